Source: an optimization exercise on an open RTL-to-GDS flow (aim: small area, a short achievable clock period and few clock cycles). Production flows keep margins and buffers that such runs may drop. At most, simulation tests tie the RTL to the original design; equivalence was not proved. Order is by start time. A run may have started before the one above it ended, and the first run may already hold edits. Some runs may be left out. An edit can pass the tests and still lose a function that they never use. The RTL of runs 1 to 3 was laid out without a check of its function. Power figures rest on the tool's default switching activity, not on a simulated workload.

==> design.v <==
`timescale 1ns/1ps
`default_nettype none
module Decode
(
    input   wire    [31:0]  instr_i,
    output  wire    [4:0]   rd_o,
    output  wire    [4:0]   rs1_o,
    output  wire    [4:0]   rs2_o,
    output  wire    [2:0]   f3_o,
    output  wire            lui_o,
    output  wire            auipc_o,
    output  wire            jal_o,
    output  wire            jalr_o,
    output  wire            branch_o,
    output  wire            load_o,
    output  wire            store_o,
    output  wire            op_o,        
    output  wire            md_o,        
    output  wire            system_o,    
    output  wire            rd_we_o,     
    output  wire            use_rs1_o,
    output  wire            use_rs2_o,
    output  wire            sub_o,       
    output  wire            sra_o,
    output  wire    [31:0]  imm_o,       
    output  wire    [31:0]  bimm_o       
);
    wire [4:0] opc = instr_i[6:2];
    wire [2:0] f3  = instr_i[14:12];
    assign rd_o  = instr_i[11:7];
    assign rs1_o = instr_i[19:15];
    assign rs2_o = instr_i[24:20];
    assign f3_o  = f3;
    assign lui_o    = (opc == 5'b01101);
    assign auipc_o  = (opc == 5'b00101);
    assign jal_o    = (opc == 5'b11011);
    assign jalr_o   = (opc == 5'b11001);
    assign branch_o = (opc == 5'b11000);
    assign load_o   = (opc == 5'b00000);
    assign store_o  = (opc == 5'b01000);
    wire   opimm    = (opc == 5'b00100);
    wire   op       = (opc == 5'b01100);
    assign op_o     = op & ~instr_i[25];
    assign md_o     = op &  instr_i[25];
    assign system_o = (opc == 5'b11100);
    assign rd_we_o  = (rd_o != 5'd0) &
                      (lui_o | auipc_o | jal_o | jalr_o | load_o | opimm | op | system_o);
    assign use_rs1_o = ~(lui_o | auipc_o | jal_o);
    assign use_rs2_o = op | store_o | branch_o;
    assign sub_o = branch_o | ((op | opimm) & (f3 == 3'b010 | f3 == 3'b011)) |
                   (op & instr_i[30] & (f3 == 3'b000));
    assign sra_o = instr_i[30];
    wire [31:0] imm_i = {{20{instr_i[31]}}, instr_i[31:20]};
    wire [31:0] imm_s = {{20{instr_i[31]}}, instr_i[31:25], instr_i[11:7]};
    wire [31:0] imm_u = {instr_i[31:12], 12'd0};
    wire [31:0] imm_j = {{12{instr_i[31]}}, instr_i[19:12], instr_i[20], instr_i[30:21], 1'b0};
    assign imm_o = store_o ? imm_s :
                   (lui_o | auipc_o) ? imm_u :
                   jal_o ? imm_j : imm_i;
    assign bimm_o = {{20{instr_i[31]}}, instr_i[7], instr_i[30:25], instr_i[11:8], 1'b0};
endmodule
`default_nettype none
module RegisterFile
(
    input   wire            Clk_i,
    input   wire            Rst_i,
    input   wire    [4:0]   Ra_Sel_i,
    output  reg     [31:0]  Ra_o,
    input   wire    [4:0]   Rb_Sel_i,
    output  reg     [31:0]  Rb_o,
    input   wire            Data_We_i,
    input   wire    [4:0]   Rd_Sel_i,
    input   wire    [31:0]  Data_i
);
    reg [31:1] valid;
    wire [31:0] regs [1:31];
    genvar g;
    generate
        for (g = 1; g < 32; g = g + 1) begin : r
            reg [31:0] q;
            always @(posedge Clk_i)
                if (Data_We_i && Rd_Sel_i == g)
                    q <= Data_i;
            assign regs[g] = q;
        end
    endgenerate
    always @(posedge Clk_i) begin
        if (Rst_i)
            valid <= 31'd0;
        else if (Data_We_i && Rd_Sel_i != 5'd0)
            valid[Rd_Sel_i] <= 1'b1;
    end
    integer i;
    always @(*) begin
        Ra_o = 32'd0;
        Rb_o = 32'd0;
        for (i = 1; i < 32; i = i + 1) begin
            Ra_o = Ra_o | ({32{Ra_Sel_i == i[4:0] && valid[i]}} & regs[i]);
            Rb_o = Rb_o | ({32{Rb_Sel_i == i[4:0] && valid[i]}} & regs[i]);
        end
    end
endmodule
`default_nettype none
module Alu
(
    input   wire    [31:0]  a_i,
    input   wire    [31:0]  b_i,
    input   wire            sub_i,       
    input   wire    [2:0]   f3_i,        
    input   wire            sra_i,       
    input   wire            sh_ovr_i,    
    input   wire    [31:0]  sh_x_i,
    input   wire    [4:0]   sh_s_i,
    output  reg     [31:0]  result_o,
    output  wire    [31:0]  sum_o,
    output  wire    [31:0]  shift_o,
    output  wire            eq_o,
    output  wire            lt_o,
    output  wire            ltu_o
);
    wire [32:0] sum33 = {1'b0, a_i} + {1'b0, b_i ^ {32{sub_i}}} + {32'd0, sub_i};
    assign sum_o = sum33[31:0];
    wire [31:0] x_ab = a_i ^ b_i;
    assign eq_o  = ~|x_ab;
    assign ltu_o = ~sum33[32];
    assign lt_o  = (a_i[31] ^ b_i[31]) ? a_i[31] : sum33[31];
    function [31:0] reverse;
        input [31:0] x;
        integer k;
        begin
            for (k = 0; k < 32; k = k + 1)
                reverse[31-k] = x[k];
        end
    endfunction
    wire        left   = sh_ovr_i | (f3_i == 3'b001);
    wire [31:0] sh_src = sh_ovr_i ? sh_x_i : a_i;
    wire [4:0]  sh_amt = sh_ovr_i ? sh_s_i : b_i[4:0];
    wire [31:0] sh_in  = left ? reverse(sh_src) : sh_src;
    wire        sh_fill = sra_i & ~left & sh_src[31];
    /*verilator lint_off UNUSEDSIGNAL*/
    wire [32:0] sh_out = $signed({sh_fill, sh_in}) >>> sh_amt;
    /*verilator lint_on UNUSEDSIGNAL*/
    assign shift_o = left ? reverse(sh_out[31:0]) : sh_out[31:0];
    always @(*) begin
        case (f3_i)
            3'b000:  result_o = sum_o;
            3'b001:  result_o = shift_o;
            3'b010:  result_o = {31'd0, lt_o};
            3'b011:  result_o = {31'd0, ltu_o};
            3'b100:  result_o = x_ab;
            3'b101:  result_o = shift_o;
            3'b110:  result_o = a_i | b_i;
            default: result_o = a_i & b_i;
        endcase
    end
endmodule
module MulDiv
(
    input   wire            clk_i,
    input   wire            rst_i,
    input   wire    [31:0]  a_i,         
    input   wire    [31:0]  b_i,         
    input   wire    [2:0]   f3_i,        
    input   wire            go_i,        
    output  wire            done_o,      
    output  wire    [31:0]  res_o,
    output  wire    [31:0]  sh_x_o,      
    output  wire    [4:0]   sh_s_o,
    input   wire    [31:0]  sh_y_i
);
    reg         act;         
    reg [31:0]  P;           
    reg [31:0]  Q;           
    reg [31:0]  Bs;          
    reg [5:0]   cnt;         
    wire first  = ~act;
    wire is_div = f3_i[2];
    wire is_mul = (f3_i[1:0] == 2'b00);
    wire [1:0] k0 = (|b_i[31:24]) ? 2'd3 :
                    (|b_i[23:16]) ? 2'd2 :
                    (|b_i[15:8])  ? 2'd1 : 2'd0;
    wire [1:0] didx = first ? (is_mul ? k0 : 2'd0) : cnt[1:0];
    reg  [7:0] d8;
    always @(*) begin
        case (didx)
            2'd0: d8 = b_i[7:0];
            2'd1: d8 = b_i[15:8];
            2'd2: d8 = b_i[23:16];
            default: d8 = b_i[31:24];
        endcase
    end
    wire dsg = (f3_i[1:0] == 2'b01) & (didx == 2'd3) & d8[7];
    wire a_signed = (f3_i[1:0] == 2'b01) | (f3_i[1:0] == 2'b10);
    wire asg = a_signed & a_i[31];
    wire signed [32:0] A33 = {asg, a_i};
    wire signed [8:0]  D9  = {dsg, d8};
    wire signed [39:0] X   = first  ? 40'd0 :
                             is_mul ? {8'd0, P[23:0], 8'd0} :
                                      {{8{a_signed & P[31]}}, P};
    wire signed [41:0] S   = X + A33 * D9;
    wire        mul_done = is_mul ? (didx == 2'd0) : (didx == 2'd3);
    wire [31:0] mul_res  = is_mul ? S[31:0] : S[39:8];
    wire [1:0]  mul_cnt  = is_mul ? didx - 2'd1 : didx + 2'd1;
    wire sgn = ~f3_i[0];
    wire rem = f3_i[1];
    wire sa  = sgn & a_i[31];
    wire sb  = sgn & b_i[31];
    wire [32:0] t1 = {1'b0, P} - {1'b0, Bs};
    wire        q1 = ~t1[32];
    wire [31:0] R1 = q1 ? t1[31:0] : P;
    wire [32:0] t2 = {1'b0, R1} - {2'b0, Bs[31:1]};
    wire        q2 = ~t2[32];
    wire [31:0] R2 = q2 ? t2[31:0] : R1;
    wire        two = |cnt[5:1];
    wire [31:0] Rn = two ? R2 : R1;
    wire [31:0] Qn = two ? {Q[29:0], q1, q2} : {Q[30:0], q1};
    wire [31:0] raw = rem ? Rn : Qn;
    wire [31:0] nin  = first ? a_i : raw;
    wire [31:0] nout = 32'd0 - nin;
    wire [31:0] amag = sa ? nout : a_i;
    wire [31:0] bmag = sb ? (32'd0 - b_i) : b_i;
    function [5:0] bitlen;
        input [31:0] x;
        integer k;
        begin
            bitlen = 6'd0;
            for (k = 0; k < 32; k = k + 1)
                if (x[k]) bitlen = k[5:0] + 6'd1;
        end
    endfunction
    wire [5:0] la = bitlen(amag);
    wire [5:0] lb = bitlen(bmag);
    wire       bz = ~|b_i;
    wire       a_lt_b = (la < lb);
    wire [5:0] s6 = la - lb;
    assign sh_x_o = bmag;
    assign sh_s_o = s6[4:0];
    wire neg = rem ? sa : (sa ^ sb);
    wire div_done = first ? (bz | a_lt_b) : ~two | (cnt == 6'd2);
    wire [31:0] div_res = first ? ((rem | ~bz) ? (rem ? a_i : 32'd0) : 32'hffffffff)
                                : (neg ? nout : raw);
    assign done_o = is_div ? div_done : mul_done;
    assign res_o  = is_div ? div_res : mul_res;
    always @(posedge clk_i) begin
        if (rst_i)
            act <= 1'b0;
        else if (go_i)
            act <= ~done_o;
    end
    always @(posedge clk_i) begin
        if (go_i) begin
            if (is_div) begin
                if (first) begin
                    P   <= amag;
                    Q   <= 32'd0;
                    Bs  <= sh_y_i;
                    cnt <= s6 + 6'd1;
                end else begin
                    P   <= Rn;
                    Q   <= Qn;
                    Bs  <= {2'b00, Bs[31:2]};
                    cnt <= cnt - 6'd2;
                end
            end else begin
                P   <= mul_res;
                cnt <= {4'd0, mul_cnt};
            end
        end
    end
endmodule
`default_nettype none
module CSR_Unit
(
    input   wire            clk_i,
    input   wire            rst_i,
    input   wire [11:0]     addr_i,
    output  wire [31:0]     data_o
);
    reg [63:0]  csr_cycle;
    always @(posedge clk_i) begin
        if (rst_i)
            csr_cycle <= 64'd0;
        else
            csr_cycle <= csr_cycle + 64'd1;
    end
    assign data_o = (addr_i == 12'hc00) ? csr_cycle[31:0] :
                    (addr_i == 12'hc80) ? csr_cycle[63:32] : 32'd0;
endmodule
`default_nettype none
module AtomRV
(
    input   wire            clk_i,
    input   wire            rst_i,
    output  wire    [31:0]  imem_addr_o,
    input   wire    [31:0]  imem_data_i,
    output  wire            imem_valid_o,
    input   wire            imem_ack_i,
    output  wire    [31:0]  dmem_addr_o,
    input   wire    [31:0]  dmem_data_i,
    output  wire    [31:0]  dmem_data_o,
    output  wire     [3:0]  dmem_sel_o,
    output  wire            dmem_we_o,
    output  wire            dmem_valid_o,
    input   wire            dmem_ack_i
);
    reg  [31:2] pc_f;
    reg         fetch_en;
    reg         v_e;
    reg  [31:0] ir;
    reg  [31:2] pc_e;
    reg         m_v;         
    reg         m_we;        
    reg         m_wen;       
    reg         m_load;
    reg  [31:0] m_addr;
    reg  [31:0] m_data;      
    reg  [3:0]  m_sel;
    reg  [4:0]  m_rd;
    reg  [2:0]  m_f3;
    wire [4:0]  rd, rs1, rs2;
    wire [2:0]  f3;
    wire        is_lui, is_auipc, is_jal, is_jalr, is_br, is_ld, is_st, is_op, is_md, is_sys;
    wire        rd_we, use1, use2, sub, sra;
    wire [31:0] imm, bimm;
    Decode decode
    (
        .instr_i    (ir),
        .rd_o       (rd),
        .rs1_o      (rs1),
        .rs2_o      (rs2),
        .f3_o       (f3),
        .lui_o      (is_lui),
        .auipc_o    (is_auipc),
        .jal_o      (is_jal),
        .jalr_o     (is_jalr),
        .branch_o   (is_br),
        .load_o     (is_ld),
        .store_o    (is_st),
        .op_o       (is_op),
        .md_o       (is_md),
        .system_o   (is_sys),
        .rd_we_o    (rd_we),
        .use_rs1_o  (use1),
        .use_rs2_o  (use2),
        .sub_o      (sub),
        .sra_o      (sra),
        .imm_o      (imm),
        .bimm_o     (bimm)
    );
    wire [31:0] rf1, rf2;
    reg  [31:0] ld_val;
    wire        rf_we = m_wen & (~m_load | dmem_ack_i);
    wire [31:0] rf_wd = m_load ? ld_val : m_data;
    RegisterFile rf
    (
        .Clk_i      (clk_i),
        .Rst_i      (rst_i),
        .Ra_Sel_i   (rs1),
        .Ra_o       (rf1),
        .Rb_Sel_i   (rs2),
        .Rb_o       (rf2),
        .Data_We_i  (rf_we),
        .Rd_Sel_i   (m_rd),
        .Data_i     (rf_wd)
    );
    wire m_fwd = m_wen & ~m_load;
    wire [31:0] rs1v = (m_fwd && m_rd == rs1) ? m_data : rf1;
    wire [31:0] rs2v = (m_fwd && m_rd == rs2) ? m_data : rf2;
    wire mem_busy = m_v & ~dmem_ack_i;
    wire load_use = m_wen & m_load & ((use1 && m_rd == rs1) || (use2 && m_rd == rs2));
    wire csr_wait = is_sys & m_v;
    wire md_done;
    wire md_go    = v_e & is_md & ~mem_busy & ~load_use;
    wire ex_stall = mem_busy | load_use | csr_wait | (is_md & ~md_done);
    wire ex_go    = v_e & ~ex_stall;
    wire ex_free  = ~v_e | ex_go;
    wire [31:0] pc_e32 = {pc_e, 2'b00};
    wire [31:0] op_a = is_lui ? 32'd0 : ((is_auipc | is_jal) ? pc_e32 : rs1v);
    wire [31:0] op_b = (is_op | is_md | is_br) ? rs2v : imm;
    wire [31:0] alu_res, sum, shift_out;
    wire        eq, lt, ltu;
    wire [31:0] md_sh_x;
    wire [4:0]  md_sh_s;
    wire [31:0] md_res;
    Alu alu
    (
        .a_i        (op_a),
        .b_i        (op_b),
        .sub_i      (sub),
        .f3_i       ((is_op | ~is_md & (ir[4] & ~ir[2])) ? f3 : 3'b000),
        .sra_i      (sra),
        .sh_ovr_i   (is_md),
        .sh_x_i     (md_sh_x),
        .sh_s_i     (md_sh_s),
        .result_o   (alu_res),
        .sum_o      (sum),
        .shift_o    (shift_out),
        .eq_o       (eq),
        .lt_o       (lt),
        .ltu_o      (ltu)
    );
    MulDiv muldiv
    (
        .clk_i      (clk_i),
        .rst_i      (rst_i),
        .a_i        (rs1v),
        .b_i        (rs2v),
        .f3_i       (f3),
        .go_i       (md_go),
        .done_o     (md_done),
        .res_o      (md_res),
        .sh_x_o     (md_sh_x),
        .sh_s_o     (md_sh_s),
        .sh_y_i     (shift_out)
    );
    wire [31:2] tsum = pc_e + (is_br ? bimm[31:2] : 30'd1);
    wire br_cond = (f3[2] ? (f3[1] ? ltu : lt) : eq) ^ f3[0];
    wire taken   = is_jal | is_jalr | (is_br & br_cond);
    wire [31:2] target = is_br ? tsum : sum[31:2];
    wire [31:0] csr_val;
    CSR_Unit csr_unit
    (
        .clk_i      (clk_i),
        .rst_i      (rst_i),
        .addr_i     (ir[31:20]),
        .data_o     (csr_val)
    );
    reg [31:0] ex_res;
    always @(*) begin
        if (is_st)
            ex_res = f3[1] ? rs2v : (f3[0] ? {2{rs2v[15:0]}} : {4{rs2v[7:0]}});
        else if (is_jal | is_jalr)
            ex_res = {tsum, 2'b00};
        else if (is_sys)
            ex_res = csr_val;
        else if (is_md)
            ex_res = md_res;
        else
            ex_res = alu_res;
    end
    reg [3:0] st_sel;
    always @(*) begin
        case (f3[1:0])
            2'b00:   st_sel = 4'b0001 << sum[1:0];
            2'b01:   st_sel = sum[1] ? 4'b1100 : 4'b0011;
            default: st_sel = 4'b1111;
        endcase
    end
    wire redirect = ex_go & taken;
    wire fetched  = fetch_en & imem_ack_i;
    assign imem_addr_o  = {pc_f, 2'b00};
    assign imem_valid_o = fetch_en;
    always @(posedge clk_i) begin
        if (rst_i) begin
            fetch_en <= 1'b0;
            pc_f     <= 30'd0;
            v_e      <= 1'b0;
        end else begin
            fetch_en <= 1'b1;
            if (redirect) begin
                pc_f <= target;
                v_e  <= 1'b0;
            end else if (ex_free) begin
                v_e  <= fetched;
                if (fetched)
                    pc_f <= pc_f + 30'd1;
            end
        end
    end
    always @(posedge clk_i) begin
        if (ex_free) begin
            ir   <= imem_data_i;
            pc_e <= pc_f;
        end
    end
    always @(posedge clk_i) begin
        if (rst_i) begin
            m_v   <= 1'b0;
            m_wen <= 1'b0;
        end else if (~mem_busy) begin
            m_v   <= ex_go & (is_ld | is_st);
            m_wen <= ex_go & rd_we;
        end
    end
    always @(posedge clk_i) begin
        if (~mem_busy) begin
            m_we   <= is_st;
            m_load <= is_ld;
            m_addr <= sum;
            m_data <= ex_res;
            m_sel  <= st_sel;
            m_rd   <= rd;
            m_f3   <= f3;
        end
    end
    assign dmem_valid_o = m_v;
    assign dmem_we_o    = m_we;
    assign dmem_addr_o  = {m_addr[31:2], 2'b00};
    assign dmem_sel_o   = m_sel;
    assign dmem_data_o  = m_data;
    wire [7:0]  ld_b = m_addr[1] ? (m_addr[0] ? dmem_data_i[31:24] : dmem_data_i[23:16])
                                 : (m_addr[0] ? dmem_data_i[15:8]  : dmem_data_i[7:0]);
    wire [15:0] ld_h = m_addr[1] ? dmem_data_i[31:16] : dmem_data_i[15:0];
    always @(*) begin
        case (m_f3[1:0])
            2'b00:   ld_val = {{24{~m_f3[2] & ld_b[7]}}, ld_b};
            2'b01:   ld_val = {{16{~m_f3[2] & ld_h[15]}}, ld_h};
            default: ld_val = dmem_data_i;
        endcase
    end
endmodule
`default_nettype none
 module AtomBones
(
    input   wire    clk_i,
    input   wire    rst_i,
    output  wire    [31:0]  imem_addr_o,     
    input   wire    [31:0]  imem_data_i,     
    output  wire            imem_valid_o,    
    input   wire            imem_ack_i,      
    output  wire    [31:0]  dmem_addr_o,     
    input   wire    [31:0]  dmem_data_i,     
    output  wire    [31:0]  dmem_data_o,     
    output  wire    [3:0]   dmem_sel_o,      
    output  wire            dmem_we_o,       
    output  wire            dmem_valid_o,    
    input   wire            dmem_ack_i       
);
    AtomRV atom_core
    (
        .clk_i          (clk_i),   
        .rst_i          (rst_i),   
        .imem_addr_o    (imem_addr_o),   
        .imem_data_i    (imem_data_i),   
        .imem_valid_o   (imem_valid_o),   
        .imem_ack_i     (imem_ack_i),   
        .dmem_addr_o    (dmem_addr_o),   
        .dmem_data_i    (dmem_data_i),   
        .dmem_data_o    (dmem_data_o),   
        .dmem_sel_o     (dmem_sel_o),   
        .dmem_we_o      (dmem_we_o),   
        .dmem_valid_o   (dmem_valid_o),   
        .dmem_ack_i     (dmem_ack_i)
    );
endmodule
==> run.sh <==
#!/bin/bash
# synth_recipe.tcl (not shown) runs the flow's synth.tcl, then flattens the netlist and writes it again
# the make line also repeats each setting of config.mk as NAME=value (left out here)
make -C /OpenROAD-flow-scripts/flow DESIGN_CONFIG=/design/flow/config.mk WORK_HOME=/design/flow/orfs CLKGATE_MAP_FILE= SYNTH_SCRIPT=/design/flow/synth_recipe.tcl finish
==> config.mk <==
export PLATFORM = sky130hd
export DESIGN_NAME = AtomBones
export DESIGN_NICKNAME = AtomBones
export VERILOG_FILES = /design/flow/design.v
export SDC_FILE = /design/flow/constraint.sdc
export NUM_CORES = 8
export LEC_CHECK = 0
export CAP_MARGIN = 30
export CORE_MARGIN = 2
export CORE_UTILIZATION = 40
export SLEW_MARGIN = 20
==> constraint.sdc <==
create_clock -name core_clock -period 135.0 [get_ports {clk_i}]
set_input_delay 27.0000 -clock core_clock [delete_from_list [all_inputs] [get_ports {clk_i}]]
set_output_delay 27.0000 -clock core_clock [all_outputs]
set_load 0.01 [all_outputs]
==> flow_metrics.env, run 1 <==
export IMPL_setup_violations=0
export IMPL_layout_area_overhead_vs_synth_pct=12.64
export IMPL_globalplace_congestion=1.034
export IMPL_routed_via_count=84990
export IMPL_fin_nets=9629
export IMPL_run_status="timing/DRC/antenna clean"
export IMPL_reg2reg_setup_slack_ns=118.86
export IMPL_post_route_cell_area_um2=101500
export IMPL_synth_seq_area_share=0.4389
export IMPL_min_to="atom_core.pc_e[20]"
export IMPL_final_min_period_over_clock_period=0.2195
export IMPL_critPathMaxFanout=18
export IMPL_cts_repair_resize_count=0
export IMPL_buffer_ports_inserted=164
export IMPL_placeableCoreArea_um2=224500
export IMPL_worst_slew_margin_rel=0.1261
export IMPL_htreeDepth=4
export IMPL_reg2reg_to="atom_core.m_data[30]"
export IMPL_rsz0062_at_grt="no"
export IMPL_highest_clock_rate_mhz=33.75
export IMPL_number_of_slew_limit_violations_in_the_final_report=0
export IMPL_finish_utilization=0.4524
export IMPL_avgViaCountPerCell=7.012
export IMPL_dpl_instance_area_um2=96270
export IMPL_maximum_number_of_pins_on_one_net_before_global_route_repair=99
export IMPL_startpoint_type="primary input"
export IMPL_finalWirelength_mm=470.0
export IMPL_fillCellCount=20980
export IMPL_tritoncts="done"
export IMPL_clk_root_buffer_cell="sky130_fd_sc_hd__clkbuf_16"
export IMPL_layout_commonest_cell="sky130_fd_sc_hd__edfxtp_1"
export IMPL_synthesis_area_um2=90150
export IMPL_final_min_clock_period_ns=29.63
export IMPL_power_leakage_nw=37.97
export IMPL_cts_hold_buffers=0
export IMPL_grt_antenna_before_repair=56
export IMPL_chipWidth_um=478.7
export IMPL_postSynthCellCount=8942
export IMPL_grt_remaining_overflow=0
export IMPL_cts_buffer_count=150
export IMPL_reg2regPathDepth=48
export IMPL_postSynth_topFlopCell="sky130_fd_sc_hd__edfxtp_1"
export IMPL_grt_util_all_layers=0.3964
export IMPL_synthDistinctLibCells=109
export IMPL_async_flop_share=0
export IMPL_detailedRoute_firstIterationViolations=16270
export IMPL_grt_util_met3=0.1586
export IMPL_grt_pass1_wl_mm=637.7
export IMPL_insertion_delay_ns=0.89
export IMPL_die_h_um=478.7
export IMPL_cp_required_ns=135.41
export IMPL_synthesis_area_per_instance_um2=10.08
export IMPL_detailedPlacementHpwl_mm=311.0
export IMPL_vdd_ir_drop_max_mv=0.01159
export IMPL_clockBufferDepth=3
export IMPL_fin_worst_skew_ns=0.1192
export IMPL_post_cts_setup_buffers=0
export IMPL_detail_route_drc_violations=0
export IMPL_timing_worst_slew_pin_value_ns=1.308
export IMPL_synth_enable_flop_cells=1231
export IMPL_hold_class="register to register"
export IMPL_gr_peak_layer="met2"
export IMPL_synth_register_bits=1361
export IMPL_grt_met1_usage=0.5014
export IMPL_globalRouteMet2Util=0.5546
export IMPL_fin_setup_tns_ns=0
export IMPL_finalPower_w=0.001003
export IMPL_floorplan_die_area_um2=229200
export IMPL_ant_nets=0
export IMPL_final_layout_size_suffix_gt1_frac=0.1047
export IMPL_io_pins=171
export IMPL_most_frequent_cells_in_the_layout="sky130_fd_sc_hd__edfxtp_1, sky130_fd_sc_hd__nand2_1, sky130_fd_sc_hd__a22oi_1"
export IMPL_power_per_cell_area_nw_per_um2=9.880
export IMPL_std_cell_rows=174
export IMPL_r2r_start="atom_core.ir[24]"
export IMPL_clkSlewWorstSetupHoldPaths_ns=0.06
export IMPL_worstHoldStart="atom_core.pc_f[20]"
export IMPL_drt_first_pass_iters=13
export IMPL_first_global_vias=79380
export IMPL_finalHoldViolations=0
export IMPL_hold_ws_ns=0.4770
export IMPL_yosys_warnings=5
export IMPL_initial_utilization=0.4016
export IMPL_hold_path_depth=0
export IMPL_worst_setup_path_end_kind="register"
export IMPL_clock_sink_count=1361
export IMPL_worstPathArrival_ns=30.04
export IMPL_cap_viol_max_count=0
export IMPL_timing_worst_setup_path_type="primary input to register"
export IMPL_route_detailed_wl_per_inst_um=38.78
[worst max-delay path, stage by stage]
cell and delay (ns):
sky130_fd_sc_hd__clkdlybuf4s50_1 0.55, sky130_fd_sc_hd__o21ai_0 0.27, sky130_fd_sc_hd__nor2_1 0.35, sky130_fd_sc_hd__nand2_1 0.29, sky130_fd_sc_hd__nor2_4 0.85, sky130_fd_sc_hd__buf_4 0.67
[synth_stat cells (132+ instances only)]
cell,n,area (um^2)
sky130_fd_sc_hd__mux2i_1,199,1992
sky130_fd_sc_hd__xnor2_1,174,1524
sky130_fd_sc_hd__nor3_1,132,660.6
sky130_fd_sc_hd__fa_1,271,5425
sky130_fd_sc_hd__nand3_1,260,1301
sky130_fd_sc_hd__nand4_1,133,832.1
sky130_fd_sc_hd__nor2_1,729,2736
sky130_fd_sc_hd__a21oi_1,480,2402
sky130_fd_sc_hd__inv_1,452,1697
sky130_fd_sc_hd__a22oi_1,725,5443
sky130_fd_sc_hd__o21ai_0,318,1592
sky130_fd_sc_hd__nand2_1,796,2988
sky130_fd_sc_hd__clkbuf_1,417,1565
sky130_fd_sc_hd__edfxtp_1,1231,36970
sky130_fd_sc_hd__ha_1,310,3879
sky130_fd_sc_hd__xor2_1,158,1384
sky130_fd_sc_hd__and3_1,172,1076
sky130_fd_sc_hd__and2_1,201,1257
[power breakdown]
group	total, W	leakage, nW	internal (W)	switching [W]
clock network	0.000422	2.39	0.000230	0.000192
registers	0.000483	12.4	0.000474	0.00000938
logic	0.0000976	23.2	0.0000288	0.0000688
total	0.00100	38.0	0.000733	0.000270
[logic make-up after synthesis]
logic type | synth area share
AND/OR/NAND/NOR | 0.1495
AO/OA/AOI/OAI | 0.1955
flip-flops | 0.4389
buffers and inverters | 0.04879
adder cells (fa/ha/maj) | 0.1032
XOR/XNOR | 0.03226
multiplexers | 0.03187
other | 0.00004160
[sequential cells by signal (all words and copies together) (netlist names), 3 cells and up]
| name | cells |
|---|---|
| atom_core.muldiv.Bs | 32 |
| atom_core.csr_unit.csr_cycle | 64 |
| atom_core.muldiv.Q | 31 |
| atom_core.rf.r.q | 992 |
| atom_core.m_addr | 32 |
| atom_core.pc_e | 30 |
| atom_core.muldiv.P | 32 |
| atom_core.ir | 30 |
| atom_core.m_f3 | 3 |
| atom_core.muldiv.cnt | 6 |
| atom_core.m_sel | 4 |
| atom_core.pc_f | 30 |
| atom_core.m_data | 32 |
| atom_core.rf.valid | 31 |
| atom_core.m_rd | 5 |
[cell type report]
type	count	area, um^2	share of cell area
multi-input combinational	6499	46970	0.4626
sequential	1361	39570	0.3897
timing repair buffer	512	4473	0.04405
clock buffer	181	3914	0.03854
tap	2992	3744	0.03687
inverter	456	1718	0.01692
clock inverter	91	1076	0.01060
antenna	30	75.07	0.0007393
[metal layers]
layer / vias up / wire, um
met4: 32 / 41270
met5: - / 284
met3: 2099 / 73230
met1: 41430 / 167900
li1: 33690 / -
met2: 7744 / 187400
[how the worst max path moves through the flow]
stage | from | end | slack (ns) | cells past startpoint
after global placement | dmem_ack_i | atom_core.v_e | 104.34 | 8
after floorplan | dmem_ack_i | atom_core.muldiv.Bs[0] | 102.80 | 4
after CTS | dmem_ack_i | atom_core.pc_f[25] | 105.21 | 8
final | dmem_ack_i | atom_core.rf.r[23].q[21] | 105.37 | 6
after detailed placement | dmem_ack_i | atom_core.pc_f[8] | 104.33 | 8
after global routing | dmem_ack_i | atom_core.pc_f[15] | 105.11 | 10
[metrics by stage]
step	worst slack, ns	instances
2_1_floorplan	102.80	8945
3_3_place_gp	104.34	11770
3_5_place_dp	104.33	11810
4_1_cts	105.21	12080
5_1_grt	105.11	12100
6_report	105.37	12120
==> run 2, diff against run 1 <==
--- a/design.v
+++ b/design.v
@@ -62,2 +62,34 @@
 `default_nettype none
+module RfAoi222 (input wire a1, a2, b1, b2, c1, c2, output wire y);
+    assign y = ~((a1 & a2) | (b1 & b2) | (c1 & c2));
+endmodule
+module RfAoi22 (input wire a1, a2, b1, b2, output wire y);
+    assign y = ~((a1 & a2) | (b1 & b2));
+endmodule
+module RfNand4 (input wire a, b, c, d, output wire y);
+    assign y = ~(a & b & c & d);
+endmodule
+module RfNand3 (input wire a, b, c, output wire y);
+    assign y = ~(a & b & c);
+endmodule
+module RfOr3 (input wire a, b, c, output wire y);
+    assign y = a | b | c;
+endmodule
+module RfRdBit (input wire [30:0] s, input wire [30:0] d, output wire y);
+    wire [10:0] t;
+    genvar k;
+    generate
+        for (k = 0; k < 9; k = k + 1) begin : a3
+            RfAoi222 u (.a1(s[3*k]), .a2(d[3*k]), .b1(s[3*k+1]), .b2(d[3*k+1]),
+                        .c1(s[3*k+2]), .c2(d[3*k+2]), .y(t[k]));
+        end
+    endgenerate
+    RfAoi22 u9  (.a1(s[27]), .a2(d[27]), .b1(s[28]), .b2(d[28]), .y(t[9]));
+    RfAoi22 u10 (.a1(s[29]), .a2(d[29]), .b1(s[30]), .b2(d[30]), .y(t[10]));
+    wire n0, n1, n2;
+    RfNand4 v0 (.a(t[0]), .b(t[1]), .c(t[2]),  .d(t[3]), .y(n0));
+    RfNand4 v1 (.a(t[4]), .b(t[5]), .c(t[6]),  .d(t[7]), .y(n1));
+    RfNand3 v2 (.a(t[8]), .b(t[9]), .c(t[10]), .y(n2));
+    RfOr3   w  (.a(n0), .b(n1), .c(n2), .y(y));
+endmodule
 module RegisterFile
@@ -67,5 +99,5 @@
     input   wire    [4:0]   Ra_Sel_i,
-    output  reg     [31:0]  Ra_o,
+    output  wire    [31:0]  Ra_o,
     input   wire    [4:0]   Rb_Sel_i,
-    output  reg     [31:0]  Rb_o,
+    output  wire    [31:0]  Rb_o,
     input   wire            Data_We_i,
@@ -76,3 +108,3 @@
     wire [31:0] regs [1:31];
-    genvar g;
+    genvar g, b;
     generate
@@ -92,13 +124,38 @@
     end
-    integer i;
-    always @(*) begin
-        Ra_o = 32'd0;
-        Rb_o = 32'd0;
-        for (i = 1; i < 32; i = i + 1) begin
-            Ra_o = Ra_o | ({32{Ra_Sel_i == i[4:0] && valid[i]}} & regs[i]);
-            Rb_o = Rb_o | ({32{Rb_Sel_i == i[4:0] && valid[i]}} & regs[i]);
+    wire [30:0] sa, sb;
+    generate
+        for (g = 1; g < 32; g = g + 1) begin : sel
+            assign sa[g-1] = (Ra_Sel_i == g) & valid[g];
+            assign sb[g-1] = (Rb_Sel_i == g) & valid[g];
         end
-    end
+        for (b = 0; b < 32; b = b + 1) begin : rd
+            wire [30:0] col;
+            for (g = 1; g < 32; g = g + 1) begin : c
+                assign col[g-1] = regs[g][b];
+            end
+            RfRdBit pa (.s(sa), .d(col), .y(Ra_o[b]));
+            RfRdBit pb (.s(sb), .d(col), .y(Rb_o[b]));
+        end
+    endgenerate
 endmodule
 `default_nettype none
+module RcAdd #(parameter W = 32)
+(
+    input   wire    [W-1:0] a_i,
+    input   wire    [W-1:0] b_i,
+    input   wire            c_i,
+    output  wire    [W-1:0] s_o,
+    output  wire            c_o
+);
+    wire [W:0] c;
+    assign c[0] = c_i;
+    genvar i;
+    generate
+        for (i = 0; i < W; i = i + 1) begin : fa
+            assign s_o[i]  = a_i[i] ^ b_i[i] ^ c[i];
+            assign c[i+1]  = (a_i[i] & b_i[i]) | (c[i] & (a_i[i] ^ b_i[i]));
+        end
+    endgenerate
+    assign c_o = c[W];
+endmodule
 module Alu
@@ -120,8 +177,15 @@
 );
-    wire [32:0] sum33 = {1'b0, a_i} + {1'b0, b_i ^ {32{sub_i}}} + {32'd0, sub_i};
-    assign sum_o = sum33[31:0];
+    wire carry;
+    RcAdd #(.W(32)) add
+    (
+        .a_i    (a_i),
+        .b_i    (b_i ^ {32{sub_i}}),
+        .c_i    (sub_i),
+        .s_o    (sum_o),
+        .c_o    (carry)
+    );
     wire [31:0] x_ab = a_i ^ b_i;
     assign eq_o  = ~|x_ab;
-    assign ltu_o = ~sum33[32];
-    assign lt_o  = (a_i[31] ^ b_i[31]) ? a_i[31] : sum33[31];
+    assign ltu_o = ~carry;
+    assign lt_o  = (a_i[31] ^ b_i[31]) ? a_i[31] : sum_o[31];
     function [31:0] reverse;
@@ -177,28 +241,63 @@
     wire is_div = f3_i[2];
-    wire is_mul = (f3_i[1:0] == 2'b00);
-    wire [1:0] k0 = (|b_i[31:24]) ? 2'd3 :
-                    (|b_i[23:16]) ? 2'd2 :
-                    (|b_i[15:8])  ? 2'd1 : 2'd0;
-    wire [1:0] didx = first ? (is_mul ? k0 : 2'd0) : cnt[1:0];
-    reg  [7:0] d8;
+    wire is_mul   = (f3_i[1:0] == 2'b00);
+    wire a_signed = (f3_i[1:0] == 2'b01) | (f3_i[1:0] == 2'b10);
+    wire corr     = ~is_mul & ~(f3_i[1:0] == 2'b01) & b_i[31];    
+    wire [35:0] bx = {3'b000, b_i, 1'b0};
+    wire [8:0]  g0 = bx[8:0];
+    wire [8:0]  g1 = bx[16:8];
+    wire [8:0]  g2 = bx[24:16];
+    wire [8:0]  g3 = bx[32:24];
+    wire nz1 = ~((g1 == 9'h000) | (g1 == 9'h1ff));
+    wire nz2 = ~((g2 == 9'h000) | (g2 == 9'h1ff));
+    wire nz3 = ~((g3 == 9'h000) | (g3 == 9'h1ff));
+    wire [2:0] k0 = nz3 ? 3'd3 : nz2 ? 3'd2 : nz1 ? 3'd1 : 3'd0;
+    wire [2:0] didx = first ? (is_mul ? k0 : 3'd0) : cnt[2:0];
+    reg  [8:0] g;
     always @(*) begin
         case (didx)
-            2'd0: d8 = b_i[7:0];
-            2'd1: d8 = b_i[15:8];
-            2'd2: d8 = b_i[23:16];
-            default: d8 = b_i[31:24];
+            3'd0:    g = g0;
+            3'd1:    g = g1;
+            3'd2:    g = g2;
+            3'd3:    g = g3;
+            default: g = 9'b000000010;       
         endcase
     end
-    wire dsg = (f3_i[1:0] == 2'b01) & (didx == 2'd3) & d8[7];
-    wire a_signed = (f3_i[1:0] == 2'b01) | (f3_i[1:0] == 2'b10);
-    wire asg = a_signed & a_i[31];
-    wire signed [32:0] A33 = {asg, a_i};
-    wire signed [8:0]  D9  = {dsg, d8};
-    wire signed [39:0] X   = first  ? 40'd0 :
-                             is_mul ? {8'd0, P[23:0], 8'd0} :
-                                      {{8{a_signed & P[31]}}, P};
-    wire signed [41:0] S   = X + A33 * D9;
-    wire        mul_done = is_mul ? (didx == 2'd0) : (didx == 2'd3);
-    wire [31:0] mul_res  = is_mul ? S[31:0] : S[39:8];
-    wire [1:0]  mul_cnt  = is_mul ? didx - 2'd1 : didx + 2'd1;
+    wire [32:0] A33 = {a_signed & a_i[31], a_i};
+    wire [39:0] pp [0:3];
+    wire [3:0]  pneg;
+    genvar gj;
+    generate
+        for (gj = 0; gj < 4; gj = gj + 1) begin : booth
+            wire b2 = g[2*gj+2];
+            wire b1 = g[2*gj+1];
+            wire b0 = g[2*gj];
+            wire one = b1 ^ b0;
+            wire two = (b2 & ~b1 & ~b0) | (~b2 & b1 & b0);
+            wire ng  = b2 & ~(b1 & b0);
+            wire [33:0] m  = one ? {A33[32], A33} : (two ? {A33, 1'b0} : 34'd0);
+            wire [33:0] mx = m ^ {34{ng}};
+            wire [39:0] e  = {{6{mx[33]}}, mx};
+            assign pp[gj]   = e << (2 * gj);
+            assign pneg[gj] = ng;
+        end
+    endgenerate
+    wire [39:0] X = first  ? 40'd0 :
+                    is_mul ? {8'd0, P[23:0], 8'd0} :
+                             {{8{P[31]}}, P};
+    wire [39:0] nb = {33'd0, pneg[3], 1'b0, pneg[2], 1'b0, pneg[1], 1'b0, pneg[0]};
+    wire [39:0] s1, c1, s2, c2, s3, c3, s4, c4;
+    assign s1 = X ^ pp[0] ^ pp[1];
+    assign c1 = {((X & pp[0]) | (pp[1] & (X ^ pp[0]))), 1'b0} ;
+    assign s2 = pp[2] ^ pp[3] ^ nb;
+    assign c2 = {((pp[2] & pp[3]) | (nb & (pp[2] ^ pp[3]))), 1'b0};
+    assign s3 = s1 ^ c1 ^ s2;
+    assign c3 = {((s1 & c1) | (s2 & (s1 ^ c1))), 1'b0};
+    assign s4 = s3 ^ c3 ^ c2;
+    assign c4 = {((s3 & c3) | (c2 & (s3 ^ c3))), 1'b0};
+    wire [39:0] S;
+    RcAdd #(.W(40)) mfin (.a_i(s4), .b_i(c4), .c_i(1'b0), .s_o(S), .c_o());
+    wire        noshift  = is_mul | (didx == 3'd4);
+    wire        mul_done = is_mul ? (didx == 3'd0) : ((didx == 3'd3) & ~corr) | (didx == 3'd4);
+    wire [31:0] mul_res  = noshift ? S[31:0] : S[39:8];
+    wire [2:0]  mul_cnt  = is_mul ? didx - 3'd1 : didx + 3'd1;
     wire sgn = ~f3_i[0];
@@ -207,2 +306,4 @@
     wire sb  = sgn & b_i[31];
+    wire neg = rem ? sa : (sa ^ sb);
+    wire fix = ~first & (cnt == 6'd0);       
     wire [32:0] t1 = {1'b0, P} - {1'b0, Bs};
@@ -210,5 +311,14 @@
     wire [31:0] R1 = q1 ? t1[31:0] : P;
-    wire [32:0] t2 = {1'b0, R1} - {2'b0, Bs[31:1]};
-    wire        q2 = ~t2[32];
-    wire [31:0] R2 = q2 ? t2[31:0] : R1;
+    wire [31:0] t2;
+    wire        c2o;
+    RcAdd #(.W(32)) sub2
+    (
+        .a_i    (R1),
+        .b_i    (~{1'b0, Bs[31:1]}),
+        .c_i    (1'b1),
+        .s_o    (t2),
+        .c_o    (c2o)
+    );
+    wire        q2 = c2o;
+    wire [31:0] R2 = q2 ? t2 : R1;
     wire        two = |cnt[5:1];
@@ -217,6 +327,18 @@
     wire [31:0] raw = rem ? Rn : Qn;
-    wire [31:0] nin  = first ? a_i : raw;
-    wire [31:0] nout = 32'd0 - nin;
+    wire [31:0] nin  = first ? a_i : (rem ? P : Q);
+    wire [31:0] nout, bneg;
+    wire [32:0] na, nb2;
+    assign na[0]  = 1'b1;
+    assign nb2[0] = 1'b1;
+    genvar gn;
+    generate
+        for (gn = 0; gn < 32; gn = gn + 1) begin : negs
+            assign nout[gn]  = ~nin[gn] ^ na[gn];
+            assign na[gn+1]  = ~nin[gn] & na[gn];
+            assign bneg[gn]  = ~b_i[gn] ^ nb2[gn];
+            assign nb2[gn+1] = ~b_i[gn] & nb2[gn];
+        end
+    endgenerate
     wire [31:0] amag = sa ? nout : a_i;
-    wire [31:0] bmag = sb ? (32'd0 - b_i) : b_i;
+    wire [31:0] bmag = sb ? bneg : b_i;
     function [5:0] bitlen;
@@ -237,6 +359,6 @@
     assign sh_s_o = s6[4:0];
-    wire neg = rem ? sa : (sa ^ sb);
-    wire div_done = first ? (bz | a_lt_b) : ~two | (cnt == 6'd2);
+    wire [5:0] cnt_dec = cnt - (two ? 6'd2 : 6'd1);
+    wire div_done = first ? (bz | a_lt_b) : (fix | (~two | (cnt == 6'd2)) & ~neg);
     wire [31:0] div_res = first ? ((rem | ~bz) ? (rem ? a_i : 32'd0) : 32'hffffffff)
-                                : (neg ? nout : raw);
+                                : (fix ? nout : raw);
     assign done_o = is_div ? div_done : mul_done;
@@ -261,3 +383,3 @@
                     Bs  <= {2'b00, Bs[31:2]};
-                    cnt <= cnt - 6'd2;
+                    cnt <= cnt_dec;
                 end
@@ -265,3 +387,3 @@
                 P   <= mul_res;
-                cnt <= {4'd0, mul_cnt};
+                cnt <= {3'd0, mul_cnt};
             end
@@ -279,2 +401,10 @@
     reg [63:0]  csr_cycle;
+    wire [64:0] cy;
+    assign cy[0] = 1'b1;
+    genvar i;
+    generate
+        for (i = 0; i < 64; i = i + 1) begin : inc
+            assign cy[i+1] = cy[i] & csr_cycle[i];
+        end
+    endgenerate
     always @(posedge clk_i) begin
@@ -283,3 +413,3 @@
         else
-            csr_cycle <= csr_cycle + 64'd1;
+            csr_cycle <= csr_cycle ^ cy[63:0];
     end
@@ -310,2 +440,3 @@
     reg  [31:2] pc_e;
+    reg         p_e;         
     reg         m_v;         
@@ -351,3 +482,3 @@
     reg  [31:0] ld_val;
-    wire        rf_we = m_wen & (~m_load | dmem_ack_i);
+    wire        rf_we = m_wen;
     wire [31:0] rf_wd = m_load ? ld_val : m_data;
@@ -368,3 +499,2 @@
     wire [31:0] rs2v = (m_fwd && m_rd == rs2) ? m_data : rf2;
-    wire mem_busy = m_v & ~dmem_ack_i;
     wire load_use = m_wen & m_load & ((use1 && m_rd == rs1) || (use2 && m_rd == rs2));
@@ -372,5 +502,6 @@
     wire md_done;
-    wire md_go    = v_e & is_md & ~mem_busy & ~load_use;
-    wire ex_stall = mem_busy | load_use | csr_wait | (is_md & ~md_done);
-    wire ex_go    = v_e & ~ex_stall;
+    wire md_go    = v_e & is_md & ~m_v & ~load_use;
+    wire ex_want  = v_e & ~load_use & ~csr_wait & ~(is_md & (m_v | ~md_done));
+    wire mem_free = ~m_v | dmem_ack_i;
+    wire ex_go    = ex_want & mem_free;
     wire ex_free  = ~v_e | ex_go;
@@ -415,5 +546,6 @@
     );
-    wire [31:2] tsum = pc_e + (is_br ? bimm[31:2] : 30'd1);
+    wire [31:2] tsum;
+    RcAdd #(.W(30)) tadd (.a_i(pc_e), .b_i(p_e ? 30'd1 : bimm[31:2]), .c_i(1'b0), .s_o(tsum), .c_o());
     wire br_cond = (f3[2] ? (f3[1] ? ltu : lt) : eq) ^ f3[0];
-    wire taken   = is_jal | is_jalr | (is_br & br_cond);
+    wire taken   = is_jal | is_jalr | (is_br & (br_cond ^ p_e));
     wire [31:2] target = is_br ? tsum : sum[31:2];
@@ -432,3 +564,3 @@
         else if (is_jal | is_jalr)
-            ex_res = {tsum, 2'b00};
+            ex_res = {pc_f, 2'b00};      
         else if (is_sys)
@@ -449,3 +581,28 @@
     wire redirect = ex_go & taken;
+    wire [31:2] pc_inc;
+    wire [30:0] pcc;
+    assign pcc[0] = 1'b1;
+    genvar gi;
+    generate
+        for (gi = 0; gi < 30; gi = gi + 1) begin : pcinc
+            assign pc_inc[gi+2] = pc_f[gi+2] ^ pcc[gi];
+            assign pcc[gi+1]    = pc_f[gi+2] & pcc[gi];
+        end
+    endgenerate
     wire fetched  = fetch_en & imem_ack_i;
+    wire [31:0] fi = imem_data_i;
+    wire        f_bwd = (fi[6:2] == 5'b11000) & fi[31];
+    wire [10:0] f_off = {fi[31], fi[7], fi[30:25], fi[11:9]};
+    wire [11:0] f_lo  = {1'b0, pc_f[12:2]} + {1'b0, f_off};
+    wire [31:13] pc_hi_dec;
+    wire [19:0] phb;
+    assign phb[0] = 1'b1;
+    genvar gh;
+    generate
+        for (gh = 0; gh < 19; gh = gh + 1) begin : hidec
+            assign pc_hi_dec[gh+13] = pc_f[gh+13] ^ phb[gh];
+            assign phb[gh+1]        = ~pc_f[gh+13] & phb[gh];
+        end
+    endgenerate
+    wire [31:2] f_target = {f_lo[11] ? pc_f[31:13] : pc_hi_dec, f_lo[10:0]};
     assign imem_addr_o  = {pc_f, 2'b00};
@@ -465,3 +622,3 @@
                 if (fetched)
-                    pc_f <= pc_f + 30'd1;
+                    pc_f <= f_bwd ? f_target : pc_inc;
             end
@@ -473,2 +630,3 @@
             pc_e <= pc_f;
+            p_e  <= f_bwd;
         end
@@ -479,5 +637,5 @@
             m_wen <= 1'b0;
-        end else if (~mem_busy) begin
-            m_v   <= ex_go & (is_ld | is_st);
-            m_wen <= ex_go & rd_we;
+        end else if (mem_free) begin
+            m_v   <= ex_want & (is_ld | is_st);
+            m_wen <= ex_want & rd_we;
         end
@@ -485,3 +643,3 @@
     always @(posedge clk_i) begin
-        if (~mem_busy) begin
+        if (mem_free) begin
             m_we   <= is_st;
--- a/config.mk
+++ b/config.mk
@@ -9,3 +9,5 @@
 export CORE_MARGIN = 2
-export CORE_UTILIZATION = 40
+export CORE_UTILIZATION = 75
 export SLEW_MARGIN = 20
+export SYNTH_HIERARCHICAL = 1
+export SYNTH_MINIMUM_KEEP_SIZE = 0
==> flow_metrics.env, run 2 <==
export IMPL_postSynthCellCount=7774
export IMPL_haltStage="5_1_grt"
export IMPL_run_status="did not finish"
export IMPL_cts_buffer_count=134
export IMPL_clockBufferDepth=3
export IMPL_globalplace_congestion=1.097
export IMPL_detailedPlacementHpwl_mm=252.3
export IMPL_maximum_number_of_pins_on_one_net_before_global_route_repair=80
export IMPL_yosys_warnings=11
export IMPL_buffer_ports_inserted=164
export IMPL_synthesis_area_um2=86980
export IMPL_chipWidth_um=344.5
export IMPL_post_place_cells=9212
export IMPL_grt_remaining_overflow=317
export IMPL_synthesis_area_per_instance_um2=11.19
export IMPL_cts_repair_resize_count=0
export IMPL_io_pins=171
export IMPL_grt_util_all_layers=0.7713
export IMPL_grt_pass1_wl_mm=659.2
export IMPL_std_cell_rows=124
export IMPL_initial_utilization=0.7586
export IMPL_clk_root_buffer_cell="sky130_fd_sc_hd__clkbuf_16"
export IMPL_cts_hold_buffers=0
export IMPL_post_cts_setup_buffers=0
export IMPL_die_h_um=344.5
export IMPL_htreeDepth=4
export IMPL_first_global_vias=92360
export IMPL_error_message="[ERROR GRT-0116] Global routing finished with congestion. Check the congestion regions in the DRC Viewer."
-- run 2: worst min path at each step --
| stage | slack [ns] | cells after the start | endpoint | start |
|---|---|---|---|---|
| global placement | 0.43 | 1 | atom_core.csr_unit.csr_cycle[0] | atom_core.csr_unit.csr_cycle[0] |
| CTS | 0.49 | 2 | atom_core.rf.valid[31] | atom_core.rf.valid[31] |
| detailed placement | 0.44 | 1 | atom_core.csr_unit.csr_cycle[0] | atom_core.csr_unit.csr_cycle[0] |
| floorplan | 0.42 | 1 | atom_core.csr_unit.csr_cycle[0] | atom_core.csr_unit.csr_cycle[0] |
-- run 2: power groups by stage --
stage / Combinational [W] / Sequential (W) / Clock (W)
floorplan: 0.0000584 / 0.000492 / 0
global placement: 0.0000969 / 0.000497 / 0
detailed placement: 0.000104 / 0.000497 / 0
CTS: 0.000108 / 0.000488 / 0.000396
-- run 2: stage by stage --
step	cell area, um^2	setup WS [ns]	util
CTS	95220	105.25	0.8304
detailed placement	90710	104.81	0.7911
global placement	90360	104.65	0.7881
floorplan	87000	105.80	-
-- run 2: metal layers --
metal  track usage  GRT overflow
met5        0.4243            12
met4        0.6663           140
met3        0.6668            40
met2        0.9019            97
met1        0.8012            28
==> run 3, diff against run 2 <==
==> flow/run.sh (new file) <==
#!/bin/bash
# Layout flow: the standard flow (standard.sh) with repair_timing asked to
# work down to a 28.5 ns period (setup margin 106.5 ns at the 135 ns clock)
# and faster port buffers. Tool output goes to standard.log here.
bash standard.sh SETUP_SLACK_MARGIN=106.5 "BUFFER_PORTS_ARGS=-buffer_cell sky130_fd_sc_hd__buf_2" finish > standard.log 2>&1
==> standard.sh (new file) <==
#!/bin/bash
# synth_recipe.tcl (not shown) runs the flow's synth.tcl, then flattens the netlist and writes it again
# the make line also repeats each setting of config.mk as NAME=value (left out here)
make -C /OpenROAD-flow-scripts/flow DESIGN_CONFIG=/design/flow/config.mk WORK_HOME=/design/flow/orfs CLKGATE_MAP_FILE= SYNTH_SCRIPT=/design/flow/synth_recipe.tcl "${@:-finish}"
--- a/config.mk
+++ b/config.mk
@@ -9,3 +9,3 @@
 export CORE_MARGIN = 2
-export CORE_UTILIZATION = 75
+export CORE_UTILIZATION = 60
 export SLEW_MARGIN = 20
removed: run.sh
==> flow_metrics.env, run 3 <==
export IMPL_run_status="timing/DRC/antenna clean"
export IMPL_sw_frac_of_total=0.2696
export IMPL_vdd_ir_drop_max_mv=0.01259
export IMPL_highest_clock_rate_mhz=34.84
export IMPL_final_min_period_over_clock_period=0.2126
export IMPL_top_register="atom_core.rf.r.q"
export IMPL_globalRouteMet2Util=0.6515
export IMPL_yosys_warnings=11
export IMPL_floorplan_die_area_um2=148000
export IMPL_finalWirelength_mm=360.2
export IMPL_hold_path_depth=1
export IMPL_fin_worst_skew_ns=0.1235
export IMPL_route_detailed_wl_per_inst_um=36.15
export IMPL_initial_utilization=0.6047
export IMPL_grt_remaining_overflow=0
export IMPL_routed_via_count=75490
export IMPL_rsz0062_at_grt="yes"
export IMPL_drt_first_pass_iters=12
export IMPL_cp_required_ns=135.47
export IMPL_grt_antenna_before_repair=36
export IMPL_post_place_cells=9594
export IMPL_layout_area_overhead_vs_synth_pct=11.34
export IMPL_power_per_cell_area_nw_per_um2=10.50
export IMPL_cap_viol_max_count=0
export IMPL_comb_power_share=0.119
export IMPL_synthesis_area_per_instance_um2=11.19
export IMPL_largest_reg_flops=992
export IMPL_total_switching_power_w=0.0002742
export IMPL_gr_peak_layer="met2"
export IMPL_htreeDepth=4
export IMPL_number_of_slew_limit_violations_in_the_final_report=0
export IMPL_std_cell_rows=139
export IMPL_cp_launch_point="dmem_data_i[23]"
export IMPL_final_layout_size_suffix_gt1_frac=0.1666
export IMPL_path_depth=7
export IMPL_detailedPlacementHpwl_mm=247.4
export IMPL_clk_root_buffer_cell="sky130_fd_sc_hd__clkbuf_16"
export IMPL_worst_slew_margin_rel=0.1367
export IMPL_dpl_instance_area_um2=90550
export IMPL_worst_path_largest_cell_delay_ns=0.68
export IMPL_largestRegisters="atom_core.rf.r.q: 992 flops, atom_core.csr_unit.csr_cycle: 64 flops"
export IMPL_tritoncts="done"
export IMPL_power_leakage_nw=36.23
export IMPL_timing_worst_slew_pin_value_ns=1.295
export IMPL_globalplace_congestion=1.062
export IMPL_post_route_cell_area_um2=96840
export IMPL_power_report_internal_total_w=0.0007428
export IMPL_clockBufferDepth=3
export IMPL_chipWidth_um=384.7
export IMPL_synthesis_area_um2=86980
export IMPL_layout_commonest_cell="sky130_fd_sc_hd__edfxtp_1"
export IMPL_grt_util_met3=0.1937
export IMPL_io_pins=171
export IMPL_startpoint_type="primary input"
export IMPL_fin_nets=8560
export IMPL_share_of_total_power_in_the_clock_network=0.405
export IMPL_first_global_vias=71360
export IMPL_path_buf_inv=2
export IMPL_worstHoldStart="atom_core.csr_unit.csr_cycle[0]"
export IMPL_ant_nets=0
export IMPL_grt_met1_usage=0.6304
export IMPL_insertion_delay_ns=0.85
export IMPL_detailedRoute_firstIterationViolations=15560
export IMPL_clock_sink_count=1363
export IMPL_maximum_number_of_pins_on_one_net_before_global_route_repair=97
export IMPL_fillCellCount=10850
export IMPL_die_h_um=384.7
export IMPL_postSynthCellCount=7774
export IMPL_r2r_start="atom_core.ir[20]"
export IMPL_power_frac_seq=0.476
export IMPL_most_frequent_cells_in_the_layout="sky130_fd_sc_hd__edfxtp_1, sky130_fd_sc_hd__a222oi_1, sky130_fd_sc_hd__nor2_1"
export IMPL_avgViaCountPerCell=7.576
export IMPL_fin_cells=9964
export IMPL_clkSlewWorstSetupHoldPaths_ns=0.07
export IMPL_reg2regPathDepth=83
export IMPL_grt_pass1_wl_mm=500.6
export IMPL_buffer_ports_inserted=164
export IMPL_cp_cell_sequence="buf_2, mux4_2, nand2_1, nor2_4, buf_4, a211oi_4, a21oi_4"
export IMPL_worst_path_dominant_cell_family="compound AO/OA/AOI/OAI gates"
export IMPL_grt_util_all_layers=0.4713
export IMPL_hold_ws_ns=0.4529
export IMPL_detail_route_drc_violations=0
export IMPL_worst_setup_path_end_kind="register"
export IMPL_worstPathArrival_ns=29.17
export IMPL_cts_hold_buffers=0
export IMPL_placeableCoreArea_um2=143800
export IMPL_setup_violations=0
export IMPL_critPathMaxFanout=15
export IMPL_slowest_stage="sky130_fd_sc_hd__a211oi_4"
export IMPL_cts_buffer_count=145
export IMPL_hold_class="register to register"
export IMPL_fin_setup_tns_ns=0
export IMPL_final_min_clock_period_ns=28.70
export IMPL_timing_worst_setup_path_type="primary input to register"
export IMPL_finalHoldViolations=0
run 3: worst paths after layout:
kind	end	slack, ns
max	atom_core.rf.r[30].q[15]	106.30
min reg2reg	atom_core.csr_unit.csr_cycle[0]	0.45
min	atom_core.csr_unit.csr_cycle[0]	0.45
max reg2reg	atom_core.m_data[31]	106.80
run 3: metal layers:
metal / part of all wire / up-vias
li1: - / 30770
met1: 0.35 / 36580
met2: 0.41 / 6880
met3: 0.18 / 1222
met4: 0.064 / 32
met5: 0.0017 / -
run 3: area by class of cell:
cell class / count / area [um^2] / share of cell area
multi-input cells: 5463 / 44480 / 0.4594
clock buffers: 176 / 3836 / 0.03961
repair buffers: 493 / 3527 / 0.03642
well taps: 1903 / 2381 / 0.02459
diodes: 10 / 25.02 / 0.0002584
clock inverters: 87 / 1111 / 0.01147
inverters: 468 / 1763 / 0.01821
repair inverters: 1 / 5.005 / 0.00005168
flip-flops and latches: 1363 / 39710 / 0.4100
run 3: power groups by stage:
stage	Combinational [W]	Clock, W	Sequential, W
global placement	0.0000976	0	0.000497
finish	0.000121	0.000412	0.000484
global route	0.000124	0.000426	0.000484
floorplan	0.0000611	0	0.000491
CTS	0.000110	0.000410	0.000484
detailed placement	0.000100	0	0.000497
run 3: worst reg2reg max path: cells and delay by family (launching register included):
| kind | cells | cell delay (ns) |
|---|---|---|
| buf+inv | 10 | 1.88 |
| xor+xnor | 1 | 0.18 |
| flops | 1 | 0.69 |
| compound gates | 12 | 2.56 |
| mux | 2 | 1.34 |
| simple gates | 14 | 4.03 |
| fa+ha+maj | 44 | 17.36 |
run 3: metrics by stage:
stage          setup slack (ns)    util  power [W]
4_1_cts                  106.40  0.6693   0.001004
5_1_grt                  106.30  0.6731   0.001034
3_5_place_dp             105.27  0.6296  0.0005969
6_report                 106.30  0.6733   0.001017
2_1_floorplan            105.82       -  0.0005523
3_3_place_gp             105.14  0.6288  0.0005943
run 3: timing repair:
item	4_1_cts	5_1_grt
pin swaps	14	29
resized for setup	73	32
setup buffers	48	27
endpoints found under the hold margin	0	0
endpoints found under the setup margin	862	267
gates cloned	6	9
==> run 4, diff against run 3 <==
--- a/design.v
+++ b/design.v
@@ -297,3 +297,8 @@
     wire [39:0] S;
-    RcAdd #(.W(40)) mfin (.a_i(s4), .b_i(c4), .c_i(1'b0), .s_o(S), .c_o());
+    wire        clo;
+    wire [19:0] shi0, shi1;
+    RcAdd #(.W(20)) mfl  (.a_i(s4[19:0]),  .b_i(c4[19:0]),  .c_i(1'b0), .s_o(S[19:0]), .c_o(clo));
+    RcAdd #(.W(20)) mfh0 (.a_i(s4[39:20]), .b_i(c4[39:20]), .c_i(1'b0), .s_o(shi0), .c_o());
+    RcAdd #(.W(20)) mfh1 (.a_i(s4[39:20]), .b_i(c4[39:20]), .c_i(1'b1), .s_o(shi1), .c_o());
+    assign S[39:20] = clo ? shi1 : shi0;
     wire        noshift  = is_mul | (didx == 3'd4);
@@ -449,3 +454,5 @@
     reg  [4:0]  m_rd;
-    reg  [2:0]  m_f3;
+    reg  [3:0]  m_lb0;
+    reg         m_l1w, m_l1h, m_lhi;
+    reg  [3:0]  m_ssel;
     wire [4:0]  rd, rs1, rs2;
@@ -481,3 +488,3 @@
     wire [31:0] rf1, rf2;
-    reg  [31:0] ld_val;
+    wire [31:0] ld_val;
     wire        rf_we = m_wen;
@@ -572,2 +579,15 @@
     end
+    reg [3:0] ld_lb0, ld_ssel;
+    always @(*) begin
+        case (f3[1:0])
+            2'b00:   ld_lb0 = 4'b0001 << sum[1:0];
+            2'b01:   ld_lb0 = sum[1] ? 4'b0100 : 4'b0001;
+            default: ld_lb0 = 4'b0001;
+        endcase
+        case ({f3[2], f3[1:0]})
+            3'b000:  ld_ssel = 4'b0001 << sum[1:0];
+            3'b001:  ld_ssel = sum[1] ? 4'b1000 : 4'b0010;
+            default: ld_ssel = 4'b0000;
+        endcase
+    end
     reg [3:0] st_sel;
@@ -650,3 +670,7 @@
             m_rd   <= rd;
-            m_f3   <= f3;
+            m_lb0  <= ld_lb0;
+            m_l1w  <= f3[1] | (f3[0] & ~sum[1]);
+            m_l1h  <= ~f3[1] & f3[0] & sum[1];
+            m_lhi  <= f3[1];
+            m_ssel <= ld_ssel;
         end
@@ -658,12 +682,9 @@
     assign dmem_data_o  = m_data;
-    wire [7:0]  ld_b = m_addr[1] ? (m_addr[0] ? dmem_data_i[31:24] : dmem_data_i[23:16])
-                                 : (m_addr[0] ? dmem_data_i[15:8]  : dmem_data_i[7:0]);
-    wire [15:0] ld_h = m_addr[1] ? dmem_data_i[31:16] : dmem_data_i[15:0];
-    always @(*) begin
-        case (m_f3[1:0])
-            2'b00:   ld_val = {{24{~m_f3[2] & ld_b[7]}}, ld_b};
-            2'b01:   ld_val = {{16{~m_f3[2] & ld_h[15]}}, ld_h};
-            default: ld_val = dmem_data_i;
-        endcase
-    end
+    wire [31:0] d = dmem_data_i;
+    wire        ld_sign = |(m_ssel & {d[31], d[23], d[15], d[7]});
+    wire [7:0]  ld_b0 = ({8{m_lb0[0]}} & d[7:0])   | ({8{m_lb0[1]}} & d[15:8]) |
+                        ({8{m_lb0[2]}} & d[23:16]) | ({8{m_lb0[3]}} & d[31:24]);
+    wire [7:0]  ld_b1 = m_l1w ? d[15:8] : (m_l1h ? d[31:24] : {8{ld_sign}});
+    wire [15:0] ld_hi = m_lhi ? d[31:16] : {16{ld_sign}};
+    assign ld_val = {ld_hi, ld_b1, ld_b0};
 endmodule
==> flow/run.sh (replaced) <==
#!/bin/bash
# Layout flow: the standard flow (standard.sh) with repair_timing asked to
# work down to a 28 ns period (setup margin 107 ns at the 135 ns clock)
# and faster port buffers. Tool output goes to standard.log here.
bash standard.sh SETUP_SLACK_MARGIN=107 "BUFFER_PORTS_ARGS=-buffer_cell sky130_fd_sc_hd__buf_2" finish > standard.log 2>&1
==> flow_metrics.env, run 4 <==
export IMPL_run_status="failed layout checks"
export IMPL_layout_failed_checks="capacitance limit, slew limit"
export IMPL_worst_path_dominant_cell_family="flip-flops"
export IMPL_slowest_stage="sky130_fd_sc_hd__edfxtp_1"
export IMPL_setup_violations=0
export IMPL_route_detailed_wl_per_inst_um=37.06
export IMPL_highest_clock_rate_mhz=34.95
export IMPL_timing_worst_slew_pin_value_ns=1.648
export IMPL_power_leakage_nw=37.40
export IMPL_worstHoldStart="atom_core.csr_unit.csr_cycle[0]"
export IMPL_clk_root_buffer_cell="sky130_fd_sc_hd__clkbuf_16"
export IMPL_grt_util_all_layers=0.4800
export IMPL_rsz0062_at_grt="yes"
export IMPL_startpoint_type="register"
export IMPL_path_buf_inv=1
export IMPL_cp_cell_sequence="buf_2"
export IMPL_worst_slew_margin_rel=-0.09847
export IMPL_vdd_ir_drop_max_mv=0.01207
export IMPL_reg2reg_setup_slack_ns=113.87
export IMPL_worst_setup_path_end_kind="output port"
export IMPL_critPathMaxFanout=2
export IMPL_layout_commonest_cell="sky130_fd_sc_hd__edfxtp_1"
export IMPL_maximum_number_of_pins_on_one_net_before_global_route_repair=98
export IMPL_synthesis_area_um2=87740
export IMPL_die_h_um=386.4
export IMPL_chipWidth_um=386.4
export IMPL_buffer_ports_inserted=164
export IMPL_min_to="atom_core.csr_unit.csr_cycle[0]"
export IMPL_grt_antenna_before_repair=32
export IMPL_drt_first_pass_iters=15
export IMPL_final_min_clock_period_ns=28.61
export IMPL_grt_pass1_wl_mm=517.7
export IMPL_cp_required_ns=108.00
export IMPL_largest_reg_flops=992
export IMPL_globalplace_congestion=1.049
export IMPL_fin_setup_tns_ns=0
export IMPL_cap_viol_max_count=1
export IMPL_tritoncts="done"
export IMPL_detailedRoute_firstIterationViolations=17270
export IMPL_final_layout_size_suffix_gt1_frac=0.1879
export IMPL_htreeDepth=4
export IMPL_clock_sink_count=1368
export IMPL_globalRouteMet2Util=0.6534
export IMPL_floorplan_die_area_um2=149300
export IMPL_largestRegisters="atom_core.rf.r.q: 992 flops, atom_core.csr_unit.csr_cycle: 64 flops"
export IMPL_postSynthCellCount=7810
export IMPL_reg2reg_to="atom_core.m_data[30]"
export IMPL_layout_area_overhead_vs_synth_pct=14.15
export IMPL_reg2regPathDepth=61
export IMPL_io_pins=171
export IMPL_clkSlewWorstSetupHoldPaths_ns=0.06
export IMPL_cp_launch_point="atom_core.m_data[23]"
export IMPL_placeableCoreArea_um2=145400
export IMPL_insertion_delay_ns=0.88
export IMPL_cts_hold_buffers=0
export IMPL_synthesis_area_per_instance_um2=11.23
export IMPL_gr_peak_layer="met2"
export IMPL_std_cell_rows=140
export IMPL_top_register="atom_core.rf.r.q"
export IMPL_timing_worst_setup_path_type="register to output port"
export IMPL_finalHoldViolations=0
export IMPL_power_per_cell_area_nw_per_um2=10.20
export IMPL_clockBufferDepth=3
export IMPL_hold_class="register to register"
export IMPL_routed_via_count=78030
export IMPL_fin_nets=8789
export IMPL_grt_met1_usage=0.6332
export IMPL_detailedPlacementHpwl_mm=253.1
export IMPL_initial_utilization=0.6035
export IMPL_finish_utilization=0.6889
export IMPL_worstPathArrival_ns=1.61
export IMPL_number_of_slew_limit_violations_in_the_final_report=61
export IMPL_ant_nets=0
export IMPL_yosys_warnings=11
export IMPL_most_frequent_cells_in_the_layout="sky130_fd_sc_hd__edfxtp_1, sky130_fd_sc_hd__a222oi_1, sky130_fd_sc_hd__inv_1"
export IMPL_detail_route_drc_violations=0
export IMPL_hold_path_depth=1
export IMPL_first_global_vias=73030
export IMPL_worst_path_largest_cell_delay_ns=0.63
export IMPL_fin_worst_skew_ns=0.1220
export IMPL_grt_remaining_overflow=0
export IMPL_finalWirelength_mm=377.9
export IMPL_avgViaCountPerCell=7.654
export IMPL_r2r_start="atom_core.ir[23]"
export IMPL_cts_buffer_count=143
export IMPL_grt_util_met3=0.2075
export IMPL_final_min_period_over_clock_period=0.2120
==> run 4: worst reg2reg max path: cells and delay by family (launching register included) <==
family / cells / cell delay (ns)
DFF: 1 / 0.65
AOI/OAI and AO/OA: 9 / 3.24
muxes: 3 / 1.93
buffers and inverters: 9 / 1.81
adders and majority gates: 25 / 9.88
xor gates and xnor gates: 1 / 0.11
and+or+nand+nor: 14 / 3.08
==> run 4: per-layer routing <==
metal / vias to the layer above / share of wire
li1: 31320 / -
met1: 37670 / 0.34
met2: 7355 / 0.40
met3: 1657 / 0.18
met4: 30 / 0.075
met5: - / 0.0016
==> run 4: layout make-up <==
type / count / area [um^2]
diodes: 20 / 50.05
clock buffers: 185 / 3777
clock inverters: 74 / 974.7
fillers: 10550 / 45240
inverters: 498 / 1879
multi-input cells: 5530 / 46300
flip-flops and latches: 1368 / 39900
well taps: 1917 / 2399
repair buffers: 603 / 4875
==> run 4: metrics by stage <==
| stage | hold slack [ns] | area, um^2 | instances | setup slack, ns | power (W) |
|---|---|---|---|---|---|
| global placement | 0.4276 | 91830 | 9685 | 105.50 | 0.0005953 |
| floorplan | 0.4167 | 88560 | 7819 | 106.05 | 0.0005534 |
| finish | 0.4633 | 100200 | 10200 | 106.39 | 0.001022 |
| CTS | 0.4533 | 98540 | 10070 | 106.43 | 0.001000 |
| global route | 0.5049 | 100100 | 10180 | 106.40 | 0.001037 |
| detailed placement | 0.4399 | 91860 | 9688 | 105.41 | 0.0005976 |
==> run 4: what timing repair did <==
action	CTS	global route
endpoints found under the setup margin	934	640
buffers inserted	108	58
resized for setup	219	126
cloned	19	33
pin swaps	44	39
==> run 4: how the worst max path moves through the flow <==
stage / endpoint / slack (ns) / cells after the start
after floorplan: atom_core.ir[10] / 106.05 / 6
after global placement: atom_core.pc_f[20] / 105.50 / 9
after detailed placement: atom_core.pc_f[20] / 105.41 / 9
after CTS: dmem_data_o[6] / 106.43 / 1
after global routing: dmem_data_o[12] / 106.40 / 1
final: dmem_data_o[23] / 106.39 / 1
==> run 4: power breakdown <==
part,total [W],switching (W),internal (W),leakage (nW)
combinational,0.000131,0.0000902,0.0000410,22.5
clock,0.000404,0.000184,0.000220,2.26
sequential,0.000487,0.00000704,0.000480,12.6
Testbench counts for the RTL of run 4, summed over its fixed seeds: cycles 515,098.
==> run 5, diff against run 4 <==
--- a/design.v
+++ b/design.v
@@ -230,2 +230,5 @@
     output  wire    [31:0]  res_o,
+    input   wire    [31:0]  p_i,
+    input   wire    [31:0]  q_i,
+    output  wire    [31:0]  q_o,         
     output  wire    [31:0]  sh_x_o,      
@@ -235,4 +238,4 @@
     reg         act;         
-    reg [31:0]  P;           
-    reg [31:0]  Q;           
+    wire [31:0] P = p_i;     
+    wire [31:0] Q = q_i;     
     reg [31:0]  Bs;          
@@ -369,3 +372,4 @@
     assign done_o = is_div ? div_done : mul_done;
-    assign res_o  = is_div ? div_res : mul_res;
+    assign res_o  = is_div ? (div_done ? div_res : (first ? amag : Rn)) : mul_res;
+    assign q_o    = first ? 32'd0 : Qn;
     always @(posedge clk_i) begin
@@ -380,4 +384,2 @@
                 if (first) begin
-                    P   <= amag;
-                    Q   <= 32'd0;
                     Bs  <= sh_y_i;
@@ -385,4 +387,2 @@
                 end else begin
-                    P   <= Rn;
-                    Q   <= Qn;
                     Bs  <= {2'b00, Bs[31:2]};
@@ -391,3 +391,2 @@
             end else begin
-                P   <= mul_res;
                 cnt <= {3'd0, mul_cnt};
@@ -522,2 +521,3 @@
     wire [31:0] md_res;
+    wire [31:0] md_q;
     Alu alu
@@ -549,2 +549,5 @@
         .res_o      (md_res),
+        .p_i        (m_data),
+        .q_i        (m_addr),
+        .q_o        (md_q),
         .sh_x_o     (md_sh_x),
@@ -666,3 +669,3 @@
             m_load <= is_ld;
-            m_addr <= sum;
+            m_addr <= is_md ? md_q : sum;
             m_data <= ex_res;
==> flow/run.sh (replaced) <==
#!/bin/bash
# Layout flow: the standard flow (standard.sh) with repair_timing asked to
# work the paths to and from the ports down to a 28.6 ns period (setup
# margin 106.4 ns at the 135 ns clock), no gate cloning, and faster port
# buffers. Tool output goes to standard.log here.
bash standard.sh SETUP_SLACK_MARGIN=106.4 SKIP_GATE_CLONING=1 "BUFFER_PORTS_ARGS=-buffer_cell sky130_fd_sc_hd__buf_2" finish > standard.log 2>&1
==> flow_metrics.env, run 5 <==
export IMPL_worst_setup_path_end_kind="output port"
export IMPL_maximum_number_of_pins_on_one_net_before_global_route_repair=74
export IMPL_multi_input_comb_area_um2=45690
export IMPL_routed_via_count=80000
export IMPL_fin_setup_tns_ns=0
export IMPL_avgViaCountPerCell=7.972
export IMPL_share_of_total_power_in_the_clock_network=0.368
export IMPL_detail_route_drc_violations=0
export IMPL_route_detailed_wl_per_inst_um=41.28
export IMPL_insertion_delay_ns=0.84
export IMPL_finalHoldViolations=0
export IMPL_hold_path_depth=2
export IMPL_final_layout_size_suffix_gt1_frac=0.1764
export IMPL_cp_required_ns=108.00
export IMPL_seqCellArea_um2=37950
export IMPL_reg2regPathDepth=60
export IMPL_final_min_period_over_clock_period=0.2124
export IMPL_clock_sink_count=1306
export IMPL_placeableCoreArea_um2=143800
export IMPL_worst_slew_margin_rel=0.1697
export IMPL_synthesis_area_per_instance_um2=11.21
export IMPL_yosys_warnings=11
export IMPL_clk_root_buffer_cell="sky130_fd_sc_hd__clkbuf_16"
export IMPL_timing_worst_slew_pin_value_ns=1.245
export IMPL_grt_remaining_overflow=0
export IMPL_clkSlewWorstSetupHoldPaths_ns=0.06
export IMPL_tritoncts="done"
export IMPL_cts_hold_buffers=0
export IMPL_power_per_cell_area_nw_per_um2=10.88
export IMPL_hold_class="register to register"
export IMPL_worst_path_dominant_cell_family="flip-flops"
export IMPL_std_cell_rows=139
export IMPL_number_of_slew_limit_violations_in_the_final_report=0
export IMPL_fin_worst_skew_ns=0.08106
export IMPL_startpoint_type="register"
export IMPL_first_global_vias=73420
export IMPL_synthesis_area_um2=87110
export IMPL_timing_worst_setup_path_type="register to output port"
export IMPL_power_frac_seq=0.446
export IMPL_clockBufferDepth=3
export IMPL_worstPathArrival_ns=1.67
export IMPL_ant_nets=0
export IMPL_io_pins=171
export IMPL_top_register="atom_core.rf.r.q"
export IMPL_fin_nets=8592
export IMPL_floorplan_die_area_um2=148300
export IMPL_initial_utilization=0.6057
export IMPL_dpl_instance_area_um2=91110
export IMPL_sw_frac_of_total=0.3077
export IMPL_cap_viol_max_count=0
export IMPL_grt_pass1_wl_mm=565.0
export IMPL_setup_violations=0
export IMPL_comb_power_share=0.186
export IMPL_rsz0062_at_grt="yes"
export IMPL_vdd_ir_drop_max_mv=0.01525
export IMPL_chipWidth_um=385.0
export IMPL_detailedPlacementHpwl_mm=284.1
export IMPL_layout_commonest_cell="sky130_fd_sc_hd__edfxtp_1"
export IMPL_run_status="timing/DRC/antenna clean"
export IMPL_most_frequent_cells_in_the_layout="sky130_fd_sc_hd__edfxtp_1, sky130_fd_sc_hd__a222oi_1, sky130_fd_sc_hd__inv_1"
export IMPL_drt_first_pass_iters=22
export IMPL_die_h_um=385.0
export IMPL_layout_area_overhead_vs_synth_pct=10.61
export IMPL_buffer_ports_inserted=164
export IMPL_post_route_cell_area_um2=96350
export IMPL_total_switching_power_w=0.0003226
export IMPL_htreeDepth=4
export IMPL_cp_cell_sequence="buf_2"
export IMPL_final_min_clock_period_ns=28.67
export IMPL_fillCellCount=10790
export IMPL_grt_antenna_before_repair=84
export IMPL_highest_clock_rate_mhz=34.87
export IMPL_reg2reg_setup_slack_ns=112.71
export IMPL_cts_buffer_count=138
export IMPL_postSynthCellCount=7773
export IMPL_largestRegisters="atom_core.rf.r.q: 992 flops, atom_core.csr_unit.csr_cycle: 64 flops"
export IMPL_detailedRoute_firstIterationViolations=17650
export IMPL_globalplace_congestion=1.107
export IMPL_reg2reg_to="atom_core.m_data[18]"
export IMPL_critPathMaxFanout=2
export IMPL_finalWirelength_mm=414.3
export IMPL_slowest_stage="sky130_fd_sc_hd__edfxtp_1"
export IMPL_r2r_start="atom_core.ir[20]"
export IMPL_power_report_internal_total_w=0.0007260
export IMPL_worstHoldStart="atom_core.rf.valid[28]"
export IMPL_worst_path_largest_cell_delay_ns=0.64
export IMPL_min_to="atom_core.rf.valid[28]"
export IMPL_power_leakage_nw=35.98
export IMPL_path_buf_inv=1
export IMPL_largest_reg_flops=992
export IMPL_grt_util_all_layers=0.5484
-- run 5: cell types whose count changed in the layout (fill, tap and decap cells not counted), moves of 32 or more --
cell / change
sky130_fd_sc_hd__buf_6: -83
sky130_fd_sc_hd__diode_2: +71
sky130_fd_sc_hd__a21oi_1: -67
sky130_fd_sc_hd__buf_2: +65
sky130_fd_sc_hd__edfxtp_1: -62
sky130_fd_sc_hd__mux2_2: +50
sky130_fd_sc_hd__mux2_1: +44
sky130_fd_sc_hd__buf_4: -43
sky130_fd_sc_hd__mux2i_1: -41
sky130_fd_sc_hd__o21ai_0: +38
sky130_fd_sc_hd__a211oi_1: +34
sky130_fd_sc_hd__o21ai_4: -33
sky130_fd_sc_hd__nor2_1: -32
-- run 5: timing repair --
item / in CTS / in global routing
pin swaps: 1 / 0
cloned: 0 / 0
setup endpoints to repair: 119 / 256
gates resized for setup: 40 / 23
setup buffers: 17 / 6
-- run 5: final cells by class --
type | instances | area share
clock inverters | 76 | 0.009726
multi-input cells | 5479 | 0.4742
flip-flops and latches | 1306 | 0.3939
clock buffers | 163 | 0.03692
well taps | 1903 | 0.02471
inverters | 485 | 0.01893
repair buffers | 533 | 0.03932
diodes | 91 | 0.002363
-- run 5: worst max-delay path by stage --
| stage | slack (ns) | to | cells after the start | from |
|---|---|---|---|---|
| 6_report | 106.33 | dmem_data_o[5] | 1 | atom_core.m_data[5] |
| 4_1_cts | 106.40 | dmem_data_o[27] | 2 | atom_core.m_data[27] |
| 2_1_floorplan | 105.98 | atom_core.rf.r[10].q[27] | 7 | dmem_data_i[23] |
| 3_5_place_dp | 105.37 | atom_core.pc_f[23] | 7 | imem_data_i[3] |
| 3_3_place_gp | 105.39 | atom_core.pc_f[22] | 7 | imem_data_i[3] |
| 5_1_grt | 106.36 | atom_core.rf.r[10].q[31] | 7 | dmem_data_i[23] |
-- run 5: per-stage QoR --
stage / total power (W) / setup slack (ns) / cells / hold WS [ns] / utilization
final: 0.001049 / 106.33 / 10040 / 0.4972 / 0.6699
after CTS: 0.001023 / 106.40 / 9928 / 0.4914 / 0.6666
after detailed placement: 0.0006472 / 105.37 / 9672 / 0.4665 / 0.6335
after global placement: 0.0006436 / 105.39 / 9662 / 0.4364 / 0.6325
after floorplan: 0.0005641 / 105.98 / 7782 / 0.4167 / -
after global routing: 0.001058 / 106.36 / 9957 / 0.5073 / 0.6686
-- run 5: power groups by stage --
stage | logic [W] | clock network (W) | registers, W
floorplan | 0.0000899 | 0 | 0.000474
global placement | 0.000167 | 0 | 0.000477
detailed placement | 0.000171 | 0 | 0.000477
CTS | 0.000176 | 0.000381 | 0.000466
global route | 0.000195 | 0.000396 | 0.000467
finish | 0.000195 | 0.000386 | 0.000467
-- run 5: metal layers --
metal  share of wire  up-vias  track usage  wire [um]
met5          0.0036        -      0.04224       1500
met4           0.087       80       0.3471      35950
met3            0.20     2102       0.3342      81340
met2            0.39     8468       0.7279     160200
met1            0.33    38440       0.6608     135200
li1                -    30910            -          -
Testbench counts for the RTL of run 5, summed over its fixed seeds: cycles 515,098.
==> run 6, diff against run 5 <==
==> flow/run.sh (replaced) <==
#!/bin/bash
# Layout flow: the standard flow (standard.sh) with repair_timing asked to
# work the paths to and from the ports down to a 28.6 ns period (setup
# margin 106.4 ns at the 135 ns clock), no gate cloning, faster port
# buffers, and a clock tree of smaller buffers without dummy loads.
# Tool output goes to standard.log here.
bash standard.sh SETUP_SLACK_MARGIN=106.4 SKIP_GATE_CLONING=1 \
  "BUFFER_PORTS_ARGS=-buffer_cell sky130_fd_sc_hd__buf_2" \
  "CTS_ARGS=-sink_clustering_enable -repair_clock_nets -dont_use_dummy_load -buf_list {sky130_fd_sc_hd__clkbuf_8}" \
  finish > standard.log 2>&1
--- a/config.mk
+++ b/config.mk
@@ -9,3 +9,3 @@
 export CORE_MARGIN = 2
-export CORE_UTILIZATION = 60
+export CORE_UTILIZATION = 45
 export SLEW_MARGIN = 20
==> flow_metrics.env, run 6 <==
export IMPL_synthesis_area_per_instance_um2=11.21
export IMPL_std_cell_rows=161
export IMPL_final_layout_size_suffix_gt1_frac=0.1857
export IMPL_clock_sink_count=1306
export IMPL_grt_remaining_overflow=0
export IMPL_hold_class="register to register"
export IMPL_cp_required_ns=108.00
export IMPL_globalplace_congestion=1.080
export IMPL_power_leakage_nw=35.71
export IMPL_final_min_clock_period_ns=28.78
export IMPL_clkSlewWorstSetupHoldPaths_ns=0.05
export IMPL_worst_slew_margin_rel=0.2388
export IMPL_drt_first_pass_iters=12
export IMPL_placeableCoreArea_um2=192400
export IMPL_min_to="atom_core.csr_unit.csr_cycle[0]"
export IMPL_chipWidth_um=444.0
export IMPL_startpoint_type="register"
export IMPL_most_frequent_cells_in_the_layout="sky130_fd_sc_hd__edfxtp_1, sky130_fd_sc_hd__a222oi_1, sky130_fd_sc_hd__inv_1"
export IMPL_clk_root_buffer_cell="sky130_fd_sc_hd__clkbuf_8"
export IMPL_ant_nets=0
export IMPL_fin_cells=10620
export IMPL_postSynthCellCount=7773
export IMPL_largestRegisters="atom_core.rf.r.q: 992 flops, atom_core.csr_unit.csr_cycle: 64 flops"
export IMPL_detailedPlacementHpwl_mm=280.9
export IMPL_top_register="atom_core.rf.r.q"
export IMPL_reg2reg_to="atom_core.m_data[31]"
export IMPL_grt_pass1_wl_mm=559.6
export IMPL_run_status="timing/DRC/antenna clean"
export IMPL_critPathMaxFanout=2
export IMPL_post_place_cells=10290
export IMPL_final_min_period_over_clock_period=0.2132
export IMPL_buffer_ports_inserted=164
export IMPL_highest_clock_rate_mhz=34.75
export IMPL_route_detailed_wl_per_inst_um=38.87
export IMPL_floorplan_die_area_um2=197100
export IMPL_maximum_number_of_pins_on_one_net_before_global_route_repair=129
export IMPL_initial_utilization=0.4528
export IMPL_yosys_warnings=11
export IMPL_rsz0062_at_grt="yes"
export IMPL_reg2regPathDepth=63
export IMPL_fin_setup_tns_ns=0
export IMPL_first_global_vias=71450
export IMPL_finalWirelength_mm=412.8
export IMPL_io_pins=171
export IMPL_setup_violations=0
export IMPL_fin_nets=8718
export IMPL_reg2reg_setup_slack_ns=113.33
export IMPL_synthesis_area_um2=87110
export IMPL_detailedRoute_firstIterationViolations=15200
export IMPL_routed_via_count=76970
export IMPL_cts_hold_buffers=0
export IMPL_worstHoldStart="atom_core.csr_unit.csr_cycle[0]"
export IMPL_grt_util_all_layers=0.4041
export IMPL_insertion_delay_ns=1.07
export IMPL_detail_route_drc_violations=0
export IMPL_layout_area_overhead_vs_synth_pct=10.36
export IMPL_r2r_start="atom_core.ir[24]"
export IMPL_fin_worst_skew_ns=0.2661
export IMPL_fillCellCount=17190
export IMPL_clockBufferDepth=3
export IMPL_post_route_cell_area_um2=96140
export IMPL_layout_commonest_cell="sky130_fd_sc_hd__edfxtp_1"
export IMPL_finalHoldViolations=0
export IMPL_finalPower_w=0.0009522
export IMPL_number_of_slew_limit_violations_in_the_final_report=0
export IMPL_htreeDepth=4
export IMPL_timing_worst_slew_pin_value_ns=1.142
export IMPL_die_h_um=444.0
export IMPL_tritoncts="done"
export IMPL_worst_setup_path_end_kind="output port"
export IMPL_cap_viol_max_count=0
export IMPL_largest_reg_flops=992
export IMPL_grt_antenna_before_repair=60
export IMPL_worstPathArrival_ns=1.78
export IMPL_cts_buffer_count=217
export IMPL_vdd_ir_drop_max_mv=0.008216
export IMPL_power_per_cell_area_nw_per_um2=9.904
export IMPL_dpl_instance_area_um2=91830
export IMPL_timing_worst_setup_path_type="register to output port"
export IMPL_avgViaCountPerCell=7.247
export IMPL_hold_path_depth=1
-- run 6: where the power goes --
part	switching, W	total [W]	leakage (nW)	internal, W
Sequential	0.00000670	0.000466	12.1	0.000459
Clock	0.000149	0.000289	1.56	0.000140
Combinational	0.000138	0.000197	22.1	0.0000591
Total	0.000294	0.000952	35.7	0.000658
-- run 6: worst max-delay path by stage --
stage / from / to / depth (start not counted)
finish: atom_core.m_data[1] / dmem_data_o[1] / 2
global route: atom_core.m_data[1] / dmem_data_o[1] / 2
CTS: atom_core.m_data[1] / dmem_data_o[1] / 2
detailed placement: imem_data_i[3] / atom_core.pc_f[24] / 7
global placement: imem_data_i[3] / atom_core.pc_f[16] / 7
floorplan: dmem_data_i[23] / atom_core.rf.r[10].q[27] / 7
-- run 6: routing by layer --
layer / GRT usage / routed length [um] / vias to the layer above
met5: 0 / 565 / -
met4: 0.2251 / 28410 / 44
met3: 0.1679 / 67270 / 1387
met2: 0.5631 / 166700 / 6406
met1: 0.5275 / 149900 / 38150
li1: - / - / 30980
-- run 6: worst max-delay path, cell delays in order (launching register included) --
cell and delay, ns:
sky130_fd_sc_hd__edfxtp_1 0.50, sky130_fd_sc_hd__buf_12 0.20, sky130_fd_sc_hd__buf_6 0.11
-- run 6: stage by stage --
step           setup WS (ns)  hold slack [ns]    util
2_1_floorplan         105.98           0.4167       -
3_3_place_gp          105.36           0.4258  0.4770
3_5_place_dp          105.31           0.4388  0.4773
4_1_cts               106.19           0.4521  0.4989
5_1_grt               106.22           0.4761  0.4994
6_report              106.22           0.4497  0.4998
-- run 6: layout make-up --
class,count,area (um^2),area share
timing repair buffer,580,4473,0.04653
inverter,485,1824,0.01897
antenna,28,70.07,0.0007288
tap,2526,3161,0.03287
clock buffer,217,2987,0.03106
sequential,1306,38010,0.3953
multi-input combinational,5479,45620,0.4745
-- run 6: timing repair --
action / in CTS / in global routing
setup endpoints to repair: 98 / 35
setup buffers: 78 / 4
pin swaps: 0 / 1
resized for setup: 126 / 2
==> run 7, diff against run 6 <==
--- a/flow/run.sh
+++ b/flow/run.sh
@@ -8,3 +8,3 @@
   "BUFFER_PORTS_ARGS=-buffer_cell sky130_fd_sc_hd__buf_2" \
-  "CTS_ARGS=-sink_clustering_enable -repair_clock_nets -dont_use_dummy_load -buf_list {sky130_fd_sc_hd__clkbuf_8}" \
+  "CTS_ARGS=-sink_clustering_enable -repair_clock_nets -dont_use_dummy_load -buf_list {sky130_fd_sc_hd__clkbuf_4 sky130_fd_sc_hd__clkbuf_8}" \
   finish > standard.log 2>&1
==> flow_metrics.env, run 7 <==
export IMPL_run_status="timing/DRC/antenna clean"
export IMPL_comb_power_share=0.207
export IMPL_fin_worst_skew_ns=0.2661
export IMPL_first_global_vias=71450
export IMPL_routed_via_count=76970
export IMPL_ant_nets=0
export IMPL_final_layout_size_suffix_gt1_frac=0.1857
export IMPL_post_route_cell_area_um2=96140
export IMPL_total_switching_power_w=0.0002941
export IMPL_detailedPlacementHpwl_mm=280.9
export IMPL_die_h_um=444.0
export IMPL_critPathMaxFanout=2
export IMPL_maximum_number_of_pins_on_one_net_before_global_route_repair=129
export IMPL_power_per_cell_area_nw_per_um2=9.904
export IMPL_avgViaCountPerCell=7.247
export IMPL_setup_violations=0
export IMPL_cap_viol_max_count=0
export IMPL_clk_root_buffer_cell="sky130_fd_sc_hd__clkbuf_8"
export IMPL_synthesis_area_um2=87110
export IMPL_multi_input_comb_area_um2=45620
export IMPL_worst_setup_path_end_kind="output port"
export IMPL_share_of_total_power_in_the_clock_network=0.304
export IMPL_hold_class="register to register"
export IMPL_number_of_slew_limit_violations_in_the_final_report=0
export IMPL_startpoint_type="register"
export IMPL_grt_antenna_before_repair=60
export IMPL_tritoncts="done"
export IMPL_power_report_internal_total_w=0.0006581
export IMPL_final_min_period_over_clock_period=0.2132
export IMPL_r2r_start="atom_core.ir[24]"
export IMPL_rsz0062_at_grt="yes"
export IMPL_grt_util_all_layers=0.4041
export IMPL_postSynthCellCount=7773
export IMPL_hold_path_depth=1
export IMPL_detail_route_drc_violations=0
export IMPL_chipWidth_um=444.0
export IMPL_sw_frac_of_total=0.3089
export IMPL_grt_pass1_wl_mm=559.6
export IMPL_reg2regPathDepth=63
export IMPL_finalWirelength_mm=412.8
export IMPL_buffer_ports_inserted=164
export IMPL_synthesis_area_per_instance_um2=11.21
export IMPL_grt_remaining_overflow=0
export IMPL_largestRegisters="atom_core.rf.r.q: 992 flops, atom_core.csr_unit.csr_cycle: 64 flops"
export IMPL_min_to="atom_core.csr_unit.csr_cycle[0]"
export IMPL_worstPathArrival_ns=1.78
export IMPL_initial_utilization=0.4528
export IMPL_power_leakage_nw=35.71
export IMPL_finalHoldViolations=0
export IMPL_dpl_instance_area_um2=91830
export IMPL_reg2reg_to="atom_core.m_data[31]"
export IMPL_fillCellCount=17190
export IMPL_worstHoldStart="atom_core.csr_unit.csr_cycle[0]"
export IMPL_timing_worst_slew_pin_value_ns=1.142
export IMPL_vdd_ir_drop_max_mv=0.008216
export IMPL_fin_nets=8718
export IMPL_cts_hold_buffers=0
export IMPL_layout_area_overhead_vs_synth_pct=10.36
export IMPL_insertion_delay_ns=1.07
export IMPL_clockBufferDepth=3
export IMPL_fin_setup_tns_ns=0
export IMPL_clock_sink_count=1306
export IMPL_drt_first_pass_iters=12
export IMPL_placeableCoreArea_um2=192400
export IMPL_final_critical_path_setup_slack_ns=106.22
export IMPL_cts_buffer_count=217
export IMPL_cp_required_ns=108.00
export IMPL_worst_slew_margin_rel=0.2388
export IMPL_route_detailed_wl_per_inst_um=38.87
export IMPL_htreeDepth=4
export IMPL_timing_worst_setup_path_type="register to output port"
export IMPL_reg2reg_setup_slack_ns=113.33
export IMPL_clkSlewWorstSetupHoldPaths_ns=0.05
export IMPL_globalplace_congestion=1.080
export IMPL_detailedRoute_firstIterationViolations=15200
export IMPL_seqCellArea_um2=38010
export IMPL_top_register="atom_core.rf.r.q"
export IMPL_io_pins=171
export IMPL_most_frequent_cells_in_the_layout="sky130_fd_sc_hd__edfxtp_1, sky130_fd_sc_hd__a222oi_1, sky130_fd_sc_hd__inv_1"
export IMPL_largest_reg_flops=992
export IMPL_layout_commonest_cell="sky130_fd_sc_hd__edfxtp_1"
export IMPL_floorplan_die_area_um2=197100
export IMPL_final_min_clock_period_ns=28.78
export IMPL_highest_clock_rate_mhz=34.75
export IMPL_pre_cts_slack_ns=105.31
export IMPL_std_cell_rows=161
export IMPL_yosys_warnings=11
export IMPL_power_frac_seq=0.489
run 7: cell type report:
type	count	area share
tap	2526	0.03287
clock buffer	217	0.03106
timing repair buffer	580	0.04653
multi-input combinational	5479	0.4745
inverter	485	0.01897
antenna	28	0.0007288
sequential	1306	0.3953
run 7: worst max path at each step:
| stage | from | to | slack (ns) | depth (start not counted) |
|---|---|---|---|---|
| 6_report | atom_core.m_data[1] | dmem_data_o[1] | 106.22 | 2 |
| 5_1_grt | atom_core.m_data[1] | dmem_data_o[1] | 106.22 | 2 |
| 4_1_cts | atom_core.m_data[1] | dmem_data_o[1] | 106.19 | 2 |
| 3_5_place_dp | imem_data_i[3] | atom_core.pc_f[24] | 105.31 | 7 |
| 3_3_place_gp | imem_data_i[3] | atom_core.pc_f[16] | 105.36 | 7 |
| 2_1_floorplan | dmem_data_i[23] | atom_core.rf.r[10].q[27] | 105.98 | 7 |
run 7: power by group through the flow:
stage | registers, W | clock network, W | logic, W
final | 0.000466 | 0.000289 | 0.000197
after CTS | 0.000465 | 0.000288 | 0.000185
after global placement | 0.000479 | 0 | 0.000164
after global routing | 0.000466 | 0.000304 | 0.000200
after detailed placement | 0.000479 | 0 | 0.000166
after floorplan | 0.000474 | 0 | 0.0000899
run 7: layer usage:
| metal | share of wire | track usage |
|---|---|---|
| met5 | 0.0014 | 0 |
| met4 | 0.069 | 0.2251 |
| met3 | 0.16 | 0.1679 |
| met2 | 0.40 | 0.5631 |
| met1 | 0.36 | 0.5275 |
run 7: worst max-delay path, stage by stage, from the launching register on:
cell and delay [ns]:
sky130_fd_sc_hd__edfxtp_1 0.50, sky130_fd_sc_hd__buf_12 0.20, sky130_fd_sc_hd__buf_6 0.11
run 7: metrics by stage:
| step | hold slack [ns] | total power (W) | cells | util |
|---|---|---|---|---|
| after global routing | 0.4761 | 0.0009696 | 10600 | 0.4994 |
| after global placement | 0.4258 | 0.0006423 | 10280 | 0.4770 |
| after floorplan | 0.4167 | 0.0005641 | 7782 | - |
| final | 0.4497 | 0.0009522 | 10620 | 0.4998 |
| after CTS | 0.4521 | 0.0009385 | 10580 | 0.4989 |
| after detailed placement | 0.4388 | 0.0006450 | 10290 | 0.4773 |
run 7: repair_timing:
item | 4_1_cts | 5_1_grt
pin swaps | 0 | 1
buffers inserted | 78 | 4
resized for setup | 126 | 2
setup endpoints to repair | 98 | 35
==> run 8, diff against run 7 <==
--- a/flow/run.sh
+++ b/flow/run.sh
@@ -8,3 +8,3 @@
   "BUFFER_PORTS_ARGS=-buffer_cell sky130_fd_sc_hd__buf_2" \
-  "CTS_ARGS=-sink_clustering_enable -repair_clock_nets -dont_use_dummy_load -buf_list {sky130_fd_sc_hd__clkbuf_4 sky130_fd_sc_hd__clkbuf_8}" \
+  "CTS_ARGS=-sink_clustering_enable -repair_clock_nets -dont_use_dummy_load -buf_list {sky130_fd_sc_hd__clkbuf_4}" \
   finish > standard.log 2>&1
--- a/config.mk
+++ b/config.mk
@@ -9,3 +9,3 @@
 export CORE_MARGIN = 2
-export CORE_UTILIZATION = 45
+export CORE_UTILIZATION = 50
 export SLEW_MARGIN = 20
==> flow_metrics.env, run 8 <==
export IMPL_reg2reg_to="atom_core.pc_f[27]"
export IMPL_slowest_stage="sky130_fd_sc_hd__edfxtp_1"
export IMPL_worst_setup_path_end_kind="output port"
export IMPL_power_per_cell_area_nw_per_um2=9.731
export IMPL_seqCellArea_um2=38010
export IMPL_yosys_warnings=11
export IMPL_final_min_period_over_clock_period=0.2163
export IMPL_clkSlewWorstSetupHoldPaths_ns=0.06
export IMPL_clockBufferDepth=4
export IMPL_die_h_um=421.4
export IMPL_globalplace_congestion=1.059
export IMPL_insertion_delay_ns=1.45
export IMPL_fillCellCount=15230
export IMPL_critPathCapture="dmem_addr_o[24]"
export IMPL_fin_setup_tns_ns=0
export IMPL_hold_class="register to register"
export IMPL_detailedPlacementHpwl_mm=297.8
export IMPL_layout_area_overhead_vs_synth_pct=10.57
export IMPL_setup_violations=0
export IMPL_cp_cell_sequence="buf_2"
export IMPL_path_depth=1
export IMPL_detail_route_drc_violations=0
export IMPL_finalHoldViolations=0
export IMPL_final_min_clock_period_ns=29.19
export IMPL_route_detailed_wl_per_inst_um=40.38
export IMPL_grt_util_all_layers=0.4678
export IMPL_buffer_ports_inserted=164
export IMPL_grt_remaining_overflow=0
export IMPL_startpoint_type="register"
export IMPL_floorplan_die_area_um2=177600
export IMPL_hold_ws_ns=0.4607
export IMPL_placeableCoreArea_um2=173400
export IMPL_synthesis_area_um2=87110
export IMPL_initial_utilization=0.5023
export IMPL_avgViaCountPerCell=7.337
export IMPL_maximum_number_of_pins_on_one_net_before_global_route_repair=96
export IMPL_cts_buffer_count=352
export IMPL_drt_first_pass_iters=11
export IMPL_most_frequent_cells_in_the_layout="sky130_fd_sc_hd__edfxtp_1, sky130_fd_sc_hd__a222oi_1, sky130_fd_sc_hd__inv_1"
export IMPL_timing_worst_setup_path_type="register to output port"
export IMPL_top_register="atom_core.rf.r.q"
export IMPL_grt_pass1_wl_mm=581.4
export IMPL_ant_nets=0
export IMPL_detailedRoute_firstIterationViolations=15300
export IMPL_grt_antenna_before_repair=63
export IMPL_finalWirelength_mm=428.3
export IMPL_cts_hold_buffers=0
export IMPL_synthesis_area_per_instance_um2=11.21
export IMPL_worst_slew_margin_rel=0.07196
export IMPL_postSynthCellCount=7773
export IMPL_layout_commonest_cell="sky130_fd_sc_hd__edfxtp_1"
export IMPL_chipWidth_um=421.4
export IMPL_power_leakage_nw=36.13
export IMPL_highest_clock_rate_mhz=34.25
export IMPL_r2r_start="atom_core.ir[23]"
export IMPL_reg2regPathDepth=54
export IMPL_timing_worst_slew_pin_value_ns=1.392
export IMPL_final_layout_size_suffix_gt1_frac=0.2044
export IMPL_clock_sink_count=1306
export IMPL_largestRegisters="atom_core.rf.r.q: 992 flops, atom_core.csr_unit.csr_cycle: 64 flops"
export IMPL_cap_viol_max_count=0
export IMPL_worst_path_largest_cell_delay_ns=0.54
export IMPL_worst_path_dominant_cell_family="flip-flops"
export IMPL_path_buf_inv=1
export IMPL_fin_worst_skew_ns=0.2269
export IMPL_fin_nets=8906
export IMPL_critPathMaxFanout=4
export IMPL_reg2reg_setup_slack_ns=113.37
export IMPL_std_cell_rows=153
export IMPL_worstPathArrival_ns=2.19
export IMPL_clk_root_buffer_cell="sky130_fd_sc_hd__clkbuf_4"
export IMPL_run_status="timing/DRC/antenna clean"
export IMPL_vdd_ir_drop_max_mv=0.009722
export IMPL_routed_via_count=77840
export IMPL_first_global_vias=72720
export IMPL_cp_launch_point="atom_core.m_addr[24]"
export IMPL_htreeDepth=5
export IMPL_cp_required_ns=108.00
export IMPL_tritoncts="done"
export IMPL_largest_reg_flops=992
export IMPL_io_pins=171
export IMPL_number_of_slew_limit_violations_in_the_final_report=0
export IMPL_rsz0062_at_grt="yes"
export IMPL_multi_input_comb_area_um2=45610
run 8: worst min-delay path by stage:
| stage | cells after the start | endpoint | start |
|---|---|---|---|
| floorplan | 1 | atom_core.csr_unit.csr_cycle[0] | atom_core.csr_unit.csr_cycle[0] |
| global placement | 1 | atom_core.csr_unit.csr_cycle[0] | atom_core.csr_unit.csr_cycle[0] |
| detailed placement | 1 | atom_core.csr_unit.csr_cycle[0] | atom_core.csr_unit.csr_cycle[0] |
| CTS | 1 | atom_core.csr_unit.csr_cycle[0] | atom_core.csr_unit.csr_cycle[0] |
| global route | 1 | atom_core.csr_unit.csr_cycle[0] | atom_core.csr_unit.csr_cycle[0] |
| finish | 1 | atom_core.csr_unit.csr_cycle[0] | atom_core.csr_unit.csr_cycle[0] |
run 8: layout make-up:
type	count	share of cell area
inverters	485	0.01894
repair buffers	633	0.05464
flip-flops and latches	1306	0.3946
well taps	2325	0.03020
diodes	29	0.0007534
clock buffers	352	0.02743
multi-input cells	5479	0.4735
run 8: power breakdown:
part	leakage, nW	switching (W)	internal [W]	total (W)
registers	12.1	0.00000663	0.000459	0.000465
clock network	1.62	0.000151	0.000118	0.000269
logic	22.4	0.000141	0.0000615	0.000203
total	36.1	0.000299	0.000638	0.000937
run 8: routing by layer:
layer	share of wire	wire, um	up-vias	track usage
met1	0.36	152700	38430	0.5942
li1	-	-	31470	-
met3	0.14	60140	1441	0.1560
met4	0.087	37140	40	0.3255
met5	0.00070	301	-	0
met2	0.42	178100	6456	0.6721
run 8: stage by stage:
step           instance area [um^2]  cells    util  setup WS [ns]  power (W)
2_1_floorplan                 87390   7782       -         105.98  0.0005641
4_1_cts                       96070  10560  0.5539         105.74  0.0009241
3_3_place_gp                  91690  10110  0.5287         105.29  0.0006445
5_1_grt                       96260  10590  0.5550         105.81  0.0009584
3_5_place_dp                  91850  10120  0.5296         105.25  0.0006467
6_report                      96320  10610  0.5554         105.81  0.0009373
run 8: timing repair:
action	4_1_cts	5_1_grt
setup endpoints to repair	99	112
gates resized for setup	219	9
pin swaps	0	0
setup buffers	88	15
==> run 9, diff against run 8 <==
--- a/flow/run.sh
+++ b/flow/run.sh
@@ -8,3 +8,3 @@
   "BUFFER_PORTS_ARGS=-buffer_cell sky130_fd_sc_hd__buf_2" \
-  "CTS_ARGS=-sink_clustering_enable -repair_clock_nets -dont_use_dummy_load -buf_list {sky130_fd_sc_hd__clkbuf_4}" \
+  "CTS_ARGS=-sink_clustering_enable -repair_clock_nets -dont_use_dummy_load -sink_clustering_size 20 -buf_list {sky130_fd_sc_hd__clkbuf_4 sky130_fd_sc_hd__clkbuf_8}" \
   finish > standard.log 2>&1
==> flow_metrics.env, run 9 <==
export IMPL_cp_cell_sequence="buf_2"
export IMPL_chipWidth_um=421.4
export IMPL_detailedPlacementHpwl_mm=297.8
export IMPL_top_register="atom_core.rf.r.q"
export IMPL_finalPower_w=0.0009518
export IMPL_routed_via_count=76980
export IMPL_fin_nets=8748
export IMPL_cp_required_ns=108.00
export IMPL_final_min_clock_period_ns=28.82
export IMPL_finalHoldViolations=0
export IMPL_insertion_delay_ns=1.07
export IMPL_detail_route_drc_violations=0
export IMPL_postSynthCellCount=7773
export IMPL_die_h_um=421.4
export IMPL_std_cell_rows=153
export IMPL_hold_class="register to register"
export IMPL_multi_input_comb_area_um2=45630
export IMPL_layout_area_overhead_vs_synth_pct=10.44
export IMPL_layout_commonest_cell="sky130_fd_sc_hd__edfxtp_1"
export IMPL_grt_util_all_layers=0.4656
export IMPL_synthesis_area_um2=87110
export IMPL_worst_slew_margin_rel=0.1785
export IMPL_synthesis_area_per_instance_um2=11.21
export IMPL_fin_setup_tns_ns=0
export IMPL_cts_buffer_count=212
export IMPL_worst_path_dominant_cell_family="flip-flops"
export IMPL_clkSlewWorstSetupHoldPaths_ns=0.06
export IMPL_final_layout_size_suffix_gt1_frac=0.1871
export IMPL_grt_pass1_wl_mm=578.0
export IMPL_path_buf_inv=1
export IMPL_post_route_cell_area_um2=96210
export IMPL_globalplace_congestion=1.059
export IMPL_io_pins=171
export IMPL_seqCellArea_um2=37960
export IMPL_route_detailed_wl_per_inst_um=40.79
export IMPL_run_status="timing/DRC/antenna clean"
export IMPL_largestRegisters="atom_core.rf.r.q: 992 flops, atom_core.csr_unit.csr_cycle: 64 flops"
export IMPL_number_of_slew_limit_violations_in_the_final_report=0
export IMPL_fin_worst_skew_ns=0.2085
export IMPL_clk_root_buffer_cell="sky130_fd_sc_hd__clkbuf_8"
export IMPL_timing_worst_setup_path_type="register to output port"
export IMPL_largest_reg_flops=992
export IMPL_floorplan_die_area_um2=177600
export IMPL_power_per_cell_area_nw_per_um2=9.893
export IMPL_maximum_number_of_pins_on_one_net_before_global_route_repair=96
export IMPL_clockBufferDepth=3
export IMPL_tritoncts="done"
export IMPL_fillCellCount=15150
export IMPL_rsz0062_at_grt="yes"
export IMPL_dpl_instance_area_um2=91850
export IMPL_initial_utilization=0.5023
export IMPL_htreeDepth=4
export IMPL_worst_path_largest_cell_delay_ns=0.55
export IMPL_grt_remaining_overflow=0
export IMPL_detailedRoute_firstIterationViolations=14780
export IMPL_power_leakage_nw=35.89
export IMPL_drt_first_pass_iters=13
export IMPL_worstPathArrival_ns=1.82
export IMPL_setup_violations=0
export IMPL_critPathMaxFanout=4
export IMPL_cap_viol_max_count=0
export IMPL_buffer_ports_inserted=164
export IMPL_vdd_ir_drop_max_mv=0.01478
export IMPL_most_frequent_cells_in_the_layout="sky130_fd_sc_hd__edfxtp_1, sky130_fd_sc_hd__a222oi_1, sky130_fd_sc_hd__inv_1"
export IMPL_startpoint_type="register"
export IMPL_yosys_warnings=11
export IMPL_finalWirelength_mm=426.6
export IMPL_grt_antenna_before_repair=67
export IMPL_worst_setup_path_end_kind="output port"
export IMPL_slowest_stage="sky130_fd_sc_hd__edfxtp_1"
export IMPL_clock_sink_count=1306
export IMPL_first_global_vias=71670
export IMPL_placeableCoreArea_um2=173400
export IMPL_avgViaCountPerCell=7.361
export IMPL_highest_clock_rate_mhz=34.70
export IMPL_reg2regPathDepth=54
export IMPL_timing_worst_slew_pin_value_ns=1.232
export IMPL_ant_nets=0
export IMPL_final_min_period_over_clock_period=0.2135
export IMPL_path_depth=1
export IMPL_hold_path_depth=1
[run 9: path summary, 6_finish.rpt]
kind | from | end | slack (ns)
worst max-delay path | atom_core.m_addr[24] | dmem_addr_o[24] | 106.18
worst min register to register | atom_core.csr_unit.csr_cycle[0] | atom_core.csr_unit.csr_cycle[0] | 0.46
worst min-delay path | atom_core.csr_unit.csr_cycle[0] | atom_core.csr_unit.csr_cycle[0] | 0.46
worst max register to register | atom_core.ir[23] | atom_core.pc_f[27] | 113.50
[run 9: where the power goes]
group	switching [W]	internal (W)
registers	0.00000686	0.000459
logic	0.000141	0.0000605
clock network	0.000148	0.000137
[run 9: metrics by stage]
stage               setup slack [ns]  std cells  hold slack, ns    util
global route                  106.18      10430          0.4627  0.5543
finish                        106.18      10460          0.4602  0.5547
CTS                           106.18      10400          0.4572  0.5530
floorplan                     105.98       7782          0.4167       -
global placement              105.29      10110          0.4294  0.5287
detailed placement            105.25      10120          0.4442  0.5296
[run 9: what timing repair did]
item,in CTS,in global routing
pin swaps,0,1
resized for setup,151,8
hold buffers,0,0
setup endpoints to repair,147,169
gates cloned,0,0
buffers inserted,69,13
[run 9: cell type report]
type                    count  share of cell area
diodes                     35           0.0009104
well taps                2325             0.03024
inverters                 485             0.01896
multi-input cells        5479              0.4743
repair buffers            615             0.05067
flip-flops and latches   1306              0.3946
clock buffers             212             0.03033
[run 9: layer usage]
| layer | up-vias | GRT usage | routed length (um) | share of wire |
|---|---|---|---|---|
| met5 | - | 0.002688 | 284 | 0.00067 |
| met4 | 36 | 0.3297 | 37350 | 0.088 |
| met3 | 1406 | 0.1546 | 60660 | 0.14 |
| met2 | 6357 | 0.6677 | 177800 | 0.42 |
| met1 | 38120 | 0.5905 | 150500 | 0.35 |
| li1 | 31060 | - | - | - |
==> run 10, diff against run 9 <==
--- a/design.v
+++ b/design.v
@@ -220,2 +220,5 @@
 endmodule
+module MdBoothCell (input wire one, two, ng, a, am1, output wire y);
+    assign y = ((one & a) | (two & am1)) ^ ng;
+endmodule
 module MulDiv
@@ -276,10 +279,14 @@
             wire b0 = g[2*gj];
-            wire one = b1 ^ b0;
-            wire two = (b2 & ~b1 & ~b0) | (~b2 & b1 & b0);
-            wire ng  = b2 & ~(b1 & b0);
-            wire [33:0] m  = one ? {A33[32], A33} : (two ? {A33, 1'b0} : 34'd0);
-            wire [33:0] mx = m ^ {34{ng}};
+            wire bone = b1 ^ b0;
+            wire btwo = (b2 & ~b1 & ~b0) | (~b2 & b1 & b0);
+            wire bng = b2 & ~(b1 & b0);
+            wire [33:0] mx;
+            wire [34:0] ae = {A33[32], A33, 1'b0};
+            genvar gb;
+            for (gb = 0; gb < 34; gb = gb + 1) begin : sel
+                MdBoothCell u (.one(bone), .two(btwo), .ng(bng), .a(ae[gb+1]), .am1(ae[gb]), .y(mx[gb]));
+            end
             wire [39:0] e  = {{6{mx[33]}}, mx};
             assign pp[gj]   = e << (2 * gj);
-            assign pneg[gj] = ng;
+            assign pneg[gj] = bng;
         end
--- a/flow/run.sh
+++ b/flow/run.sh
@@ -8,3 +8,3 @@
   "BUFFER_PORTS_ARGS=-buffer_cell sky130_fd_sc_hd__buf_2" \
-  "CTS_ARGS=-sink_clustering_enable -repair_clock_nets -dont_use_dummy_load -sink_clustering_size 20 -buf_list {sky130_fd_sc_hd__clkbuf_4 sky130_fd_sc_hd__clkbuf_8}" \
+  "CTS_ARGS=-sink_clustering_enable -repair_clock_nets -dont_use_dummy_load -buf_list {sky130_fd_sc_hd__clkbuf_4 sky130_fd_sc_hd__clkbuf_8}" \
   finish > standard.log 2>&1
--- a/config.mk
+++ b/config.mk
@@ -9,3 +9,3 @@
 export CORE_MARGIN = 2
-export CORE_UTILIZATION = 50
+export CORE_UTILIZATION = 45
 export SLEW_MARGIN = 20
==> flow_metrics.env, run 10 <==
export IMPL_layout_area_overhead_vs_synth_pct=10.77
export IMPL_worst_path_largest_cell_delay_ns=0.38
export IMPL_hold_ws_ns=0.4675
export IMPL_clkSlewWorstSetupHoldPaths_ns=0.06
export IMPL_chipWidth_um=442.9
export IMPL_worst_path_dominant_cell_family="buffers and inverters"
export IMPL_dpl_instance_area_um2=91700
export IMPL_final_layout_size_suffix_gt1_frac=0.1927
export IMPL_finish_utilization=0.5002
export IMPL_run_status="timing/DRC/antenna clean"
export IMPL_fin_nets=8592
export IMPL_fin_setup_tns_ns=0
export IMPL_cp_common_cell="sky130_fd_sc_hd__buf_6"
export IMPL_grt_remaining_overflow=0
export IMPL_floorplan_die_area_um2=196200
export IMPL_worstPathArrival_ns=1.70
export IMPL_routed_via_count=75530
export IMPL_largestRegisters="atom_core.rf.r.q: 992 flops, atom_core.csr_unit.csr_cycle: 64 flops"
export IMPL_ant_nets=0
export IMPL_reg2reg_to="atom_core.m_data[31]"
export IMPL_htreeDepth=4
export IMPL_grt_util_all_layers=0.3946
export IMPL_number_of_slew_limit_violations_in_the_final_report=0
export IMPL_timing_worst_setup_path_type="register to output port"
export IMPL_startpoint_type="register"
export IMPL_most_frequent_cells_in_the_layout="sky130_fd_sc_hd__edfxtp_1, sky130_fd_sc_hd__a222oi_1, sky130_fd_sc_hd__inv_1"
export IMPL_cts_buffer_count=220
export IMPL_critPathMaxFanout=2
export IMPL_finalWirelength_mm=399.7
export IMPL_clk_root_buffer_cell="sky130_fd_sc_hd__clkbuf_8"
export IMPL_layout_commonest_cell="sky130_fd_sc_hd__edfxtp_1"
export IMPL_tritoncts="done"
export IMPL_setup_violations=0
export IMPL_cts_hold_buffers=0
export IMPL_largest_reg_flops=992
export IMPL_post_route_cell_area_um2=96030
export IMPL_timing_worst_slew_pin_value_ns=1.163
export IMPL_hold_class="register to register"
export IMPL_slowest_stage="sky130_fd_sc_hd__edfxtp_1"
export IMPL_clock_sink_count=1306
export IMPL_final_min_clock_period_ns=28.70
export IMPL_avgViaCountPerCell=7.197
export IMPL_detail_route_drc_violations=0
export IMPL_die_h_um=442.9
export IMPL_cp_required_ns=108.00
export IMPL_drt_first_pass_iters=14
export IMPL_synthesis_area_um2=86690
export IMPL_power_per_cell_area_nw_per_um2=9.862
export IMPL_synthesis_area_per_instance_um2=11.42
export IMPL_first_global_vias=70820
export IMPL_std_cell_rows=161
export IMPL_route_detailed_wl_per_inst_um=38.09
export IMPL_cap_viol_max_count=0
export IMPL_vdd_ir_drop_max_mv=0.009090
export IMPL_yosys_warnings=11
export IMPL_worst_slew_margin_rel=0.2236
export IMPL_rsz0062_at_grt="yes"
export IMPL_top_register="atom_core.rf.r.q"
export IMPL_maximum_number_of_pins_on_one_net_before_global_route_repair=129
export IMPL_finalHoldViolations=0
export IMPL_insertion_delay_ns=1.01
export IMPL_reg2reg_setup_slack_ns=113.27
export IMPL_r2r_start="atom_core.ir[22]"
export IMPL_grt_antenna_before_repair=60
export IMPL_path_buf_inv=3
export IMPL_postSynthCellCount=7590
export IMPL_final_min_period_over_clock_period=0.2126
export IMPL_initial_utilization=0.4516
export IMPL_globalplace_congestion=1.082
export IMPL_clockBufferDepth=3
export IMPL_power_leakage_nw=34.97
export IMPL_buffer_ports_inserted=164
export IMPL_grt_pass1_wl_mm=547.4
export IMPL_detailedRoute_firstIterationViolations=14490
export IMPL_worstHoldStart="atom_core.csr_unit.csr_cycle[0]"
export IMPL_highest_clock_rate_mhz=34.84
export IMPL_min_to="atom_core.csr_unit.csr_cycle[0]"
export IMPL_io_pins=171
export IMPL_detailedPlacementHpwl_mm=270.0
export IMPL_reg2regPathDepth=66
export IMPL_fin_worst_skew_ns=0.1412
export IMPL_hold_path_depth=1
export IMPL_worst_setup_path_end_kind="output port"
export IMPL_cp_cell_sequence="buf_6, buf_12, buf_6"
export IMPL_placeableCoreArea_um2=192000
run 10: cell types whose count changed in the layout (fill, tap and decap cells not counted), sizes merged, moves of 14 or more:
cell	delta
nor3	-22
nor3b	-26
nor2	-43
o21ai	-14
mux2	-80
nand2	-68
mux2i	-38
xor2	-32
buf	-57
a22oi	+133
xnor2	+36
run 10: power by group:
part	internal [W]	switching [W]	total, W	leakage, nW
clock network	0.000142	0.000150	0.000291	1.58
logic	0.0000574	0.000132	0.000190	21.3
registers	0.000459	0.00000664	0.000466	12.1
run 10: layout make-up:
cell class / instances / area, um^2
antenna: 29 / 72.57
clock buffer: 220 / 3028
fill: 17200 / 95950
inverter: 485 / 1823
multi-input combinational: 5369 / 45590
sequential: 1306 / 38020
tap: 2526 / 3161
timing repair buffer: 559 / 4337
run 10: worst max path at each step:
stage	start	to	slack, ns	cells past startpoint
after CTS	atom_core.m_data[7]	dmem_data_o[7]	106.26	3
after floorplan	dmem_data_i[23]	atom_core.rf.r[10].q[27]	105.98	7
after detailed placement	imem_data_i[3]	atom_core.pc_f[15]	105.08	7
after global placement	imem_data_i[3]	atom_core.pc_f[16]	105.10	7
final	atom_core.m_data[7]	dmem_data_o[7]	106.30	3
after global routing	atom_core.m_data[7]	dmem_data_o[7]	106.24	3
run 10: repair_timing:
| item | in CTS | in global routing |
|---|---|---|
| setup buffers | 69 | 1 |
| cloned | 0 | 0 |
| pin swaps | 1 | 0 |
| setup endpoints to repair | 113 | 105 |
| gates resized for setup | 152 | 7 |
run 10: per-stage QoR:
stage	std cells	power, W	setup slack, ns
2_1_floorplan	7603	0.0005630	105.98
3_3_place_gp	10160	0.0006353	105.10
3_5_place_dp	10170	0.0006382	105.08
4_1_cts	10460	0.0009350	106.26
5_1_grt	10470	0.0009669	106.24
6_report	10490	0.0009470	106.30
run 10: routing by layer:
metal	vias to the layer above	wire (um)	global-route usage
li1	30710	-	-
met1	37150	142800	0.5032
met2	6370	160700	0.5486
met3	1268	64310	0.1604
met4	34	31620	0.2584
met5	-	211	0
run 10: worst register-to-register path: cells and delay by family (launching register included):
| kind | cells | cell delay [ns] |
|---|---|---|
| fa+ha+maj | 26 | 10.16 |
| xor+xnor | 1 | 0.18 |
| buf+inv | 11 | 1.79 |
| flops | 1 | 0.78 |
| compound gates | 11 | 3.74 |
| mux | 3 | 1.12 |
| simple gates | 14 | 3.69 |
Testbench counts for the RTL of run 10, summed over its fixed seeds: cycles 515,098.
==> run 11, diff against run 10 <==
--- a/config.mk
+++ b/config.mk
@@ -10,2 +10,3 @@
 export CORE_UTILIZATION = 45
+export GPL_TIMING_DRIVEN = 0
 export SLEW_MARGIN = 20
==> flow_metrics.env, run 11 <==
export IMPL_post_place_cells=10540
export IMPL_final_min_clock_period_ns=28.80
export IMPL_detailedRoute_firstIterationViolations=15950
export IMPL_grt_pass1_wl_mm=615.8
export IMPL_avgViaCountPerCell=7.261
export IMPL_routed_via_count=79270
export IMPL_final_critical_path_setup_slack_ns=106.20
export IMPL_timing_worst_setup_path_type="register to output port"
export IMPL_r2r_start="atom_core.ir[20]"
export IMPL_insertion_delay_ns=1.04
export IMPL_io_pins=171
export IMPL_reg2reg_setup_slack_ns=112.02
export IMPL_maximum_number_of_pins_on_one_net_before_global_route_repair=63
export IMPL_power_per_cell_area_nw_per_um2=9.585
export IMPL_std_cell_rows=161
export IMPL_finalHoldViolations=0
export IMPL_layout_commonest_cell="sky130_fd_sc_hd__edfxtp_1"
export IMPL_placeableCoreArea_um2=192000
export IMPL_highest_clock_rate_mhz=34.72
export IMPL_worstHoldStart="atom_core.csr_unit.csr_cycle[0]"
export IMPL_setup_violations=0
export IMPL_cap_viol_max_count=0
export IMPL_rsz0062_at_grt="yes"
export IMPL_most_frequent_cells_in_the_layout="sky130_fd_sc_hd__edfxtp_1, sky130_fd_sc_hd__a222oi_1, sky130_fd_sc_hd__inv_1"
export IMPL_synthesis_area_um2=86690
export IMPL_grt_util_all_layers=0.4545
export IMPL_worst_setup_path_end_kind="output port"
export IMPL_route_detailed_wl_per_inst_um=42.18
export IMPL_fin_nets=9012
export IMPL_largestRegisters="atom_core.rf.r.q: 992 flops, atom_core.csr_unit.csr_cycle: 64 flops"
export IMPL_power_leakage_nw=36.81
export IMPL_die_h_um=442.9
export IMPL_initial_utilization=0.4516
export IMPL_floorplan_die_area_um2=196200
export IMPL_number_of_slew_limit_violations_in_the_final_report=0
export IMPL_htreeDepth=4
export IMPL_top_register="atom_core.rf.r.q"
export IMPL_detailedPlacementHpwl_mm=350.0
export IMPL_worst_slew_margin_rel=0.1869
export IMPL_vdd_ir_drop_max_mv=0.01238
export IMPL_finalWirelength_mm=460.5
export IMPL_startpoint_type="register"
export IMPL_cts_buffer_count=212
export IMPL_buffer_ports_inserted=164
export IMPL_ant_nets=0
export IMPL_tritoncts="done"
export IMPL_critPathMaxFanout=2
export IMPL_globalplace_congestion=1.054
export IMPL_fin_cells=10920
export IMPL_pre_cts_slack_ns=105.62
export IMPL_first_global_vias=73760
export IMPL_final_layout_size_suffix_gt1_frac=0.2088
export IMPL_drt_first_pass_iters=11
export IMPL_finalPower_w=0.0009697
export IMPL_cp_launch_point="atom_core.m_data[7]"
export IMPL_timing_worst_slew_pin_value_ns=1.201
export IMPL_hold_class="register to register"
export IMPL_fin_setup_tns_ns=0
export IMPL_worstPathArrival_ns=1.80
export IMPL_run_status="timing/DRC/antenna clean"
export IMPL_grt_remaining_overflow=0
export IMPL_cp_required_ns=108.00
export IMPL_detail_route_drc_violations=0
export IMPL_clock_sink_count=1306
export IMPL_yosys_warnings=11
export IMPL_clk_root_buffer_cell="sky130_fd_sc_hd__clkbuf_8"
export IMPL_synthesis_area_per_instance_um2=11.42
export IMPL_fin_worst_skew_ns=0.2210
export IMPL_final_min_period_over_clock_period=0.2134
export IMPL_largest_reg_flops=992
export IMPL_layout_area_overhead_vs_synth_pct=16.70
export IMPL_grt_antenna_before_repair=73
export IMPL_clkSlewWorstSetupHoldPaths_ns=0.05
export IMPL_clockBufferDepth=3
export IMPL_postSynthCellCount=7590
export IMPL_chipWidth_um=442.9
==> run 11: metrics by stage <==
stage / cell area [um^2] / hold WS (ns) / util
after floorplan: 86990 / 0.4167 / -
after global placement: 90970 / 0.4297 / 0.4739
after detailed placement: 96480 / 0.4378 / 0.5025
after CTS: 100800 / 0.4553 / 0.5251
after global routing: 101100 / 0.4964 / 0.5266
final: 101200 / 0.4496 / 0.5270
==> run 11: report_power, final <==
group	internal [W]	leakage [nW]	switching, W
clock network	0.000137	1.52	0.000146
logic	0.0000709	23.2	0.000149
registers	0.000459	12.1	0.00000802
total	0.000667	36.8	0.000303
==> run 11: path summary, 6_finish.rpt <==
kind                                endpoint  cells after the start
max                           dmem_data_o[7]                      2
max reg2reg             atom_core.m_data[31]                     67
min reg2reg  atom_core.csr_unit.csr_cycle[0]                      1
min          atom_core.csr_unit.csr_cycle[0]                      1
==> run 11: cell type report <==
cell class	count	area (um^2)
fillers	16890	90810
multi-input cells	5369	45830
flip-flops and latches	1306	37990
repair buffers	544	6974
well taps	2526	3161
clock buffers	212	2918
plain buffers	443	2405
inverters	485	1821
diodes	32	80.08
==> run 11: metal layers <==
metal,wire length (um),global-route usage,up-vias
met5,249,0,-
li1,-,-,31600
met4,32210,0.2601,32
met1,171000,0.5947,39520
met3,69490,0.1771,1341
met2,187500,0.6374,6776
==> run 11: what timing repair did <==
action	CTS	global route
hold buffers	0	0
buffers inserted	111	12
resized for setup	130	30
cloned	0	0
endpoints found under the setup margin	89	56
pin swaps	0	0
==> run 11: worst max-delay path, cell delays in order, from the launching register on <==
cell and delay, ns:
sky130_fd_sc_hd__edfxtp_1 0.55, sky130_fd_sc_hd__buf_12 0.23, sky130_fd_sc_hd__buf_6 0.12
==> run 12, diff against run 11 <==
--- a/config.mk
+++ b/config.mk
@@ -10,3 +10,3 @@
 export CORE_UTILIZATION = 45
-export GPL_TIMING_DRIVEN = 0
+export PLACE_DENSITY = 0.75
 export SLEW_MARGIN = 20
==> flow_metrics.env, run 12 <==
export IMPL_run_status="timing/DRC/antenna clean"
export IMPL_total_switching_power_w=0.0002920
export IMPL_finalWirelength_mm=411.8
export IMPL_hold_class="register to register"
export IMPL_first_global_vias=72580
export IMPL_top_register="atom_core.rf.r.q"
export IMPL_clock_sink_count=1306
export IMPL_dpl_instance_area_um2=91850
export IMPL_critPathMaxFanout=2
export IMPL_share_of_total_power_in_the_clock_network=0.300
export IMPL_seqCellArea_um2=38020
export IMPL_detailedPlacementHpwl_mm=281.7
export IMPL_htreeDepth=4
export IMPL_postSynthCellCount=7590
export IMPL_highest_clock_rate_mhz=34.64
export IMPL_worst_path_largest_cell_delay_ns=0.57
export IMPL_largestRegisters="atom_core.rf.r.q: 992 flops, atom_core.csr_unit.csr_cycle: 64 flops"
export IMPL_startpoint_type="register"
export IMPL_rsz0062_at_grt="yes"
export IMPL_fillCellCount=16740
export IMPL_pre_cts_slack_ns=105.30
export IMPL_most_frequent_cells_in_the_layout="sky130_fd_sc_hd__edfxtp_1, sky130_fd_sc_hd__a222oi_1, sky130_fd_sc_hd__inv_1"
export IMPL_layout_commonest_cell="sky130_fd_sc_hd__edfxtp_1"
export IMPL_std_cell_rows=161
export IMPL_clk_root_buffer_cell="sky130_fd_sc_hd__clkbuf_8"
export IMPL_setup_violations=0
export IMPL_worst_path_dominant_cell_family="flip-flops"
export IMPL_comb_power_share=0.206
export IMPL_placeableCoreArea_um2=192000
export IMPL_cts_buffer_count=209
export IMPL_cp_common_cell="sky130_fd_sc_hd__buf_6"
export IMPL_worst_setup_path_end_kind="output port"
export IMPL_yosys_warnings=11
export IMPL_hold_path_depth=1
export IMPL_avgViaCountPerCell=7.314
export IMPL_grt_met1_usage=0.4922
export IMPL_cap_viol_max_count=0
export IMPL_grt_pass1_wl_mm=561.1
export IMPL_slowest_stage="sky130_fd_sc_hd__edfxtp_1"
export IMPL_multi_input_comb_area_um2=45550
export IMPL_post_route_cell_area_um2=96120
export IMPL_grt_remaining_overflow=0
export IMPL_chipWidth_um=442.9
export IMPL_worst_slew_margin_rel=0.1876
export IMPL_largest_reg_flops=992
export IMPL_detailedRoute_firstIterationViolations=15690
export IMPL_tritoncts="done"
export IMPL_buffer_ports_inserted=164
export IMPL_gr_peak_layer="met2"
export IMPL_timing_worst_slew_pin_value_ns=1.203
export IMPL_globalplace_congestion=1.069
export IMPL_cp_cell_sequence="buf_6, buf_6"
export IMPL_timing_worst_setup_path_type="register to output port"
export IMPL_final_layout_size_suffix_gt1_frac=0.1938
export IMPL_grt_antenna_before_repair=84
export IMPL_r2r_start="atom_core.ir[20]"
export IMPL_floorplan_die_area_um2=196200
export IMPL_power_leakage_nw=35.08
export IMPL_drt_first_pass_iters=13
export IMPL_reg2regPathDepth=66
export IMPL_cp_required_ns=108.00
export IMPL_detail_route_drc_violations=0
export IMPL_initial_utilization=0.4516
export IMPL_vdd_ir_drop_max_mv=0.008066
export IMPL_grt_util_met3=0.1822
export IMPL_grt_util_all_layers=0.4055
export IMPL_clkSlewWorstSetupHoldPaths_ns=0.06
export IMPL_synthesis_area_um2=86690
export IMPL_fin_setup_tns_ns=0
export IMPL_reg2reg_setup_slack_ns=113.78
export IMPL_io_pins=171
export IMPL_fin_nets=8615
export IMPL_min_to="atom_core.csr_unit.csr_cycle[0]"
export IMPL_power_report_internal_total_w=0.0006510
export IMPL_final_min_period_over_clock_period=0.2138
export IMPL_final_min_clock_period_ns=28.86
export IMPL_fin_worst_skew_ns=0.1453
export IMPL_maximum_number_of_pins_on_one_net_before_global_route_repair=71
export IMPL_worstPathArrival_ns=1.86
export IMPL_ant_nets=0
export IMPL_routed_via_count=77010
export IMPL_final_critical_path_setup_slack_ns=106.14
export IMPL_clockBufferDepth=3
export IMPL_globalRouteMet2Util=0.5698
export IMPL_finalHoldViolations=0
export IMPL_reg2reg_to="atom_core.m_data[31]"
export IMPL_worstHoldStart="atom_core.csr_unit.csr_cycle[0]"
export IMPL_layout_area_overhead_vs_synth_pct=10.87
export IMPL_route_detailed_wl_per_inst_um=39.11
export IMPL_die_h_um=442.9
export IMPL_sw_frac_of_total=0.3097
export IMPL_insertion_delay_ns=1.00
export IMPL_path_buf_inv=2
export IMPL_power_frac_seq=0.495
export IMPL_number_of_slew_limit_violations_in_the_final_report=0
export IMPL_synthesis_area_per_instance_um2=11.42
export IMPL_power_per_cell_area_nw_per_um2=9.811
==> run 12: how the worst max path moves through the flow <==
stage,slack (ns),end,cells after the start,start
5_1_grt,106.19,dmem_data_o[21],2,atom_core.m_data[21]
4_1_cts,106.15,dmem_data_o[21],2,atom_core.m_data[21]
3_3_place_gp,105.32,atom_core.rf.r[4].q[10],7,dmem_data_i[23]
6_report,106.14,dmem_data_o[21],2,atom_core.m_data[21]
3_5_place_dp,105.30,atom_core.pc_f[16],7,imem_data_i[3]
2_1_floorplan,105.98,atom_core.rf.r[10].q[27],7,dmem_data_i[23]
==> run 12: area by class of cell <==
| class | instances | area share |
|---|---|---|
| multi-input combinational | 5369 | 0.4739 |
| sequential | 1306 | 0.3956 |
| timing repair buffer | 593 | 0.04770 |
| tap | 2526 | 0.03288 |
| clock buffer | 209 | 0.02993 |
| inverter | 485 | 0.01897 |
| antenna | 41 | 0.001067 |
==> run 12: through the flow <==
step                      instances  hold slack, ns  total power, W  utilization
after global routing          10490          0.4911       0.0009584       0.5002
final                         10530          0.4489       0.0009430       0.5007
after CTS                     10470          0.4546       0.0009275       0.4991
after detailed placement      10190          0.4428       0.0006445       0.4785
after floorplan                7603          0.4167       0.0005630            -
after global placement        10170          0.4275       0.0006408       0.4772
==> run 12: power groups by stage <==
stage                     clock [W]  sequential (W)  combinational [W]
final                      0.000283        0.000466           0.000194
after detailed placement          0        0.000477           0.000168
after floorplan                   0        0.000474          0.0000889
after CTS                  0.000280        0.000466           0.000181
after global placement            0        0.000477           0.000164
after global routing       0.000295        0.000466           0.000197
==> run 12: what timing repair did <==
item	CTS	global route
setup buffers	74	7
gates resized for setup	138	7
hold buffers	0	0
endpoints found under the setup margin	110	133
pin swaps	0	2
==> run 12: per-layer routing <==
layer / up-vias / share of wire
li1: 30790 / -
met3: 1719 / 0.17
met1: 37230 / 0.34
met2: 7210 / 0.40
met5: - / 0.0011
met4: 62 / 0.091
==> run 13, diff against run 12 <==
==> flow/run.sh (replaced) <==
#!/bin/bash
# Layout flow: the standard flow (standard.sh) with repair_timing asked to
# work the paths to and from the ports down to a 28.4 ns period (setup
# margin 106.6 ns at the 135 ns clock), no gate cloning, faster port
# buffers, and a clock tree of smaller buffers without dummy loads.
# Tool output goes to standard.log here.
bash standard.sh SETUP_SLACK_MARGIN=106.6 SKIP_GATE_CLONING=1 \
  "BUFFER_PORTS_ARGS=-buffer_cell sky130_fd_sc_hd__buf_2" \
  "CTS_ARGS=-sink_clustering_enable -repair_clock_nets -dont_use_dummy_load -buf_list {sky130_fd_sc_hd__clkbuf_4 sky130_fd_sc_hd__clkbuf_8}" \
  finish > standard.log 2>&1
--- a/config.mk
+++ b/config.mk
@@ -10,3 +10,2 @@
 export CORE_UTILIZATION = 45
-export PLACE_DENSITY = 0.75
 export SLEW_MARGIN = 20
==> flow_metrics.env, run 13 <==
export IMPL_cts_hold_buffers=0
export IMPL_maximum_number_of_pins_on_one_net_before_global_route_repair=111
export IMPL_tritoncts="done"
export IMPL_vdd_ir_drop_max_mv=0.007819
export IMPL_floorplan_die_area_um2=196200
export IMPL_detail_route_drc_violations=0
export IMPL_layout_area_overhead_vs_synth_pct=11.40
export IMPL_detailedRoute_firstIterationViolations=14620
export IMPL_route_detailed_wl_per_inst_um=39.52
export IMPL_synthesis_area_um2=86690
export IMPL_finalPower_w=0.0009493
export IMPL_insertion_delay_ns=1.04
export IMPL_globalplace_congestion=1.067
export IMPL_cp_required_ns=108.00
export IMPL_postSynthCellCount=7590
export IMPL_finalHoldViolations=0
export IMPL_reg2regPathDepth=66
export IMPL_clockBufferDepth=3
export IMPL_worst_path_largest_cell_delay_ns=0.62
export IMPL_worstPathArrival_ns=1.72
export IMPL_power_leakage_nw=35.28
export IMPL_io_pins=171
export IMPL_cp_cell_sequence="buf_2"
export IMPL_timing_worst_slew_pin_value_ns=1.211
export IMPL_number_of_slew_limit_violations_in_the_final_report=0
export IMPL_final_min_clock_period_ns=28.72
export IMPL_power_per_cell_area_nw_per_um2=9.830
export IMPL_grt_antenna_before_repair=58
export IMPL_die_h_um=442.9
export IMPL_cts_buffer_count=217
export IMPL_layout_commonest_cell="sky130_fd_sc_hd__edfxtp_1"
export IMPL_largestRegisters="atom_core.rf.r.q: 992 flops, atom_core.csr_unit.csr_cycle: 64 flops"
export IMPL_detailedPlacementHpwl_mm=287.1
export IMPL_cp_launch_point="atom_core.m_sel[2]"
export IMPL_critPathCapture="dmem_sel_o[2]"
export IMPL_top_register="atom_core.rf.r.q"
export IMPL_highest_clock_rate_mhz=34.82
export IMPL_run_status="timing/DRC/antenna clean"
export IMPL_drt_first_pass_iters=13
export IMPL_htreeDepth=4
export IMPL_final_layout_size_suffix_gt1_frac=0.1974
export IMPL_rsz0062_at_grt="yes"
export IMPL_ant_nets=0
export IMPL_clkSlewWorstSetupHoldPaths_ns=0.06
export IMPL_startpoint_type="register"
export IMPL_path_buf_inv=1
export IMPL_hold_class="register to register"
export IMPL_worst_path_dominant_cell_family="flip-flops"
export IMPL_reg2reg_setup_slack_ns=113.41
export IMPL_buffer_ports_inserted=164
export IMPL_synthesis_area_per_instance_um2=11.42
export IMPL_worst_setup_path_end_kind="output port"
export IMPL_reg2reg_to="atom_core.m_data[31]"
export IMPL_initial_utilization=0.4516
export IMPL_timing_worst_setup_path_type="register to output port"
export IMPL_clk_root_buffer_cell="sky130_fd_sc_hd__clkbuf_8"
export IMPL_setup_violations=0
export IMPL_placeableCoreArea_um2=192000
export IMPL_avgViaCountPerCell=7.208
export IMPL_grt_util_all_layers=0.4116
export IMPL_std_cell_rows=161
export IMPL_chipWidth_um=442.9
export IMPL_routed_via_count=76060
export IMPL_slowest_stage="sky130_fd_sc_hd__edfxtp_1"
export IMPL_fin_worst_skew_ns=0.2038
export IMPL_yosys_warnings=11
export IMPL_grt_pass1_wl_mm=566.9
export IMPL_fin_nets=8645
export IMPL_grt_remaining_overflow=0
export IMPL_fin_setup_tns_ns=0
export IMPL_largest_reg_flops=992
export IMPL_final_min_period_over_clock_period=0.2127
export IMPL_r2r_start="atom_core.ir[23]"
export IMPL_most_frequent_cells_in_the_layout="sky130_fd_sc_hd__edfxtp_1, sky130_fd_sc_hd__a222oi_1, sky130_fd_sc_hd__inv_1"
export IMPL_first_global_vias=71520
export IMPL_path_depth=1
export IMPL_finalWirelength_mm=417.0
export IMPL_cap_viol_max_count=0
export IMPL_critPathMaxFanout=1
export IMPL_worst_slew_margin_rel=0.1823
export IMPL_clock_sink_count=1306
[run 13: where the power goes]
part | internal (W) | switching, W | total [W] | leakage (nW)
clock | 0.000140 | 0.000149 | 0.000289 | 1.56
sequential | 0.000459 | 0.00000643 | 0.000465 | 12.1
combinational | 0.0000583 | 0.000137 | 0.000195 | 21.7
total | 0.000657 | 0.000292 | 0.000949 | 35.3
[run 13: layout make-up]
class,instances,area (um^2)
Fill cell,17190,95400
Inverter,485,1823
Tap cell,2526,3161
Sequential cell,1306,38040
Timing Repair Buffer,615,4926
Multi-Input combinational cell,5369,45550
Antenna cell,34,85.08
Clock buffer,217,2987
[run 13: worst min path at each step]
stage / startpoint / endpoint / slack, ns / cells past startpoint
2_1_floorplan: atom_core.csr_unit.csr_cycle[0] / atom_core.csr_unit.csr_cycle[0] / 0.42 / 1
6_report: atom_core.csr_unit.csr_cycle[0] / atom_core.csr_unit.csr_cycle[0] / 0.46 / 1
3_5_place_dp: atom_core.csr_unit.csr_cycle[0] / atom_core.csr_unit.csr_cycle[0] / 0.45 / 1
3_3_place_gp: atom_core.csr_unit.csr_cycle[0] / atom_core.csr_unit.csr_cycle[0] / 0.43 / 1
5_1_grt: atom_core.csr_unit.csr_cycle[0] / atom_core.csr_unit.csr_cycle[0] / 0.48 / 1
4_1_cts: atom_core.csr_unit.csr_cycle[0] / atom_core.csr_unit.csr_cycle[0] / 0.47 / 1
[run 13: timing repair]
action | 4_1_cts | 5_1_grt
gates resized for setup | 203 | 12
pin swaps | 1 | 5
setup endpoints to repair | 118 | 114
setup buffers | 99 | 14
[run 13: routing by layer]
metal	share of wire	GRT usage	up-vias	wire length, um
li1	-	-	30780	-
met1	0.37	0.5291	37860	152600
met2	0.40	0.5730	6188	168600
met3	0.16	0.1746	1192	66000
met4	0.070	0.2454	42	29360
met5	0.0011	0	-	447
[run 13: metrics by stage]
stage,utilization,cell area (um^2),hold slack [ns],cells,setup slack [ns]
2_1_floorplan,-,87100,0.4167,7603,106.08
3_5_place_dp,0.4779,91740,0.4537,10180,105.17
3_3_place_gp,0.4774,91640,0.4323,10170,105.19
5_1_grt,0.5027,96510,0.4837,10520,106.27
6_report,0.5031,96580,0.4620,10550,106.28
4_1_cts,0.5015,96270,0.4669,10500,106.27
==> run 14, diff against run 13 <==
--- a/design.v
+++ b/design.v
@@ -2,62 +2,2 @@
 `default_nettype none
-module Decode
-(
-    input   wire    [31:0]  instr_i,
-    output  wire    [4:0]   rd_o,
-    output  wire    [4:0]   rs1_o,
-    output  wire    [4:0]   rs2_o,
-    output  wire    [2:0]   f3_o,
-    output  wire            lui_o,
-    output  wire            auipc_o,
-    output  wire            jal_o,
-    output  wire            jalr_o,
-    output  wire            branch_o,
-    output  wire            load_o,
-    output  wire            store_o,
-    output  wire            op_o,        
-    output  wire            md_o,        
-    output  wire            system_o,    
-    output  wire            rd_we_o,     
-    output  wire            use_rs1_o,
-    output  wire            use_rs2_o,
-    output  wire            sub_o,       
-    output  wire            sra_o,
-    output  wire    [31:0]  imm_o,       
-    output  wire    [31:0]  bimm_o       
-);
-    wire [4:0] opc = instr_i[6:2];
-    wire [2:0] f3  = instr_i[14:12];
-    assign rd_o  = instr_i[11:7];
-    assign rs1_o = instr_i[19:15];
-    assign rs2_o = instr_i[24:20];
-    assign f3_o  = f3;
-    assign lui_o    = (opc == 5'b01101);
-    assign auipc_o  = (opc == 5'b00101);
-    assign jal_o    = (opc == 5'b11011);
-    assign jalr_o   = (opc == 5'b11001);
-    assign branch_o = (opc == 5'b11000);
-    assign load_o   = (opc == 5'b00000);
-    assign store_o  = (opc == 5'b01000);
-    wire   opimm    = (opc == 5'b00100);
-    wire   op       = (opc == 5'b01100);
-    assign op_o     = op & ~instr_i[25];
-    assign md_o     = op &  instr_i[25];
-    assign system_o = (opc == 5'b11100);
-    assign rd_we_o  = (rd_o != 5'd0) &
-                      (lui_o | auipc_o | jal_o | jalr_o | load_o | opimm | op | system_o);
-    assign use_rs1_o = ~(lui_o | auipc_o | jal_o);
-    assign use_rs2_o = op | store_o | branch_o;
-    assign sub_o = branch_o | ((op | opimm) & (f3 == 3'b010 | f3 == 3'b011)) |
-                   (op & instr_i[30] & (f3 == 3'b000));
-    assign sra_o = instr_i[30];
-    wire [31:0] imm_i = {{20{instr_i[31]}}, instr_i[31:20]};
-    wire [31:0] imm_s = {{20{instr_i[31]}}, instr_i[31:25], instr_i[11:7]};
-    wire [31:0] imm_u = {instr_i[31:12], 12'd0};
-    wire [31:0] imm_j = {{12{instr_i[31]}}, instr_i[19:12], instr_i[20], instr_i[30:21], 1'b0};
-    assign imm_o = store_o ? imm_s :
-                   (lui_o | auipc_o) ? imm_u :
-                   jal_o ? imm_j : imm_i;
-    assign bimm_o = {{20{instr_i[31]}}, instr_i[7], instr_i[30:25], instr_i[11:8], 1'b0};
-endmodule
-`default_nettype none
 module RfAoi222 (input wire a1, a2, b1, b2, c1, c2, output wire y);
@@ -141,81 +81,2 @@
 `default_nettype none
-module RcAdd #(parameter W = 32)
-(
-    input   wire    [W-1:0] a_i,
-    input   wire    [W-1:0] b_i,
-    input   wire            c_i,
-    output  wire    [W-1:0] s_o,
-    output  wire            c_o
-);
-    wire [W:0] c;
-    assign c[0] = c_i;
-    genvar i;
-    generate
-        for (i = 0; i < W; i = i + 1) begin : fa
-            assign s_o[i]  = a_i[i] ^ b_i[i] ^ c[i];
-            assign c[i+1]  = (a_i[i] & b_i[i]) | (c[i] & (a_i[i] ^ b_i[i]));
-        end
-    endgenerate
-    assign c_o = c[W];
-endmodule
-module Alu
-(
-    input   wire    [31:0]  a_i,
-    input   wire    [31:0]  b_i,
-    input   wire            sub_i,       
-    input   wire    [2:0]   f3_i,        
-    input   wire            sra_i,       
-    input   wire            sh_ovr_i,    
-    input   wire    [31:0]  sh_x_i,
-    input   wire    [4:0]   sh_s_i,
-    output  reg     [31:0]  result_o,
-    output  wire    [31:0]  sum_o,
-    output  wire    [31:0]  shift_o,
-    output  wire            eq_o,
-    output  wire            lt_o,
-    output  wire            ltu_o
-);
-    wire carry;
-    RcAdd #(.W(32)) add
-    (
-        .a_i    (a_i),
-        .b_i    (b_i ^ {32{sub_i}}),
-        .c_i    (sub_i),
-        .s_o    (sum_o),
-        .c_o    (carry)
-    );
-    wire [31:0] x_ab = a_i ^ b_i;
-    assign eq_o  = ~|x_ab;
-    assign ltu_o = ~carry;
-    assign lt_o  = (a_i[31] ^ b_i[31]) ? a_i[31] : sum_o[31];
-    function [31:0] reverse;
-        input [31:0] x;
-        integer k;
-        begin
-            for (k = 0; k < 32; k = k + 1)
-                reverse[31-k] = x[k];
-        end
-    endfunction
-    wire        left   = sh_ovr_i | (f3_i == 3'b001);
-    wire [31:0] sh_src = sh_ovr_i ? sh_x_i : a_i;
-    wire [4:0]  sh_amt = sh_ovr_i ? sh_s_i : b_i[4:0];
-    wire [31:0] sh_in  = left ? reverse(sh_src) : sh_src;
-    wire        sh_fill = sra_i & ~left & sh_src[31];
-    /*verilator lint_off UNUSEDSIGNAL*/
-    wire [32:0] sh_out = $signed({sh_fill, sh_in}) >>> sh_amt;
-    /*verilator lint_on UNUSEDSIGNAL*/
-    assign shift_o = left ? reverse(sh_out[31:0]) : sh_out[31:0];
-    always @(*) begin
-        case (f3_i)
-            3'b000:  result_o = sum_o;
-            3'b001:  result_o = shift_o;
-            3'b010:  result_o = {31'd0, lt_o};
-            3'b011:  result_o = {31'd0, ltu_o};
-            3'b100:  result_o = x_ab;
-            3'b101:  result_o = shift_o;
-            3'b110:  result_o = a_i | b_i;
-            default: result_o = a_i & b_i;
-        endcase
-    end
-endmodule
 module MdBoothCell (input wire one, two, ng, a, am1, output wire y);
@@ -240,2 +101,15 @@
 );
+    function [32:0] rc_add;
+        input [32:0] a, b;
+        input        c;
+        integer k;
+        reg cy;
+        begin
+            cy = c;
+            for (k = 0; k < 33; k = k + 1) begin
+                rc_add[k] = a[k] ^ b[k] ^ cy;
+                cy = (a[k] & b[k]) | (cy & (a[k] ^ b[k]));
+            end
+        end
+    endfunction
     reg         act;         
@@ -309,5 +183,9 @@
     wire [19:0] shi0, shi1;
-    RcAdd #(.W(20)) mfl  (.a_i(s4[19:0]),  .b_i(c4[19:0]),  .c_i(1'b0), .s_o(S[19:0]), .c_o(clo));
-    RcAdd #(.W(20)) mfh0 (.a_i(s4[39:20]), .b_i(c4[39:20]), .c_i(1'b0), .s_o(shi0), .c_o());
-    RcAdd #(.W(20)) mfh1 (.a_i(s4[39:20]), .b_i(c4[39:20]), .c_i(1'b1), .s_o(shi1), .c_o());
+    wire [32:0] slo  = rc_add({13'd0, s4[19:0]},  {13'd0, c4[19:0]},  1'b0);
+    wire [32:0] sh0x = rc_add({13'd0, s4[39:20]}, {13'd0, c4[39:20]}, 1'b0);
+    wire [32:0] sh1x = rc_add({13'd0, s4[39:20]}, {13'd0, c4[39:20]}, 1'b1);
+    assign S[19:0] = slo[19:0];
+    assign clo  = slo[20];
+    assign shi0 = sh0x[19:0];
+    assign shi1 = sh1x[19:0];
     assign S[39:20] = clo ? shi1 : shi0;
@@ -326,13 +204,5 @@
     wire [31:0] R1 = q1 ? t1[31:0] : P;
-    wire [31:0] t2;
-    wire        c2o;
-    RcAdd #(.W(32)) sub2
-    (
-        .a_i    (R1),
-        .b_i    (~{1'b0, Bs[31:1]}),
-        .c_i    (1'b1),
-        .s_o    (t2),
-        .c_o    (c2o)
-    );
-    wire        q2 = c2o;
+    wire [32:0] t2x = rc_add({1'b0, R1}, {1'b0, ~{1'b0, Bs[31:1]}}, 1'b1);
+    wire [31:0] t2  = t2x[31:0];
+    wire        q2  = t2x[32];
     wire [31:0] R2 = q2 ? t2 : R1;
@@ -446,2 +316,23 @@
 );
+    function [32:0] rc_add;
+        input [32:0] a, b;
+        input        c;
+        integer k;
+        reg cy;
+        begin
+            cy = c;
+            for (k = 0; k < 33; k = k + 1) begin
+                rc_add[k] = a[k] ^ b[k] ^ cy;
+                cy = (a[k] & b[k]) | (cy & (a[k] ^ b[k]));
+            end
+        end
+    endfunction
+    function [31:0] reverse32;
+        input [31:0] x;
+        integer k;
+        begin
+            for (k = 0; k < 32; k = k + 1)
+                reverse32[31-k] = x[k];
+        end
+    endfunction
     reg  [31:2] pc_f;
@@ -468,27 +359,32 @@
     wire [31:0] imm, bimm;
-    Decode decode
-    (
-        .instr_i    (ir),
-        .rd_o       (rd),
-        .rs1_o      (rs1),
-        .rs2_o      (rs2),
-        .f3_o       (f3),
-        .lui_o      (is_lui),
-        .auipc_o    (is_auipc),
-        .jal_o      (is_jal),
-        .jalr_o     (is_jalr),
-        .branch_o   (is_br),
-        .load_o     (is_ld),
-        .store_o    (is_st),
-        .op_o       (is_op),
-        .md_o       (is_md),
-        .system_o   (is_sys),
-        .rd_we_o    (rd_we),
-        .use_rs1_o  (use1),
-        .use_rs2_o  (use2),
-        .sub_o      (sub),
-        .sra_o      (sra),
-        .imm_o      (imm),
-        .bimm_o     (bimm)
-    );
+    wire [4:0] opc   = ir[6:2];
+    assign rd  = ir[11:7];
+    assign rs1 = ir[19:15];
+    assign rs2 = ir[24:20];
+    assign f3  = ir[14:12];
+    assign is_lui   = (opc == 5'b01101);
+    assign is_auipc = (opc == 5'b00101);
+    assign is_jal   = (opc == 5'b11011);
+    assign is_jalr  = (opc == 5'b11001);
+    assign is_br    = (opc == 5'b11000);
+    assign is_ld    = (opc == 5'b00000);
+    assign is_st    = (opc == 5'b01000);
+    wire   is_opimm = (opc == 5'b00100);
+    wire   is_opall = (opc == 5'b01100);
+    assign is_op    = is_opall & ~ir[25];
+    assign is_md    = is_opall &  ir[25];
+    assign is_sys   = (opc == 5'b11100);
+    assign rd_we = (rd != 5'd0) &
+                   (is_lui | is_auipc | is_jal | is_jalr | is_ld | is_opimm | is_opall | is_sys);
+    assign use1  = ~(is_lui | is_auipc | is_jal);
+    assign use2  = is_opall | is_st | is_br;
+    assign sub   = is_br | ((is_opall | is_opimm) & (f3 == 3'b010 | f3 == 3'b011)) |
+                   (is_opall & ir[30] & (f3 == 3'b000));
+    assign sra   = ir[30];
+    wire [31:0] imm_i = {{20{ir[31]}}, ir[31:20]};
+    wire [31:0] imm_s = {{20{ir[31]}}, ir[31:25], ir[11:7]};
+    wire [31:0] imm_u = {ir[31:12], 12'd0};
+    wire [31:0] imm_j = {{12{ir[31]}}, ir[19:12], ir[20], ir[30:21], 1'b0};
+    assign imm  = is_st ? imm_s : (is_lui | is_auipc) ? imm_u : is_jal ? imm_j : imm_i;
+    assign bimm = {{20{ir[31]}}, ir[7], ir[30:25], ir[11:8], 1'b0};
     wire [31:0] rf1, rf2;
@@ -529,19 +425,33 @@
     wire [31:0] md_q;
-    Alu alu
-    (
-        .a_i        (op_a),
-        .b_i        (op_b),
-        .sub_i      (sub),
-        .f3_i       ((is_op | ~is_md & (ir[4] & ~ir[2])) ? f3 : 3'b000),
-        .sra_i      (sra),
-        .sh_ovr_i   (is_md),
-        .sh_x_i     (md_sh_x),
-        .sh_s_i     (md_sh_s),
-        .result_o   (alu_res),
-        .sum_o      (sum),
-        .shift_o    (shift_out),
-        .eq_o       (eq),
-        .lt_o       (lt),
-        .ltu_o      (ltu)
-    );
+    wire [32:0] sum33 = rc_add({1'b0, op_a}, {1'b0, op_b ^ {32{sub}}}, sub);
+    assign sum = sum33[31:0];
+    wire carry = sum33[32];
+    wire [31:0] x_ab = op_a ^ op_b;
+    assign eq  = ~|x_ab;
+    assign ltu = ~carry;
+    assign lt  = (op_a[31] ^ op_b[31]) ? op_a[31] : sum[31];
+    wire [2:0]  alu_f3 = (is_op | ~is_md & (ir[4] & ~ir[2])) ? f3 : 3'b000;
+    wire        sh_left = is_md | (alu_f3 == 3'b001);
+    wire [31:0] sh_src  = is_md ? md_sh_x : op_a;
+    wire [4:0]  sh_amt  = is_md ? md_sh_s : op_b[4:0];
+    wire [31:0] sh_in   = sh_left ? reverse32(sh_src) : sh_src;
+    wire        sh_fill = sra & ~sh_left & sh_src[31];
+    /*verilator lint_off UNUSEDSIGNAL*/
+    wire [32:0] sh_out  = $signed({sh_fill, sh_in}) >>> sh_amt;
+    /*verilator lint_on UNUSEDSIGNAL*/
+    assign shift_out = sh_left ? reverse32(sh_out[31:0]) : sh_out[31:0];
+    reg [31:0] alu_r;
+    always @(*) begin
+        case (alu_f3)
+            3'b000:  alu_r = sum;
+            3'b001:  alu_r = shift_out;
+            3'b010:  alu_r = {31'd0, lt};
+            3'b011:  alu_r = {31'd0, ltu};
+            3'b100:  alu_r = x_ab;
+            3'b101:  alu_r = shift_out;
+            3'b110:  alu_r = op_a | op_b;
+            default: alu_r = op_a & op_b;
+        endcase
+    end
+    assign alu_res = alu_r;
     MulDiv muldiv
@@ -563,4 +473,4 @@
     );
-    wire [31:2] tsum;
-    RcAdd #(.W(30)) tadd (.a_i(pc_e), .b_i(p_e ? 30'd1 : bimm[31:2]), .c_i(1'b0), .s_o(tsum), .c_o());
+    wire [32:0] tsum33 = rc_add({3'd0, pc_e}, {3'd0, p_e ? 30'd1 : bimm[31:2]}, 1'b0);
+    wire [31:2] tsum   = tsum33[29:0];
     wire br_cond = (f3[2] ? (f3[1] ? ltu : lt) : eq) ^ f3[0];
==> flow/run.sh (replaced) <==
#!/bin/bash
# Layout flow: the standard flow (standard.sh) with repair_timing asked to
# work the paths to and from the ports down to a 28.6 ns period (setup
# margin 106.4 ns at the 135 ns clock), no gate cloning, faster port
# buffers, and a clock tree of smaller buffers without dummy loads.
# Tool output goes to standard.log here.
bash standard.sh SETUP_SLACK_MARGIN=106.4 SKIP_GATE_CLONING=1 \
  "BUFFER_PORTS_ARGS=-buffer_cell sky130_fd_sc_hd__buf_2" \
  "CTS_ARGS=-sink_clustering_enable -repair_clock_nets -dont_use_dummy_load -buf_list {sky130_fd_sc_hd__clkbuf_4 sky130_fd_sc_hd__clkbuf_8}" \
  finish > standard.log 2>&1
==> flow_metrics.env, run 14 <==
export IMPL_final_min_clock_period_ns=29.06
export IMPL_hold_class="register to register"
export IMPL_r2r_start="atom_core.ir[22]"
export IMPL_detailedPlacementHpwl_mm=291.0
export IMPL_insertion_delay_ns=1.09
export IMPL_post_place_cells=9987
export IMPL_synthTopCellsByCount="sky130_fd_sc_hd__edfxtp_1, sky130_fd_sc_hd__a222oi_1, sky130_fd_sc_hd__nor2_1, sky130_fd_sc_hd__inv_1, sky130_fd_sc_hd__nand2_1"
export IMPL_detailedRoute_firstIterationViolations=13100
export IMPL_synthDominantAreaCellType="sky130_fd_sc_hd__edfxtp_1"
export IMPL_synthDistinctLibCells=114
export IMPL_avgViaCountPerCell=7.225
export IMPL_postSynth_topFlopCell="sky130_fd_sc_hd__edfxtp_1"
export IMPL_top_register="atom_core.rf.r.q"
export IMPL_chipWidth_um=433.9
export IMPL_clk_root_buffer_cell="sky130_fd_sc_hd__clkbuf_8"
export IMPL_floorplan_die_area_um2=188300
export IMPL_dr_wl_met3_mm=51.09
export IMPL_number_of_slew_limit_violations_in_the_final_report=0
export IMPL_largest_reg_flops=992
export IMPL_routed_via_count=74700
export IMPL_cp_required_ns=135.81
export IMPL_maximum_number_of_pins_on_one_net_before_global_route_repair=75
export IMPL_tritoncts="done"
export IMPL_placeableCoreArea_um2=183500
export IMPL_clkSlewWorstSetupHoldPaths_ns=0.05
export IMPL_detail_route_drc_violations=0
export IMPL_finalPower_w=0.001125
export IMPL_finish_utilization=0.5114
export IMPL_die_h_um=433.9
export IMPL_grt_remaining_overflow=0
export IMPL_highest_signal_layer="met5"
export IMPL_highest_clock_rate_mhz=34.41
export IMPL_reg2reg_to="atom_core.m_data[30]"
export IMPL_ant_nets=0
export IMPL_dpl_instance_area_um2=89070
export IMPL_fin_nets=8476
export IMPL_setup_violations=0
export IMPL_initial_utilization=0.4534
export IMPL_layout_area_overhead_vs_synth_pct=12.81
export IMPL_drt_first_pass_iters=13
export IMPL_clock_sink_count=1306
export IMPL_cts_buffer_count=216
export IMPL_io_pins=171
export IMPL_routedLengthMet1_mm=144.9
export IMPL_cp_launch_point="imem_data_i[3]"
export IMPL_final_layout_size_suffix_gt1_frac=0.1941
export IMPL_std_cell_rows=157
export IMPL_finalHoldViolations=0
export IMPL_finalWirelength_mm=422.0
export IMPL_grt_util_all_layers=0.4382
export IMPL_synth_enable_flop_cells=1176
export IMPL_synthesis_area_um2=83180
export IMPL_rsz0062_at_grt="yes"
export IMPL_first_global_vias=70750
export IMPL_globalplace_congestion=1.112
export IMPL_worstPathArrival_ns=29.87
export IMPL_fin_worst_skew_ns=0.1669
export IMPL_timing_worst_slew_pin_value_ns=1.199
export IMPL_grt_antenna_before_repair=43
export IMPL_largestRegisters="atom_core.rf.r.q: 992 flops, atom_core.csr_unit.csr_cycle: 64 flops"
export IMPL_cts_hold_buffers=0
export IMPL_synth_most_common_cell="sky130_fd_sc_hd__edfxtp_1"
export IMPL_run_status="timing/DRC/antenna clean"
export IMPL_htreeDepth=4
export IMPL_critPathMaxFanout=3
export IMPL_route_detailed_wl_per_inst_um=40.82
export IMPL_startpoint_type="primary input"
export IMPL_fin_setup_tns_ns=0
export IMPL_critPathCapture="atom_core.pc_f[26]"
export IMPL_postSynthCellCount=7358
export IMPL_worst_slew_margin_rel=0.2010
export IMPL_synth_seq_area_share=0.4558
export IMPL_ys_top_cells_by_area="sky130_fd_sc_hd__edfxtp_1, sky130_fd_sc_hd__a222oi_1, sky130_fd_sc_hd__fa_1"
export IMPL_detailed_routed_wire_length_on_met2_mm=180.2
export IMPL_grt_pass1_wl_mm=569.9
export IMPL_buffer_ports_inserted=164
export IMPL_power_leakage_nw=34.75
export IMPL_final_min_period_over_clock_period=0.2153
export IMPL_layout_commonest_cell="sky130_fd_sc_hd__edfxtp_1"
export IMPL_yosys_warnings=10
export IMPL_synth_top_cell_area_share=0.4245
export IMPL_worst_setup_path_end_kind="register"
export IMPL_power_per_cell_area_nw_per_um2=11.98
export IMPL_synthesis_area_per_instance_um2=11.30
export IMPL_async_flop_share=0
export IMPL_synth_register_bits=1306
export IMPL_timing_worst_setup_path_type="primary input to register"
export IMPL_post_route_cell_area_um2=93840
export IMPL_clockBufferDepth=3
export IMPL_cap_viol_max_count=0
export IMPL_most_frequent_cells_in_the_layout="sky130_fd_sc_hd__edfxtp_1, sky130_fd_sc_hd__a222oi_1, sky130_fd_sc_hd__inv_1"
export IMPL_reg2regPathDepth=81
export IMPL_fin_cells=10340
export IMPL_vdd_ir_drop_max_mv=0.01055
export IMPL_reg2reg_setup_slack_ns=107.08
## run 14: per-module statistics from Yosys (local to each module, per instance), excerpt
module	copies in the design	flip-flops and latches	cell area (um^2)	cells
MdBoothCell	136	0	21.27	2
RfOr3	64	0	6.256	1
RfAoi22	128	0	12.51	1
MulDiv	1	39	16050	2059
RegisterFile	1	1023	32160	1316
RfNand3	64	0	5.005	1
RfAoi222	576	0	10.01	1
AtomRV	1	180	19860	2470
RfNand4	128	0	6.256	1
CSR_Unit	1	64	3326	281
## run 14: layer usage
metal / vias up / GRT usage
met4: 38 / 0.3876
met2: 5810 / 0.6468
met5: - / 0.006766
li1: 30250 / -
met3: 1564 / 0.1323
met1: 37040 / 0.5160
## run 14: final cells by class
class | instances | area (um^2)
Tap cell | 2464 | 3083
Timing Repair Buffer | 638 | 5009
Sequential cell | 1306 | 38010
Fill cell | 16600 | 89640
Multi-Input combinational cell | 5226 | 42950
Clock buffer | 216 | 2973
Antenna cell | 22 | 55.05
Inverter | 467 | 1755
## run 14: cell families after synthesis
group / share of synthesized area
AOI/OAI and AO/OA: 0.2208
xor gates and xnor gates: 0.02742
adders and majority gates: 0.1041
buffers and inverters: 0.04081
DFF: 0.4558
muxes: 0.04078
other: 0.00009029
and+or+nand+nor: 0.1102
## run 14: per-stage QoR
| step | hold slack (ns) | setup WS [ns] |
|---|---|---|
| after global routing | 0.4711 | 105.86 |
| after floorplan | 0.4167 | 105.26 |
| after CTS | 0.4484 | 106.01 |
| after global placement | 0.4296 | 104.54 |
| final | 0.4442 | 105.94 |
| after detailed placement | 0.4372 | 104.53 |
## run 14: worst min path at each step
stage	startpoint	to	cells past startpoint
after floorplan	atom_core.csr_unit.csr_cycle[0]	atom_core.csr_unit.csr_cycle[0]	1
final	atom_core.csr_unit.csr_cycle[0]	atom_core.csr_unit.csr_cycle[0]	1
after CTS	atom_core.csr_unit.csr_cycle[0]	atom_core.csr_unit.csr_cycle[0]	1
after detailed placement	atom_core.csr_unit.csr_cycle[0]	atom_core.csr_unit.csr_cycle[0]	1
after global routing	atom_core.csr_unit.csr_cycle[0]	atom_core.csr_unit.csr_cycle[0]	1
after global placement	atom_core.csr_unit.csr_cycle[0]	atom_core.csr_unit.csr_cycle[0]	1
## run 14: repair_timing
action                     in CTS  in global routing
resized for setup             157                 54
setup buffers                  79                 18
pin swaps                      16                 42
setup endpoints to repair     100                 58
## run 14: power by group
group | switching (W) | internal (W)
combinational | 0.000244 | 0.000100
clock | 0.000153 | 0.000139
sequential | 0.0000100 | 0.000478
total | 0.000407 | 0.000717
## run 14: critical path, cell delays in order
cell and delay, ns:
sky130_fd_sc_hd__buf_6 0.10, sky130_fd_sc_hd__nor4b_4 0.36, sky130_fd_sc_hd__nand3_4 0.17, sky130_fd_sc_hd__or4_4 0.45, sky130_fd_sc_hd__or4_4 0.45, sky130_fd_sc_hd__buf_6 0.14, sky130_fd_sc_hd__buf_6 0.11, sky130_fd_sc_hd__buf_6 0.10
sky130_fd_sc_hd__buf_6 0.10, sky130_fd_sc_hd__or3_4 0.36, sky130_fd_sc_hd__nor3_4 0.14, sky130_fd_sc_hd__a21oi_1 0.08, sky130_fd_sc_hd__nor2_1 0.11, sky130_fd_sc_hd__xnor2_1 0.13, sky130_fd_sc_hd__a21boi_1 0.07
Testbench counts for the RTL of run 14, summed over its fixed seeds: cycles 515,098.
==> run 15, diff against run 14 <==
--- a/config.mk
+++ b/config.mk
@@ -9,3 +9,3 @@
 export CORE_MARGIN = 2
-export CORE_UTILIZATION = 45
+export CORE_UTILIZATION = 52
 export SLEW_MARGIN = 20
==> flow_metrics.env, run 15 <==
export IMPL_run_status="timing/DRC/antenna clean"
export IMPL_htreeDepth=4
export IMPL_startpoint_type="primary input"
export IMPL_fin_worst_skew_ns=0.1398
export IMPL_largestRegisters="atom_core.rf.r.q: 992 flops, atom_core.csr_unit.csr_cycle: 64 flops"
export IMPL_die_h_um=404.0
export IMPL_power_per_cell_area_nw_per_um2=11.90
export IMPL_placeableCoreArea_um2=158600
export IMPL_synth_register_bits=1306
export IMPL_insertion_delay_ns=1.04
export IMPL_postSynthCellCount=7358
export IMPL_final_layout_size_suffix_gt1_frac=0.1891
export IMPL_top_register="atom_core.rf.r.q"
export IMPL_reg2reg_setup_slack_ns=107.07
export IMPL_tritoncts="done"
export IMPL_buffer_ports_inserted=164
export IMPL_first_global_vias=69980
export IMPL_grt_remaining_overflow=0
export IMPL_cp_launch_point="imem_data_i[4]"
export IMPL_avgViaCountPerCell=7.587
export IMPL_timing_worst_setup_path_type="primary input to register"
export IMPL_routed_via_count=75260
export IMPL_hold_path_depth=1
export IMPL_layout_commonest_cell="sky130_fd_sc_hd__edfxtp_1"
export IMPL_share_of_total_power_in_the_clock_network=0.258
export IMPL_synth_seq_area_share=0.4558
export IMPL_layout_area_overhead_vs_synth_pct=11.75
export IMPL_r2r_start="atom_core.ir[23]"
export IMPL_async_flop_share=0
export IMPL_largest_reg_flops=992
export IMPL_initial_utilization=0.5246
export IMPL_cp_required_ns=135.80
export IMPL_rsz0062_at_grt="yes"
export IMPL_fin_cells=9920
export IMPL_cp_cell_sequence="buf_6, nor4b_4, nand3_2, buf_12, or4_4, or4_4, or4_4, or3_4, nor3_2, a21oi_1, nor2_1, xnor2_1, a21boi_1"
export IMPL_drt_first_pass_iters=14
export IMPL_postSynth_topFlopCell="sky130_fd_sc_hd__edfxtp_1"
export IMPL_cts_hold_buffers=0
export IMPL_grt_util_all_layers=0.4893
export IMPL_std_cell_rows=146
export IMPL_synthDistinctLibCells=114
export IMPL_critPathCapture="atom_core.pc_f[31]"
export IMPL_synthDominantAreaCellType="sky130_fd_sc_hd__edfxtp_1"
export IMPL_detailedPlacementHpwl_mm=276.3
export IMPL_highest_clock_rate_mhz=34.34
export IMPL_finalHoldViolations=0
export IMPL_comb_power_share=0.298
export IMPL_synthTopCellsByCount="sky130_fd_sc_hd__edfxtp_1, sky130_fd_sc_hd__a222oi_1, sky130_fd_sc_hd__nor2_1, sky130_fd_sc_hd__inv_1, sky130_fd_sc_hd__nand2_1"
export IMPL_io_pins=171
export IMPL_fin_setup_tns_ns=0
export IMPL_vdd_ir_drop_max_mv=0.01099
export IMPL_synth_top_cell_area_share=0.4245
export IMPL_worst_slew_margin_rel=0.1152
export IMPL_setup_violations=0
export IMPL_cap_viol_max_count=0
export IMPL_hold_class="register to register"
export IMPL_power_report_internal_total_w=0.0007143
export IMPL_finalWirelength_mm=408.9
export IMPL_cts_buffer_count=213
export IMPL_worst_setup_path_end_kind="register"
export IMPL_grt_pass1_wl_mm=554.2
export IMPL_detailedRoute_firstIterationViolations=14910
export IMPL_clockBufferDepth=3
export IMPL_dpl_instance_area_um2=88390
export IMPL_fin_nets=8438
export IMPL_total_switching_power_w=0.0003919
export IMPL_route_detailed_wl_per_inst_um=41.22
export IMPL_final_min_clock_period_ns=29.12
export IMPL_number_of_slew_limit_violations_in_the_final_report=0
export IMPL_synth_enable_flop_cells=1176
export IMPL_ys_top_cells_by_area="sky130_fd_sc_hd__edfxtp_1, sky130_fd_sc_hd__a222oi_1, sky130_fd_sc_hd__fa_1"
export IMPL_slowest_stage="sky130_fd_sc_hd__or4_4"
export IMPL_most_frequent_cells_in_the_layout="sky130_fd_sc_hd__edfxtp_1, sky130_fd_sc_hd__a222oi_1, sky130_fd_sc_hd__inv_1"
export IMPL_synthesis_area_per_instance_um2=11.30
export IMPL_timing_worst_slew_pin_value_ns=1.327
export IMPL_synth_most_common_cell="sky130_fd_sc_hd__edfxtp_1"
export IMPL_cp_common_cell="sky130_fd_sc_hd__or4_4"
export IMPL_finalPower_w=0.001106
export IMPL_synthesis_area_um2=83180
export IMPL_maximum_number_of_pins_on_one_net_before_global_route_repair=91
export IMPL_yosys_warnings=10
export IMPL_clk_root_buffer_cell="sky130_fd_sc_hd__clkbuf_8"
export IMPL_globalplace_congestion=1.122
export IMPL_grt_antenna_before_repair=44
export IMPL_chipWidth_um=404.0
export IMPL_worst_path_largest_cell_delay_ns=0.45
export IMPL_final_min_period_over_clock_period=0.2157
export IMPL_reg2reg_to="atom_core.m_data[31]"
export IMPL_ant_nets=0
export IMPL_critPathMaxFanout=3
export IMPL_detail_route_drc_violations=0
export IMPL_post_place_cells=9573
export IMPL_clock_sink_count=1306
export IMPL_sw_frac_of_total=0.3543
export IMPL_worstPathArrival_ns=29.92
export IMPL_floorplan_die_area_um2=163200
export IMPL_power_leakage_nw=34.54
export IMPL_post_route_cell_area_um2=92950
export IMPL_power_frac_seq=0.444
export IMPL_clkSlewWorstSetupHoldPaths_ns=0.06
export IMPL_reg2regPathDepth=82
-- run 15: repair_timing --
action	CTS	global route
buffers inserted	76	17
gates cloned	0	0
resized for setup	137	52
endpoints found under the hold margin	0	0
setup endpoints to repair	116	177
pin swaps	8	39
-- run 15: cells by family (layout without fill, tap and decap cells) --
logic type	after synthesis	after routing	synth area share
other	2	41	0.00009029
and+or+nand+nor	1824	1824	0.1102
xor gates and xnor gates	258	258	0.02742
muxes	319	319	0.04078
buffers and inverters	832	1283	0.04081
AOI/OAI and AO/OA	2264	2264	0.2208
adders and majority gates	553	553	0.1041
DFF	1306	1306	0.4558
-- run 15: per-stage QoR --
step                setup slack, ns  hold WS (ns)    util
finish                       105.88        0.4522  0.5862
global route                 105.80        0.4848  0.5858
CTS                          105.95        0.4536  0.5833
detailed placement           104.78        0.4403  0.5575
global placement             104.79        0.4329  0.5564
floorplan                    105.26        0.4167       -
-- run 15: metal layers --
layer / wire length [um] / track usage / vias up
met1: 136900 / 0.5925 / 36960
met2: 169300 / 0.7003 / 6517
met3: 58780 / 0.1681 / 1590
met4: 43760 / 0.4125 / 20
met5: 187 / 0 / -
li1: - / - / 30170
-- run 15: per-module statistics from Yosys (local to each module, per instance), a selection --
module	cells	area, um^2	copies in the design	flops+latches
RfNand4	1	6.256	128	0
RfOr3	1	6.256	64	0
AtomRV	2470	19860	1	180
RfNand3	1	5.005	64	0
CSR_Unit	281	3326	1	64
RegisterFile	1316	32160	1	1023
-- run 15: final cells by class --
type,instances,area (um^2)
Antenna cell,33,82.58
Clock buffer,213,2932
Fill cell,13380,65610
Sequential cell,1306,38000
Multi-Input combinational cell,5226,42880
Timing Repair Buffer,603,4707
Inverter,467,1759
Tap cell,2072,2592
-- run 15: how the worst min path moves through the flow --
stage / slack (ns) / startpoint / to
floorplan: 0.42 / atom_core.csr_unit.csr_cycle[0] / atom_core.csr_unit.csr_cycle[0]
global placement: 0.43 / atom_core.csr_unit.csr_cycle[0] / atom_core.csr_unit.csr_cycle[0]
detailed placement: 0.44 / atom_core.csr_unit.csr_cycle[0] / atom_core.csr_unit.csr_cycle[0]
CTS: 0.45 / atom_core.csr_unit.csr_cycle[0] / atom_core.csr_unit.csr_cycle[0]
global route: 0.48 / atom_core.csr_unit.csr_cycle[0] / atom_core.csr_unit.csr_cycle[0]
finish: 0.45 / atom_core.csr_unit.csr_cycle[0] / atom_core.csr_unit.csr_cycle[0]
-- run 15: worst max-delay path, delay by kind of cell --
| family | cells | cell delay [ns] |
|---|---|---|
| xor gates and xnor gates | 1 | 0.14 |
| and+or+nand+nor | 8 | 2.37 |
| AOI/OAI and AO/OA | 2 | 0.16 |
| buffers and inverters | 2 | 0.25 |
-- run 15: power groups by stage --
stage | clock (W) | combinational, W | sequential (W)
floorplan | 0 | 0.000148 | 0.000497
global placement | 0 | 0.000275 | 0.000504
detailed placement | 0 | 0.000280 | 0.000504
CTS | 0.000285 | 0.000307 | 0.000490
global route | 0.000300 | 0.000334 | 0.000491
finish | 0.000285 | 0.000330 | 0.000491
==> run 16, diff against run 15 <==
--- a/design.v
+++ b/design.v
@@ -300,2 +300,18 @@
 `default_nettype none
+module FetchPred
+(
+    input   wire [31:0]  fi_i,
+    input   wire [31:2]  pc_i,
+    input   wire [31:13] pc_hi_dec_i,
+    output  wire         bwd_o,
+    output  wire [31:2]  target_o
+);
+    assign bwd_o = (fi_i[6:2] == 5'b11000) & fi_i[31];
+    wire [10:0] off = {fi_i[31], fi_i[7], fi_i[30:25], fi_i[11:9]};
+    wire [11:0] lo  = {1'b0, pc_i[12:2]} + {1'b0, off};
+    assign target_o = {lo[11] ? pc_i[31:13] : pc_hi_dec_i, lo[10:0]};
+endmodule
+module PcMux (input wire a, b, s, output wire y);
+    assign y = s ? a : b;
+endmodule
 module AtomRV
@@ -532,6 +548,2 @@
     wire fetched  = fetch_en & imem_ack_i;
-    wire [31:0] fi = imem_data_i;
-    wire        f_bwd = (fi[6:2] == 5'b11000) & fi[31];
-    wire [10:0] f_off = {fi[31], fi[7], fi[30:25], fi[11:9]};
-    wire [11:0] f_lo  = {1'b0, pc_f[12:2]} + {1'b0, f_off};
     wire [31:13] pc_hi_dec;
@@ -546,3 +558,12 @@
     endgenerate
-    wire [31:2] f_target = {f_lo[11] ? pc_f[31:13] : pc_hi_dec, f_lo[10:0]};
+    wire        f_bwd;
+    wire [31:2] f_target;
+    FetchPred fpred
+    (
+        .fi_i       (imem_data_i),
+        .pc_i       (pc_f),
+        .pc_hi_dec_i(pc_hi_dec),
+        .bwd_o      (f_bwd),
+        .target_o   (f_target)
+    );
     assign imem_addr_o  = {pc_f, 2'b00};
@@ -552,3 +573,2 @@
             fetch_en <= 1'b0;
-            pc_f     <= 30'd0;
             v_e      <= 1'b0;
@@ -556,12 +576,21 @@
             fetch_en <= 1'b1;
-            if (redirect) begin
-                pc_f <= target;
+            if (redirect)
                 v_e  <= 1'b0;
-            end else if (ex_free) begin
+            else if (ex_free)
                 v_e  <= fetched;
-                if (fetched)
-                    pc_f <= f_bwd ? f_target : pc_inc;
-            end
         end
     end
+    wire [31:2] pc_base = rst_i ? 30'd0 :
+                          redirect ? target :
+                          (ex_free & fetched) ? pc_inc : pc_f;
+    wire        take_pred = ~rst_i & ~redirect & ex_free & fetched & f_bwd;
+    wire [31:2] pc_next;
+    genvar gp;
+    generate
+        for (gp = 2; gp < 32; gp = gp + 1) begin : pcmux
+            PcMux u (.a(f_target[gp]), .b(pc_base[gp]), .s(take_pred), .y(pc_next[gp]));
+        end
+    endgenerate
+    always @(posedge clk_i)
+        pc_f <= pc_next;
     always @(posedge clk_i) begin
--- a/config.mk
+++ b/config.mk
@@ -9,3 +9,3 @@
 export CORE_MARGIN = 2
-export CORE_UTILIZATION = 52
+export CORE_UTILIZATION = 45
 export SLEW_MARGIN = 20
==> flow_metrics.env, run 16 <==
export IMPL_detailedPlacementHpwl_mm=282.1
export IMPL_chipWidth_um=438.2
export IMPL_synthDominantAreaCellType="sky130_fd_sc_hd__edfxtp_1"
export IMPL_worst_slew_margin_rel=0.1151
export IMPL_initial_utilization=0.4522
export IMPL_drt_first_pass_iters=13
export IMPL_post_route_cell_area_um2=94560
export IMPL_grt_antenna_before_repair=37
export IMPL_number_of_slew_limit_violations_in_the_final_report=0
export IMPL_critPathMaxFanout=2
export IMPL_run_status="timing/DRC/antenna clean"
export IMPL_std_cell_rows=159
export IMPL_synth_register_bits=1306
export IMPL_top_register="atom_core.rf.r.q"
export IMPL_synth_seq_area_share=0.4469
export IMPL_layout_commonest_cell="sky130_fd_sc_hd__edfxtp_1"
export IMPL_worst_setup_path_end_kind="output port"
export IMPL_final_min_period_over_clock_period=0.2132
export IMPL_fin_setup_tns_ns=0
export IMPL_final_layout_size_suffix_gt1_frac=0.1817
export IMPL_synthesis_area_per_instance_um2=11.23
export IMPL_maximum_number_of_pins_on_one_net_before_global_route_repair=116
export IMPL_power_per_cell_area_nw_per_um2=12.07
export IMPL_die_h_um=438.2
export IMPL_synthDistinctLibCells=126
export IMPL_cap_viol_max_count=0
export IMPL_fin_worst_skew_ns=0.1927
export IMPL_grt_remaining_overflow=0
export IMPL_avgViaCountPerCell=7.169
export IMPL_synthTopCellsByCount="sky130_fd_sc_hd__edfxtp_1, sky130_fd_sc_hd__a222oi_1, sky130_fd_sc_hd__inv_1, sky130_fd_sc_hd__nor2_1, sky130_fd_sc_hd__nand2_1"
export IMPL_clock_sink_count=1306
export IMPL_total_switching_power_w=0.0004199
export IMPL_detail_route_drc_violations=0
export IMPL_globalplace_congestion=1.120
export IMPL_pre_cts_slack_ns=105.19
export IMPL_post_place_cells=10180
export IMPL_worstPathArrival_ns=1.78
export IMPL_route_detailed_wl_per_inst_um=38.91
export IMPL_first_global_vias=70580
export IMPL_fin_nets=8638
export IMPL_detailedRoute_firstIterationViolations=13540
export IMPL_synthesis_area_um2=84840
export IMPL_sw_frac_of_total=0.3679
export IMPL_grt_met1_usage=0.4986
export IMPL_ant_nets=0
export IMPL_synth_enable_flop_cells=1176
export IMPL_rsz0062_at_grt="yes"
export IMPL_clk_root_buffer_cell="sky130_fd_sc_hd__clkbuf_8"
export IMPL_buffer_ports_inserted=164
export IMPL_routed_via_count=75330
export IMPL_synth_top_cell_area_share=0.4162
export IMPL_slowest_stage="sky130_fd_sc_hd__edfxtp_1"
export IMPL_hold_class="register to register"
export IMPL_dpl_instance_area_um2=90300
export IMPL_largestRegisters="atom_core.rf.r.q: 992 flops, atom_core.csr_unit.csr_cycle: 64 flops"
export IMPL_htreeDepth=4
export IMPL_io_pins=171
export IMPL_gr_peak_layer="met2"
export IMPL_finalWirelength_mm=408.8
export IMPL_worst_path_largest_cell_delay_ns=0.52
export IMPL_tritoncts="done"
export IMPL_comb_power_share=0.319
export IMPL_power_report_internal_total_w=0.0007213
export IMPL_postSynth_topFlopCell="sky130_fd_sc_hd__edfxtp_1"
export IMPL_path_buf_inv=2
export IMPL_power_frac_seq=0.432
export IMPL_highest_clock_rate_mhz=34.74
export IMPL_cts_buffer_count=211
export IMPL_most_frequent_cells_in_the_layout="sky130_fd_sc_hd__edfxtp_1, sky130_fd_sc_hd__a222oi_1, sky130_fd_sc_hd__inv_1"
export IMPL_postSynthCellCount=7554
export IMPL_synth_most_common_cell="sky130_fd_sc_hd__edfxtp_1"
export IMPL_finalHoldViolations=0
export IMPL_clkSlewWorstSetupHoldPaths_ns=0.06
export IMPL_power_leakage_nw=34.91
export IMPL_placeableCoreArea_um2=187600
export IMPL_yosys_warnings=10
export IMPL_share_of_total_power_in_the_clock_network=0.249
export IMPL_vdd_ir_drop_max_mv=0.01590
export IMPL_fin_cells=10510
export IMPL_async_flop_share=0
export IMPL_timing_worst_setup_path_type="register to output port"
export IMPL_worst_path_dominant_cell_family="flip-flops"
export IMPL_grt_pass1_wl_mm=556.9
export IMPL_cp_required_ns=108.00
export IMPL_final_critical_path_setup_slack_ns=106.22
export IMPL_grt_util_all_layers=0.4139
export IMPL_ys_top_cells_by_area="sky130_fd_sc_hd__edfxtp_1, sky130_fd_sc_hd__a222oi_1, sky130_fd_sc_hd__fa_1"
export IMPL_floorplan_die_area_um2=192000
export IMPL_grt_util_met3=0.1221
export IMPL_timing_worst_slew_pin_value_ns=1.319
export IMPL_layout_area_overhead_vs_synth_pct=11.45
export IMPL_insertion_delay_ns=1.04
export IMPL_clockBufferDepth=3
export IMPL_setup_violations=0
export IMPL_final_min_clock_period_ns=28.78
export IMPL_cp_cell_sequence="buf_12, buf_6"
export IMPL_startpoint_type="register"
export IMPL_largest_reg_flops=992
export IMPL_globalRouteMet2Util=0.6173
==> run 16: changes by cell type in the layout (fill, tap and decap cells not counted), moves of 22 or more <==
cell / delta
sky130_fd_sc_hd__a22oi_1: +26
sky130_fd_sc_hd__inv_1: +53
sky130_fd_sc_hd__o22ai_1: -24
sky130_fd_sc_hd__o211ai_1: +33
sky130_fd_sc_hd__xnor2_1: -39
sky130_fd_sc_hd__o21ai_0: +37
sky130_fd_sc_hd__xor2_1: +22
sky130_fd_sc_hd__ha_1: +36
sky130_fd_sc_hd__mux2_4: +24
==> run 16: layout make-up <==
cell class / count / area [um^2]
Sequential cell: 1306 / 38000
Fill cell: 16960 / 93040
Tap cell: 2495 / 3122
Clock buffer: 211 / 2904
Multi-Input combinational cell: 5359 / 43980
Inverter: 516 / 1938
Antenna cell: 31 / 77.57
Timing Repair Buffer: 589 / 4532
==> run 16: power by group through the flow <==
stage                     Combinational, W  Clock [W]  Sequential (W)
after floorplan                   0.000161          0        0.000499
after detailed placement          0.000311          0        0.000504
after CTS                         0.000342   0.000286        0.000492
after global routing              0.000368   0.000303        0.000493
after global placement            0.000308          0        0.000504
final                             0.000364   0.000285        0.000493
==> run 16: worst paths after layout <==
check                                  start                         endpoint  slack (ns)  cells after the start
min reg2reg  atom_core.csr_unit.csr_cycle[0]  atom_core.csr_unit.csr_cycle[0]        0.44                      1
max reg2reg                 atom_core.ir[20]             atom_core.m_data[31]      107.44                     82
max                     atom_core.m_data[11]                  dmem_data_o[11]      106.22                      2
min          atom_core.csr_unit.csr_cycle[0]  atom_core.csr_unit.csr_cycle[0]        0.44                      1
==> run 16: stage by stage <==
stage / util / hold slack (ns) / power, W
2_1_floorplan: - / 0.4167 / 0.0006603
6_report: 0.5040 / 0.4443 / 0.001141
5_1_grt: 0.5037 / 0.4913 / 0.001163
3_3_place_gp: 0.4812 / 0.4290 / 0.0008116
4_1_cts: 0.5033 / 0.4474 / 0.001120
3_5_place_dp: 0.4814 / 0.4358 / 0.0008154
==> run 16: cell families after synthesis <==
logic type	Yosys count	synth area share
xor+xnor	240	0.02503
simple gates	1839	0.1096
other cells	2	0.00008852
buf+inv	895	0.04340
flops	1306	0.4469
mux	361	0.04589
compound gates	2323	0.2219
fa+ha+maj	588	0.1072
==> run 16: routing by layer <==
layer	wire length, um	vias up
met5	154	-
met1	141100	37260
met4	40490	18
met2	175500	5833
li1	-	30880
met3	51610	1340
==> run 16: per-module statistics from Yosys, one instance, submodules excluded, excerpt <==
module,times used,flops+latches,area (um^2)
RfNand4,128,0,6.256
RfAoi22,128,0,12.51
FetchPred,1,0,749.5
AtomRV,1,180,20060
RfAoi222,576,0,10.01
RegisterFile,1,1023,32160
RfNand3,64,0,5.005
==> run 16: timing repair <==
item	4_1_cts	5_1_grt
cloned	0	0
hold buffers	0	0
setup buffers	83	4
pin swaps	1	0
setup endpoints to repair	120	73
resized for setup	147	5
Testbench counts for the RTL of run 16, summed over its fixed seeds: cycles 515,098.
==> run 17, diff against run 16 <==
==> flow/run.sh (replaced) <==
#!/bin/bash
# Layout flow: the standard flow (standard.sh) with repair_timing asked to
# work the paths to and from the ports down to a 28.7 ns period (setup
# margin 106.3 ns at the 135 ns clock), no gate cloning, faster port
# buffers, and a clock tree of smaller buffers without dummy loads.
# Tool output goes to standard.log here.
bash standard.sh SETUP_SLACK_MARGIN=106.3 SKIP_GATE_CLONING=1 \
  "BUFFER_PORTS_ARGS=-buffer_cell sky130_fd_sc_hd__buf_2" \
  "CTS_ARGS=-sink_clustering_enable -repair_clock_nets -dont_use_dummy_load -buf_list {sky130_fd_sc_hd__clkbuf_4 sky130_fd_sc_hd__clkbuf_8}" \
  finish > standard.log 2>&1
==> flow_metrics.env, run 17 <==
export IMPL_synth_register_bits=1306
export IMPL_dpl_instance_area_um2=90300
export IMPL_routedLengthMet1_mm=141.0
export IMPL_highest_clock_rate_mhz=34.71
export IMPL_worst_slew_margin_rel=0.2120
export IMPL_clkSlewWorstSetupHoldPaths_ns=0.06
export IMPL_startpoint_type="register"
export IMPL_grt_pass1_wl_mm=555.5
export IMPL_highest_signal_layer="met5"
export IMPL_layout_area_overhead_vs_synth_pct=10.90
export IMPL_synthDominantAreaCellType="sky130_fd_sc_hd__edfxtp_1"
export IMPL_detailedPlacementHpwl_mm=282.1
export IMPL_synth_top_cell_area_share=0.4162
export IMPL_postSynthCellCount=7554
export IMPL_cts_buffer_count=211
export IMPL_most_frequent_cells_in_the_layout="sky130_fd_sc_hd__edfxtp_1, sky130_fd_sc_hd__a222oi_1, sky130_fd_sc_hd__inv_1"
export IMPL_fin_worst_skew_ns=0.1847
export IMPL_synth_enable_flop_cells=1176
export IMPL_timing_worst_slew_pin_value_ns=1.170
export IMPL_drt_first_pass_iters=14
export IMPL_routed_via_count=75320
export IMPL_setup_violations=0
export IMPL_insertion_delay_ns=1.04
export IMPL_floorplan_die_area_um2=192000
export IMPL_first_global_vias=70440
export IMPL_detail_route_drc_violations=0
export IMPL_postSynth_topFlopCell="sky130_fd_sc_hd__edfxtp_1"
export IMPL_run_status="timing/DRC/antenna clean"
export IMPL_hold_class="register to register"
export IMPL_fin_nets=8597
export IMPL_synthTopCellsByCount="sky130_fd_sc_hd__edfxtp_1, sky130_fd_sc_hd__a222oi_1, sky130_fd_sc_hd__inv_1, sky130_fd_sc_hd__nor2_1, sky130_fd_sc_hd__nand2_1"
export IMPL_cp_required_ns=108.00
export IMPL_avgViaCountPerCell=7.201
export IMPL_power_per_cell_area_nw_per_um2=12.06
export IMPL_synthesis_area_um2=84840
export IMPL_final_min_period_over_clock_period=0.2134
export IMPL_finalHoldViolations=0
export IMPL_grt_remaining_overflow=0
export IMPL_placeableCoreArea_um2=187600
export IMPL_dr_wl_met3_mm=51.52
export IMPL_timing_worst_setup_path_type="register to output port"
export IMPL_buffer_ports_inserted=164
export IMPL_power_leakage_nw=34.67
export IMPL_clockBufferDepth=3
export IMPL_maximum_number_of_pins_on_one_net_before_global_route_repair=116
export IMPL_ys_top_cells_by_area="sky130_fd_sc_hd__edfxtp_1, sky130_fd_sc_hd__a222oi_1, sky130_fd_sc_hd__fa_1"
export IMPL_layout_commonest_cell="sky130_fd_sc_hd__edfxtp_1"
export IMPL_detailedRoute_firstIterationViolations=13360
export IMPL_final_layout_size_suffix_gt1_frac=0.1767
export IMPL_largestRegisters="atom_core.rf.r.q: 992 flops, atom_core.csr_unit.csr_cycle: 64 flops"
export IMPL_ant_nets=0
export IMPL_grt_util_all_layers=0.4126
export IMPL_initial_utilization=0.4522
export IMPL_worst_setup_path_end_kind="output port"
export IMPL_post_route_cell_area_um2=94090
export IMPL_std_cell_rows=159
export IMPL_finalWirelength_mm=407.7
export IMPL_synth_seq_area_share=0.4469
export IMPL_clk_root_buffer_cell="sky130_fd_sc_hd__clkbuf_8"
export IMPL_worstPathArrival_ns=1.81
export IMPL_top_register="atom_core.rf.r.q"
export IMPL_async_flop_share=0
export IMPL_rsz0062_at_grt="yes"
export IMPL_vdd_ir_drop_max_mv=0.01597
export IMPL_globalplace_congestion=1.120
export IMPL_htreeDepth=4
export IMPL_chipWidth_um=438.2
export IMPL_synthDistinctLibCells=126
export IMPL_fin_setup_tns_ns=0
export IMPL_die_h_um=438.2
export IMPL_detailed_routed_wire_length_on_met2_mm=174.9
export IMPL_yosys_warnings=10
export IMPL_cap_viol_max_count=0
export IMPL_io_pins=171
export IMPL_final_min_clock_period_ns=28.81
export IMPL_tritoncts="done"
export IMPL_synth_most_common_cell="sky130_fd_sc_hd__edfxtp_1"
export IMPL_synthesis_area_per_instance_um2=11.23
export IMPL_grt_antenna_before_repair=35
export IMPL_number_of_slew_limit_violations_in_the_final_report=0
export IMPL_clock_sink_count=1306
export IMPL_route_detailed_wl_per_inst_um=38.97
export IMPL_largest_reg_flops=992
export IMPL_critPathMaxFanout=3
export IMPL_cts_hold_buffers=0
## run 17: cell count changes in the layout (fill, tap and decap cells not counted), sizes merged
cell   before  now
diode      31   25
buf       588  547
## run 17: kinds of logic after synthesis
kind of cell | Yosys count | synth area share
simple gates | 1839 | 0.1096
fa+ha+maj | 588 | 0.1072
buf+inv | 895 | 0.04340
compound gates | 2323 | 0.2219
other cells | 2 | 0.00008852
xor+xnor | 240 | 0.02503
flops | 1306 | 0.4469
mux | 361 | 0.04589
## run 17: worst paths after layout
| kind | start | endpoint | slack, ns | cells past startpoint |
|---|---|---|---|---|
| worst max-delay path | atom_core.m_data[11] | dmem_data_o[11] | 106.19 | 2 |
| worst min-delay path | atom_core.csr_unit.csr_cycle[0] | atom_core.csr_unit.csr_cycle[0] | 0.44 | 1 |
| worst max register to register | atom_core.ir[20] | atom_core.m_data[31] | 107.15 | 82 |
| worst min register to register | atom_core.csr_unit.csr_cycle[0] | atom_core.csr_unit.csr_cycle[0] | 0.44 | 1 |
## run 17: repair_timing
item                                    CTS  global route
gates resized for setup                 105             6
hold endpoints to repair                  0             0
endpoints found under the setup margin   87            31
buffers inserted                         44             2
pin swaps                                 1             0
## run 17: where the power goes
group          switching, W  internal (W)
Sequential        0.0000154      0.000480
Combinational      0.000254      0.000101
Clock              0.000149      0.000136
## run 17: cell type report
| cell class | count | area [um^2] |
|---|---|---|
| Fill cell | 17000 | 93510 |
| Multi-Input combinational cell | 5359 | 43980 |
| Sequential cell | 1306 | 37950 |
| Timing Repair Buffer | 548 | 4130 |
| Tap cell | 2495 | 3122 |
| Clock buffer | 211 | 2904 |
| Inverter | 516 | 1938 |
| Antenna cell | 25 | 62.56 |
## run 17: metal layers
metal,GRT usage,up-vias
met5,0,-
met1,0.4974,37390
li1,-,30790
met3,0.1223,1363
met2,0.6154,5750
met4,0.3280,22
## run 17: metrics by stage
step                      total power [W]    util  hold slack (ns)  instances  setup slack [ns]
final                            0.001134  0.5016           0.4435      10460            106.19
after CTS                        0.001114  0.5009           0.4474      10430            106.02
after floorplan                 0.0006603       -           0.4167       7560            104.66
after global routing             0.001157  0.5013           0.4913      10440            106.21
after global placement          0.0008116  0.4812           0.4290      10170            105.24
after detailed placement        0.0008154  0.4814           0.4358      10180            105.19
## run 17: modules after synthesis (local to each module, per instance), excerpt
| module | flops+latches | times used | cells inside | area, um^2 |
|---|---|---|---|---|
| RfNand4 | 0 | 128 | 1 | 6.256 |
| PcMux | 0 | 30 | 1 | 15.01 |
| RfAoi222 | 0 | 576 | 1 | 10.01 |
| CSR_Unit | 64 | 1 | 281 | 3326 |
| FetchPred | 0 | 1 | 86 | 749.5 |
| RfOr3 | 0 | 64 | 1 | 6.256 |
| AtomRV | 180 | 1 | 2507 | 20060 |
| MulDiv | 39 | 1 | 2102 | 16320 |
| MdBoothCell | 0 | 136 | 2 | 21.27 |
| RfAoi22 | 0 | 128 | 1 | 12.51 |
| RfNand3 | 0 | 64 | 1 | 5.005 |
| RegisterFile | 1023 | 1 | 1316 | 32160 |
## run 17: worst max-delay path, cell delays in order, from the launching register on
cell and delay [ns]:
sky130_fd_sc_hd__edfxtp_1 0.54, sky130_fd_sc_hd__buf_12 0.21, sky130_fd_sc_hd__buf_6 0.11
==> run 18, diff against run 17 <==
==> flow/run.sh (replaced) <==
#!/bin/bash
# Layout flow: the standard flow (standard.sh) with repair_timing asked to
# work the paths to and from the ports down to a 28.6 ns period (setup
# margin 106.4 ns at the 135 ns clock), no gate cloning, faster port
# buffers, and a clock tree of smaller buffers without dummy loads.
# Tool output goes to standard.log here.
bash standard.sh SETUP_SLACK_MARGIN=106.4 SKIP_GATE_CLONING=1 \
  "BUFFER_PORTS_ARGS=-buffer_cell sky130_fd_sc_hd__buf_2" \
  "CTS_ARGS=-sink_clustering_enable -repair_clock_nets -dont_use_dummy_load -buf_list {sky130_fd_sc_hd__clkbuf_4 sky130_fd_sc_hd__clkbuf_8}" \
  finish > standard.log 2>&1
--- a/config.mk
+++ b/config.mk
@@ -9,3 +9,3 @@
 export CORE_MARGIN = 2
-export CORE_UTILIZATION = 45
+export CORE_UTILIZATION = 40
 export SLEW_MARGIN = 20
==> flow_metrics.env, run 18 <==
export IMPL_cts_buffer_count=213
export IMPL_chipWidth_um=464.6
export IMPL_globalplace_congestion=1.075
export IMPL_cp_required_ns=108.00
export IMPL_synthesis_area_per_instance_um2=11.23
export IMPL_clock_sink_count=1306
export IMPL_final_min_period_over_clock_period=0.2126
export IMPL_tritoncts="done"
export IMPL_slowest_stage="sky130_fd_sc_hd__edfxtp_1"
export IMPL_clk_root_buffer_cell="sky130_fd_sc_hd__clkbuf_8"
export IMPL_final_min_clock_period_ns=28.70
export IMPL_worst_slew_margin_rel=0.1867
export IMPL_clkSlewWorstSetupHoldPaths_ns=0.06
export IMPL_power_frac_seq=0.429
export IMPL_yosys_warnings=10
export IMPL_top_register="atom_core.rf.r.q"
export IMPL_largestRegisters="atom_core.rf.r.q: 992 flops, atom_core.csr_unit.csr_cycle: 64 flops"
export IMPL_vdd_ir_drop_max_mv=0.01250
export IMPL_synth_register_bits=1306
export IMPL_rsz0062_at_grt="yes"
export IMPL_htreeDepth=4
export IMPL_fin_nets=8654
export IMPL_detail_route_drc_violations=0
export IMPL_seqCellArea_um2=38000
export IMPL_cts_hold_buffers=0
export IMPL_die_h_um=464.6
export IMPL_clockBufferDepth=3
export IMPL_total_switching_power_w=0.0004234
export IMPL_drt_first_pass_iters=13
export IMPL_startpoint_type="register"
export IMPL_fillCellCount=19920
export IMPL_routed_via_count=75320
export IMPL_ant_nets=0
export IMPL_maximum_number_of_pins_on_one_net_before_global_route_repair=125
export IMPL_pre_cts_slack_ns=105.32
export IMPL_worst_path_largest_cell_delay_ns=0.54
export IMPL_grt_pass1_wl_mm=575.5
export IMPL_floorplan_die_area_um2=215800
export IMPL_placeableCoreArea_um2=211500
export IMPL_synth_enable_flop_cells=1176
export IMPL_hold_class="register to register"
export IMPL_synth_seq_area_share=0.4469
export IMPL_worst_setup_path_end_kind="output port"
export IMPL_power_leakage_nw=35.03
export IMPL_final_layout_size_suffix_gt1_frac=0.1843
export IMPL_number_of_slew_limit_violations_in_the_final_report=0
export IMPL_grt_util_all_layers=0.3805
export IMPL_cp_cell_sequence="buf_2"
export IMPL_postSynth_topFlopCell="sky130_fd_sc_hd__edfxtp_1"
export IMPL_critPathMaxFanout=2
export IMPL_worstPathArrival_ns=1.70
export IMPL_power_per_cell_area_nw_per_um2=12.05
export IMPL_ys_top_cells_by_area="sky130_fd_sc_hd__edfxtp_1, sky130_fd_sc_hd__a222oi_1, sky130_fd_sc_hd__fa_1"
export IMPL_hold_path_depth=2
export IMPL_timing_worst_setup_path_type="register to output port"
export IMPL_io_pins=171
export IMPL_buffer_ports_inserted=164
export IMPL_worst_path_dominant_cell_family="flip-flops"
export IMPL_synth_most_common_cell="sky130_fd_sc_hd__edfxtp_1"
export IMPL_insertion_delay_ns=1.04
export IMPL_power_report_internal_total_w=0.0007235
export IMPL_synthDominantAreaCellType="sky130_fd_sc_hd__edfxtp_1"
export IMPL_synthesis_area_um2=84840
export IMPL_share_of_total_power_in_the_clock_network=0.253
export IMPL_highest_clock_rate_mhz=34.85
export IMPL_timing_worst_slew_pin_value_ns=1.207
export IMPL_route_detailed_wl_per_inst_um=39.24
export IMPL_grt_antenna_before_repair=39
export IMPL_synthDistinctLibCells=126
export IMPL_path_buf_inv=1
export IMPL_reg2regPathDepth=80
export IMPL_layout_commonest_cell="sky130_fd_sc_hd__edfxtp_1"
export IMPL_synthTopCellsByCount="sky130_fd_sc_hd__edfxtp_1, sky130_fd_sc_hd__a222oi_1, sky130_fd_sc_hd__inv_1, sky130_fd_sc_hd__nor2_1, sky130_fd_sc_hd__nand2_1"
export IMPL_fin_setup_tns_ns=0
export IMPL_final_critical_path_setup_slack_ns=106.30
export IMPL_grt_remaining_overflow=0
export IMPL_cap_viol_max_count=0
export IMPL_finalHoldViolations=0
export IMPL_detailedPlacementHpwl_mm=297.0
export IMPL_synth_top_cell_area_share=0.4162
export IMPL_sw_frac_of_total=0.3691
export IMPL_std_cell_rows=169
export IMPL_finalWirelength_mm=425.4
export IMPL_async_flop_share=0
export IMPL_largest_reg_flops=992
export IMPL_first_global_vias=71520
export IMPL_fin_worst_skew_ns=0.1652
export IMPL_detailedRoute_firstIterationViolations=12730
export IMPL_postSynthCellCount=7554
export IMPL_initial_utilization=0.4012
export IMPL_layout_area_overhead_vs_synth_pct=12.19
export IMPL_setup_violations=0
export IMPL_run_status="timing/DRC/antenna clean"
export IMPL_path_depth=1
export IMPL_avgViaCountPerCell=6.947
export IMPL_comb_power_share=0.318
export IMPL_most_frequent_cells_in_the_layout="sky130_fd_sc_hd__edfxtp_1, sky130_fd_sc_hd__a222oi_1, sky130_fd_sc_hd__inv_1"
export IMPL_multi_input_comb_area_um2=44020
==> run 18: routing by layer <==
layer	GRT usage	vias to the layer above	wire length, um
li1	-	30920	-
met4	0.2940	24	40580
met2	0.5818	5372	186100
met3	0.1034	1293	49620
met1	0.4544	37700	148700
met5	0.002897	-	358
==> run 18: final cells by class <==
| class | count | area share |
|---|---|---|
| Antenna cell | 24 | 0.0006309 |
| Multi-Input combinational cell | 5359 | 0.4625 |
| Clock buffer | 213 | 0.03080 |
| Timing Repair Buffer | 603 | 0.04945 |
| Tap cell | 2821 | 0.03708 |
| Inverter | 516 | 0.02036 |
| Sequential cell | 1306 | 0.3992 |
==> run 18: power groups by stage <==
stage | combinational [W] | sequential, W | clock (W)
floorplan | 0.000161 | 0.000499 | 0
global placement | 0.000312 | 0.000503 | 0
detailed placement | 0.000317 | 0.000503 | 0
CTS | 0.000346 | 0.000491 | 0.000291
global route | 0.000370 | 0.000492 | 0.000307
finish | 0.000365 | 0.000492 | 0.000290
==> run 18: kinds of logic after synthesis <==
logic type                 count (synthesis)  share of synthesized area
muxes                                    361                    0.04589
DFF                                     1306                     0.4469
adders and majority gates                588                     0.1072
buffers and inverters                    895                    0.04340
AOI/OAI and AO/OA                       2323                     0.2219
xor gates and xnor gates                 240                    0.02503
other                                      2                 0.00008852
and+or+nand+nor                         1839                     0.1096
==> run 18: modules after synthesis, one instance, submodules excluded, excerpt <==
| module | flip-flops and latches | cell area (um^2) | cells inside |
|---|---|---|---|
| RfNand3 | 0 | 5.005 | 1 |
| PcMux | 0 | 15.01 | 1 |
| MdBoothCell | 0 | 21.27 | 2 |
| CSR_Unit | 64 | 3326 | 281 |
| RfAoi22 | 0 | 12.51 | 1 |
| RfNand4 | 0 | 6.256 | 1 |
| RfAoi222 | 0 | 10.01 | 1 |
| RegisterFile | 1023 | 32160 | 1316 |
| AtomRV | 180 | 20060 | 2507 |
| RfOr3 | 0 | 6.256 | 1 |
| MulDiv | 39 | 16320 | 2102 |
| FetchPred | 0 | 749.5 | 86 |
==> run 18: through the flow <==
step	area, um^2	instances	util	total power (W)	hold WS [ns]
2_1_floorplan	84970	7560	-	0.0006603	0.4167
4_1_cts	94970	10810	0.4491	0.001128	0.4812
6_report	95190	10840	0.4502	0.001147	0.4828
3_5_place_dp	90930	10520	0.4300	0.0008199	0.4716
5_1_grt	95140	10830	0.4500	0.001169	0.4996
3_3_place_gp	90820	10510	0.4295	0.0008150	0.4284
==> run 18: final timing paths <==
check                          from                     end  slack (ns)
min reg2reg  atom_core.rf.valid[15]  atom_core.rf.valid[15]        0.48
max reg2reg        atom_core.ir[24]    atom_core.m_data[31]      107.19
min          atom_core.rf.valid[15]  atom_core.rf.valid[15]        0.48
max            atom_core.m_data[31]         dmem_data_o[31]      106.30
==> run 18: what timing repair did <==
item,CTS,global route
gates resized for setup,153,4
endpoints found under the setup margin,253,74
buffers inserted,68,7
pin swaps,0,2
endpoints found under the hold margin,0,0
==> run 19, diff against run 18 <==
==> flow/run.sh (replaced) <==
#!/bin/bash
# Layout flow: the standard flow (standard.sh) with repair_timing asked to
# work the paths to and from the ports down to a 29.2 ns period (setup
# margin 105.8 ns at the 135 ns clock), no gate cloning, faster port
# buffers, and a clock tree of smaller buffers without dummy loads.
# Tool output goes to standard.log here.
bash standard.sh SETUP_SLACK_MARGIN=105.8 SKIP_GATE_CLONING=1 \
  "BUFFER_PORTS_ARGS=-buffer_cell sky130_fd_sc_hd__buf_2" \
  "CTS_ARGS=-sink_clustering_enable -repair_clock_nets -dont_use_dummy_load -buf_list {sky130_fd_sc_hd__clkbuf_4 sky130_fd_sc_hd__clkbuf_8}" \
  finish > standard.log 2>&1
--- a/config.mk
+++ b/config.mk
@@ -9,3 +9,3 @@
 export CORE_MARGIN = 2
-export CORE_UTILIZATION = 40
+export CORE_UTILIZATION = 45
 export SLEW_MARGIN = 20
==> flow_metrics.env, run 19 <==
export IMPL_globalplace_congestion=1.118
export IMPL_tritoncts="done"
export IMPL_rsz0062_at_grt="no"
export IMPL_synth_seq_area_share=0.4469
export IMPL_sw_frac_of_total=0.3670
export IMPL_first_global_vias=70910
export IMPL_synth_enable_flop_cells=1176
export IMPL_synth_most_common_cell="sky130_fd_sc_hd__edfxtp_1"
export IMPL_worst_slew_margin_rel=0.1206
export IMPL_placeableCoreArea_um2=187600
export IMPL_timing_worst_setup_path_type="register to output port"
export IMPL_slowest_stage="sky130_fd_sc_hd__edfxtp_1"
export IMPL_comb_power_share=0.299
export IMPL_floorplan_die_area_um2=192000
export IMPL_final_min_period_over_clock_period=0.2155
export IMPL_std_cell_rows=159
export IMPL_synth_top_cell_area_share=0.4162
export IMPL_post_cts_setup_buffers=0
export IMPL_highest_clock_rate_mhz=34.38
export IMPL_cts_buffer_count=210
export IMPL_postSynth_topFlopCell="sky130_fd_sc_hd__edfxtp_1"
export IMPL_synthesis_area_per_instance_um2=11.23
export IMPL_initial_utilization=0.4522
export IMPL_synthTopCellsByCount="sky130_fd_sc_hd__edfxtp_1, sky130_fd_sc_hd__a222oi_1, sky130_fd_sc_hd__inv_1, sky130_fd_sc_hd__nor2_1, sky130_fd_sc_hd__nand2_1"
export IMPL_grt_pass1_wl_mm=555.6
export IMPL_io_pins=171
export IMPL_cap_viol_max_count=0
export IMPL_vdd_ir_drop_max_mv=0.01115
export IMPL_grt_antenna_before_repair=36
export IMPL_route_detailed_wl_per_inst_um=39.12
export IMPL_insertion_delay_ns=1.02
export IMPL_grt_util_all_layers=0.4128
export IMPL_power_frac_seq=0.447
export IMPL_hold_class="register to register"
export IMPL_clock_sink_count=1306
export IMPL_final_layout_size_suffix_gt1_frac=0.1706
export IMPL_finalWirelength_mm=407.6
export IMPL_chipWidth_um=438.2
export IMPL_htreeDepth=4
export IMPL_cp_required_ns=108.00
export IMPL_number_of_slew_limit_violations_in_the_final_report=0
export IMPL_cts_repair_resize_count=0
export IMPL_drt_first_pass_iters=14
export IMPL_layout_area_overhead_vs_synth_pct=10.09
export IMPL_finalHoldViolations=0
export IMPL_maximum_number_of_pins_on_one_net_before_global_route_repair=67
export IMPL_synthDominantAreaCellType="sky130_fd_sc_hd__edfxtp_1"
export IMPL_ant_nets=0
export IMPL_detailedRoute_firstIterationViolations=13350
export IMPL_fin_worst_skew_ns=0.1500
export IMPL_power_leakage_nw=34.36
export IMPL_synthDistinctLibCells=126
export IMPL_clkSlewWorstSetupHoldPaths_ns=0.05
export IMPL_ys_top_cells_by_area="sky130_fd_sc_hd__edfxtp_1, sky130_fd_sc_hd__a222oi_1, sky130_fd_sc_hd__fa_1"
export IMPL_startpoint_type="register"
export IMPL_avgViaCountPerCell=7.159
export IMPL_dpl_instance_area_um2=90360
export IMPL_post_route_cell_area_um2=93410
export IMPL_clk_root_buffer_cell="sky130_fd_sc_hd__clkbuf_8"
export IMPL_finalPower_w=0.001113
export IMPL_detailedPlacementHpwl_mm=286.7
export IMPL_fin_nets=8563
export IMPL_worst_setup_path_end_kind="output port"
export IMPL_final_min_clock_period_ns=29.09
export IMPL_synthesis_area_um2=84840
export IMPL_total_switching_power_w=0.0004083
export IMPL_buffer_ports_inserted=164
export IMPL_cp_cell_sequence="buf_2"
export IMPL_hold_path_depth=1
export IMPL_power_per_cell_area_nw_per_um2=11.91
export IMPL_layout_commonest_cell="sky130_fd_sc_hd__edfxtp_1"
export IMPL_worstPathArrival_ns=2.09
export IMPL_routed_via_count=74600
export IMPL_share_of_total_power_in_the_clock_network=0.255
export IMPL_final_critical_path_setup_slack_ns=105.91
export IMPL_worst_path_dominant_cell_family="flip-flops"
export IMPL_synth_register_bits=1306
export IMPL_postSynthCellCount=7554
export IMPL_worst_path_largest_cell_delay_ns=0.90
export IMPL_cts_hold_buffers=0
export IMPL_critPathMaxFanout=3
export IMPL_async_flop_share=0
export IMPL_run_status="timing/DRC/antenna clean"
export IMPL_yosys_warnings=10
export IMPL_path_depth=1
export IMPL_pre_cts_slack_ns=105.46
export IMPL_most_frequent_cells_in_the_layout="sky130_fd_sc_hd__edfxtp_1, sky130_fd_sc_hd__a222oi_1, sky130_fd_sc_hd__inv_1"
export IMPL_die_h_um=438.2
export IMPL_top_register="atom_core.rf.r.q"
export IMPL_clockBufferDepth=3
export IMPL_setup_violations=0
export IMPL_largestRegisters="atom_core.rf.r.q: 992 flops, atom_core.csr_unit.csr_cycle: 64 flops"
export IMPL_path_buf_inv=1
export IMPL_reg2regPathDepth=82
export IMPL_power_report_internal_total_w=0.0007043
export IMPL_timing_worst_slew_pin_value_ns=1.305
export IMPL_grt_remaining_overflow=0
export IMPL_largest_reg_flops=992
export IMPL_detail_route_drc_violations=0
export IMPL_fin_setup_tns_ns=0
## run 19: cell types whose count changed in the layout (fill, tap and decap cells not counted), moves of 5 or more
cell                      before  now
sky130_fd_sc_hd__buf_12       27    2
sky130_fd_sc_hd__buf_2       141  167
sky130_fd_sc_hd__buf_4       387  341
sky130_fd_sc_hd__buf_6        41    0
sky130_fd_sc_hd__dfxtp_1      99  129
sky130_fd_sc_hd__dfxtp_2      15    0
sky130_fd_sc_hd__dfxtp_4      16    1
sky130_fd_sc_hd__diode_2      24   19
sky130_fd_sc_hd__o21ai_0     276  287
sky130_fd_sc_hd__o21ai_1      44   33
## run 19: layer usage
layer  global-route usage  wire [um]
met1               0.4952     141400
met2               0.6162     176100
met3               0.1204      49800
met4               0.3365      40200
met5                    0        180
## run 19: worst register-to-register path, delay by kind of cell (launching register included)
kind                     cells  cell delay, ns
AO/OA/AOI/OAI               14            3.78
adder cells (fa/ha/maj)     40           16.50
flip-flops                   1            0.66
XOR/XNOR                     4            0.75
AND/OR/NAND/NOR             12            3.46
buffers and inverters       11            1.86
multiplexers                 1            0.82
## run 19: final cells by class
class                   instances  area [um^2]
clock buffers                 210         2890
well taps                    2495         3122
multi-input cells            5359        44000
flip-flops and latches       1306        37920
diodes                         19        47.55
fillers                     17000        94200
inverters                     516         1939
repair buffers                515         3490
## run 19: path summary, 6_finish.rpt
path / from / endpoint / slack [ns]
setup / recovery: atom_core.m_data[10] / dmem_data_o[10] / 105.91
hold / removal: atom_core.csr_unit.csr_cycle[0] / atom_core.csr_unit.csr_cycle[0] / 0.45
setup reg to reg: atom_core.ir[23] / atom_core.m_data[31] / 106.83
hold reg to reg: atom_core.csr_unit.csr_cycle[0] / atom_core.csr_unit.csr_cycle[0] / 0.45
## run 19: cell families (layout without fill, tap and decap cells)
kind of cell,Yosys count,count (layout),synth area share
buffers and inverters,895,1241,0.04340
muxes,361,361,0.04589
xor gates and xnor gates,240,240,0.02503
and+or+nand+nor,1839,1839,0.1096
AOI/OAI and AO/OA,2323,2323,0.2219
adders and majority gates,588,588,0.1072
DFF,1306,1306,0.4469
other,2,27,0.00008852
## run 19: per-module statistics from Yosys (local to each module, per instance), excerpt
module,times used,flip-flops and latches
MdBoothCell,136,0
RegisterFile,1,1023
PcMux,30,0
RfOr3,64,0
FetchPred,1,0
RfNand4,128,0
CSR_Unit,1,64
RfNand3,64,0
## run 19: power groups by stage
stage / logic (W) / clock network [W] / registers (W)
2_1_floorplan: 0.000160 / 0 / 0.000500
3_3_place_gp: 0.000309 / 0 / 0.000504
3_5_place_dp: 0.000313 / 0 / 0.000504
4_1_cts: 0.000314 / 0.000286 / 0.000496
5_1_grt: 0.000339 / 0.000300 / 0.000496
6_report: 0.000332 / 0.000283 / 0.000497
## run 19: stage by stage
step           cells  hold WS (ns)    util
3_5_place_dp   10180        0.4408  0.4817
3_3_place_gp   10180        0.4329  0.4815
2_1_floorplan   7560        0.4167       -
5_1_grt        10400        0.4689  0.4977
6_report       10420        0.4537  0.4979
4_1_cts        10390        0.4531  0.4971
==> run 20, diff against run 19 <==
==> flow/run.sh (replaced) <==
#!/bin/bash
# Layout flow: the standard flow (standard.sh) with repair_timing asked to
# work the paths to and from the ports down to a 29.5 ns period (setup
# margin 105.5 ns at the 135 ns clock), no gate cloning, faster port
# buffers, and a clock tree of smaller buffers without dummy loads.
# Tool output goes to standard.log here.
bash standard.sh SETUP_SLACK_MARGIN=105.5 SKIP_GATE_CLONING=1 \
  "BUFFER_PORTS_ARGS=-buffer_cell sky130_fd_sc_hd__buf_2" \
  "CTS_ARGS=-sink_clustering_enable -repair_clock_nets -dont_use_dummy_load -buf_list {sky130_fd_sc_hd__clkbuf_4 sky130_fd_sc_hd__clkbuf_8}" \
  finish > standard.log 2>&1
==> flow_metrics.env, run 20 <==
export IMPL_cp_launch_point="atom_core.m_data[10]"
export IMPL_synth_most_common_cell="sky130_fd_sc_hd__edfxtp_1"
export IMPL_vdd_ir_drop_max_mv=0.01115
export IMPL_power_per_cell_area_nw_per_um2=11.91
export IMPL_fin_nets=8563
export IMPL_detail_route_drc_violations=0
export IMPL_reg2regPathDepth=82
export IMPL_grt_util_met3=0.1204
export IMPL_clock_sink_count=1306
export IMPL_path_buf_inv=1
export IMPL_maximum_number_of_pins_on_one_net_before_global_route_repair=67
export IMPL_worst_path_largest_cell_delay_ns=0.90
export IMPL_insertion_delay_ns=1.02
export IMPL_layout_commonest_cell="sky130_fd_sc_hd__edfxtp_1"
export IMPL_postSynth_topFlopCell="sky130_fd_sc_hd__edfxtp_1"
export IMPL_multi_input_comb_area_um2=44000
export IMPL_io_pins=171
export IMPL_synthDistinctLibCells=126
export IMPL_largestRegisters="atom_core.rf.r.q: 992 flops, atom_core.csr_unit.csr_cycle: 64 flops"
export IMPL_synthesis_area_per_instance_um2=11.23
export IMPL_fillCellCount=17000
export IMPL_slowest_stage="sky130_fd_sc_hd__edfxtp_1"
export IMPL_synthDominantAreaCellType="sky130_fd_sc_hd__edfxtp_1"
export IMPL_detailedRoute_firstIterationViolations=13350
export IMPL_synth_register_bits=1306
export IMPL_cts_repair_resize_count=0
export IMPL_fin_setup_tns_ns=0
export IMPL_cp_cell_sequence="buf_2"
export IMPL_startpoint_type="register"
export IMPL_grt_remaining_overflow=0
export IMPL_worst_slew_margin_rel=0.1206
export IMPL_route_detailed_wl_per_inst_um=39.12
export IMPL_final_min_clock_period_ns=29.09
export IMPL_finish_utilization=0.4979
export IMPL_yosys_warnings=10
export IMPL_final_min_period_over_clock_period=0.2155
export IMPL_buffer_ports_inserted=164
export IMPL_floorplan_die_area_um2=192000
export IMPL_rsz0062_at_grt="no"
export IMPL_worstPathArrival_ns=2.09
export IMPL_cp_required_ns=108.00
export IMPL_grt_util_all_layers=0.4128
export IMPL_run_status="timing/DRC/antenna clean"
export IMPL_cap_viol_max_count=0
export IMPL_placeableCoreArea_um2=187600
export IMPL_ys_top_cells_by_area="sky130_fd_sc_hd__edfxtp_1, sky130_fd_sc_hd__a222oi_1, sky130_fd_sc_hd__fa_1"
export IMPL_most_frequent_cells_in_the_layout="sky130_fd_sc_hd__edfxtp_1, sky130_fd_sc_hd__a222oi_1, sky130_fd_sc_hd__inv_1"
export IMPL_initial_utilization=0.4522
export IMPL_grt_pass1_wl_mm=555.6
export IMPL_finalHoldViolations=0
export IMPL_highest_clock_rate_mhz=34.38
export IMPL_clk_root_buffer_cell="sky130_fd_sc_hd__clkbuf_8"
export IMPL_reg2reg_to="atom_core.m_data[31]"
export IMPL_reg2reg_setup_slack_ns=106.83
export IMPL_chipWidth_um=438.2
export IMPL_grt_antenna_before_repair=36
export IMPL_die_h_um=438.2
export IMPL_ant_nets=0
export IMPL_number_of_slew_limit_violations_in_the_final_report=0
export IMPL_hold_class="register to register"
export IMPL_post_cts_setup_buffers=0
export IMPL_std_cell_rows=159
export IMPL_first_global_vias=70910
export IMPL_grt_met1_usage=0.4952
export IMPL_gr_peak_layer="met2"
export IMPL_path_depth=1
export IMPL_layout_area_overhead_vs_synth_pct=10.09
export IMPL_top_register="atom_core.rf.r.q"
export IMPL_timing_worst_setup_path_type="register to output port"
export IMPL_tritoncts="done"
export IMPL_seqCellArea_um2=37920
export IMPL_synth_seq_area_share=0.4469
export IMPL_worst_setup_path_end_kind="output port"
export IMPL_cts_buffer_count=210
export IMPL_cts_hold_buffers=0
export IMPL_detailedPlacementHpwl_mm=286.7
export IMPL_htreeDepth=4
export IMPL_worst_path_dominant_cell_family="flip-flops"
export IMPL_power_leakage_nw=34.36
export IMPL_final_layout_size_suffix_gt1_frac=0.1706
export IMPL_routed_via_count=74600
export IMPL_synthesis_area_um2=84840
export IMPL_avgViaCountPerCell=7.159
export IMPL_postSynthCellCount=7554
export IMPL_synth_top_cell_area_share=0.4162
export IMPL_critPathCapture="dmem_data_o[10]"
export IMPL_fin_worst_skew_ns=0.1500
export IMPL_globalplace_congestion=1.118
export IMPL_largest_reg_flops=992
export IMPL_clkSlewWorstSetupHoldPaths_ns=0.05
export IMPL_clockBufferDepth=3
export IMPL_finalWirelength_mm=407.6
export IMPL_synthTopCellsByCount="sky130_fd_sc_hd__edfxtp_1, sky130_fd_sc_hd__a222oi_1, sky130_fd_sc_hd__inv_1, sky130_fd_sc_hd__nor2_1, sky130_fd_sc_hd__nand2_1"
export IMPL_async_flop_share=0
export IMPL_setup_violations=0
export IMPL_drt_first_pass_iters=14
export IMPL_timing_worst_slew_pin_value_ns=1.305
export IMPL_synth_enable_flop_cells=1176
export IMPL_r2r_start="atom_core.ir[23]"
export IMPL_critPathMaxFanout=3
export IMPL_globalRouteMet2Util=0.6162
-- run 20: cell counts after synthesis --
No cell type changed its count.
-- run 20: stage by stage --
step	hold slack, ns	instance area [um^2]	total power [W]	cells	setup WS, ns
3_5_place_dp	0.4408	90360	0.0008165	10180	105.46
4_1_cts	0.4531	93250	0.001095	10390	105.95
3_3_place_gp	0.4329	90330	0.0008128	10180	105.49
5_1_grt	0.4689	93370	0.001136	10400	105.82
6_report	0.4537	93410	0.001113	10420	105.91
2_1_floorplan	0.4167	84920	0.0006602	7560	104.61
-- run 20: cell type report --
type	instances	area share
tap	2495	0.03342
clock buffer	210	0.03094
antenna	19	0.0005090
multi-input combinational	5359	0.4710
inverter	516	0.02076
timing repair buffer	515	0.03736
sequential	1306	0.4060
-- run 20: power by group --
part	internal, W	switching (W)
sequential	0.000480	0.0000174
combinational	0.0000891	0.000243
clock	0.000136	0.000148
total	0.000704	0.000408
-- run 20: how the worst min path moves through the flow --
stage | cells past startpoint | start | slack (ns) | to
after CTS | 1 | atom_core.csr_unit.csr_cycle[0] | 0.45 | atom_core.csr_unit.csr_cycle[0]
after global routing | 1 | atom_core.csr_unit.csr_cycle[0] | 0.47 | atom_core.csr_unit.csr_cycle[0]
after global placement | 1 | atom_core.csr_unit.csr_cycle[0] | 0.43 | atom_core.csr_unit.csr_cycle[0]
after floorplan | 1 | atom_core.csr_unit.csr_cycle[0] | 0.42 | atom_core.csr_unit.csr_cycle[0]
final | 1 | atom_core.csr_unit.csr_cycle[0] | 0.45 | atom_core.csr_unit.csr_cycle[0]
after detailed placement | 1 | atom_core.csr_unit.csr_cycle[0] | 0.44 | atom_core.csr_unit.csr_cycle[0]
-- run 20: layer usage --
layer | routed length, um | up-vias | part of all wire
met5 | 180 | - | 0.00044
met4 | 40200 | 26 | 0.099
met3 | 49800 | 1337 | 0.12
met2 | 176100 | 5533 | 0.43
met1 | 141400 | 37000 | 0.35
li1 | - | 30710 | -
-- run 20: logic make-up after synthesis --
family / count (synthesis) / synth area share
adders and majority gates: 588 / 0.1072
xor gates and xnor gates: 240 / 0.02503
buffers and inverters: 895 / 0.04340
muxes: 361 / 0.04589
other: 2 / 0.00008852
and+or+nand+nor: 1839 / 0.1096
DFF: 1306 / 0.4469
AOI/OAI and AO/OA: 2323 / 0.2219
-- run 20: modules after synthesis, one instance, submodules excluded, excerpt --
module | copies in the design | area, um^2 | cells inside | flops+latches
RfNand4 | 128 | 6.256 | 1 | 0
FetchPred | 1 | 749.5 | 86 | 0
RfAoi22 | 128 | 12.51 | 1 | 0
MulDiv | 1 | 16320 | 2102 | 39
AtomRV | 1 | 20060 | 2507 | 180
MdBoothCell | 136 | 21.27 | 2 | 0
CSR_Unit | 1 | 3326 | 281 | 64
RfNand3 | 64 | 5.005 | 1 | 0
RegisterFile | 1 | 32160 | 1316 | 1023
RfAoi222 | 576 | 10.01 | 1 | 0
RfOr3 | 64 | 6.256 | 1 | 0
PcMux | 30 | 15.01 | 1 | 0
==> run 21, diff against run 20 <==
==> flow/run.sh (replaced) <==
#!/bin/bash
# Layout flow: the standard flow (standard.sh) with repair_timing asked to
# work the paths to and from the ports down to a 28.9 ns period (setup
# margin 106.1 ns at the 135 ns clock), no gate cloning, faster port
# buffers, and a clock tree of smaller buffers without dummy loads.
# Tool output goes to standard.log here.
bash standard.sh SETUP_SLACK_MARGIN=106.1 SKIP_GATE_CLONING=1 \
  "BUFFER_PORTS_ARGS=-buffer_cell sky130_fd_sc_hd__buf_2" \
  "CTS_ARGS=-sink_clustering_enable -repair_clock_nets -dont_use_dummy_load -buf_list {sky130_fd_sc_hd__clkbuf_4 sky130_fd_sc_hd__clkbuf_8}" \
  finish > standard.log 2>&1
==> flow_metrics.env, run 21 <==
export IMPL_run_status="timing/DRC/antenna clean"
export IMPL_finish_utilization=0.4984
export IMPL_grt_pass1_wl_mm=559.3
export IMPL_layout_commonest_cell="sky130_fd_sc_hd__edfxtp_1"
export IMPL_cp_required_ns=108.00
export IMPL_seqCellArea_um2=37920
export IMPL_vdd_ir_drop_max_mv=0.01512
export IMPL_grt_util_met3=0.1287
export IMPL_first_global_vias=70950
export IMPL_path_buf_inv=1
export IMPL_route_detailed_wl_per_inst_um=39.47
export IMPL_placeableCoreArea_um2=187600
export IMPL_fin_setup_tns_ns=0
export IMPL_die_h_um=438.2
export IMPL_synth_seq_area_share=0.4469
export IMPL_power_per_cell_area_nw_per_um2=11.95
export IMPL_clockBufferDepth=3
export IMPL_routed_via_count=75620
export IMPL_io_pins=171
export IMPL_final_layout_size_suffix_gt1_frac=0.1714
export IMPL_most_frequent_cells_in_the_layout="sky130_fd_sc_hd__edfxtp_1, sky130_fd_sc_hd__a222oi_1, sky130_fd_sc_hd__inv_1"
export IMPL_cp_cell_sequence="buf_2"
export IMPL_cap_viol_max_count=0
export IMPL_detailedPlacementHpwl_mm=286.3
export IMPL_finalWirelength_mm=412.1
export IMPL_synthesis_area_um2=84840
export IMPL_gr_peak_layer="met2"
export IMPL_synth_top_cell_area_share=0.4162
export IMPL_buffer_ports_inserted=164
export IMPL_std_cell_rows=159
export IMPL_timing_worst_setup_path_type="register to output port"
export IMPL_rsz0062_at_grt="no"
export IMPL_detail_route_drc_violations=0
export IMPL_htreeDepth=4
export IMPL_largest_reg_flops=992
export IMPL_insertion_delay_ns=1.01
export IMPL_ant_nets=0
export IMPL_ys_top_cells_by_area="sky130_fd_sc_hd__edfxtp_1, sky130_fd_sc_hd__a222oi_1, sky130_fd_sc_hd__fa_1"
export IMPL_multi_input_comb_area_um2=44000
export IMPL_drt_first_pass_iters=14
export IMPL_grt_met1_usage=0.4992
export IMPL_grt_util_all_layers=0.4168
export IMPL_layout_area_overhead_vs_synth_pct=10.20
export IMPL_fillCellCount=17140
export IMPL_synth_most_common_cell="sky130_fd_sc_hd__edfxtp_1"
export IMPL_worstPathArrival_ns=1.92
export IMPL_grt_remaining_overflow=0
export IMPL_highest_clock_rate_mhz=34.57
export IMPL_worst_slew_margin_rel=0.1523
export IMPL_floorplan_die_area_um2=192000
export IMPL_fin_nets=8568
export IMPL_detailedRoute_firstIterationViolations=13750
export IMPL_finalHoldViolations=0
export IMPL_clock_sink_count=1306
export IMPL_startpoint_type="register"
export IMPL_cts_buffer_count=213
export IMPL_setup_violations=0
export IMPL_worst_setup_path_end_kind="output port"
export IMPL_globalRouteMet2Util=0.6125
export IMPL_final_min_clock_period_ns=28.92
export IMPL_synthesis_area_per_instance_um2=11.23
export IMPL_hold_class="register to register"
export IMPL_power_leakage_nw=34.39
export IMPL_grt_antenna_before_repair=38
export IMPL_synthDistinctLibCells=126
export IMPL_synth_enable_flop_cells=1176
export IMPL_critPathMaxFanout=3
export IMPL_postSynthCellCount=7554
export IMPL_pre_cts_slack_ns=105.42
export IMPL_clk_root_buffer_cell="sky130_fd_sc_hd__clkbuf_8"
export IMPL_worst_path_largest_cell_delay_ns=0.71
export IMPL_yosys_warnings=10
export IMPL_fin_worst_skew_ns=0.1160
export IMPL_globalplace_congestion=1.106
export IMPL_largestRegisters="atom_core.rf.r.q: 992 flops, atom_core.csr_unit.csr_cycle: 64 flops"
export IMPL_async_flop_share=0
export IMPL_clkSlewWorstSetupHoldPaths_ns=0.06
export IMPL_initial_utilization=0.4522
export IMPL_slowest_stage="sky130_fd_sc_hd__edfxtp_1"
export IMPL_synthDominantAreaCellType="sky130_fd_sc_hd__edfxtp_1"
export IMPL_tritoncts="done"
export IMPL_final_critical_path_setup_slack_ns=106.08
export IMPL_cts_hold_buffers=0
export IMPL_avgViaCountPerCell=7.243
export IMPL_worst_path_dominant_cell_family="flip-flops"
export IMPL_maximum_number_of_pins_on_one_net_before_global_route_repair=68
export IMPL_synthTopCellsByCount="sky130_fd_sc_hd__edfxtp_1, sky130_fd_sc_hd__a222oi_1, sky130_fd_sc_hd__inv_1, sky130_fd_sc_hd__nor2_1, sky130_fd_sc_hd__nand2_1"
export IMPL_synth_register_bits=1306
export IMPL_number_of_slew_limit_violations_in_the_final_report=0
export IMPL_final_min_period_over_clock_period=0.2143
export IMPL_postSynth_topFlopCell="sky130_fd_sc_hd__edfxtp_1"
export IMPL_timing_worst_slew_pin_value_ns=1.271
export IMPL_top_register="atom_core.rf.r.q"
export IMPL_chipWidth_um=438.2
run 21: cell count changes in the layout (fill, tap and decap cells not counted), moves of 2 or more:
cell                       previous run  this run
sky130_fd_sc_hd__clkbuf_8           210       214
sky130_fd_sc_hd__buf_8                0         2
sky130_fd_sc_hd__o21ai_1             33        31
sky130_fd_sc_hd__o21ai_2             23        25
sky130_fd_sc_hd__buf_4              341       336
sky130_fd_sc_hd__o21ai_0            287       289
sky130_fd_sc_hd__o21ai_4              3         1
sky130_fd_sc_hd__buf_6                0         3
sky130_fd_sc_hd__diode_2             19        34
sky130_fd_sc_hd__buf_2              167       172
run 21: path summary, 6_finish.rpt:
kind | startpoint | endpoint | slack, ns | cells past startpoint
max | atom_core.m_data[0] | dmem_data_o[0] | 106.08 | 1
min | atom_core.csr_unit.csr_cycle[0] | atom_core.csr_unit.csr_cycle[0] | 0.46 | 1
max reg2reg | atom_core.ir[20] | atom_core.m_data[31] | 107.57 | 82
min reg2reg | atom_core.csr_unit.csr_cycle[0] | atom_core.csr_unit.csr_cycle[0] | 0.46 | 1
run 21: kinds of logic after synthesis:
logic type	synth area share
AO/OA/AOI/OAI	0.2219
XOR/XNOR	0.02503
adder cells (fa/ha/maj)	0.1072
buffers and inverters	0.04340
flip-flops	0.4469
multiplexers	0.04589
other	0.00008852
AND/OR/NAND/NOR	0.1096
run 21: modules after synthesis, one instance, submodules excluded, a selection:
module        cell area [um^2]  cells  flops+latches  times used
RegisterFile             32160   1316           1023           1
AtomRV                   20060   2507            180           1
MulDiv                   16320   2102             39           1
CSR_Unit                  3326    281             64           1
FetchPred                749.5     86              0           1
MdBoothCell              21.27      2              0         136
PcMux                    15.01      1              0          30
RfAoi22                  12.51      1              0         128
RfAoi222                 10.01      1              0         576
RfNand4                  6.256      1              0         128
RfOr3                    6.256      1              0          64
RfNand3                  5.005      1              0          64
run 21: stage by stage:
| stage | instances | area, um^2 | power (W) | hold WS [ns] |
|---|---|---|---|---|
| 2_1_floorplan | 7560 | 84920 | 0.0006600 | 0.4167 |
| 3_3_place_gp | 10170 | 90300 | 0.0008123 | 0.4342 |
| 3_5_place_dp | 10180 | 90340 | 0.0008167 | 0.4506 |
| 4_1_cts | 10400 | 93320 | 0.001099 | 0.4636 |
| 5_1_grt | 10410 | 93420 | 0.001139 | 0.4812 |
| 6_report | 10440 | 93500 | 0.001117 | 0.4630 |
run 21: timing repair:
action                     4_1_cts  5_1_grt
setup endpoints to repair        6        3
gates resized for setup          5        4
setup buffers                    3        1
run 21: report_power, final:
part | internal, W | switching (W)
registers | 0.000480 | 0.0000156
logic | 0.0000897 | 0.000246
clock network | 0.000137 | 0.000149
run 21: routing by layer:
layer | vias up | share of wire
li1 | 30740 | -
met1 | 37400 | 0.34
met2 | 5997 | 0.43
met3 | 1471 | 0.13
met4 | 20 | 0.10
met5 | - | 0.00029
run 21: cell type report:
cell class | instances | share of cell area
timing repair buffer | 517 | 0.03739
multi-input combinational | 5359 | 0.4706
sequential | 1306 | 0.4056
tap | 2495 | 0.03339
inverter | 516 | 0.02074
antenna | 34 | 0.0009100
clock buffer | 213 | 0.03135
==> run 22, diff against run 21 <==
--- a/design.v
+++ b/design.v
@@ -97,2 +97,4 @@
     output  wire    [31:0]  q_o,         
+    input   wire    [31:2]  bs_hi_i,
+    output  wire    [31:2]  bs_hi_o,     
     output  wire    [31:0]  sh_x_o,      
@@ -117,3 +119,4 @@
     wire [31:0] Q = q_i;     
-    reg [31:0]  Bs;          
+    reg [1:0]   bs_lo;
+    wire [31:0] Bs = {bs_hi_i, bs_lo};
     reg [5:0]   cnt;         
@@ -251,2 +254,3 @@
     assign q_o    = first ? 32'd0 : Qn;
+    assign bs_hi_o = first ? sh_y_i[31:2] : {2'b00, Bs[31:4]};
     always @(posedge clk_i) begin
@@ -261,7 +265,7 @@
                 if (first) begin
-                    Bs  <= sh_y_i;
-                    cnt <= s6 + 6'd1;
+                    bs_lo <= sh_y_i[1:0];
+                    cnt   <= s6 + 6'd1;
                 end else begin
-                    Bs  <= {2'b00, Bs[31:2]};
-                    cnt <= cnt_dec;
+                    bs_lo <= Bs[3:2];
+                    cnt   <= cnt_dec;
                 end
@@ -441,2 +445,3 @@
     wire [31:0] md_q;
+    wire [31:2] md_bs_hi;
     wire [32:0] sum33 = rc_add({1'b0, op_a}, {1'b0, op_b ^ {32{sub}}}, sub);
@@ -485,2 +490,4 @@
         .q_o        (md_q),
+        .bs_hi_i    (pc_e),
+        .bs_hi_o    (md_bs_hi),
         .sh_x_o     (md_sh_x),
@@ -600,2 +607,4 @@
             p_e  <= f_bwd;
+        end else if (md_go & f3[2]) begin
+            pc_e <= md_bs_hi;        
         end
==> flow_metrics.env, run 22 <==
export IMPL_cap_viol_max_count=0
export IMPL_finish_utilization=0.5010
export IMPL_largestRegisters="atom_core.rf.r.q: 992 flops, atom_core.csr_unit.csr_cycle: 64 flops"
export IMPL_synthTopCellsByCount="sky130_fd_sc_hd__edfxtp_1, sky130_fd_sc_hd__a222oi_1, sky130_fd_sc_hd__inv_1, sky130_fd_sc_hd__nor2_1, sky130_fd_sc_hd__nand2_1"
export IMPL_maximum_number_of_pins_on_one_net_before_global_route_repair=119
export IMPL_die_h_um=436.9
export IMPL_tritoncts="done"
export IMPL_worstPathArrival_ns=1.86
export IMPL_synthesis_area_per_instance_um2=11.29
export IMPL_final_layout_size_suffix_gt1_frac=0.1832
export IMPL_clkSlewWorstSetupHoldPaths_ns=0.06
export IMPL_postSynthCellCount=7472
export IMPL_drt_first_pass_iters=12
export IMPL_largest_reg_flops=992
export IMPL_dpl_instance_area_um2=89770
export IMPL_clockBufferDepth=3
export IMPL_worst_slew_margin_rel=0.1678
export IMPL_yosys_warnings=10
export IMPL_finalWirelength_mm=439.6
export IMPL_post_route_cell_area_um2=93100
export IMPL_avgViaCountPerCell=7.247
export IMPL_startpoint_type="register"
export IMPL_postSynth_topFlopCell="sky130_fd_sc_hd__edfxtp_1"
export IMPL_comb_power_share=0.330
export IMPL_top_register="atom_core.rf.r.q"
export IMPL_cp_cell_sequence="buf_6, buf_2"
export IMPL_cts_hold_buffers=0
export IMPL_critPathMaxFanout=12
export IMPL_number_of_slew_limit_violations_in_the_final_report=0
export IMPL_htreeDepth=4
export IMPL_synth_seq_area_share=0.4389
export IMPL_run_status="timing/DRC/antenna clean"
export IMPL_fin_nets=8503
export IMPL_chipWidth_um=436.9
export IMPL_finalPower_w=0.001155
export IMPL_insertion_delay_ns=1.02
export IMPL_route_detailed_wl_per_inst_um=42.42
export IMPL_routed_via_count=75110
export IMPL_most_frequent_cells_in_the_layout="sky130_fd_sc_hd__edfxtp_1, sky130_fd_sc_hd__a222oi_1, sky130_fd_sc_hd__inv_1"
export IMPL_fin_worst_skew_ns=0.1485
export IMPL_rsz0062_at_grt="no"
export IMPL_synthesis_area_um2=84340
export IMPL_timing_worst_setup_path_type="register to output port"
export IMPL_slowest_stage="sky130_fd_sc_hd__edfxtp_1"
export IMPL_final_min_clock_period_ns=28.86
export IMPL_synth_register_bits=1276
export IMPL_power_per_cell_area_nw_per_um2=12.40
export IMPL_placeableCoreArea_um2=185800
export IMPL_power_report_internal_total_w=0.0007186
export IMPL_ys_top_cells_by_area="sky130_fd_sc_hd__edfxtp_1, sky130_fd_sc_hd__a222oi_1, sky130_fd_sc_hd__fa_1"
export IMPL_detailedRoute_firstIterationViolations=13200
export IMPL_highest_clock_rate_mhz=34.65
export IMPL_worst_path_largest_cell_delay_ns=0.33
export IMPL_buffer_ports_inserted=164
export IMPL_grt_antenna_before_repair=47
export IMPL_power_leakage_nw=34.28
export IMPL_worst_setup_path_end_kind="output port"
export IMPL_clock_sink_count=1276
export IMPL_globalplace_congestion=1.060
export IMPL_power_frac_seq=0.421
export IMPL_async_flop_share=0
export IMPL_std_cell_rows=158
export IMPL_fin_setup_tns_ns=0
export IMPL_worst_path_dominant_cell_family="buffers and inverters"
export IMPL_total_switching_power_w=0.0004362
export IMPL_path_buf_inv=2
export IMPL_synthDistinctLibCells=135
export IMPL_ant_nets=0
export IMPL_timing_worst_slew_pin_value_ns=1.235
export IMPL_grt_util_all_layers=0.4475
export IMPL_cp_required_ns=108.00
export IMPL_synth_enable_flop_cells=1146
export IMPL_sw_frac_of_total=0.3777
export IMPL_setup_violations=0
export IMPL_cts_buffer_count=213
export IMPL_grt_remaining_overflow=0
export IMPL_detail_route_drc_violations=0
export IMPL_initial_utilization=0.4539
export IMPL_first_global_vias=71060
export IMPL_finalHoldViolations=0
export IMPL_fin_cells=10360
export IMPL_synth_most_common_cell="sky130_fd_sc_hd__edfxtp_1"
export IMPL_synthDominantAreaCellType="sky130_fd_sc_hd__edfxtp_1"
export IMPL_detailedPlacementHpwl_mm=310.7
export IMPL_hold_class="register to register"
export IMPL_share_of_total_power_in_the_clock_network=0.248
export IMPL_final_min_period_over_clock_period=0.2138
export IMPL_synth_top_cell_area_share=0.4080
export IMPL_vdd_ir_drop_max_mv=0.01241
export IMPL_floorplan_die_area_um2=190900
export IMPL_layout_area_overhead_vs_synth_pct=10.39
export IMPL_post_place_cells=10090
export IMPL_layout_commonest_cell="sky130_fd_sc_hd__edfxtp_1"
export IMPL_grt_pass1_wl_mm=591.2
export IMPL_io_pins=171
export IMPL_clk_root_buffer_cell="sky130_fd_sc_hd__clkbuf_8"
## run 22: cell count changes in the layout (fill, tap and decap cells not counted), sizes merged, moves of 14 or more
| cell | before | now |
|---|---|---|
| a21oi | 385 | 320 |
| mux2 | 109 | 149 |
| edfxtp | 1176 | 1146 |
| nor3 | 92 | 68 |
| a31oi | 69 | 46 |
| a221oi | 34 | 55 |
| o21ai | 346 | 326 |
| nand2 | 450 | 431 |
| nand3 | 171 | 153 |
| o22ai | 64 | 82 |
| buf | 514 | 528 |
| inv | 515 | 529 |
## run 22: worst paths after layout
path                                   startpoint                              end  slack [ns]  depth (start not counted)
setup / recovery             atom_core.m_data[10]                  dmem_data_o[10]      106.14                          2
hold / removal    atom_core.csr_unit.csr_cycle[0]  atom_core.csr_unit.csr_cycle[0]        0.45                          1
setup reg to reg                 atom_core.ir[20]             atom_core.m_data[31]      107.29                         81
hold reg to reg   atom_core.csr_unit.csr_cycle[0]  atom_core.csr_unit.csr_cycle[0]        0.45                          1
## run 22: cell families (layout without fill, tap and decap cells)
logic type	after synthesis	after routing	synth area share
XOR/XNOR	241	241	0.02528
multiplexers	403	403	0.05185
buffers and inverters	904	1272	0.04507
AO/OA/AOI/OAI	2273	2273	0.2230
adder cells (fa/ha/maj)	587	587	0.1077
AND/OR/NAND/NOR	1786	1786	0.1081
other	2	46	0.00008904
flip-flops	1276	1276	0.4389
## run 22: per-layer routing
metal  track usage  up-vias  wire (um)
li1              -    30450          -
met1        0.5338    37540     153800
met2        0.6809     5617     191600
met3        0.1049     1477      47650
met4        0.3850       20      46430
met5             0        -        119
## run 22: cell type report
type                    instances  area [um^2]
diodes                         38        95.09
clock buffers                 213         2932
fillers                     16920        92730
inverters                     530         1991
multi-input cells            5298        44210
flip-flops and latches       1276        37020
well taps                    2480         3103
repair buffers                529         3752
## run 22: power by group through the flow
| stage | sequential, W | clock (W) | combinational [W] |
|---|---|---|---|
| floorplan | 0.000489 | 0 | 0.000193 |
| global placement | 0.000496 | 0 | 0.000353 |
| detailed placement | 0.000496 | 0 | 0.000356 |
| CTS | 0.000485 | 0.000288 | 0.000365 |
| global route | 0.000486 | 0.000303 | 0.000391 |
| finish | 0.000487 | 0.000287 | 0.000381 |
## run 22: Yosys stat by module (local to each module, per instance), a selection
| module | cells inside | flip-flops and latches |
|---|---|---|
| RegisterFile | 1316 | 1023 |
| AtomRV | 2544 | 180 |
| MulDiv | 1983 | 9 |
| CSR_Unit | 281 | 64 |
| FetchPred | 86 | 0 |
| MdBoothCell | 2 | 0 |
| PcMux | 1 | 0 |
| RfAoi22 | 1 | 0 |
| RfAoi222 | 1 | 0 |
## run 22: timing repair
item	in CTS	in global routing
pin swaps	0	0
endpoints found under the setup margin	43	30
setup buffers	12	1
resized for setup	8	0
## run 22: stage by stage
step,setup WS (ns),hold WS (ns)
after floorplan,104.56,0.4167
after global placement,104.98,0.4289
after detailed placement,104.92,0.4373
after CTS,106.11,0.4487
after global routing,106.15,0.4650
final,106.14,0.4457
Testbench counts for the RTL of run 22, summed over its fixed seeds: cycles 515,098.

-- afterwards: timing with drivers on the ports --
The results above use ideal ports. As a check the final layouts listed here were re-extracted and re-timed, cells and wires unchanged.
Step 1 sets driving cells, clkbuf_16 on the clock port and buf_2 on the other inputs (assumed; they add their load-dependent delay and slew).
Step 2 moves the port delays by t, midway between the first and last clock arrival at a register: inputs arrive t later, outputs are due t later. That takes back most of the time a late clock gives input paths.
Slacks: ideal ports / drivers / drivers and shift; pairs: ideal ports / drivers.
run	shift t [ns]	slack for setup (ns)	clock arrival spread, ns	pins driven straight from the clock port
run 1	0.943	105.370 / 105.453 / 104.510	0.119 / 0.119	1
run 3	0.880	106.298 / 106.366 / 105.486	0.123 / 0.124	1
run 4	0.910	106.385 / 106.295 / 105.472	0.122 / 0.123	1
run 5	0.884	106.325 / 106.241 / 105.554	0.081 / 0.082	1
run 6	1.013	106.221 / 106.141 / 105.458	0.266 / 0.266	1
run 7	1.013	106.221 / 106.141 / 105.458	0.266 / 0.266	1
run 8	1.441	105.806 / 105.706 / 105.163	0.232 / 0.232	1
run 9	1.050	106.181 / 106.094 / 105.449	0.209 / 0.209	1
run 10	1.022	106.298 / 106.213 / 105.538	0.141 / 0.141	1
run 11	1.018	106.197 / 106.108 / 105.495	0.221 / 0.221	1
run 12	1.008	106.135 / 106.055 / 105.439	0.146 / 0.145	1
run 13	1.034	106.279 / 106.186 / 105.649	0.203 / 0.204	1
run 14	1.099	105.935 / 105.991 / 104.893	0.167 / 0.167	1
run 15	1.063	105.877 / 105.939 / 104.876	0.147 / 0.147	1
run 16	1.030	106.219 / 106.133 / 105.492	0.193 / 0.193	1
run 17	1.041	106.192 / 106.101 / 105.421	0.185 / 0.185	1
run 18	1.038	106.302 / 106.216 / 105.425	0.165 / 0.165	1
run 19	1.032	105.912 / 105.818 / 105.362	0.157 / 0.157	1
run 20	1.032	105.912 / 105.818 / 105.362	0.157 / 0.157	1
run 21	1.038	106.075 / 105.988 / 105.328	0.116 / 0.116	1
run 22	1.036	106.138 / 106.045 / 105.287	0.153 / 0.152	1
For run 14, which loses most, drivers alone change the setup slack by +0.056 ns; drivers and shift together by -1.042 ns.
